Background: an optimization exercise with open tools, aiming at small area. Do not read the settings as production practice. At most, simulation tests tie the RTL to the original design; equivalence was not proved. Order is by start time. A run may have started before the one above it ended, and the first run may already hold edits. The series may have gaps, and a smaller design here may also do less where the tests do not look. For run 1, only the layout was checked, not whether the RTL still works. No activity file was given, so power comes from the tool's default toggle rates.

$ cat flow/run.sh
#!/bin/bash
# synth_recipe.tcl (not shown) runs the flow's synth.tcl, then flattens the netlist and writes it again
# the make line also repeats each setting of config.mk as NAME=value (left out here)
make -C /OpenROAD-flow-scripts/flow DESIGN_CONFIG=/design/flow/config.mk WORK_HOME=/design/flow/orfs CLKGATE_MAP_FILE= SYNTH_SCRIPT=/design/flow/synth_recipe.tcl finish
$ cat flow/config.mk
export PLATFORM = sky130hd
export DESIGN_NAME = top_vga
export DESIGN_NICKNAME = top_vga
export VERILOG_FILES = /design/flow/design.v
export SDC_FILE = /design/flow/constraint.sdc
export NUM_CORES = 4
export LEC_CHECK = 0
export CAP_MARGIN = 20
export CORE_MARGIN = 2
export CORE_UTILIZATION = 40
export SLEW_MARGIN = 20
$ cat flow/constraint.sdc
create_clock -name core_clock -period 15.0 [get_ports {clk_65M}]
set_input_delay 3.0000 -clock core_clock [delete_from_list [all_inputs] [get_ports {clk_65M}]]
set_output_delay 3.0000 -clock core_clock [all_outputs]
set_load 0.01 [all_outputs]
$ cat flow/design.v
`timescale 1ns / 1ps
module clk_div
#(parameter count_div=10000)
(
    input reset,
    input clk_in,
    input en,
    output clk_div
    );
    reg[20:0] count_next,count_reg;
    always@(posedge clk_in)
        if(reset==1'b1)
            count_reg<=0;
        else if(en==1'b1)
            count_reg<=count_next;
    always@(*) begin
        count_next=count_reg;
        if(count_reg==count_div-1)
            count_next=0;
        else
            count_next=count_reg+1;
        end
    assign clk_div=en && (count_reg==count_div-1);
endmodule
`timescale 1ns / 1ps
module clk_pulse(
    input clk,
    input clear,
    input clk_200h,
    input inp_0,
    input inp_1,
    output inp_pulse
    );
    wire inp_comp;
    reg FF1_reg,FF2_reg,FF3_reg;
    reg FF1_next,FF2_next,FF3_next;
    assign inp_comp=inp_0|inp_1;
    always@(posedge clk)
        if(clear==1'b1)
        begin
        FF1_reg<=1'b0;
        FF2_reg<=1'b0;
        FF3_reg<=1'b0;
        end
        else if(clk_200h==1'b1)
        begin
        FF1_reg<=FF1_next;
        FF2_reg<=FF2_next;
        FF3_reg<=FF3_next; 
        end
    always@(*)begin
        FF1_next=inp_comp;
    end
    always@(*)begin
        FF2_next=FF1_reg;
    end
    always@(*)begin
        FF3_next=FF2_reg;
    end
    assign inp_pulse=FF1_reg & FF2_reg & ~ FF3_reg;
endmodule
`timescale 1ns / 1ps
module vga_ctrl(
    input clk_65M,
    input clear,
    output reg V_sync,
    output reg H_sync,
    output [16:0] H_count,
    output [16:0] V_count,
    output reg vid_on
    );
   parameter HPIXELS =1344;
       parameter VLINES = 806;
       parameter HBP = 296;
       parameter HFP = 1320;
       parameter VBP = 35;
       parameter VFP = 803;
       parameter HSP = 136;
       parameter VSP = 6;
    reg [16:0] H_count_reg, H_count_next;
    always@(posedge clk_65M)
    begin
    if(clear==1'b1)
        H_count_reg<=17'd0;
    else
        H_count_reg<=H_count_next;
    end
    always@(*)
            begin
            H_count_next=H_count_reg;
            if(H_count_reg == HPIXELS - 1)
                H_count_next=17'd0;
            else
                H_count_next=H_count_reg+1;
            end
    assign H_count= H_count_reg;
    always@(*)
            begin
            if(H_count_reg<HSP)
                H_sync=1'b0;
            else
                H_sync=1'b1;
            end    
    reg V_count_en;
        always@(*)
        begin
        if(H_count_reg==HPIXELS-1)
            V_count_en<=1'b1;
        else
            V_count_en<=1'b0;
        end
   reg [16:0] V_count_reg, V_count_next;
   always@(posedge clk_65M)
                begin
                if(clear==1'b1)
                    V_count_reg<=17'd0;
                else
                    V_count_reg<=V_count_next;
                end
    always@(*)
    begin
    V_count_next=V_count_reg;
    if(V_count_en==1'b1)
        if(V_count_reg == VLINES-1)
            V_count_next=17'd0;
        else
            V_count_next=V_count_reg + 1;
    end
    assign V_count= V_count_reg;
    always@(*)
    begin
    if(V_count_reg<VSP)
        V_sync=1'b0;
    else
        V_sync=1'b1;
    end
    always@(*)
    begin
    if((H_count_reg>HBP) && (H_count_reg<HFP) && (V_count_reg > VBP) && (V_count_reg<VFP))
        vid_on=1'b1;
    else
        vid_on=1'b0;
    end
endmodule
module attacker1
(
    input clk_65M,
    input clear,
    input game_on,
    input [16:0] H_count,
    input [16:0] V_count,
    input vid_on,
    input game_stop,
    input [16:0] shooter_ymid, shooter_xmid,
    output reg atk1_on,  
    output reg game1_over
    );
    parameter HBP = 296;
    parameter HFP = 1320;
    parameter VBP = 35;
    parameter VFP = 803;
    parameter HSP = 136;
    parameter VSP = 6;
    parameter WALL_1_LEFT= 170;
    parameter WALL_1_RIGHT = 180;
    parameter WALL_2_LEFT= 1000;
    parameter WALL_2_RIGHT = 1010;
    parameter WALL_4_LEFT= 180;
    parameter WALL_4_RIGHT = 1010;
    parameter WALL_2_TOP= 20;
    parameter WALL_2_BOTTOM= 750;
    parameter WALL_1_TOP= 20;
    parameter WALL_1_BOTTOM= 750;
    parameter WALL_4_TOP= 740;
    parameter WALL_4_BOTTOM= 750;
    parameter ATTK_X_START = 627; 
    parameter ATTK_Y_START = 49; 
    parameter ATTK_XVEL_DEF = 2; 
    parameter ATTK_YVEL_DEF = 4; 
    parameter ATTK_SIZE = 3;
    parameter SHOOTER_SIZE = 10; 
    wire [16:0]atk_ystart, atk_xstart;
    wire [16:0]atk_ystop, atk_xstop;
    reg [16:0] atk_ystart_next, atk_ystart_reg;
    reg [16:0] atk_xstart_next, atk_xstart_reg;
    reg game1_over_next;
    always@(*)
    begin
    if(((H_count>=atk_xstart + HBP) && (H_count<=HBP+ atk_xstop)) &&((V_count>=atk_ystart + VBP) && (V_count<=VBP+ atk_ystop)) && game1_over == 1'b0)
        atk1_on=1;
    else
        atk1_on=0;
    end
    assign atk_xstart = atk_xstart_reg;
    assign atk_xstop = atk_xstart_reg + ATTK_SIZE;
    assign atk_ystart = atk_ystart_reg;
    assign atk_ystop = atk_ystart_reg + ATTK_SIZE;
    always@(posedge clk_65M)
    begin
    if(game_stop == 1'b1|| clear == 1'b1)
        begin
            atk_xstart_reg<=ATTK_X_START;
            atk_ystart_reg<=ATTK_Y_START;
        end
    else
        begin
            atk_xstart_reg<=atk_xstart_next;
            atk_ystart_reg<=atk_ystart_next;
        end
    end
    wire [16:0] shooter_xstart, shooter_xstop, shooter_ystart, shooter_ystop;   
    assign shooter_xstart = shooter_xmid - (SHOOTER_SIZE);
    assign shooter_xstop = shooter_xmid + (SHOOTER_SIZE);
    assign shooter_ystart = shooter_ymid - (SHOOTER_SIZE);
    assign shooter_ystop = shooter_ymid + (SHOOTER_SIZE);
    wire refr_tick;
    reg atk1_hit;
    assign refr_tick=((V_count==0) && (H_count==0));      
    always@(*)
    begin
        atk_xstart_next= atk_xstart_reg;
        if(game_stop==1'b1 || clear == 1'b1)
            atk_xstart_next=ATTK_X_START;   
        else if(refr_tick==1'b1 && (atk_ystop < WALL_4_TOP )) 
           atk_xstart_next= atk_xstart_reg - ATTK_XVEL_DEF;
        else if(refr_tick==1'b1 && (atk_ystop >= WALL_4_TOP)) 
            atk_xstart_next = ATTK_X_START;    
    end
    always@(*)
    begin
        atk_ystart_next= atk_ystart_reg;
        game1_over_next = game1_over;
        if(game_stop==1'b1 || clear == 1'b1)
        begin
            atk_ystart_next <= ATTK_Y_START;
            game1_over_next = 1'b0;
        end
        else if((refr_tick ==1'b1) && game1_over == 1'b0 && (atk_xstart >= shooter_xstart) && (atk_xstop<=shooter_xstop) && (atk_ystop<=shooter_ystop)&& (atk_ystart>=shooter_ystart))
        game1_over_next =1'b1;
        else if(refr_tick ==1'b1 && (atk_ystop < WALL_4_TOP )&& game1_over == 1'b0) 
        begin
            atk_ystart_next <= atk_ystart_reg + ATTK_YVEL_DEF;   
            game1_over_next = 1'b0;
        end
        else if(refr_tick==1'b1 && (atk_ystop >= WALL_4_TOP )&& game1_over == 1'b0) 
        begin
            atk_ystart_next <= ATTK_Y_START;    
            game1_over_next = 1'b0;
        end
        else if(game1_over == 1'b1)
            game1_over_next = 1'b1;
    end
        always@(posedge clk_65M)
        game1_over <= game1_over_next;
endmodule
module attacker2
(
    input clk_65M,
    input clear,
    input game_on,
    input [16:0] H_count,
    input [16:0] V_count,
    input vid_on,
    input game_stop,
    input [16:0] shooter_ymid, shooter_xmid,
    output reg atk2_on,  
    output reg game2_over
    );
    parameter HBP = 296;
    parameter HFP = 1320;
    parameter VBP = 35;
    parameter VFP = 803;
    parameter HSP = 136;
    parameter VSP = 6;
    parameter WALL_1_LEFT= 170;
    parameter WALL_1_RIGHT = 180;
    parameter WALL_2_LEFT= 1000;
    parameter WALL_2_RIGHT = 1010;
    parameter WALL_4_LEFT= 180;
    parameter WALL_4_RIGHT = 1010;
    parameter WALL_2_TOP= 20;
    parameter WALL_2_BOTTOM= 750;
    parameter WALL_1_TOP= 20;
    parameter WALL_1_BOTTOM= 750;
    parameter WALL_4_TOP= 740;
    parameter WALL_4_BOTTOM= 750;
    parameter ATTK_X_START = 627; 
    parameter ATTK_Y_START = 49; 
    parameter ATTK_XVEL_DEF = 1; 
    parameter ATTK_YVEL_DEF = 5;
    parameter ATTK_SIZE=3;
    parameter SHOOTER_SIZE=10; 
    wire [16:0]atk_ystart, atk_xstart;
    wire [16:0]atk_ystop, atk_xstop;
    reg [16:0] atk_ystart_next, atk_ystart_reg;
    reg [16:0] atk_xstart_next, atk_xstart_reg;
    reg game2_over_next;
    always@(*)
    begin
    if(((H_count>=atk_xstart + HBP) && (H_count<=HBP+ atk_xstop)) &&((V_count>=atk_ystart + VBP) && (V_count<=VBP+ atk_ystop)) && game2_over == 1'b0)
        atk2_on=1;
    else
        atk2_on=0;
    end
    assign atk_xstart = atk_xstart_reg;
    assign atk_xstop = atk_xstart_reg + ATTK_SIZE;
    assign atk_ystart = atk_ystart_reg;
    assign atk_ystop = atk_ystart_reg + ATTK_SIZE;
    always@(posedge clk_65M)
    begin
    if(game_stop == 1'b1)
        begin
            atk_xstart_reg<=ATTK_X_START;
            atk_ystart_reg<=ATTK_Y_START;
        end
    else
        begin
            atk_xstart_reg<=atk_xstart_next;
            atk_ystart_reg<=atk_ystart_next;
        end
    end
    wire [16:0] shooter_xstart, shooter_xstop, shooter_ystart, shooter_ystop;   
    assign shooter_xstart = shooter_xmid - (SHOOTER_SIZE);
    assign shooter_xstop = shooter_xmid + (SHOOTER_SIZE);
    assign shooter_ystart = shooter_ymid - (SHOOTER_SIZE);
    assign shooter_ystop = shooter_ymid + (SHOOTER_SIZE);
    wire refr_tick;
    reg atk1_hit;
    assign refr_tick=((V_count==0) && (H_count==0));      
    always@(*)
    begin
        atk_xstart_next= atk_xstart_reg;
        if(game_stop==1'b1)
            atk_xstart_next=ATTK_X_START;   
        else if(refr_tick==1'b1 && (atk_ystop < WALL_4_TOP )) 
           atk_xstart_next= atk_xstart_reg - ATTK_XVEL_DEF;
        else if(refr_tick==1'b1 && (atk_ystop >= WALL_4_TOP)) 
            atk_xstart_next = ATTK_X_START;    
    end
    always@(*)
    begin
        atk_ystart_next= atk_ystart_reg;
        game2_over_next = game2_over;
        if(game_stop==1'b1)
        begin
            atk_ystart_next <= ATTK_Y_START;
            game2_over_next = 1'b0;
        end
        else if((refr_tick ==1'b1) && game2_over == 1'b0 && (atk_xstart >= shooter_xstart) && (atk_xstop<=shooter_xstop) && (atk_ystop<=shooter_ystop)&& (atk_ystart>=shooter_ystart))
        game2_over_next =1'b1;
        else if(refr_tick ==1'b1 && (atk_ystop < WALL_4_TOP ) && game2_over == 1'b0) 
        begin
            atk_ystart_next <= atk_ystart_reg + ATTK_YVEL_DEF;   
            game2_over_next = 1'b0;
        end
        else if(refr_tick==1'b1 && (atk_ystop >= WALL_4_TOP ) && game2_over == 1'b0) 
        begin
            atk_ystart_next <= ATTK_Y_START;    
            game2_over_next = 1'b0;
        end
        else if(game2_over == 1'b1)
                game2_over_next = 1'b1;
    end
        always@(posedge clk_65M)
        game2_over <= game2_over_next;
endmodule
module attacker3
(
    input clk_65M,
    input clear,
    input game_on,
    input [16:0] H_count,
    input [16:0] V_count,
    input vid_on,
    input game_stop,
    input [16:0] shooter_ymid, shooter_xmid,
    output reg atk3_on,  
    output reg game3_over
    );
    parameter HBP = 296;
    parameter HFP = 1320;
    parameter VBP = 35;
    parameter VFP = 803;
    parameter HSP = 136;
    parameter VSP = 6;
    parameter WALL_1_LEFT= 170;
    parameter WALL_1_RIGHT = 180;
    parameter WALL_2_LEFT= 1000;
    parameter WALL_2_RIGHT = 1010;
    parameter WALL_4_LEFT= 180;
    parameter WALL_4_RIGHT = 1010;
    parameter WALL_2_TOP= 20;
    parameter WALL_2_BOTTOM= 750;
    parameter WALL_1_TOP= 20;
    parameter WALL_1_BOTTOM= 750;
    parameter WALL_4_TOP= 740;
    parameter WALL_4_BOTTOM= 750;
    parameter ATTK_X_START = 627; 
    parameter ATTK_Y_START = 49; 
    parameter ATTK_XVEL_DEF = 1; 
    parameter ATTK_YVEL_DEF = 4;
    parameter ATTK_SIZE=3;
    parameter SHOOTER_SIZE=10; 
    wire [16:0]atk_ystart, atk_xstart;
    wire [16:0]atk_ystop, atk_xstop;
    reg [16:0] atk_ystart_next, atk_ystart_reg;
    reg [16:0] atk_xstart_next, atk_xstart_reg;
    reg game3_over_next;
    always@(*)
    begin
    if(((H_count>=atk_xstart + HBP) && (H_count<=HBP+ atk_xstop)) &&((V_count>=atk_ystart + VBP) && (V_count<=VBP+ atk_ystop)) && game3_over == 1'b0)
        atk3_on=1;
    else
        atk3_on=0;
    end
    assign atk_xstart = atk_xstart_reg;
    assign atk_xstop = atk_xstart_reg + ATTK_SIZE;
    assign atk_ystart = atk_ystart_reg;
    assign atk_ystop = atk_ystart_reg + ATTK_SIZE;
    always@(posedge clk_65M)
    begin
    if(game_stop == 1'b1)
        begin
            atk_xstart_reg<=ATTK_X_START;
            atk_ystart_reg<=ATTK_Y_START;
        end
    else
        begin
            atk_xstart_reg<=atk_xstart_next;
            atk_ystart_reg<=atk_ystart_next;
        end
    end
    wire [16:0] shooter_xstart, shooter_xstop, shooter_ystart, shooter_ystop;   
    assign shooter_xstart = shooter_xmid - (SHOOTER_SIZE);
    assign shooter_xstop = shooter_xmid + (SHOOTER_SIZE);
    assign shooter_ystart = shooter_ymid - (SHOOTER_SIZE);
    assign shooter_ystop = shooter_ymid + (SHOOTER_SIZE);
    wire refr_tick;
    reg atk1_hit;
    assign refr_tick=((V_count==0) && (H_count==0));      
    always@(*)
    begin
        atk_xstart_next= atk_xstart_reg;
        if(game_stop==1'b1)
            atk_xstart_next=ATTK_X_START;   
        else if(refr_tick==1'b1 && (atk_ystop < WALL_4_TOP )) 
           atk_xstart_next= atk_xstart_reg + ATTK_XVEL_DEF;
        else if(refr_tick==1'b1 && (atk_ystop >= WALL_4_TOP)) 
            atk_xstart_next = ATTK_X_START;    
    end
    always@(*)
    begin
        atk_ystart_next= atk_ystart_reg;
        game3_over_next = game3_over;
        if(game_stop==1'b1)
        begin
            atk_ystart_next <= ATTK_Y_START;
            game3_over_next = 1'b0;
        end
        else if((refr_tick ==1'b1) && game3_over == 1'b0 && (atk_xstart >= shooter_xstart) && (atk_xstop<=shooter_xstop) && (atk_ystop<=shooter_ystop)&& (atk_ystart>=shooter_ystart))
        game3_over_next =1'b1;
        else if(refr_tick ==1'b1 && (atk_ystop < WALL_4_TOP )&& game3_over == 1'b0) 
        begin
            atk_ystart_next <= atk_ystart_reg + ATTK_YVEL_DEF;   
            game3_over_next = 1'b0;
        end
        else if(refr_tick==1'b1 && (atk_ystop >= WALL_4_TOP )&& game3_over == 1'b0) 
        begin
            atk_ystart_next <= ATTK_Y_START;    
            game3_over_next = 1'b0;
        end
        else if(game3_over == 1'b1)
            game3_over_next = 1'b1;
    end
        always@(posedge clk_65M)
        game3_over <= game3_over_next;
endmodule
module attacker4
(
    input clk_65M,
    input clear,
    input game_on,
    input [16:0] H_count,
    input [16:0] V_count,
    input vid_on,
    input game_stop,
    input [16:0] shooter_ymid, shooter_xmid,
    output reg atk4_on,  
    output reg game4_over
    );
    parameter HBP = 296;
    parameter HFP = 1320;
    parameter VBP = 35;
    parameter VFP = 803;
    parameter HSP = 136;
    parameter VSP = 6;
    parameter WALL_1_LEFT= 170;
    parameter WALL_1_RIGHT = 180;
    parameter WALL_2_LEFT= 1000;
    parameter WALL_2_RIGHT = 1010;
    parameter WALL_4_LEFT= 180;
    parameter WALL_4_RIGHT = 1010;
    parameter WALL_2_TOP= 20;
    parameter WALL_2_BOTTOM= 750;
    parameter WALL_1_TOP= 20;
    parameter WALL_1_BOTTOM= 750;
    parameter WALL_4_TOP= 740;
    parameter WALL_4_BOTTOM= 750;
    parameter ATTK_X_START = 627; 
    parameter ATTK_Y_START = 49; 
    parameter ATTK_XVEL_DEF = 2; 
    parameter ATTK_YVEL_DEF = 5;
    parameter ATTK_SIZE=3;
    parameter SHOOTER_SIZE=10; 
    wire [16:0]atk_ystart, atk_xstart;
    wire [16:0]atk_ystop, atk_xstop;
    reg [16:0] atk_ystart_next, atk_ystart_reg;
    reg [16:0] atk_xstart_next, atk_xstart_reg;
    reg game4_over_next;
    always@(*)
    begin
    if(((H_count>=atk_xstart + HBP) && (H_count<=HBP+ atk_xstop)) &&((V_count>=atk_ystart + VBP) && (V_count<=VBP+ atk_ystop)) && game4_over == 1'b0)
        atk4_on=1;
    else
        atk4_on=0;
    end
    assign atk_xstart = atk_xstart_reg;
    assign atk_xstop = atk_xstart_reg + ATTK_SIZE;
    assign atk_ystart = atk_ystart_reg;
    assign atk_ystop = atk_ystart_reg + ATTK_SIZE;
    always@(posedge clk_65M)
    begin
    if(game_stop == 1'b1)
        begin
            atk_xstart_reg<=ATTK_X_START;
            atk_ystart_reg<=ATTK_Y_START;
        end
    else
        begin
            atk_xstart_reg<=atk_xstart_next;
            atk_ystart_reg<=atk_ystart_next;
        end
    end
    wire [16:0] shooter_xstart, shooter_xstop, shooter_ystart, shooter_ystop;   
    assign shooter_xstart = shooter_xmid - (SHOOTER_SIZE);
    assign shooter_xstop = shooter_xmid + (SHOOTER_SIZE);
    assign shooter_ystart = shooter_ymid - (SHOOTER_SIZE);
    assign shooter_ystop = shooter_ymid + (SHOOTER_SIZE);
    wire refr_tick;
    reg atk1_hit;
    assign refr_tick=((V_count==0) && (H_count==0));      
    always@(*)
    begin
        atk_xstart_next= atk_xstart_reg;
        if(game_stop==1'b1)
            atk_xstart_next=ATTK_X_START;   
        else if(refr_tick==1'b1 && (atk_ystop < WALL_4_TOP )) 
           atk_xstart_next= atk_xstart_reg + ATTK_XVEL_DEF;
        else if(refr_tick==1'b1 && (atk_ystop >= WALL_4_TOP)) 
            atk_xstart_next = ATTK_X_START;    
    end
    always@(*)
    begin
        atk_ystart_next= atk_ystart_reg;
        game4_over_next = game4_over;
        if(game_stop==1'b1)
        begin
            atk_ystart_next <= ATTK_Y_START;
            game4_over_next = 1'b0;
        end
        else if((refr_tick ==1'b1) && game4_over == 1'b0 && (atk_xstart >= shooter_xstart) && (atk_xstop<=shooter_xstop) && (atk_ystop<=shooter_ystop)&& (atk_ystart>=shooter_ystart))
        game4_over_next =1'b1;
        else if(refr_tick ==1'b1 && (atk_ystop < WALL_4_TOP ) && game4_over == 1'b0) 
        begin
            atk_ystart_next <= atk_ystart_reg + ATTK_YVEL_DEF;   
            game4_over_next = 1'b0;
        end
        else if(refr_tick==1'b1 && (atk_ystop >= WALL_4_TOP ) && game4_over == 1'b0) 
        begin
            atk_ystart_next <= ATTK_Y_START;    
            game4_over_next = 1'b0;
        end
        else if(game4_over == 1'b1)
            game4_over_next = 1'b1;
    end
        always@(posedge clk_65M)
        game4_over <= game4_over_next;
endmodule
module attacker5
(
    input clk_65M,
    input clear,
    input game_on,
    input [16:0] H_count,
    input [16:0] V_count,
    input vid_on,
    input game_stop,
    input [16:0] shooter_ymid, shooter_xmid,
    output reg atk5_on,  
    output reg game5_over
    );
    parameter HBP = 296;
    parameter HFP = 1320;
    parameter VBP = 35;
    parameter VFP = 803;
    parameter HSP = 136;
    parameter VSP = 6;
    parameter WALL_1_LEFT= 170;
    parameter WALL_1_RIGHT = 180;
    parameter WALL_2_LEFT= 1000;
    parameter WALL_2_RIGHT = 1010;
    parameter WALL_4_LEFT= 180;
    parameter WALL_4_RIGHT = 1010;
    parameter WALL_2_TOP= 20;
    parameter WALL_2_BOTTOM= 750;
    parameter WALL_1_TOP= 20;
    parameter WALL_1_BOTTOM= 750;
    parameter WALL_4_TOP= 740;
    parameter WALL_4_BOTTOM= 750;
    parameter ATTK_X_START = 627; 
    parameter ATTK_Y_START = 49; 
    parameter ATTK_XVEL_DEF = 4; 
    parameter ATTK_YVEL_DEF = 3;
    parameter ATTK_SIZE=3;
    parameter SHOOTER_SIZE=10; 
    wire [16:0]atk_ystart, atk_xstart;
    wire [16:0]atk_ystop, atk_xstop;
    reg [16:0] atk_ystart_next, atk_ystart_reg;
    reg [16:0] atk_xstart_next, atk_xstart_reg;
    reg game5_over_next;
    always@(*)
    begin
    if(((H_count>=atk_xstart + HBP) && (H_count<=HBP+ atk_xstop)) &&((V_count>=atk_ystart + VBP) && (V_count<=VBP+ atk_ystop)) && game5_over == 1'b0)
        atk5_on=1;
    else
        atk5_on=0;
    end
    assign atk_xstart = atk_xstart_reg;
    assign atk_xstop = atk_xstart_reg + ATTK_SIZE;
    assign atk_ystart = atk_ystart_reg;
    assign atk_ystop = atk_ystart_reg + ATTK_SIZE;
    always@(posedge clk_65M)
    begin
    if(game_stop == 1'b1)
        begin
            atk_xstart_reg<=ATTK_X_START;
            atk_ystart_reg<=ATTK_Y_START;
        end
    else
        begin
            atk_xstart_reg<=atk_xstart_next;
            atk_ystart_reg<=atk_ystart_next;
        end
    end
    wire [16:0] shooter_xstart, shooter_xstop, shooter_ystart, shooter_ystop;   
    assign shooter_xstart = shooter_xmid - (SHOOTER_SIZE);
    assign shooter_xstop = shooter_xmid + (SHOOTER_SIZE);
    assign shooter_ystart = shooter_ymid - (SHOOTER_SIZE);
    assign shooter_ystop = shooter_ymid + (SHOOTER_SIZE);
    wire refr_tick;
    reg atk1_hit;
    assign refr_tick=((V_count==0) && (H_count==0));      
    always@(*)
    begin
        atk_xstart_next= atk_xstart_reg;
        if(game_stop==1'b1)
            atk_xstart_next=ATTK_X_START;   
        else if(refr_tick==1'b1 && (atk_xstart > WALL_1_RIGHT )) 
           atk_xstart_next= atk_xstart_reg - ATTK_XVEL_DEF;
        else if(refr_tick==1'b1 && (atk_xstart <= WALL_1_RIGHT)) 
            atk_xstart_next = ATTK_X_START;    
    end
    always@(*)
    begin
        atk_ystart_next= atk_ystart_reg;
        game5_over_next = game5_over;
        if(game_stop==1'b1)
        begin
            atk_ystart_next = ATTK_Y_START;
            game5_over_next = 1'b0;
        end
        else if((refr_tick ==1'b1) && game5_over == 1'b0 && (atk_xstart >= shooter_xstart) && (atk_xstop<=shooter_xstop) && (atk_ystop<=shooter_ystop)&& (atk_ystart>=shooter_ystart))
        game5_over_next =1'b1;
        else if(refr_tick ==1'b1 && (atk_xstart > WALL_1_RIGHT) && game5_over == 1'b0) 
        begin
            atk_ystart_next = atk_ystart_reg + ATTK_YVEL_DEF;   
            game5_over_next = 1'b0;
        end
        else if(refr_tick==1'b1 && (atk_xstart <= WALL_1_RIGHT) && game5_over == 1'b0) 
        begin
            atk_ystart_next = ATTK_Y_START;    
            game5_over_next = 1'b0;
        end
        else if(game5_over == 1'b1)
            game5_over_next = 1'b1;
    end
        always@(posedge clk_65M)
        game5_over <= game5_over_next;
endmodule
module attacker6
(
    input clk_65M,
    input clear,
    input game_on,
    input [16:0] H_count,
    input [16:0] V_count,
    input vid_on,
    input game_stop,
    input [16:0] shooter_ymid, shooter_xmid,
    output reg atk6_on,  
    output reg game6_over
    );
    parameter HBP = 296;
    parameter HFP = 1320;
    parameter VBP = 35;
    parameter VFP = 803;
    parameter HSP = 136;
    parameter VSP = 6;
    parameter WALL_1_LEFT= 170;
    parameter WALL_1_RIGHT = 180;
    parameter WALL_2_LEFT= 1000;
    parameter WALL_2_RIGHT = 1010;
    parameter WALL_4_LEFT= 180;
    parameter WALL_4_RIGHT = 1010;
    parameter WALL_2_TOP= 20;
    parameter WALL_2_BOTTOM= 750;
    parameter WALL_1_TOP= 20;
    parameter WALL_1_BOTTOM= 750;
    parameter WALL_4_TOP= 740;
    parameter WALL_4_BOTTOM= 750;
    parameter ATTK_X_START = 627; 
    parameter ATTK_Y_START = 49; 
    parameter ATTK_XVEL_DEF = 3; 
    parameter ATTK_YVEL_DEF = 2;
    parameter ATTK_SIZE=3;
    parameter SHOOTER_SIZE=10; 
    wire [16:0]atk_ystart, atk_xstart;
    wire [16:0]atk_ystop, atk_xstop;
    reg [16:0] atk_ystart_next, atk_ystart_reg;
    reg [16:0] atk_xstart_next, atk_xstart_reg;
    reg game6_over_next;
    always@(*)
    begin
    if(((H_count>=atk_xstart + HBP) && (H_count<=HBP+ atk_xstop)) &&((V_count>=atk_ystart + VBP) && (V_count<=VBP+ atk_ystop)) && game6_over == 1'b0)
        atk6_on=1;
    else
        atk6_on=0;
    end
    assign atk_xstart = atk_xstart_reg;
    assign atk_xstop = atk_xstart_reg + ATTK_SIZE;
    assign atk_ystart = atk_ystart_reg;
    assign atk_ystop = atk_ystart_reg + ATTK_SIZE;
    always@(posedge clk_65M)
    begin
    if(game_stop == 1'b1)
        begin
            atk_xstart_reg<=ATTK_X_START;
            atk_ystart_reg<=ATTK_Y_START;
        end
    else
        begin
            atk_xstart_reg<=atk_xstart_next;
            atk_ystart_reg<=atk_ystart_next;
        end
    end
    wire [16:0] shooter_xstart, shooter_xstop, shooter_ystart, shooter_ystop;   
    assign shooter_xstart = shooter_xmid - (SHOOTER_SIZE);
    assign shooter_xstop = shooter_xmid + (SHOOTER_SIZE);
    assign shooter_ystart = shooter_ymid - (SHOOTER_SIZE);
    assign shooter_ystop = shooter_ymid + (SHOOTER_SIZE);
    wire refr_tick;
    reg atk1_hit;
    assign refr_tick=((V_count==0) && (H_count==0));      
    always@(*)
    begin
        atk_xstart_next= atk_xstart_reg;
        if(game_stop==1'b1)
            atk_xstart_next=ATTK_X_START;   
        else if(refr_tick==1'b1 && (atk_xstart > WALL_1_RIGHT )) 
           atk_xstart_next= atk_xstart_reg - ATTK_XVEL_DEF;
        else if(refr_tick==1'b1 && (atk_xstart <= WALL_1_RIGHT)) 
            atk_xstart_next = ATTK_X_START;    
    end
    always@(*)
    begin
        atk_ystart_next= atk_ystart_reg;
        game6_over_next = game6_over;
        if(game_stop==1'b1)
        begin
            atk_ystart_next = ATTK_Y_START;
            game6_over_next = 1'b0;
        end
        else if((refr_tick ==1'b1) && game6_over == 1'b0 && (atk_xstart >= shooter_xstart) && (atk_xstop<=shooter_xstop) && (atk_ystop<=shooter_ystop)&& (atk_ystart>=shooter_ystart))
        game6_over_next =1'b1;
        else if(refr_tick ==1'b1 && (atk_xstart > WALL_1_RIGHT) && game6_over == 1'b0) 
        begin
            atk_ystart_next = atk_ystart_reg + ATTK_YVEL_DEF;   
            game6_over_next = 1'b0;
        end
        else if(refr_tick==1'b1 && (atk_xstart <= WALL_1_RIGHT) && game6_over == 1'b0) 
        begin
            atk_ystart_next = ATTK_Y_START;    
            game6_over_next = 1'b0;
        end
        else if(game6_over == 1'b1)
            game6_over_next = 1'b1;
    end
        always@(posedge clk_65M)
        game6_over <= game6_over_next;
endmodule
`timescale 1ns / 1ps
module shot_2wall(
    input clk_65M,
    input clear,
    input game_on,
    input game_startp,
    input move_left,   
    input move_right,  
    input move_up,     
    input move_down,   
    input p_fire,      
    input [16:0] H_count,
    input [16:0] V_count,
    input wire [0:63]brom_ball_data,     
    output wire [5:0] brom_ball_addr,
    input wire [0:255]brom_thumb_data,  
    input wire [0:255]brom_thumbup_data,    
    output wire [7:0] brom_thumb_addr,    
    output wire [7:0] brom_thumbup_addr,  
    input vid_on,
    input atk1_on,atk2_on,atk3_on,atk4_on,atk5_on,atk6_on,
    input game1_over, game2_over,game3_over, game4_over, game5_over, game6_over,
    output [16:0] shooter_ymid, shooter_xmid,
    output reg[3:0] VGA_red,
    output reg[3:0] VGA_green,
    output reg[3:0] VGA_blue,
    input wire [0:31] brom_count_data,
    output wire [8:0] brom_count_addr,
    output reg game_stop,
    input wire [0:63]brom_devil_data, 
    output wire [7:0] brom_devil_addr   
);
    parameter HPIXELS =1344;
    parameter VLINES = 806;
    parameter HBP = 296;
    parameter HFP = 1320;
    parameter VBP = 35;
    parameter VFP = 803;
    parameter HSP = 136;
    parameter VSP = 6;
    parameter HSCREEN=1024;
    parameter VSCREEN= 768;
    parameter WALL_1_LEFT= 170;
    parameter WALL_1_RIGHT = 180;
    parameter WALL_2_LEFT= 1000;
    parameter WALL_2_RIGHT = 1010;
    parameter WALL_3_LEFT= 180;
    parameter WALL_3_RIGHT = 1010;
    parameter WALL_4_LEFT= 180;
    parameter WALL_4_RIGHT = 1010;
    parameter WALL_2_TOP= 20;
    parameter WALL_2_BOTTOM= 750;
    parameter WALL_3_TOP= 20;
    parameter WALL_3_BOTTOM= 30;
    parameter WALL_1_TOP= 20;
    parameter WALL_1_BOTTOM= 750;
    parameter WALL_4_TOP= 740;
    parameter WALL_4_BOTTOM= 750;
    parameter ball_xstart=627;
    parameter ball_ystart=49;
    parameter ball_xstop=690;
    parameter ball_ystop=112;
    parameter thumb_xstart=250;
    parameter thumb_ystart=150;
    parameter thumb_xstop=505;
    parameter thumb_ystop=405;
    parameter thumbup_xstart=300;
    parameter thumbup_ystart=200;
    parameter thumbup_xstop=555;
    parameter thumbup_ystop=455;
    parameter SHOOTER_X_START=600;   
    parameter SHOOTER_Y_START=745;
    parameter SHOOTER_SIZE=10;  
    parameter VELOCITY_SHOOTER_DEFAULT=3;
    parameter c_xstart=100;
    parameter c_xstop=131;
    parameter c_ystart=200;
    parameter c_ystop =231;
    parameter W1_X0=300, W1_X1=330, W1_Y0=100, W1_Y1=120;
    parameter W2_X0=370, W2_X1=400, W2_Y0=130, W2_Y1=150; 
    parameter W3_X0=440, W3_X1=470, W3_Y0=160, W3_Y1=180;
    parameter W4_X0=500, W4_X1=530, W4_Y0=190, W4_Y1=210;    
    parameter W5_X0=570, W5_X1=600, W5_Y0=220, W5_Y1=240; 
    parameter W6_X0=640, W6_X1=670, W6_Y0=250, W6_Y1=270; 
    parameter W7_X0=700, W7_X1=730, W7_Y0=280, W7_Y1=300; 
    parameter W8_X0=770, W8_X1=800, W8_Y0=310, W8_Y1=330;
    parameter W9_X0=840, W9_X1=870, W9_Y0=340, W9_Y1=360;
    parameter W10_X0=900, W10_X1=930, W10_Y0=370, W10_Y1=390;
    parameter DEVIL_XSTART=675; 
    parameter DEVIL_YSTART=49; 
    parameter DEVIL_YSTOP=112; 
    parameter BULLET_Y_START = 735;
    parameter BULLET_X_START = 170;
    parameter BULLET_X_START2 = 1011;
    parameter BULLET_SIZE=6;
    parameter VELOCITY_BULLET_DEFAULT=20;
    wire [16:0]bullet_ystart, bullet_ystop, bullet_ystart1, bullet_ystop1;
    wire [16:0]bullet_xstart, bullet_xstop, bullet_xstart1, bullet_xstop1;
    wire fire_bullet;
    wire stop_play;
    wire [4:0] total_wall_hit;
    reg [16:0] bullet_ystart_next, bullet_ystart_reg, bullet_ystart2_next, bullet_ystart2_reg, bullet_xstart_next, bullet_xstart_reg, bullet_xstart2_reg, bullet_xstart2_next;
    reg game_win, game_win_next; 
     parameter S0 = 1'b0,  
               S1 = 1'b1;  
    reg [3:0] count_reg, count_next;
    reg bullet_present_state;
    reg bullet_next_state;
    wire[16:0] shooter_xstart,shooter_ystart,shooter_xstop, shooter_ystop;
    reg wall_1, wall_2, wall_3, wall_4, ball_on, shooter_on,thumb_on, thumbup_on;
    reg w1,w2,w3,w4,w5,w6,w7,w8,w9,w10,w11;
    reg w1_hit,w2_hit,w3_hit,w4_hit,w5_hit,w6_hit,w7_hit,w8_hit,w9_hit,w10_hit,w11_hit;
    reg w1_hit_next,w2_hit_next,w3_hit_next,w4_hit_next,w5_hit_next,w6_hit_next,w7_hit_next,w8_hit_next,w9_hit_next,w10_hit_next,w11_hit_next;
    reg devil_hit_next, y_hit_next;
    wire [3:0] counter_index;
    reg counter_on;
    wire [5:0] rom_ball_addr, rom_ball_pix;
    wire [4:0] rom_count_addr, rom_count_pix;
    wire [7:0] rom_thumb_addr, rom_thumb_pix;
    wire [7:0] rom_thumbup_addr, rom_thumbup_pix;
    reg game_over, game_over_next;
    reg ball, count,thumb, thumbup;
    wire [16:0] devil_xstart, devil_xstop; 
    wire [5:0] rom_devil_addr, rom_devil_pix;
    reg devil_move, devil_on, devil;
    reg devil_hit;
   always@(*)
        begin
        wall_1=1'b0;
        wall_2=1'b0;
        wall_3=1'b0;
        wall_4=1'b0;
        if((H_count>=WALL_1_LEFT+ HBP) && (H_count<=WALL_1_RIGHT +HBP) && (V_count>=WALL_1_TOP+ VBP) && (V_count<=WALL_1_BOTTOM +VBP) && stop_play==1'b0)
            begin
            wall_1<=1'b1;
            wall_2<=1'b0;
            wall_3<=1'b0;
            wall_4<=1'b0;
            end   
        else if((H_count>=WALL_2_LEFT+ HBP) && (H_count<=WALL_2_RIGHT +HBP) && (V_count>=WALL_2_TOP+ VBP) && (V_count<=WALL_2_BOTTOM +VBP)&& stop_play==1'b0)
            begin
                wall_2<=1'b1;
                wall_1<=1'b0;
                wall_3<=1'b0;
                wall_4<=1'b0;
            end
        else if((H_count>=WALL_3_LEFT+ HBP) && (H_count<=WALL_3_RIGHT +HBP) && (V_count>=WALL_3_TOP+ VBP) && (V_count<=WALL_3_BOTTOM +VBP)&& stop_play==1'b0)
            begin
                wall_3<=1'b1;
                wall_1<=1'b0;
                wall_2<=1'b0;
                wall_4<=1'b0;
                end
        else if((H_count>=WALL_4_LEFT+ HBP) && (H_count<=WALL_4_RIGHT +HBP) && (V_count>=WALL_4_TOP+ VBP) && (V_count<=WALL_4_BOTTOM +VBP)&& stop_play==1'b0)
        begin
                wall_3<=1'b0;
                wall_1<=1'b0;
                wall_2<=1'b0;
                wall_4<=1'b1;
        end
        end
    always@(*)
        begin
            if(((H_count>=ball_xstart + HBP) && (H_count<=HBP+ ball_xstop)) &&((V_count>=ball_ystart + VBP) && (V_count<=VBP+ ball_ystop))&& stop_play==1'b0 && devil_move==1'b0)
                ball_on=1;
            else
                ball_on=0;
        end
       always@(*)
            begin
                if(((H_count>=devil_xstart + HBP) && (H_count<=HBP+ devil_xstop)) &&((V_count>=DEVIL_YSTART + VBP) && (V_count<=VBP+ DEVIL_YSTOP))&& devil_move==1'b1)
                    devil_on=1;
                else
                    devil_on=0;
            end         
    always@(*)
        begin
            if(((H_count>=thumb_xstart + HBP) && (H_count<=HBP+ thumb_xstop)) &&((V_count>=thumb_ystart + VBP) && (V_count<=VBP+ thumb_ystop))&& game_over==1'b1)
                thumb_on=1;
            else
                thumb_on=0;
        end
    always@(*)
        begin
            if(((H_count>=thumbup_xstart + HBP) && (H_count<=HBP+ thumbup_xstop)) &&((V_count>=thumbup_ystart + VBP) && (V_count<=VBP+ thumbup_ystop))&& game_win==1'b1)
                thumbup_on=1;
            else
                thumbup_on=0;
        end
    always@(*)
        begin
        if(((H_count>=shooter_xstart+ HBP) && (H_count<=HBP+ shooter_xstop)) &&((V_count>=shooter_ystart+ VBP) && (V_count<=VBP+ shooter_ystop))&& stop_play==1'b0)
            shooter_on=1;
        else
            shooter_on=0;
        end        
    always@(*)
    begin
    if(((H_count>=W1_X0 + HBP) && (H_count<=HBP+ W1_X1)) &&((V_count>=W1_Y0 + VBP) && (V_count<=VBP+ W1_Y1)) && (w1_hit == 1'b0)&& stop_play==1'b0)
    w1=1;
    else
    w1=0;
    end
    always@(*)
    begin
    if(((H_count>=W2_X0 + HBP) && (H_count<=HBP+ W2_X1)) &&((V_count>=W2_Y0 + VBP) && (V_count<=VBP+ W2_Y1)) && (w2_hit == 1'b0)&& stop_play==1'b0)
    w2=1;
    else
    w2=0;
    end
    always@(*)
    begin
    if(((H_count>=W3_X0 + HBP) && (H_count<=HBP+ W3_X1)) &&((V_count>=W3_Y0 + VBP) && (V_count<=VBP+ W3_Y1)) && (w3_hit == 1'b0)&& stop_play==1'b0)
    w3=1;
    else
    w3=0;
    end
    always@(*)
    begin
    if(((H_count>=W4_X0 + HBP) && (H_count<=HBP+ W4_X1)) &&((V_count>=W4_Y0 + VBP) && (V_count<=VBP+ W4_Y1)) && (w4_hit == 1'b0)&& stop_play==1'b0)
    w4=1;
    else
    w4=0;
    end
    always@(*)
    begin
    if(((H_count>=W5_X0 + HBP) && (H_count<=HBP+ W5_X1)) &&((V_count>=W5_Y0 + VBP) && (V_count<=VBP+ W5_Y1)) && (w5_hit == 1'b0)&& stop_play==1'b0)
    w5=1;
    else
    w5=0;
    end
    always@(*)
    begin
    if(((H_count>=W6_X0 + HBP) && (H_count<=HBP+ W6_X1)) &&((V_count>=W6_Y0 + VBP) && (V_count<=VBP+ W6_Y1)) && (w6_hit == 1'b0)&& stop_play==1'b0)
    w6=1;
    else
    w6=0;
    end
    always@(*)
    begin
    if(((H_count>=W7_X0 + HBP) && (H_count<=HBP+ W7_X1)) &&((V_count>=W7_Y0 + VBP) && (V_count<=VBP+ W7_Y1)) && (w7_hit == 1'b0)&& stop_play==1'b0)
    w7=1;
    else
    w7=0;
    end
    always@(*)
    begin
    if(((H_count>=W8_X0 + HBP) && (H_count<=HBP+ W8_X1)) &&((V_count>=W8_Y0 + VBP) && (V_count<=VBP+ W8_Y1))&& (w8_hit == 1'b0)&& stop_play==1'b0)
    w8=1;
    else
    w8=0;
    end
    always@(*)
    begin
    if(((H_count>=W9_X0 + HBP) && (H_count<=HBP+ W9_X1)) &&((V_count>=W9_Y0 + VBP) && (V_count<=VBP+ W9_Y1)) && (w9_hit == 1'b0)&& stop_play==1'b0)
    w9=1;
    else
    w9=0;
    end
    always@(*)
    begin
    if(((H_count>=W10_X0 + HBP) && (H_count<=HBP+ W10_X1)) &&((V_count>=W10_Y0 + VBP) && (V_count<=VBP+ W10_Y1)) && (w10_hit == 1'b0)&& stop_play==1'b0)
    w10=1;
    else
    w10=0;
    end                                          
   reg [16:0] shooter_ymid_reg, shooter_xmid_reg; 
    reg [16:0] shooter_xmid_next, shooter_ymid_next;
    assign shooter_xmid=shooter_xmid_reg;
    assign shooter_ymid=shooter_ymid_reg;
    assign shooter_xstart=shooter_xmid - (SHOOTER_SIZE);
    assign shooter_xstop =shooter_xmid + (SHOOTER_SIZE);
    assign shooter_ystart = shooter_ymid - (SHOOTER_SIZE);
    assign shooter_ystop = shooter_ymid + (SHOOTER_SIZE);
    wire refr_tick;
    assign refr_tick=((V_count==0) && (H_count==0));
    always@(posedge clk_65M)
    begin
    if(clear ==1'b1)
    begin
        shooter_xmid_reg<=SHOOTER_X_START;
        shooter_ymid_reg<=SHOOTER_Y_START;
    end
    else
    begin
        shooter_xmid_reg<=shooter_xmid_next;
        shooter_ymid_reg<=shooter_ymid_next;
    end
    end
    always@(*)
    begin
    shooter_xmid_next<=shooter_xmid_reg;
    shooter_ymid_next<=shooter_ymid_reg;
    if(game_stop==1'b1)
    begin
        shooter_xmid_next<=SHOOTER_X_START;
        shooter_ymid_next<=SHOOTER_Y_START;
    end 
    else if(shooter_xstop<(715+HBP)&& refr_tick==1'b1 && move_right==1'b1 && shooter_ymid >=745)
    begin
        shooter_xmid_next<=shooter_xmid_reg+VELOCITY_SHOOTER_DEFAULT;
    end
    else if(shooter_xstart>(170) && refr_tick==1'b1 && move_left==1'b1 && shooter_ymid >=745) 
    begin
       shooter_xmid_next<=shooter_xmid_reg-VELOCITY_SHOOTER_DEFAULT;
    end    
    else if(shooter_ystart>VSP && refr_tick==1'b1 && move_down==1'b1 && shooter_ymid <745 && (shooter_xstop>=(715+HBP) ||shooter_xstart<=170))  
    begin
       shooter_ymid_next<=shooter_ymid_reg+VELOCITY_SHOOTER_DEFAULT;
    end  
    else if(shooter_ystop<(VFP-VSP-VBP) && refr_tick==1'b1 && move_up==1'b1 && shooter_ymid >=25 && (shooter_xstop>=(715+HBP)||shooter_xstart<=170))
    begin
       shooter_ymid_next<=shooter_ymid_reg-VELOCITY_SHOOTER_DEFAULT;
    end   
    end
    assign rom_ball_addr=V_count[5:0]-VBP[5:0]-ball_ystart;
    assign brom_ball_addr = rom_ball_addr[5:0];
    assign rom_ball_pix=H_count[5:0]- HBP[5:0]-ball_xstart;
    assign rom_thumb_addr=V_count[7:0]-VBP[7:0]-thumb_ystart;
    assign brom_thumb_addr = rom_thumb_addr[7:0];
    assign rom_thumb_pix=H_count[7:0]- HBP[7:0]-thumb_xstart;
    assign rom_thumbup_addr=V_count[7:0]-VBP[7:0]-thumbup_ystart;
    assign brom_thumbup_addr = rom_thumbup_addr[7:0];
    assign rom_thumbup_pix=H_count[7:0]- HBP[7:0]-thumbup_xstart;
    assign rom_devil_addr=V_count[5:0]-VBP[5:0]-DEVIL_YSTART;
    assign brom_devil_addr = rom_devil_addr[5:0];
    assign rom_devil_pix=H_count[5:0]- HBP[5:0]-devil_xstart;  
    always@(*)   
    begin
        VGA_red=4'b0000;  
        VGA_green=4'b0000;
        VGA_blue=4'b0000;
        thumbup=1'b0;
        thumb=1'b0;
        ball=1'b0;
        count=1'b0;
        devil=1'b0;
        if(vid_on==1 && game_on==1 && game_win ==1'b1 && thumbup_on==1 && game_over!=1'b1 )  
           begin
               thumbup=brom_thumbup_data[rom_thumbup_pix];
               if(thumbup==1'b1)
                 begin
                     VGA_red=4'b0000; 
                     VGA_green=4'b0000;
                     VGA_blue=4'b1111;
                 end
                else
                begin
                    VGA_red=4'b1111; 
                     VGA_green=4'b1111;
                     VGA_blue=4'b1111;
                end
            end
        else if(vid_on==1 && game_on==1 && game_win==1'b1 && game_over!=1'b1)
                    begin
                        VGA_red=4'b0000; 
                               VGA_green=4'b1111;
                               VGA_blue=4'b0000;
                    end
        else if(vid_on==1 && game_on==1 && game_over ==1'b1 && thumb_on==1 )  
           begin
               thumb=brom_thumb_data[rom_thumb_pix];
               if(thumb==1'b1)
                 begin
                     VGA_red=4'b0000; 
                     VGA_green=4'b0000;
                     VGA_blue=4'b1111;
                 end
                else
                begin
                    VGA_red=4'b1111; 
                     VGA_green=4'b1111;
                     VGA_blue=4'b1111;
                end
            end
        else if (vid_on==1 && game_on ==1 && game_over==1'b1)
           begin
                   VGA_red=4'b0000;
                   VGA_green=4'b0000; 
                   VGA_blue=4'b0000;
           end
        else if(vid_on==1 && game_on==1 && (atk1_on == 1 || atk2_on == 1 || atk3_on == 1 || atk4_on == 1 || atk5_on == 1 || atk6_on == 1)  && stop_play==1'b0 && devil_move==1'b0)  
                   begin
                      VGA_red=4'b0000; 
                      VGA_green=4'b0000;
                      VGA_blue=4'b0000;
                   end      
       else if (vid_on==1 && game_on==1 && fire_bullet==1  && stop_play==1'b0)  
                       begin
                           VGA_red=4'b1111; 
                           VGA_green=4'b0000;
                           VGA_blue=4'b0000;
                       end      
       else if(vid_on==1 && game_on==1 && ball_on==1 && devil_move==1'b0)  
        begin
        ball=brom_ball_data[rom_ball_pix];
        if(ball==1'b1)
                begin
                    VGA_red=4'b1111;  
                    VGA_green=4'b0000;
                    VGA_blue=4'b0000;
                end 
        else
            begin
                   VGA_red=4'b1000;
                   VGA_green=4'b1000;
                   VGA_blue=4'b1000;
           end
       end
       else if(vid_on==1 && game_on==1 && devil_on==1 && devil_move==1'b1)  
          begin
          devil=brom_devil_data[rom_devil_pix];
          if(devil==1'b1)
                  begin
                      VGA_red=4'b0000;  
                      VGA_green=4'b1111;
                      VGA_blue=4'b0000;
                  end 
          else
              begin
                     VGA_red=4'b1000;
                     VGA_green=4'b1000;
                     VGA_blue=4'b1000;
             end
         end
       else if(vid_on==1 && game_on==1 && shooter_on==1)  
           begin
               VGA_red=4'b1111;  
               VGA_green=4'b0011;
               VGA_blue=4'b1001;
           end 
       else if(vid_on == 1 && game_on == 1 && counter_on == 1 )      
       begin
           count = brom_count_data[rom_count_pix];
           if(count == 1'b1)
           begin
               VGA_red = 4'b1100; 
               VGA_green = 4'b1111;
               VGA_blue = 4'b1111; 
           end
           else
           begin
             VGA_red=4'b1000;  
              VGA_green=4'b1000;
              VGA_blue=4'b1000;
          end  
      end
    else if(vid_on==1 && game_on==1 && w1==1 )  
    begin
        VGA_red=4'b1111; 
        VGA_green=4'b1001;
        VGA_blue=4'b1001;
    end 
    else if(vid_on==1 && game_on==1 && w2==1 )  
    begin
        VGA_red=4'b1111;  
        VGA_green=4'b1111;
        VGA_blue=4'b1111;
    end 
    else if(vid_on==1 && game_on==1 && w3==1 )  
    begin
        VGA_red=4'b0000; 
        VGA_green=4'b0000;
        VGA_blue=4'b1111;
    end 
    else if(vid_on==1 && game_on==1 && w4==1 )  
    begin
        VGA_red=4'b1111;  
        VGA_green=4'b1001;
        VGA_blue=4'b1001;
    end 
    else if(vid_on==1 && game_on==1 && w5==1 )  
    begin
        VGA_red=4'b1111; 
        VGA_green=4'b1111;
        VGA_blue=4'b1111;
    end 
    else if(vid_on==1 && game_on==1 && w6==1 )  
    begin
        VGA_red=4'b0000;  
        VGA_green=4'b0000;
        VGA_blue=4'b1111;
    end 
    else if(vid_on==1 && game_on==1 && w7==1 )  
    begin
        VGA_red=4'b1111; 
        VGA_green=4'b1001;
        VGA_blue=4'b1001;
    end 
    else if(vid_on==1 && game_on==1 && w8==1 )  
    begin
        VGA_red=4'b1111;  
        VGA_green=4'b1111;
        VGA_blue=4'b1111;
    end 
    else if(vid_on==1 && game_on==1 && w9==1 )  
    begin
        VGA_red=4'b0000; 
        VGA_green=4'b0000;
        VGA_blue=4'b1111;
    end 
    else if(vid_on==1 && game_on==1 && w10==1 )  
    begin
        VGA_red=4'b1111;
        VGA_green=4'b1001;
        VGA_blue=4'b1001;
    end 
    else if(vid_on==1 && game_on==1 && wall_1==1  )  
    begin
       VGA_red=4'b0000;
       VGA_green=4'b0011;
       VGA_blue=4'b0011;
    end
    else if(vid_on==1 && game_on==1 && wall_2==1  )  
    begin
       VGA_red=4'b0000;
       VGA_green=4'b0011;
       VGA_blue=4'b0011;
    end
    else if(vid_on==1 && game_on==1 && wall_3==1 )  
    begin
       VGA_red=4'b0000;
       VGA_green=4'b0011;
       VGA_blue=4'b0011;
    end
    else if(vid_on==1 && game_on==1 && wall_4==1 )  
    begin
       VGA_red=4'b0000;
       VGA_green=4'b0011;
       VGA_blue=4'b0011;
    end
     else if(vid_on==1 && game_on==1 ) 
           begin
               VGA_red=4'b1000;
              VGA_green=4'b1000; 
              VGA_blue=4'b1000;
           end
    else if(vid_on==1) 
    begin
        VGA_red=4'b1111;
        VGA_green=4'b1111; 
        VGA_blue=4'b1111;
    end
  end
    reg next_state;
    reg present_state;
    reg y_hit;
    reg bullet_on;
    always @(posedge clk_65M)
    begin
    if(clear == 1'b0 && game_on == 1'b1) 
        begin
           present_state <= next_state;
        end
    else
       begin
       present_state <= S0;
       end
    end
    always@(posedge clk_65M)
    begin
       if(clear ==1'b1 || y_hit == 1'b1)
       begin
          bullet_ystart_reg <= BULLET_Y_START;
          bullet_xstart_reg <= BULLET_X_START;
          bullet_xstart2_reg <= BULLET_X_START2;
       end
       else
       begin
          bullet_ystart_reg <= bullet_ystart_next;
          bullet_xstart_reg <= bullet_xstart_next;
          bullet_xstart2_reg <= bullet_xstart2_next;    
       end
    end
    always@(posedge clk_65M)
    begin
       if(clear == 1'b1)
          count_reg <=0;
       else
          count_reg <= count_next;    
    end
    always @(*)
    begin
       next_state = present_state;
       count_next = count_reg;
       case(present_state)
       S0: if(p_fire == 1 && count_reg < 4'd11)
            begin
                next_state <= S1;
                count_next <= count_reg + 1;
            end
           else
                next_state <= S0;
       S1: if(y_hit == 1)
           begin
               next_state <= S0;
           end
           else
           next_state <= S1;
        default : next_state <= S0;
        endcase
    end
   assign bullet_ystart = bullet_ystart_reg;
   assign bullet_ystop = bullet_ystart + BULLET_SIZE;
   assign bullet_xstart = shooter_xmid - 2;
   assign bullet_xstop = shooter_xmid +2;
   assign bullet_ystart1 = shooter_ymid - 2;
   assign bullet_ystop1 = shooter_ymid +2;
   assign bullet_xstart1 = bullet_xstart_reg;
   assign bullet_xstop1 = bullet_xstart1 + BULLET_SIZE;
   wire bullet_xstart2, bullet_xstop2, bullet_ystart2, bullet_ystop2;
   assign bullet_xstart2 = bullet_xstart2_reg;
   assign bullet_xstop2 = bullet_xstart2 + BULLET_SIZE;
   always@(*)
   begin
   if (present_state == S1 && y_hit == 1'b0)
       if((H_count >= bullet_xstart + HBP) && (H_count <= bullet_xstop + HBP) && (V_count >= bullet_ystart + VBP) && (V_count <= bullet_ystop + VBP))
            bullet_on = 1'b1;
       else if(((H_count >= bullet_xstart1 + HBP)) && ((H_count <= bullet_xstop1 + HBP)) && ((V_count >= bullet_ystart1 + VBP)) && ((V_count <= bullet_ystop1 + VBP)))
            bullet_on = 1'b1;
       else if(((H_count >= bullet_xstart2 + HBP)) && ((H_count <= bullet_xstop2 + HBP)) && ((V_count >= bullet_ystart1 + VBP)) && ((V_count <= bullet_ystop1 + VBP)))
            bullet_on = 1'b1;
       else
            bullet_on = 1'b0;
    else 
       bullet_on = 1'b0;  
    end  
   always@(*)
   begin
    bullet_ystart_next= bullet_ystart_reg;
    bullet_xstart_next= bullet_xstart_reg;
    bullet_xstart2_next= bullet_xstart2_reg;
    w1_hit_next=w1_hit; w2_hit_next=w2_hit; w3_hit_next=w3_hit; w4_hit_next=w4_hit; w5_hit_next=w5_hit;
    w6_hit_next=w6_hit; w7_hit_next=w7_hit; w8_hit_next=w8_hit; w9_hit_next=w9_hit; w10_hit_next=w10_hit;
    w11_hit_next=w11_hit; devil_hit_next=devil_hit; y_hit_next=1'b0;
       if(!(clear == 1'b0 &&  game_on == 1'b1))
           begin
               w1_hit_next = 1'b0;
               w2_hit_next = 1'b0;
               w3_hit_next = 1'b0;
               w4_hit_next = 1'b0;
               w5_hit_next = 1'b0;
               w6_hit_next = 1'b0;
               w7_hit_next = 1'b0;
               w8_hit_next = 1'b0;
               w9_hit_next = 1'b0;
               w10_hit_next = 1'b0;               
               w11_hit_next = 1'b0;
               devil_hit_next=1'b0;
           end
        else
            begin
            if (shooter_ymid >= 745 && shooter_xstop < 1011)
            begin
               if(present_state == S1 && (bullet_ystart >16'd60) && refr_tick==1'b1 && y_hit == 1'b0)
                begin
                    bullet_ystart_next<= bullet_ystart_reg - VELOCITY_BULLET_DEFAULT;
                    if((bullet_ystart <=  W1_Y1)&& (bullet_ystop >= W1_Y0)&& (bullet_xstart >= W1_X0 - 3) && (bullet_xstop<= W1_X1 + 3) && w1_hit!=1'b1)
                        begin
                            y_hit_next = 1'b1;
                            w1_hit_next=1'b1;
                        end 
                    else if((bullet_ystart <=  W2_Y1)&& (bullet_ystop >= W2_Y0)&& (bullet_xstart >= W2_X0 - 3) && (bullet_xstop<= W2_X1 + 3) && w2_hit!=1'b1)
                        begin
                            y_hit_next = 1'b1;
                            w2_hit_next=1'b1;
                        end 
                    else if((bullet_ystart <=  W3_Y1)&& (bullet_ystop >= W3_Y0)&& (bullet_xstart >= W3_X0 - 3) && (bullet_xstop<= W3_X1 + 3) && w3_hit!=1'b1)
                        begin
                            y_hit_next = 1'b1;
                            w3_hit_next=1'b1;
                        end 
                    else if((bullet_ystart <=  W4_Y1)&& (bullet_ystop >= W4_Y0)&& (bullet_xstart >= W4_X0 - 3) && (bullet_xstop<= W4_X1 + 3) && w4_hit!=1'b1)
                        begin
                            y_hit_next = 1'b1;
                            w4_hit_next=1'b1;
                        end 
                    else if((bullet_ystart <=  W5_Y1)&& (bullet_ystop >= W5_Y0)&& (bullet_xstart >= W5_X0 - 3) && (bullet_xstop<= W5_X1 + 3) && w5_hit!=1'b1)
                        begin
                            y_hit_next = 1'b1;
                            w5_hit_next=1'b1;
                        end 
                    else if((bullet_ystart <=  W6_Y1)&& (bullet_ystop >= W6_Y0)&& (bullet_xstart >= W6_X0 - 3) && (bullet_xstop<= W6_X1 + 3) && w6_hit!=1'b1)
                        begin
                            y_hit_next = 1'b1;
                            w6_hit_next=1'b1;
                        end 
                    else if((bullet_ystart <=  W7_Y1)&& (bullet_ystop >= W7_Y0)&& (bullet_xstart >= W7_X0 - 3) && (bullet_xstop<= W7_X1 + 3) && w7_hit!=1'b1)
                        begin
                            y_hit_next = 1'b1;
                            w7_hit_next=1'b1;
                        end 
                    else if((bullet_ystart <=  W8_Y1)&& (bullet_ystop >= W8_Y0)&& (bullet_xstart >= W8_X0 - 3) && (bullet_xstop<= W8_X1 + 3) && w8_hit!=1'b1)
                        begin
                            y_hit_next = 1'b1;
                            w8_hit_next=1'b1;
                        end
                    else if((bullet_ystart <=  W9_Y1)&& (bullet_ystop >= W9_Y0)&& ( bullet_xstart>= W9_X0 - 3) && (bullet_xstop <= W9_X1 + 3) && w9_hit!=1'b1)
                        begin
                            y_hit_next = 1'b1;
                            w9_hit_next=1'b1;
                        end 
                    else if((bullet_ystart <=  W10_Y1)&& (bullet_ystop >= W10_Y0)&& (bullet_xstart >= W10_X0 - 3) && ( bullet_xstop <= W10_X1 + 3) && w10_hit!=1'b1)
                        begin
                            y_hit_next = 1'b1;
                            w10_hit_next=1'b1;
                        end 
                    else if (bullet_ystart<=DEVIL_YSTOP && bullet_xstart>=devil_xstart && bullet_xstop<=devil_xstop && devil_move==1'b1 && devil_hit!=1'b1)
                        begin
                        devil_hit_next=1'b1;
                        y_hit_next=1'b1;
                        end
                    else 
                        y_hit_next = 1'b0;
                end
                else if(present_state == S1 && bullet_ystart <= 16'd60 && refr_tick == 1'b1)
                       y_hit_next = 1'b1;
                else 
                    y_hit_next = 1'b0;
            end 
            else if (shooter_xstart <= 170 && shooter_xstop < 1011)
            begin
                if(present_state == S1 && (bullet_xstart1 < 16'd1000) && refr_tick==1'b1 && y_hit == 1'b0)
                begin
                     bullet_xstart_next <= bullet_xstart_reg + VELOCITY_BULLET_DEFAULT;
                    if((bullet_ystart1 <=  W1_Y1)&& (bullet_ystop1 >= W1_Y0)&& (bullet_xstart1 >= W1_X0 - 3) && (bullet_xstop1 <= W1_X1 + 3) && w1_hit!=1'b1)
                         begin
                             y_hit_next = 1'b1;
                             w1_hit_next=1'b1;
                         end 
                     else if((bullet_ystart1 <=  W2_Y1)&& (bullet_ystop1 >= W2_Y0)&& (bullet_xstart1 >= W2_X0 - 3) && (bullet_xstop1 <= W2_X1 + 3) && w2_hit!=1'b1)
                         begin
                             y_hit_next = 1'b1;
                             w2_hit_next=1'b1;
                         end 
                     else if((bullet_ystart1 <=  W3_Y1)&& (bullet_ystop1 >= W3_Y0)&& (bullet_xstart1 >= W3_X0 - 3) && (bullet_xstop1 <= W3_X1 + 3) && w3_hit!=1'b1)
                         begin
                             y_hit_next = 1'b1;
                             w3_hit_next=1'b1;
                         end 
                     else if((bullet_ystart1 <=  W4_Y1)&& (bullet_ystop1 >= W4_Y0)&& (bullet_xstart1 >= W4_X0 - 3) && (bullet_xstop1 <= W4_X1 + 3) && w4_hit!=1'b1)
                         begin
                             y_hit_next = 1'b1;
                             w4_hit_next=1'b1;
                         end 
                     else if((bullet_ystart1 <=  W5_Y1)&& (bullet_ystop1 >= W5_Y0)&& (bullet_xstart1 >= W5_X0 - 3) && (bullet_xstop1 <= W5_X1 + 3) && w5_hit!=1'b1)
                         begin
                             y_hit_next = 1'b1;
                             w5_hit_next=1'b1;
                         end 
                     else if((bullet_ystart1 <=  W6_Y1)&& (bullet_ystop1 >= W6_Y0)&& (bullet_xstart1 >= W6_X0 - 3) && (bullet_xstop1 <= W6_X1 + 3) && w6_hit!=1'b1)
                         begin
                             y_hit_next = 1'b1;
                             w6_hit_next=1'b1;
                         end 
                     else if((bullet_ystart1 <=  W7_Y1)&& (bullet_ystop1 >= W7_Y0)&& (bullet_xstart1 >= W7_X0 - 3) && (bullet_xstop1 <= W7_X1 + 3) && w7_hit!=1'b1)
                         begin
                             y_hit_next = 1'b1;
                             w7_hit_next=1'b1;
                         end 
                     else if((bullet_ystart1 <=  W8_Y1)&& (bullet_ystop1 >= W8_Y0)&& (bullet_xstart1 >= W8_X0 - 3) && (bullet_xstop1 <= W8_X1 + 3) && w8_hit!=1'b1)
                         begin
                             y_hit_next = 1'b1;
                             w8_hit_next=1'b1;
                         end
                     else if((bullet_ystart1 <=  W9_Y1)&& (bullet_ystop1 >= W9_Y0)&& ( bullet_xstart1 >= W9_X0 - 3) && (bullet_xstop1 <= W9_X1 + 3) && w9_hit!=1'b1)
                         begin
                             y_hit_next = 1'b1;
                             w9_hit_next=1'b1;
                         end 
                     else if((bullet_ystart1 <=  W10_Y1)&& (bullet_ystop1 >= W10_Y0)&& (bullet_xstart1 >= W10_X0 - 3) && ( bullet_xstop1 <= W10_X1 + 3) && w10_hit!=1'b1)
                         begin
                             y_hit_next = 1'b1;
                             w10_hit_next=1'b1;
                         end 
                     else if (bullet_ystart<=DEVIL_YSTOP && bullet_xstart>=devil_xstart && bullet_xstop<=devil_xstop && devil_move==1'b1 && devil_hit!=1'b1)
                         begin
                         devil_hit_next=1'b1;
                         y_hit_next=1'b1;
                         end
                     else 
                         y_hit_next = 1'b0;
                 end
                else if(present_state == S1 && bullet_xstart1 >= 16'd1000 && refr_tick == 1'b1)
                     y_hit_next = 1'b1;
                else 
                     y_hit_next = 1'b0;
            end
            else if (shooter_xstart > 170 && shooter_xstop >= 1011) 
            begin
                if(present_state == S1 && (bullet_xstart2 > 16'd170) && refr_tick==1'b1 && y_hit == 1'b0)
                     bullet_xstart2_next <= bullet_xstart2_reg - VELOCITY_BULLET_DEFAULT;
                else if(present_state == S1 && bullet_xstart2 <= 16'd170 && refr_tick == 1'b1)
                     y_hit_next = 1'b1;
                else 
                     y_hit_next = 1'b0;
            end
            end
        end
 always@(posedge clk_65M)
   begin
    w1_hit<=w1_hit_next; w2_hit<=w2_hit_next; w3_hit<=w3_hit_next; w4_hit<=w4_hit_next; w5_hit<=w5_hit_next;
    w6_hit<=w6_hit_next; w7_hit<=w7_hit_next; w8_hit<=w8_hit_next; w9_hit<=w9_hit_next; w10_hit<=w10_hit_next;
    w11_hit<=w11_hit_next; devil_hit<=devil_hit_next; y_hit<=y_hit_next;
   end
 assign fire_bullet = bullet_on;
 assign total_wall_hit =(w1_hit+w2_hit+w3_hit+w4_hit+w5_hit+w6_hit+w7_hit+w8_hit+w9_hit+w10_hit);
 always@(*)
     begin
        if ((H_count>=c_xstart +HBP && H_count <=c_xstop +HBP) && (V_count>=c_ystart+VBP && V_count<=c_ystop+VBP) && stop_play==1'b0)
           counter_on = 1;
         else
           counter_on = 0;
     end   
     assign rom_count_addr = V_count [4:0] - VBP [4:0] - c_ystart;
     assign brom_count_addr = rom_count_addr [4:0] + count_reg * 32;
     assign rom_count_pix = H_count [4:0] - HBP [4:0] - c_xstart; 
     always@(posedge clk_65M)
     begin     
     if(clear ==1'b1)         
         game_stop<=1'b1;     
     else if ((game_startp ==1'b1))         
         game_stop<=1'b0;     
     else if(game_on==1'b0)         
         game_stop<=1'b1;       
     end   
     always@(posedge clk_65M)
      begin     
      if(game_stop ==1'b1)         
        game_over <= 1'b0;   
      else
        game_over <= game_over_next;
      end 
     always@(*)
     begin
     game_over_next = game_over;
     if((count_reg == 4'd11 || ((game1_over == 1'b1 || game2_over == 1'b1 || game3_over==1'b1 || game4_over == 1'b1 || game5_over == 1'b1 || game6_over == 1'b1) && devil_move == 1'b0)) && game_win != 1'b1)
        game_over_next=1'b1;
     else 
        game_over_next=1'b0;
     end
     always@(posedge clk_65M)
       begin     
       if(game_stop ==1'b1)         
         game_win <= 1'b0;   
       else
         game_win <= game_win_next;
       end 
     always@(*)
     begin
        game_win_next = game_win;
         if(total_wall_hit>=4'd2 && devil_hit==1'b1) 
            game_win_next=1'b1;
         else
            game_win_next=1'b0;
     end
     always@(*)
      begin
          if(total_wall_hit>=4'd2 ) 
             devil_move=1'b1; 
          else
            devil_move=1'b0;
      end
    assign stop_play=(game_over || game_win);
    reg [16:0] devil_xstart_reg, devil_xstart_next; 
    assign devil_xstart=devil_xstart_reg;
    assign devil_xstop=devil_xstart+63;
    reg wall_hit_left,wall_hit_left_next;
    reg wall_hit_right,wall_hit_right_next;
    always@(posedge clk_65M)
    begin
        if(game_stop==1'b1)
            begin
            wall_hit_left<=1'b0;
            wall_hit_right<=1'b0;
            end
        else
            begin
            wall_hit_left<=wall_hit_left_next;
            wall_hit_right<=wall_hit_right_next;
            end
    end
    always@(*)
       begin
       wall_hit_left_next=wall_hit_left;
       wall_hit_right_next=wall_hit_right;
       if(devil_xstop>=WALL_2_LEFT)
            begin
            wall_hit_right_next<=1'b1;
            wall_hit_left_next<=1'b0;
            end
       else if(devil_xstart<=WALL_1_RIGHT)  
            begin
            wall_hit_left_next<=1'b1;
            wall_hit_right_next<=1'b0;
            end
        end
    always@(posedge clk_65M)
        begin
        if(total_wall_hit<4'd2) 
            devil_xstart_reg<=DEVIL_XSTART;
        else if(total_wall_hit>=4'd2) 
            devil_xstart_reg<=devil_xstart_next;
        end
    always@(*)
       begin
         devil_xstart_next=devil_xstart_reg; 
       if((wall_hit_left==1'b0 && wall_hit_right==1'b0) && refr_tick==1'b1 && devil_move==1'b1 )
            devil_xstart_next=devil_xstart_reg+VELOCITY_SHOOTER_DEFAULT; 
       else if(wall_hit_right==1'b1 && wall_hit_left==1'b0 && refr_tick==1'b1 && devil_move==1'b1 )
            devil_xstart_next=devil_xstart_reg-VELOCITY_SHOOTER_DEFAULT;                         
       else if((wall_hit_left==1'b1 && wall_hit_right==1'b0) && refr_tick==1'b1 && devil_move==1'b1 )
            devil_xstart_next=devil_xstart_reg+VELOCITY_SHOOTER_DEFAULT;
       else if(game_stop==1'b1)
            devil_xstart_next<=DEVIL_XSTART;
       end   
endmodule
`timescale 1ns / 1ps
module top_vga(
    input clk_65M,
    input clear,
    input game_on,
    input game_start,
    output H_sync,
    output V_sync,
    input move_left,
    input move_right,
    input move_up,
    input move_down,
    input fire_in,
    output [3:0]VGA_red,
    output [3:0]VGA_green,
    output [3:0]VGA_blue,
    output [5:0] brom_ball_addr,
    input [0:63] brom_ball_data,
    output [8:0] brom_count_addr,
    input [0:31] brom_count_data,
    output [7:0] brom_thumb_addr,
    input [0:255] brom_thumb_data,
    output [7:0] brom_thumbup_addr,
    input [0:255] brom_thumbup_data,
    output [7:0] brom_devil_addr,
    input [0:63] brom_devil_data
    );
    wire clk_5M, clk_1k, clk_200h;
    wire [16:0]H_count,V_count;
    wire vid_on;
    wire game_startp;
    wire [16:0] shooter_xmid, shooter_ymid;
    wire p_fire;
    wire fire_bullet, y_hit, w11_hit, bullet_on, present_state;
    wire w11;
    wire game1_over, atk1_on, game2_over, atk2_on, game3_over, atk3_on, game4_over, atk4_on, game5_over, atk5_on, game6_over, atk6_on, game_stop;
     clk_div #(.count_div(13)) clk1(.reset(clear),.clk_in(clk_65M),.en(1'b1),.clk_div(clk_5M));
     clk_div #(.count_div(5000)) clk2(.reset(clear),.clk_in(clk_65M),.en(clk_5M),.clk_div(clk_1k));
     clk_div #(.count_div(5)) clk3(.reset(clear),.clk_in(clk_65M),.en(clk_1k),.clk_div(clk_200h));
     clk_pulse clp0(.clk(clk_65M),.clear(clear),.clk_200h(clk_200h),.inp_0(fire_in),.inp_1(1'b0),.inp_pulse(p_fire));
     vga_ctrl vgac1(.clk_65M(clk_65M),.clear(clear),.V_sync(V_sync),.H_sync(H_sync),.H_count(H_count),.V_count(V_count),.vid_on(vid_on));
     shot_2wall shooter(.clk_65M(clk_65M),.brom_ball_data(brom_ball_data), .brom_ball_addr (brom_ball_addr) ,.game_startp(game_start),.brom_count_data(brom_count_data),.brom_count_addr(brom_count_addr),
                        .move_down(move_down),.move_up(move_up),.move_left(move_left),.move_right(move_right),.clear(clear),.game_on(game_on),.H_count(H_count),.V_count(V_count),.vid_on(vid_on),
                        .brom_thumbup_data(brom_thumbup_data),.brom_thumbup_addr(brom_thumbup_addr),.brom_thumb_data(brom_thumb_data),.brom_thumb_addr(brom_thumb_addr),.shooter_ymid(shooter_ymid),.shooter_xmid(shooter_xmid),.VGA_red(VGA_red),.VGA_green(VGA_green),
                        .VGA_blue(VGA_blue),.p_fire(p_fire),.atk1_on(atk1_on),.atk2_on(atk2_on),.atk3_on(atk3_on),.atk4_on(atk4_on),.atk5_on(atk5_on),.atk6_on(atk6_on),.game_stop(game_stop),.game1_over(game1_over),.game2_over(game2_over),
                        .game3_over(game3_over),.game4_over(game4_over),.game5_over(game5_over),.game6_over(game6_over), 
                        .brom_devil_addr(brom_devil_addr), .brom_devil_data(brom_devil_data));  
      attacker1  ATK1 (.clk_65M(clk_65M),.clear(1'b0),.game_on(1'b0),.H_count(H_count),.V_count(V_count),.vid_on(vid_on),.shooter_ymid(shooter_ymid),.shooter_xmid(shooter_xmid),.game_stop(game_stop),.atk1_on(atk1_on),.game1_over(game1_over));
      attacker2  ATK2 (.clk_65M(clk_65M),.clear(1'b0),.game_on(1'b0),.H_count(H_count),.V_count(V_count),.vid_on(vid_on),.shooter_ymid(shooter_ymid),.shooter_xmid(shooter_xmid),.game_stop(game_stop),.atk2_on(atk2_on),.game2_over(game2_over));
      attacker3  ATK3 (.clk_65M(clk_65M),.clear(1'b0),.game_on(1'b0),.H_count(H_count),.V_count(V_count),.vid_on(vid_on),.shooter_ymid(shooter_ymid),.shooter_xmid(shooter_xmid),.game_stop(game_stop),.atk3_on(atk3_on),.game3_over(game3_over));
      attacker4  ATK4 (.clk_65M(clk_65M),.clear(1'b0),.game_on(1'b0),.H_count(H_count),.V_count(V_count),.vid_on(vid_on),.shooter_ymid(shooter_ymid),.shooter_xmid(shooter_xmid),.game_stop(game_stop),.atk4_on(atk4_on),.game4_over(game4_over));
      attacker5  ATK5 (.clk_65M(clk_65M),.clear(1'b0),.game_on(1'b0),.H_count(H_count),.V_count(V_count),.vid_on(vid_on),.shooter_ymid(shooter_ymid),.shooter_xmid(shooter_xmid),.game_stop(game_stop),.atk5_on(atk5_on),.game5_over(game5_over));
      attacker6  ATK6 (.clk_65M(clk_65M),.clear(1'b0),.game_on(1'b0),.H_count(H_count),.V_count(V_count),.vid_on(vid_on),.shooter_ymid(shooter_ymid),.shooter_xmid(shooter_xmid),.game_stop(game_stop),.atk6_on(atk6_on),.game6_over(game6_over));
endmodule
==> results.py, run 1 <==
metrics = {
    "grt": {
        "grt.busiest_layer": "met2",
        "met2_usage": 0.571,
        "grt.overflow.total": 0,
        "grt_max_degree": 88,
        "antenna_found_initial": 31,
        "grtUsageMet1": 0.444,
        "grt_usage": 0.356,
        "grt_pass1_vias": 74500,
        "use_met3": 0.0559,
        "grt_first_pass_wirelength_mm": 498,
    },
    "synth": {
        "async_flop_share": 0,
        "synthDistinctLibCells": 123,
        "yosys-top-cells-count": "1251 x ha_1, 922 x nor2_1, 751 x nand2_1",
        "synth-edff-count": 0,
        "yosys_warnings": 12,
        "synth_seq_area_share": 0.112,
        "ys_seq_elements": 410,
        "yosysMostFrequentCell": "ha_1",
        "synthTopCellsByArea": "ha_1 21%, dfxtp_1 11%, xnor2_1 8.3%",
        "synth_largest_area_cell": "ha_1",
        "synthesis.area_um2": 73200,
        "synth_top_cell_area_share": 0.214,
        "avgSynthCellArea_um2": 7.70,
        "synth_flop_cell": "dfxtp_1",
        "netlist_instances": 9505,
    },
    "placed_design": {
        "numPortBuffers": 731,
        "hpwl_mm": 270,
        "postPlaceCellArea_um2": 83200,
        "gp_congestion": 1.04,
        "dp_cells": 12300,
    },
    "sta": {
        "final-setup-viol-count": 0,
        "period_share": 0.772,
        "tightestPinTransition_ps": 1220,
        "hold_violations": 0,
        "slew_violations": 0,
        "slew-limit-headroom": 0.188,
        "setup_tns_ps": 0,
        "skew_ps": 28.5,
        "max_freq_ghz": 0.0864,
        "layout_min_cycle_time_ps": 11570,
        "rsz0062_at_grt": "false",
    },
    "routing": {
        "viasPerCell": 6.25,
        "drc": 0,
        "ant_nets": 0,
        "drt_iter0_markers": 7432,
        "routedWlPerCell_um": 27.7,
        "dr_total_vias": 78000,
        "routed_wl_mm": 346,
        "dr.pass1.iters": 8,
    },
    "floorplan": {
        "coreArea_um2": 182000,
        "die-width_um": 432,
        "die_h_um": 432,
        "io_pins": 734,
        "fp-row-count": 157,
        "start_util": 0.401,
        "dieArea_um2": 186000,
    },
    "power": {
        "leakage_uw": 0.0352,
        "pwr_density_cell_nw_per_um2": 48.7,
        "peakVddDrop_uv": 97.2,
    },
    "cts": {
        "cts-root-buf": "clkbuf_16",
        "cts.sinks": 410,
        "cts_max_path_buffers": 3,
        "clk_latency_ps": 740,
        "cts_tree": "yes",
        "clkTransAtPathRegs_ps": 60,
        "cts_max_level": 2,
        "post_cts_buffers": 0,
        "numCtsBuffers": 57,
        "cts_hold_repair.buffers": 0,
        "cts_resized": 0,
    },
    "worst_setup_path": {
        "slowest_delay_ps": 1010,
        "cp_slowest_cell": "a211oi_1",
        "path_max_fanout": 22,
        "cp.required_ps": 12000,
        "worstSetupStartpointType": "flip-flop",
        "path_class": "reg2out",
        "crit_arrival_ps": 8570,
        "crit_family": "compound AO/OA/AOI/OAI gates",
        "crit_buf_inv": 3,
        "crit_path_end_kind": "output port",
        "cp_cell_sequence": "ha_1, nand2_1, nor3_1, xnor2_1, buf_4, clkinv_1, o21ai_0, nor2_1, and3_1, xnor2_1, ha_1, a21o_1, a21oi_1, o21ai_0, a211o_1, a32oi_1, nand4_1, a211oi_1, a21oi_1, a21boi_1, a31oi_1, clkdlybuf4s50_1",
    },
    "final_layout": {
        "area_delta_synth_final_pct": 16.4,
        "fin_area_um2": 85200,
        "nNetsFinal": 12000,
        "instances_no_fill": 12500,
        "layout-drive-gt1-share": 0.0644,
    },
    "min_path": {
        "holdCritPathClass": "reg2reg",
    },
    "status": {
        "status": "complete, no violations",
    },
    "flow_run": {
        "max-cap-violations": 0,
    },
}
## power by group
part	leakage [µW]	internal (µW)	total, µW	switching, µW
combinational	0.0309	650	1530	876
clock	0.000955	853	1480	624
sequential	0.00333	1100	1150	48.9
## logic make-up after synthesis
kind of cell	synth area share
AO/OA/AOI/OAI	0.187
flip-flops	0.112
adder cells (fa/ha/maj)	0.217
multiplexers	0.0620
AND/OR/NAND/NOR	0.248
other	0.0000512
XOR/XNOR	0.127
buffers and inverters	0.0474
## per-layer routing
layer | up-vias | part of all wire
met5 | - | 0.000095
met4 | 4 | 0.073
met3 | 845 | 0.072
met2 | 3472 | 0.45
met1 | 37600 | 0.41
li1 | 36100 | -
## metrics by stage
stage	total power [µW]	worst slack, ps	hold slack, ps	utilization
after CTS	4160	3550	472	0.467
final	4150	3430	463	0.467
after floorplan	2030	5970	430	-
after global routing	4330	3250	507	0.467
after global placement	2650	4330	447	0.456
after detailed placement	2670	4360	458	0.456
## cell type report
cell class              instances  area, µm²
multi-input cells            8222      61700
diodes                         32       80.1
repair buffers                921       8770
well taps                    2385       2980
fillers                     18100      97200
inverters                     401       1510
flip-flops and latches        410       8260
clock inverters                28        349
clock buffers                  77       1600
## worst register-to-register path, stage by stage (launching register included)
cell      delay [ps]
dfxtp_2          420
buf_4            360
buf_4            360
nor4_1           420
nand2_1          530
nor2_1           680
nand2_1          270
nor3_2           520
buf_4            570
and3_1           270
o31ai_1           70
nor2_1           140
inv_1            330
ha_1             470
nor2b_1          150
o21ai_0          590
a21oi_1          240
o41a_1           390
nand4_1          130
a31oi_1          140
a311oi_1         430
nor2_1           110
a211oi_1         500
a21oi_1           80
a31oi_1          140
o21ai_0           90
## final timing paths
| check | slack [ps] | cells after the start | endpoint | start |
|---|---|---|---|---|
| max reg2reg | 6450 | 25 | shooter.shooter_ymid_reg[16] | vgac1.V_count_reg[9] |
| max | 3430 | 22 | VGA_red[1] | shooter.shooter_xmid_reg[2] |
| min | 460 | 1 | clk1.count_reg[0] | clk1.count_reg[0] |
| min reg2reg | 460 | 1 | clk1.count_reg[0] | clk1.count_reg[0] |
## layout by cell type, fill, tap and decap left out, types with 31 or more instances in the layout
cell type,count
a2111oi_0,34
a211o_1,31
a211oi_1,88
a21o_1,242
a21oi_1,548
a31oi_1,103
and2_1,54
and3_1,100
and4_1,50
buf_4,186
clkbuf_16,59
clkdlybuf4s50_1,731
dfxtp_1,378
diode_2,32
ha_1,1251
inv_1,388
mux2i_1,46
mux4_2,178
nand2_1,751
nand2b_1,106
nand3_1,356
nand3b_1,42
nand4_1,294
nor2_1,920
nor2b_1,137
nor3_1,276
nor4_1,148
o2111ai_1,31
o211ai_1,84
o21a_1,97
o21ai_0,404
o22ai_1,37
o31ai_1,54
or2_2,55
or3_1,112
or4_1,47
xnor2_1,690
xor2_1,360
==> run 2: changes to the inputs <==
==> flow/design.v (replaced) <==
`timescale 1ns / 1ps
module top_vga(
    input clk_65M,
    input clear,
    input game_on,
    input game_start,
    output H_sync,
    output V_sync,
    input move_left,
    input move_right,
    input move_up,
    input move_down,
    input fire_in,
    output reg [3:0]VGA_red,
    output reg [3:0]VGA_green,
    output reg [3:0]VGA_blue,
    output [5:0] brom_ball_addr,
    input [0:63] brom_ball_data,
    output [8:0] brom_count_addr,
    input [0:31] brom_count_data,
    output [7:0] brom_thumb_addr,
    input [0:255] brom_thumb_data,
    output [7:0] brom_thumbup_addr,
    input [0:255] brom_thumbup_data,
    output [7:0] brom_devil_addr,
    input [0:63] brom_devil_data
    );
    reg [10:0] hc;
    reg [9:0]  vc;
    wire h_end = hc[10] & hc[8] & (&hc[5:0]);           
    wire v_end = vc[9] & vc[8] & vc[5] & vc[2] & vc[0];  
    always @(posedge clk_65M)
        if (clear) begin
            hc <= 11'd0;
            vc <= 10'd0;
        end else begin
            hc <= h_end ? 11'd0 : hc + 11'd1;
            if (h_end)
                vc <= v_end ? 10'd0 : vc + 10'd1;
        end
    assign H_sync = (hc >= 11'd136);
    assign V_sync = (vc >= 10'd6);
    wire vid_on = (hc > 11'd296) && (hc < 11'd1320) && (vc > 10'd35) && (vc < 10'd803);
    wire refr = (hc == 11'd0) && (vc == 10'd0);
    reg [18:0] lf;
    wire en200 = (lf == 19'h0bf80);
    always @(posedge clk_65M)
        if (clear | en200)
            lf <= 19'd0;
        else
            lf <= {lf[17:0], ~(lf[18] ^ lf[17] ^ lf[16] ^ lf[13])};
    reg ff1, ff2, ff3;
    always @(posedge clk_65M)
        if (clear) begin
            ff1 <= 1'b0; ff2 <= 1'b0; ff3 <= 1'b0;
        end else if (en200) begin
            ff1 <= fire_in; ff2 <= ff1; ff3 <= ff2;
        end
    wire p_fire = ff1 & ff2 & ~ff3;
    reg gs;
    always @(posedge clk_65M)
        if (clear)
            gs <= 1'b1;
        else if (game_start)
            gs <= 1'b0;
        else if (!game_on)
            gs <= 1'b1;
    reg [9:0] sx, sy;
    wire on_floor = (sy >= 10'd745);
    wire at_wall  = (sx >= 10'd1001) || (sx <= 10'd180);
    always @(posedge clk_65M)
        if (clear || gs) begin
            sx <= 10'd600;
            sy <= 10'd745;
        end else if (refr) begin
            if (move_right && sx < 10'd1001 && on_floor)
                sx <= sx + 10'd3;
            else if (move_left && sx > 10'd180 && on_floor)
                sx <= sx - 10'd3;
            else if (move_down && !on_floor && at_wall)
                sy <= sy + 10'd3;
            else if (move_up && sy >= 10'd25 && at_wall)
                sy <= sy - 10'd3;
        end
    wire [10:0] dhs = hc - {1'b0, sx};
    wire [9:0]  dvs = vc - sy;
    wire shooter_raw = (dhs >= 11'd286) && (dhs <= 11'd306) && (dvs >= 10'd25) && (dvs <= 10'd45);
    wire b1_h  = (dhs >= 11'd294) && (dhs <= 11'd298);
    wire b23_v = (dvs >= 10'd33) && (dvs <= 10'd37);
    reg [7:0] k13, k24, k6;
    reg [6:0] k5;
    reg go1, go2, go3, go4, go5, go6;    
    reg c1, c2, c3, c4, c5, c6;          
    wire [10:0] Q    = hc - 11'd923;
    wire [10:0] Qm2  = hc - 11'd925;
    wire [10:0] Qm4  = hc - 11'd927;
    wire [10:0] P3   = 11'd926 - hc;
    wire [10:0] P3m2 = 11'd924 - hc;
    wire [10:0] P3m4 = 11'd922 - hc;
    wire [9:0]  Vq   = vc - 10'd84;
    wire [9:0]  Vqm2 = vc - 10'd86;
    wire [9:0]  Vqm4 = vc - 10'd88;
    wire [9:0]  k24x5 = {2'b0, k24} + {k24, 2'b0};
    wire [9:0]  k5x3  = {3'b0, k5} + {2'b0, k5, 1'b0};
    wire [10:0] k6x3  = {3'b0, k6} + {2'b0, k6, 1'b0};
    wire ah1 = (P3[10:1] == {2'b0, k13}) || (P3m2[10:1] == {2'b0, k13});
    wire ah2 = ((P3[10:2] == {3'b0, k24[7:2]}) && (P3[1:0] >= k24[1:0])) ||
               ((P3m4[10:2] == {3'b0, k24[7:2]}) && (P3[1:0] < k24[1:0]));
    wire ah3 = ((Q[10:2] == {3'b0, k13[7:2]}) && (Q[1:0] >= k13[1:0])) ||
               ((Qm4[10:2] == {3'b0, k13[7:2]}) && (Q[1:0] < k13[1:0]));
    wire ah4 = (Q[10:1] == {2'b0, k24}) || (Qm2[10:1] == {2'b0, k24});
    wire ah5 = (P3[10:2] == {2'b0, k5});
    wire ah6 = ((P3[10:2] == k6x3[10:2]) && (P3[1:0] >= k6x3[1:0])) ||
               ((P3m4[10:2] == k6x3[10:2]) && (P3[1:0] < k6x3[1:0]));
    wire av13 = (Vq[9:2] == k13);
    wire av24 = ((Vq[9:2] == k24x5[9:2]) && (Vq[1:0] >= k24x5[1:0])) ||
                ((Vqm4[9:2] == k24x5[9:2]) && (Vq[1:0] < k24x5[1:0]));
    wire av5 = ((Vq[9:2] == k5x3[9:2]) && (Vq[1:0] >= k5x3[1:0])) ||
               ((Vqm4[9:2] == k5x3[9:2]) && (Vq[1:0] < k5x3[1:0]));
    wire av6 = (Vq[9:1] == {1'b0, k6}) || (Vqm2[9:1] == {1'b0, k6});
    wire ar1 = ah1 & av13;
    wire ar2 = ah2 & av24;
    wire ar3 = ah3 & av13;
    wire ar4 = ah4 & av24;
    wire ar5 = ah5 & av5;
    wire ar6 = ah6 & av6;
    wire atk_on = (ar1 & ~go1) | (ar2 & ~go2) | (ar3 & ~go3) | (ar4 & ~go4) | (ar5 & ~go5) | (ar6 & ~go6);
    wire any_go = go1 | go2 | go3 | go4 | go5 | go6;
    wire r1 = gs | clear;
    always @(posedge clk_65M) begin
        if (r1) k13 <= 8'd0;
        else if (refr) k13 <= (k13 >= 8'd172) ? 8'd0 : k13 + 8'd1;
        if (gs) k24 <= 8'd0;
        else if (refr) k24 <= (k24 >= 8'd138) ? 8'd0 : k24 + 8'd1;
        if (gs) k5 <= 7'd0;
        else if (refr) k5 <= (k5 >= 7'd112) ? 7'd0 : k5 + 7'd1;
        if (gs) k6 <= 8'd0;
        else if (refr) k6 <= (k6 >= 8'd149) ? 8'd0 : k6 + 8'd1;
        if (r1) go1 <= 1'b0; else if (refr && c1) go1 <= 1'b1;
        if (gs) go2 <= 1'b0; else if (refr && c2) go2 <= 1'b1;
        if (gs) go3 <= 1'b0; else if (refr && c3) go3 <= 1'b1;
        if (gs) go4 <= 1'b0; else if (refr && c4) go4 <= 1'b1;
        if (gs) go5 <= 1'b0; else if (refr && c5) go5 <= 1'b1;
        if (gs) go6 <= 1'b0; else if (refr && c6) go6 <= 1'b1;
    end
    always @(posedge clk_65M) begin
        if (r1) c1 <= 1'b0; else if (refr) c1 <= 1'b1; else if (ar1) c1 <= c1 & shooter_raw;
        if (gs) c2 <= 1'b0; else if (refr) c2 <= 1'b1; else if (ar2) c2 <= c2 & shooter_raw;
        if (gs) c3 <= 1'b0; else if (refr) c3 <= 1'b1; else if (ar3) c3 <= c3 & shooter_raw;
        if (gs) c4 <= 1'b0; else if (refr) c4 <= 1'b1; else if (ar4) c4 <= c4 & shooter_raw;
        if (gs) c5 <= 1'b0; else if (refr) c5 <= 1'b1; else if (ar5) c5 <= c5 & shooter_raw;
        if (gs) c6 <= 1'b0; else if (refr) c6 <= 1'b1; else if (ar6) c6 <= c6 & shooter_raw;
    end
    reg [9:0] wh;         
    reg dvh;              
    wire dm = (wh[0]+wh[1]+wh[2]+wh[3]+wh[4]+wh[5]+wh[6]+wh[7]+wh[8]+wh[9]) >= 4'd2;
    reg [10:0] dxp;       
    reg dright;           
    always @(posedge clk_65M) begin
        if (!dm)
            dxp <= 11'd971;
        else if (refr)
            dxp <= dright ? dxp - 11'd3 : dxp + 11'd3;
        else if (gs)
            dxp <= 11'd971;
        if (gs)
            dright <= 1'b0;
        else if (dxp >= 11'd1233)
            dright <= 1'b1;
        else if (dxp <= 11'd476)
            dright <= 1'b0;
    end
    wire [10:0] dhd = hc - dxp;
    wire devil_h = (dhd < 11'd64);
    wire sprite_v = (vc >= 10'd84) && (vc <= 10'd147);
    reg dd;
    always @(posedge clk_65M)
        if (gs) dd <= 1'b0; else if (refr) dd <= 1'b1; else if (b1_h) dd <= dd & devil_h;
    reg ps;               
    reg [3:0] cnt;        
    reg yh;               
    reg [7:0] bb;         
    reg [7:0] ba;         
    wire run = !clear && game_on;
    wire fire = !ps && p_fire && (cnt < 4'd11);
    always @(posedge clk_65M) begin
        if (!run) ps <= 1'b0;
        else if (ps) ps <= !yh;
        else ps <= fire;
        if (clear) cnt <= 4'd0;
        else if (fire) cnt <= cnt + 4'd1;
    end
    wire [9:0] by = {bb, 2'b11};
    wire [9:0] bx = {ba, 2'b10};
    wire brA = on_floor && (sx < 10'd1001);
    wire brB = (sx <= 10'd180);
    wire brC = (sx >= 10'd1001);
    wire [9:0] hA, hB;
    assign hA[0] = (by <= 10'd120) && (by + 10'd6 >= 10'd100) && (sx >= 10'd299) && (sx <= 10'd331);
    assign hA[1] = (by <= 10'd150) && (by + 10'd6 >= 10'd130) && (sx >= 10'd369) && (sx <= 10'd401);
    assign hA[2] = (by <= 10'd180) && (by + 10'd6 >= 10'd160) && (sx >= 10'd439) && (sx <= 10'd471);
    assign hA[3] = (by <= 10'd210) && (by + 10'd6 >= 10'd190) && (sx >= 10'd499) && (sx <= 10'd531);
    assign hA[4] = (by <= 10'd240) && (by + 10'd6 >= 10'd220) && (sx >= 10'd569) && (sx <= 10'd601);
    assign hA[5] = (by <= 10'd270) && (by + 10'd6 >= 10'd250) && (sx >= 10'd639) && (sx <= 10'd671);
    assign hA[6] = (by <= 10'd300) && (by + 10'd6 >= 10'd280) && (sx >= 10'd699) && (sx <= 10'd731);
    assign hA[7] = (by <= 10'd330) && (by + 10'd6 >= 10'd310) && (sx >= 10'd769) && (sx <= 10'd801);
    assign hA[8] = (by <= 10'd360) && (by + 10'd6 >= 10'd340) && (sx >= 10'd839) && (sx <= 10'd871);
    assign hA[9] = (by <= 10'd390) && (by + 10'd6 >= 10'd370) && (sx >= 10'd899) && (sx <= 10'd931);
    assign hB[0] = (sy <= 10'd122) && (sy >= 10'd98)  && (bx >= 10'd297) && (bx <= 10'd327);
    assign hB[1] = (sy <= 10'd152) && (sy >= 10'd128) && (bx >= 10'd367) && (bx <= 10'd397);
    assign hB[2] = (sy <= 10'd182) && (sy >= 10'd158) && (bx >= 10'd437) && (bx <= 10'd467);
    assign hB[3] = (sy <= 10'd212) && (sy >= 10'd188) && (bx >= 10'd497) && (bx <= 10'd527);
    assign hB[4] = (sy <= 10'd242) && (sy >= 10'd218) && (bx >= 10'd567) && (bx <= 10'd597);
    assign hB[5] = (sy <= 10'd272) && (sy >= 10'd248) && (bx >= 10'd637) && (bx <= 10'd667);
    assign hB[6] = (sy <= 10'd302) && (sy >= 10'd278) && (bx >= 10'd697) && (bx <= 10'd727);
    assign hB[7] = (sy <= 10'd332) && (sy >= 10'd308) && (bx >= 10'd767) && (bx <= 10'd797);
    assign hB[8] = (sy <= 10'd362) && (sy >= 10'd338) && (bx >= 10'd837) && (bx <= 10'd867);
    assign hB[9] = (sy <= 10'd392) && (sy >= 10'd368) && (bx >= 10'd897) && (bx <= 10'd927);
    wire devil_hit_ok = (by <= 10'd112) && dd && dm && !dvh;
    wire stepA = brA && ps && (bb > 8'd14) && refr;
    wire stepB = !brA && brB && ps && (ba < 8'd250) && refr;
    wire [9:0] cand = (brA ? hA : hB) & ~wh;
    wire [9:0] first = cand;
    wire step = stepA | stepB;
    wire any_brick = |cand;
    wire yh_next = run && (
                     (step && (any_brick || devil_hit_ok)) ||
                     (brA && ps && (bb <= 8'd14) && refr) ||
                     (!brA && brB && ps && (ba >= 8'd250) && refr) ||
                     (!brA && !brB && brC && ps && refr));
    always @(posedge clk_65M) begin
        yh <= yh_next;
        if (!run) begin
            wh <= 10'd0;
            dvh <= 1'b0;
        end else if (step) begin
            wh <= wh | first;
            if (!any_brick && devil_hit_ok)
                dvh <= 1'b1;
        end
        if (clear || yh) begin
            bb <= 8'd183;
            ba <= 8'd42;
        end else if (run) begin
            if (stepA) bb <= bb - 8'd5;
            if (stepB) ba <= ba + 8'd5;
        end
    end
    reg gover, gwin;
    always @(posedge clk_65M) begin
        if (gs) gover <= 1'b0;
        else gover <= ((cnt == 4'd11) || (any_go && !dm)) && !gwin;
        if (gs) gwin <= 1'b0;
        else gwin <= dm && dvh;
    end
    wire [9:0] dvb = vc - by;
    wire [10:0] dhb = hc - {1'b0, bx};
    wire bullet_on = ps && !yh && (
          (b1_h && (dvb >= 10'd35) && (dvb <= 10'd41)) ||
          ((dhb >= 11'd296) && (dhb <= 11'd302) && b23_v) ||
          ((hc == 11'd297) && b23_v));
    assign brom_ball_addr    = vc[5:0] - 6'd20;
    assign brom_devil_addr   = {2'b00, vc[5:0] - 6'd20};
    assign brom_thumb_addr   = vc[7:0] - 8'd185;
    assign brom_thumbup_addr = vc[7:0] - 8'd235;
    assign brom_count_addr   = {cnt, vc[4:0] - 5'd11};
    reg [255:0] thumb_w, thumbup_w;
    reg [63:0]  ball_w, devil_w;
    reg [31:0]  count_w;
    integer pi;
    always @(*) begin
        for (pi = 0; pi < 256; pi = pi + 1) begin
            thumb_w[pi]   = brom_thumb_data[(pi + 256 - 34) % 256];
            thumbup_w[pi] = brom_thumbup_data[(pi + 256 - 84) % 256];
        end
        for (pi = 0; pi < 64; pi = pi + 1) begin
            ball_w[pi]  = brom_ball_data[(pi + 64 - 27) % 64];
            devil_w[pi] = brom_devil_data[pi];
        end
        for (pi = 0; pi < 32; pi = pi + 1)
            count_w[pi] = brom_count_data[(pi + 32 - 12) % 32];
    end
    wire [7:0] sa  = 8'b1 << hc[2:0];
    wire [7:0] sb  = 8'b1 << hc[5:3];
    wire [3:0] sc  = 4'b1 << hc[7:6];
    wire [3:0] sb4 = 4'b1 << hc[4:3];
    wire [7:0] da  = 8'b1 << dhd[2:0];
    wire [7:0] db  = 8'b1 << dhd[5:3];
    wire [31:0] t1, u1;
    wire [3:0]  t2, u2, cw1;
    wire [7:0]  b1, d1;
    genvar gi;
    generate
        for (gi = 0; gi < 32; gi = gi + 1) begin : g_t1
            assign t1[gi] = |(thumb_w[gi*8 +: 8] & sa);
            assign u1[gi] = |(thumbup_w[gi*8 +: 8] & sa);
        end
        for (gi = 0; gi < 4; gi = gi + 1) begin : g_t2
            assign t2[gi] = |(t1[gi*8 +: 8] & sb);
            assign u2[gi] = |(u1[gi*8 +: 8] & sb);
            assign cw1[gi] = |(count_w[gi*8 +: 8] & sa);
        end
        for (gi = 0; gi < 8; gi = gi + 1) begin : g_b1
            assign b1[gi] = |(ball_w[gi*8 +: 8] & sa);
            assign d1[gi] = |(devil_w[gi*8 +: 8] & da);
        end
    endgenerate
    wire thumb_pix   = |(t2 & sc);
    wire thumbup_pix = |(u2 & sc);
    wire ball_pix    = |(b1 & sb);
    wire devil_pix   = |(d1 & db);
    wire count_pix   = |(cw1 & sb4);
    wire thumb_reg   = (hc >= 11'd546) && (hc <= 11'd801) && (vc >= 10'd185) && (vc <= 10'd440);
    wire thumbup_reg = (hc >= 11'd596) && (hc <= 11'd851) && (vc >= 10'd235) && (vc <= 10'd490);
    wire ball_reg    = (hc >= 11'd923) && (hc <= 11'd986) && sprite_v;
    wire devil_reg   = devil_h && sprite_v;
    wire count_reg_on = (hc >= 11'd396) && (hc <= 11'd427) && (vc >= 10'd235) && (vc <= 10'd266);
    wire [9:0] brick;
    assign brick[0] = (hc >= 11'd596)  && (hc <= 11'd626)  && (vc >= 10'd135) && (vc <= 10'd155);
    assign brick[1] = (hc >= 11'd666)  && (hc <= 11'd696)  && (vc >= 10'd165) && (vc <= 10'd185);
    assign brick[2] = (hc >= 11'd736)  && (hc <= 11'd766)  && (vc >= 10'd195) && (vc <= 10'd215);
    assign brick[3] = (hc >= 11'd796)  && (hc <= 11'd826)  && (vc >= 10'd225) && (vc <= 10'd245);
    assign brick[4] = (hc >= 11'd866)  && (hc <= 11'd896)  && (vc >= 10'd255) && (vc <= 10'd275);
    assign brick[5] = (hc >= 11'd936)  && (hc <= 11'd966)  && (vc >= 10'd285) && (vc <= 10'd305);
    assign brick[6] = (hc >= 11'd996)  && (hc <= 11'd1026) && (vc >= 10'd315) && (vc <= 10'd335);
    assign brick[7] = (hc >= 11'd1066) && (hc <= 11'd1096) && (vc >= 10'd345) && (vc <= 10'd365);
    assign brick[8] = (hc >= 11'd1136) && (hc <= 11'd1166) && (vc >= 10'd375) && (vc <= 10'd395);
    assign brick[9] = (hc >= 11'd1196) && (hc <= 11'd1226) && (vc >= 10'd405) && (vc <= 10'd425);
    wire [9:0] bshow = brick & ~wh;
    wire walls = (((hc >= 11'd466) && (hc <= 11'd476)) || ((hc >= 11'd1296) && (hc <= 11'd1306))) && (vc >= 10'd55) && (vc <= 10'd785)
              || ((hc >= 11'd476) && (hc <= 11'd1306) && (((vc >= 10'd55) && (vc <= 10'd65)) || ((vc >= 10'd775) && (vc <= 10'd785))));
    always @(*) begin
        {VGA_red, VGA_green, VGA_blue} = 12'h000;
        if (!vid_on)
            {VGA_red, VGA_green, VGA_blue} = 12'h000;
        else if (!game_on)
            {VGA_red, VGA_green, VGA_blue} = 12'hFFF;
        else if (gwin && !gover) begin
            if (thumbup_reg)
                {VGA_red, VGA_green, VGA_blue} = thumbup_pix ? 12'h00F : 12'hFFF;
            else
                {VGA_red, VGA_green, VGA_blue} = 12'h0F0;
        end else if (gover) begin
            if (thumb_reg)
                {VGA_red, VGA_green, VGA_blue} = thumb_pix ? 12'h00F : 12'hFFF;
            else
                {VGA_red, VGA_green, VGA_blue} = 12'h000;
        end else if (atk_on && !dm)
            {VGA_red, VGA_green, VGA_blue} = 12'h000;
        else if (bullet_on)
            {VGA_red, VGA_green, VGA_blue} = 12'hF00;
        else if (ball_reg && !dm)
            {VGA_red, VGA_green, VGA_blue} = ball_pix ? 12'hF00 : 12'h888;
        else if (devil_reg && dm)
            {VGA_red, VGA_green, VGA_blue} = devil_pix ? 12'h0F0 : 12'h888;
        else if (shooter_raw)
            {VGA_red, VGA_green, VGA_blue} = 12'hF39;
        else if (count_reg_on)
            {VGA_red, VGA_green, VGA_blue} = count_pix ? 12'hCFF : 12'h888;
        else if (bshow[0] | bshow[3] | bshow[6] | bshow[9])
            {VGA_red, VGA_green, VGA_blue} = 12'hF99;
        else if (bshow[1] | bshow[4] | bshow[7])
            {VGA_red, VGA_green, VGA_blue} = 12'hFFF;
        else if (bshow[2] | bshow[5] | bshow[8])
            {VGA_red, VGA_green, VGA_blue} = 12'h00F;
        else if (walls)
            {VGA_red, VGA_green, VGA_blue} = 12'h033;
        else
            {VGA_red, VGA_green, VGA_blue} = 12'h888;
    end
endmodule
==> flow/flow/run.sh (new file) <==
#!/bin/bash
# Layout flow: the standard ORFS flow (standard.sh), with two changes that
# only make the cells smaller:
#  - synthesis maps the logic with an area-oriented ABC script and leaves adders
#    to ABC instead of ORFS's fixed half/full-adder cells (registers are mapped
#    exactly as in the standard synthesis);
#  - the port buffers use the smallest buffer cell.
set -euo pipefail
W="$(pwd)"
rm -rf "$W/scripts_area"
cp -r "$FLOW_HOME/scripts" "$W/scripts_area"
cp "$W/flow/abc_area_map.script" "$W/scripts_area/abc_speed.script"
bash "$W/standard.sh" SCRIPTS_DIR="$W/scripts_area" ADDER_MAP_FILE= \
    BUFFER_PORTS_ARGS="-buffer_cell sky130_fd_sc_hd__buf_1" finish > "$W/standard_flow.log" 2>&1
==> flow/flow/abc_area_map.script (new file) <==
strash
&get -n
&fraig -x
&put
scorr
dc2
dretime
strash
&get -n
&dch -f
&nf
&put
==> flow/standard.sh (new file) <==
#!/bin/bash
# synth_recipe.tcl (not shown) runs the flow's synth.tcl, then flattens the netlist and writes it again
# the make line also repeats each setting of config.mk as NAME=value (left out here)
make -C /OpenROAD-flow-scripts/flow DESIGN_CONFIG=/design/flow/config.mk WORK_HOME=/design/flow/orfs CLKGATE_MAP_FILE= SYNTH_SCRIPT=/design/flow/synth_recipe.tcl "${@:-finish}"
removed: flow/run.sh
==> results.py, run 2 <==
metrics = {
    "status": {
        "status": "complete, no violations",
    },
    "placed_design": {
        "dp_cells": 3905,
        "postPlaceCellArea_um2": 21700,
        "gp_congestion": 1.10,
        "numPortBuffers": 731,
        "hpwl_mm": 85.4,
    },
    "routing": {
        "ant_nets": 0,
        "dr.pass1.iters": 13,
        "routedWlPerCell_um": 28.1,
        "viasPerCell": 6.84,
        "drt_iter0_markers": 4933,
        "dr_total_vias": 27000,
        "drc": 0,
        "routed_wl_mm": 111,
    },
    "synth": {
        "synthDistinctLibCells": 70,
        "netlist_instances": 2538,
        "synth_top_cell_area_share": 0.174,
        "yosys-top-cells-count": "290 x nor2_1, 281 x nand2_1, 199 x a21oi_1",
        "synth_largest_area_cell": "dfxtp_1",
        "synth_seq_area_share": 0.174,
        "yosysMostFrequentCell": "nor2_1",
        "synth_flop_cell": "dfxtp_1",
        "synth-edff-count": 0,
        "async_flop_share": 0,
        "synthesis.area_um2": 17800,
        "avgSynthCellArea_um2": 7.02,
        "ys_seq_elements": 155,
        "synthTopCellsByArea": "dfxtp_1 17%, xnor2_1 9.4%, a222oi_1 6.2%",
        "yosys_warnings": 1,
    },
    "floorplan": {
        "die_h_um": 215,
        "dieArea_um2": 46200,
        "coreArea_um2": 44100,
        "start_util": 0.404,
        "fp-row-count": 77,
        "io_pins": 734,
        "die-width_um": 215,
    },
    "final_layout": {
        "regMostFlops": "lf",
        "layout.cells.most_common": "buf_1",
        "layout-drive-gt1-share": 0.0305,
        "fin_area_um2": 22300,
        "multi_input_area_um2": 14500,
        "instances_no_fill": 3951,
        "largest_reg_flops": 19,
        "nNetsFinal": 4013,
        "fin_util": 0.506,
        "mostFrequentLayoutCells": "731 x buf_1, 285 x nor2_1, 281 x nand2_1",
        "regArea_um2": 3100,
        "fill_cells": 4535,
        "area_delta_synth_final_pct": 25.4,
    },
    "power": {
        "netSwitchingPower_uw": 467,
        "p_seq_frac": 0.344,
        "switching_share": 0.372,
        "combPwrFrac": 0.275,
        "pwr_density_cell_nw_per_um2": 56.3,
        "peakVddDrop_uv": 89.9,
        "internal-power_uw": 789,
        "power.clock.fraction": 0.381,
        "leakage_uw": 0.00705,
    },
    "cts": {
        "cts.sinks": 155,
        "cts_resized": 0,
        "cts_max_path_buffers": 2,
        "cts-root-buf": "clkbuf_16",
        "numCtsBuffers": 17,
        "post_cts_buffers": 0,
        "cts_hold_repair.buffers": 0,
        "cts_tree": "yes",
        "cts_max_level": 4,
        "clkTransAtPathRegs_ps": 80,
        "clk_latency_ps": 500,
    },
    "sta": {
        "tightestPinTransition_ps": 1190,
        "rsz0062_at_grt": "false",
        "slew-limit-headroom": 0.201,
        "period_share": 0.626,
        "setup_tns_ps": 0,
        "skew_ps": 24.2,
        "max_freq_ghz": 0.106,
        "layout_min_cycle_time_ps": 9400,
        "hold_violations": 0,
        "final-setup-viol-count": 0,
        "slew_violations": 0,
    },
    "min_path": {
        "holdCritPathClass": "reg2reg",
    },
    "worst_setup_path": {
        "cp_cell_sequence": "clkinv_1, nand2_1, a31oi_1, a221o_1, a311oi_1, or2_0, xor2_1, nand2_1, nor4_1, a21oi_1, nor3_1, nor2b_1, o21ai_0, a31oi_1, o21ai_0, buf_1",
        "crit_path_end_kind": "output port",
        "cp.required_ps": 12000,
        "path_class": "reg2out",
        "cp_slowest_cell": "nor3_1",
        "crit_arrival_ps": 6400,
        "path_max_fanout": 10,
        "slowest_delay_ps": 940,
        "worstSetupStartpointType": "flip-flop",
    },
    "grt": {
        "grt_usage": 0.456,
        "grt_max_degree": 54,
        "grt.overflow.total": 0,
        "grt_first_pass_wirelength_mm": 160,
        "grt_pass1_vias": 25000,
        "antenna_found_initial": 16,
    },
    "flow_run": {
        "max-cap-violations": 0,
    },
}
## run 2: cell types whose count changed after synthesis, moves of 191 or more
cell | before | now
xnor2_1 | 694 | 191
xor2_1 | 363 | 104
a21oi_1 | 548 | 199
nand3_1 | 356 | 116
o21ai_0 | 405 | 157
nor2_1 | 922 | 290
nand2_1 | 751 | 281
clkbuf_1 | 327 | 0
nand4_1 | 294 | 34
ha_1 | 1251 | 0
a21o_1 | 242 | 11
dfxtp_1 | 410 | 155
inv_1 | 388 | 0
nor3_1 | 278 | 87
## run 2: layer usage
metal	GRT usage	vias to the layer above	wire length [µm]
met3	0.164	463	16000
met4	0.273	12	7680
met5	0	-	77
li1	-	11600	-
met1	0.571	12700	41700
met2	0.671	2267	45600
## run 2: cell families (layout without fill, tap and decap cells)
| kind of cell | Yosys count | in the layout | synth area share |
|---|---|---|---|
| buffers and inverters | 69 | 875 | 0.0181 |
| adder cells (fa/ha/maj) | 20 | 20 | 0.0112 |
| other | 1 | 16 | 0.000211 |
| multiplexers | 7 | 7 | 0.00407 |
| AO/OA/AOI/OAI | 926 | 926 | 0.363 |
| XOR/XNOR | 295 | 295 | 0.145 |
| flip-flops | 155 | 155 | 0.174 |
| AND/OR/NAND/NOR | 1065 | 1065 | 0.285 |
## run 2: power groups by stage
stage | clock [µW] | combinational [µW] | sequential [µW]
4_1_cts | 479 | 331 | 431
3_5_place_dp | 0 | 329 | 441
6_report | 479 | 346 | 432
5_1_grt | 495 | 365 | 433
3_3_place_gp | 0 | 324 | 440
2_1_floorplan | 0 | 165 | 438
## run 2: layout make-up
cell class / count / share of cell area
flip-flops and latches: 155 / 0.139
clock inverters: 15 / 0.00851
inverters: 52 / 0.00874
multi-input cells: 2315 / 0.647
well taps: 592 / 0.0332
diodes: 14 / 0.00157
clock buffers: 17 / 0.0190
repair buffers: 791 / 0.143
## run 2: final timing paths
kind	startpoint	end	slack [ps]	cells past startpoint
max	hc[3]	VGA_blue[3]	5600	16
min	gwin	gover	460	1
max reg2reg	sx[0]	sx[9]	10160	14
min reg2reg	gwin	gover	460	1
## run 2: per-stage QoR
step	power, µW	worst slack, ps	hold WS, ps
2_1_floorplan	604	5040	399
3_3_place_gp	764	5770	415
3_5_place_dp	770	5800	441
4_1_cts	1240	5780	456
5_1_grt	1290	5460	477
6_report	1260	5600	457
## run 2: critical path, delay by kind of cell, from the launching register on
family	cells	cell delay, ps
buffers and inverters	2	980
XOR/XNOR	1	200
AO/OA/AOI/OAI	7	1840
AND/OR/NAND/NOR	6	2040
flip-flops	1	830
==> run 3: changes to the inputs <==
--- a/flow/design.v
+++ b/flow/design.v
@@ -70,2 +70,8 @@
     wire at_wall  = (sx >= 10'd1001) || (sx <= 10'd180);
+    wire mv_r = move_right && (sx < 10'd1001) && on_floor;
+    wire mv_l = !mv_r && move_left && (sx > 10'd180) && on_floor;
+    wire mv_d = !mv_r && !mv_l && move_down && !on_floor && at_wall;
+    wire mv_u = !mv_r && !mv_l && !mv_d && move_up && (sy >= 10'd25) && at_wall;
+    wire mv_x = mv_r | mv_l;
+    wire [9:0] mv_sum = (mv_x ? sx : sy) + ((mv_r | mv_d) ? 10'd3 : 10'h3fd);
     always @(posedge clk_65M)
@@ -75,10 +81,4 @@
         end else if (refr) begin
-            if (move_right && sx < 10'd1001 && on_floor)
-                sx <= sx + 10'd3;
-            else if (move_left && sx > 10'd180 && on_floor)
-                sx <= sx - 10'd3;
-            else if (move_down && !on_floor && at_wall)
-                sy <= sy + 10'd3;
-            else if (move_up && sy >= 10'd25 && at_wall)
-                sy <= sy - 10'd3;
+            if (mv_x) sx <= mv_sum;
+            if (mv_d | mv_u) sy <= mv_sum;
         end
@@ -96,5 +96,5 @@
     wire [10:0] Qm4  = hc - 11'd927;
-    wire [10:0] P3   = 11'd926 - hc;
-    wire [10:0] P3m2 = 11'd924 - hc;
-    wire [10:0] P3m4 = 11'd922 - hc;
+    wire [10:0] P3   = ~Qm4;              
+    wire [10:0] P3m2 = ~Qm2;              
+    wire [10:0] P3m4 = ~Q;                
     wire [9:0]  Vq   = vc - 10'd84;
@@ -162,3 +162,3 @@
         else if (refr)
-            dxp <= dright ? dxp - 11'd3 : dxp + 11'd3;
+            dxp <= dxp + (dright ? 11'h7fd : 11'd3);
         else if (gs)
@@ -197,26 +197,52 @@
     wire brC = (sx >= 10'd1001);
-    wire [9:0] hA, hB;
-    assign hA[0] = (by <= 10'd120) && (by + 10'd6 >= 10'd100) && (sx >= 10'd299) && (sx <= 10'd331);
-    assign hA[1] = (by <= 10'd150) && (by + 10'd6 >= 10'd130) && (sx >= 10'd369) && (sx <= 10'd401);
-    assign hA[2] = (by <= 10'd180) && (by + 10'd6 >= 10'd160) && (sx >= 10'd439) && (sx <= 10'd471);
-    assign hA[3] = (by <= 10'd210) && (by + 10'd6 >= 10'd190) && (sx >= 10'd499) && (sx <= 10'd531);
-    assign hA[4] = (by <= 10'd240) && (by + 10'd6 >= 10'd220) && (sx >= 10'd569) && (sx <= 10'd601);
-    assign hA[5] = (by <= 10'd270) && (by + 10'd6 >= 10'd250) && (sx >= 10'd639) && (sx <= 10'd671);
-    assign hA[6] = (by <= 10'd300) && (by + 10'd6 >= 10'd280) && (sx >= 10'd699) && (sx <= 10'd731);
-    assign hA[7] = (by <= 10'd330) && (by + 10'd6 >= 10'd310) && (sx >= 10'd769) && (sx <= 10'd801);
-    assign hA[8] = (by <= 10'd360) && (by + 10'd6 >= 10'd340) && (sx >= 10'd839) && (sx <= 10'd871);
-    assign hA[9] = (by <= 10'd390) && (by + 10'd6 >= 10'd370) && (sx >= 10'd899) && (sx <= 10'd931);
-    assign hB[0] = (sy <= 10'd122) && (sy >= 10'd98)  && (bx >= 10'd297) && (bx <= 10'd327);
-    assign hB[1] = (sy <= 10'd152) && (sy >= 10'd128) && (bx >= 10'd367) && (bx <= 10'd397);
-    assign hB[2] = (sy <= 10'd182) && (sy >= 10'd158) && (bx >= 10'd437) && (bx <= 10'd467);
-    assign hB[3] = (sy <= 10'd212) && (sy >= 10'd188) && (bx >= 10'd497) && (bx <= 10'd527);
-    assign hB[4] = (sy <= 10'd242) && (sy >= 10'd218) && (bx >= 10'd567) && (bx <= 10'd597);
-    assign hB[5] = (sy <= 10'd272) && (sy >= 10'd248) && (bx >= 10'd637) && (bx <= 10'd667);
-    assign hB[6] = (sy <= 10'd302) && (sy >= 10'd278) && (bx >= 10'd697) && (bx <= 10'd727);
-    assign hB[7] = (sy <= 10'd332) && (sy >= 10'd308) && (bx >= 10'd767) && (bx <= 10'd797);
-    assign hB[8] = (sy <= 10'd362) && (sy >= 10'd338) && (bx >= 10'd837) && (bx <= 10'd867);
-    assign hB[9] = (sy <= 10'd392) && (sy >= 10'd368) && (bx >= 10'd897) && (bx <= 10'd927);
-    wire devil_hit_ok = (by <= 10'd112) && dd && dm && !dvh;
-    wire stepA = brA && ps && (bb > 8'd14) && refr;
-    wire stepB = !brA && brB && ps && (ba < 8'd250) && refr;
+    wire [5:0] bu = bb[7:2];
+    wire [5:0] au = ba[7:2];
+    wire [9:0] rowA, colA, rowB, colB;
+    assign rowA[0] = (bu >= 6'd5) && (bu <= 6'd7);
+    assign rowA[1] = (bu == 6'd8);
+    assign rowA[2] = (bu >= 6'd9) && (bu <= 6'd11);
+    assign rowA[3] = (bu == 6'd12);
+    assign rowA[4] = (bu == 6'd13) || (bu == 6'd14);
+    assign rowA[5] = (bu == 6'd15);
+    assign rowA[6] = (bu >= 6'd16) && (bu <= 6'd18);
+    assign rowA[7] = (bu == 6'd19);
+    assign rowA[8] = (bu >= 6'd20) && (bu <= 6'd22);
+    assign rowA[9] = (bu == 6'd23);
+    assign colA[0] = (sx >= 10'd299) && (sx <= 10'd331);
+    assign colA[1] = (sx >= 10'd369) && (sx <= 10'd401);
+    assign colA[2] = (sx >= 10'd439) && (sx <= 10'd471);
+    assign colA[3] = (sx >= 10'd499) && (sx <= 10'd531);
+    assign colA[4] = (sx >= 10'd569) && (sx <= 10'd601);
+    assign colA[5] = (sx >= 10'd639) && (sx <= 10'd671);
+    assign colA[6] = (sx >= 10'd699) && (sx <= 10'd731);
+    assign colA[7] = (sx >= 10'd769) && (sx <= 10'd801);
+    assign colA[8] = (sx >= 10'd839) && (sx <= 10'd871);
+    assign colA[9] = (sx >= 10'd899) && (sx <= 10'd931);
+    assign rowB[0] = (sy <= 10'd122) && (sy >= 10'd98);
+    assign rowB[1] = (sy <= 10'd152) && (sy >= 10'd128);
+    assign rowB[2] = (sy <= 10'd182) && (sy >= 10'd158);
+    assign rowB[3] = (sy <= 10'd212) && (sy >= 10'd188);
+    assign rowB[4] = (sy <= 10'd242) && (sy >= 10'd218);
+    assign rowB[5] = (sy <= 10'd272) && (sy >= 10'd248);
+    assign rowB[6] = (sy <= 10'd302) && (sy >= 10'd278);
+    assign rowB[7] = (sy <= 10'd332) && (sy >= 10'd308);
+    assign rowB[8] = (sy <= 10'd362) && (sy >= 10'd338);
+    assign rowB[9] = (sy <= 10'd392) && (sy >= 10'd368);
+    assign colB[0] = (au == 6'd19);
+    assign colB[1] = (au == 6'd23) || (au == 6'd24);
+    assign colB[2] = (au == 6'd28);
+    assign colB[3] = (au == 6'd31);
+    assign colB[4] = (au == 6'd35) || (au == 6'd36);
+    assign colB[5] = (au == 6'd40);
+    assign colB[6] = (au == 6'd44);
+    assign colB[7] = (au == 6'd48) || (au == 6'd49);
+    assign colB[8] = (au == 6'd53);
+    assign colB[9] = (au == 6'd56);
+    wire [9:0] hA = rowA & colA;
+    wire [9:0] hB = rowB & colB;
+    wire devil_hit_ok = (bu <= 6'd6) && dd && dm && !dvh;    
+    wire by_high = (bb[7:4] != 4'd0);       
+    wire bx_low  = (au != 6'd63);            
+    wire stepA = brA && ps && by_high && refr;
+    wire stepB = !brA && brB && ps && bx_low && refr;
     wire [9:0] cand = (brA ? hA : hB) & ~wh;
@@ -227,4 +253,4 @@
                      (step && (any_brick || devil_hit_ok)) ||
-                     (brA && ps && (bb <= 8'd14) && refr) ||
-                     (!brA && brB && ps && (ba >= 8'd250) && refr) ||
+                     (brA && ps && !by_high && refr) ||
+                     (!brA && brB && ps && !bx_low && refr) ||
                      (!brA && !brB && brC && ps && refr));
@@ -288,4 +314,6 @@
     wire [7:0] db  = 8'b1 << dhd[5:3];
-    wire [31:0] t1, u1;
-    wire [3:0]  t2, u2, cw1;
+    wire [7:0] sat = sa & {8{gover}};
+    wire [7:0] sau = sa & {8{~gover}};
+    wire [31:0] t1;
+    wire [3:0]  t2, cw1;
     wire [7:0]  b1, d1;
@@ -294,4 +322,3 @@
         for (gi = 0; gi < 32; gi = gi + 1) begin : g_t1
-            assign t1[gi] = |(thumb_w[gi*8 +: 8] & sa);
-            assign u1[gi] = |(thumbup_w[gi*8 +: 8] & sa);
+            assign t1[gi] = |(thumb_w[gi*8 +: 8] & sat) | |(thumbup_w[gi*8 +: 8] & sau);
         end
@@ -299,3 +326,2 @@
             assign t2[gi] = |(t1[gi*8 +: 8] & sb);
-            assign u2[gi] = |(u1[gi*8 +: 8] & sb);
             assign cw1[gi] = |(count_w[gi*8 +: 8] & sa);
@@ -307,4 +333,5 @@
     endgenerate
-    wire thumb_pix   = |(t2 & sc);
-    wire thumbup_pix = |(u2 & sc);
+    wire thumbs_pix  = |(t2 & sc);
+    wire thumb_pix   = thumbs_pix;
+    wire thumbup_pix = thumbs_pix;
     wire ball_pix    = |(b1 & sb);
==> flow/flow/run.sh (replaced) <==
#!/bin/bash
# Layout flow: the standard ORFS flow (standard.sh), with changes that only
# make the cells smaller:
#  - synthesis maps the logic with an area-oriented ABC script (with a
#    time-limited &deepsyn pass) and leaves adders
#    to ABC instead of ORFS's fixed half/full-adder cells (registers are mapped
#    exactly as in the standard synthesis);
#  - the port buffers (and synthesis's pass-through buffers) use the smallest
#    buffer cell;
#  - the clock tree uses clkbuf_4 cells and no dummy loads.
set -euo pipefail
W="$(pwd)"
rm -rf "$W/scripts_area"
cp -r "$FLOW_HOME/scripts" "$W/scripts_area"
cp "$W/flow/abc_area_map.script" "$W/scripts_area/abc_speed.script"
bash "$W/standard.sh" SCRIPTS_DIR="$W/scripts_area" ADDER_MAP_FILE= \
    MIN_BUF_CELL_AND_PORTS="sky130_fd_sc_hd__buf_1 A X" \
    BUFFER_PORTS_ARGS="-buffer_cell sky130_fd_sc_hd__buf_1" \
    CTS_ARGS="-sink_clustering_enable -repair_clock_nets -dont_use_dummy_load -buf_list sky130_fd_sc_hd__clkbuf_4" \
    finish > "$W/standard_flow.log" 2>&1
==> flow/flow/abc_area_map.script (replaced) <==
strash
&get -n
&fraig -x
&put
scorr
dc2
dretime
strash
&get -n
&deepsyn -T 180
&put
dc2
&get -n
&dch -f
&nf -a -R 1000
&put
strash
&get -n
&dch -f
&nf -a -R 1000
&put
==> results.py, run 3 <==
metrics = {
    "synth": {
        "netlist_instances": 2343,
        "synth-edff-count": 0,
        "synthTopCellsByArea": "dfxtp_1 20%, a21oi_1 7.5%, nand2_1 6.9%",
        "yosys-top-cells-count": "291 x nand2_1, 287 x nor2_1, 236 x a21oi_1",
        "ys_seq_elements": 155,
        "synthDistinctLibCells": 65,
        "yosys_warnings": 1,
        "synth_seq_area_share": 0.196,
        "async_flop_share": 0,
        "avgSynthCellArea_um2": 6.74,
        "synth_largest_area_cell": "dfxtp_1",
        "synth_flop_cell": "dfxtp_1",
        "synthesis.area_um2": 15800,
        "synth_top_cell_area_share": 0.196,
        "yosysMostFrequentCell": "nand2_1",
    },
    "status": {
        "haltStage": "I/O pin placement (3_2_place_iop)",
        "first-error": "[ERROR PPL-0024] Number of IO pins (734) exceeds maximum number of available positions (728). Increase the die perimeter from 810.96um to 998.24um.",
        "status": "stopped before the end",
    },
    "floorplan": {
        "fp-row-count": 72,
        "die_h_um": 203,
        "start_util": 0.407,
        "die-width_um": 203,
    },
}
==> run 3: cell families after synthesis <==
kind of cell	after synthesis	synth area share
adders and majority gates	6	0.00380
AOI/OAI and AO/OA	933	0.398
other	1	0.000237
buffers and inverters	68	0.0162
DFF	155	0.196
muxes	8	0.00539
and+or+nand+nor	1046	0.311
xor gates and xnor gates	126	0.0699
==> run 4: changes to the inputs <==
--- a/flow/flow/run.sh
+++ b/flow/flow/run.sh
@@ -9,3 +9,3 @@
 #    buffer cell;
-#  - the clock tree uses clkbuf_4 cells and no dummy loads.
+#  - the clock tree gets no dummy loads.
 set -euo pipefail
@@ -18,3 +18,3 @@
     BUFFER_PORTS_ARGS="-buffer_cell sky130_fd_sc_hd__buf_1" \
-    CTS_ARGS="-sink_clustering_enable -repair_clock_nets -dont_use_dummy_load -buf_list sky130_fd_sc_hd__clkbuf_4" \
+    CTS_ARGS="-sink_clustering_enable -repair_clock_nets -dont_use_dummy_load" \
     finish > "$W/standard_flow.log" 2>&1
--- a/flow/config.mk
+++ b/flow/config.mk
@@ -8,4 +8,4 @@
 export CAP_MARGIN = 20
-export CORE_MARGIN = 2
-export CORE_UTILIZATION = 40
+export CORE_AREA = 5 5 285 285
+export DIE_AREA = 0 0 290 290
 export SLEW_MARGIN = 20
==> results.py, run 4 <==
metrics = {
    "sta": {
        "layout_min_cycle_time_ps": 9640,
        "hold_violations": 0,
        "tightestPinTransition_ps": 1200,
        "period_share": 0.643,
        "final-setup-viol-count": 0,
        "max_freq_ghz": 0.104,
        "rsz0062_at_grt": "false",
        "layout_setup_ws_ps": 5360,
        "slew_violations": 0,
        "hold_ws_ps": 460,
        "skew_ps": 32.2,
        "slew-limit-headroom": 0.197,
        "setup_tns_ps": 0,
    },
    "synth": {
        "synthTopCellsByArea": "dfxtp_1 20%, a21oi_1 6.9%, nor2_1 6.1%",
        "synth_flop_cell": "dfxtp_1",
        "yosys_warnings": 1,
        "yosys-top-cells-count": "259 x nor2_1, 256 x nand2_1, 217 x a21oi_1",
        "synthesis.area_um2": 15800,
        "synthAdderAreaFrac": 0.00253,
        "muxShareOfSynthArea": 0.00649,
        "avgSynthCellArea_um2": 6.81,
        "synth_top_family_by_area": "compound AO/OA/AOI/OAI gates",
        "synth_seq_area_share": 0.196,
        "async_flop_share": 0,
        "synth_xor_area_frac": 0.0698,
        "synth_largest_area_cell": "dfxtp_1",
        "synthDistinctLibCells": 67,
        "ys_seq_elements": 155,
        "yosysMostFrequentCell": "nor2_1",
        "synth_top_cell_area_share": 0.196,
        "netlist_instances": 2324,
        "synth_compound_area_frac": 0.392,
        "synthSimpleGateAreaFrac": 0.317,
        "synth-edff-count": 0,
    },
    "routing": {
        "dr.pass1.iters": 9,
        "drc": 0,
        "dr_total_vias": 25300,
        "drt_iter0_markers": 3704,
        "viasPerCell": 6.00,
        "ant_nets": 0,
        "routed_wl_mm": 150,
        "routedWlPerCell_um": 35.6,
    },
    "worst_setup_path": {
        "path_class": "in2out",
        "crit_arrival_ps": 6640,
        "cp.required_ps": 12000,
        "worstSetupStartpointType": "input port",
        "path_max_fanout": 3,
        "crit_path_end_kind": "output port",
    },
    "placed_design": {
        "gp_congestion": 1.07,
        "hpwl_mm": 124,
        "numPortBuffers": 731,
        "dp_slack_ps": 5470,
    },
    "cts": {
        "cts.sinks": 155,
        "post_cts_buffers": 0,
        "cts_max_path_buffers": 2,
        "cts-root-buf": "clkbuf_16",
        "cts_hold_repair.buffers": 0,
        "clkTransAtPathRegs_ps": 60,
        "cts_max_level": 4,
        "clk_latency_ps": 500,
        "cts_resized": 0,
        "cts_tree": "yes",
        "numCtsBuffers": 17,
    },
    "floorplan": {
        "die-width_um": 290,
        "fp-row-count": 102,
        "io_pins": 734,
        "dieArea_um2": 84100,
        "coreArea_um2": 77600,
        "die_h_um": 290,
        "start_util": 0.204,
    },
    "final_layout": {
        "area_delta_synth_final_pct": 32.6,
        "layout-drive-gt1-share": 0.0340,
        "regMostFlops": "lf",
        "mostFrequentLayoutCells": "731 x buf_1, 256 x nand2_1, 248 x nor2_1",
        "multi_input_area_um2": 12600,
        "largest_reg_flops": 19,
        "regArea_um2": 3110,
        "nNetsFinal": 3804,
        "fill_cells": 8981,
        "layout.cells.most_common": "buf_1",
    },
    "grt": {
        "antenna_found_initial": 109,
        "grt.overflow.total": 0,
        "grt_first_pass_wirelength_mm": 198,
        "grt_pass1_vias": 22800,
        "grt_usage": 0.333,
        "grt_max_degree": 36,
    },
    "flow_run": {
        "max-cap-violations": 0,
    },
    "status": {
        "status": "complete, no violations",
    },
    "power": {
        "pwr_density_cell_nw_per_um2": 54.8,
        "power.total_uw": 1150,
        "leakage_uw": 0.00638,
        "peakVddDrop_uv": 91.7,
    },
    "min_path": {
        "holdCritPathClass": "reg2reg",
    },
}
-- run 4: changes by cell type after synthesis, sizes merged, moves of 8 or more --
cell,delta
nand2,-35
nor2,-28
a21oi,-19
a22oi,+16
o21ai,+16
and3,-13
and2,+12
o22ai,-12
nor2b,+11
or3,+8
-- run 4: final timing paths --
| path | start | endpoint | slack (ps) | cells past startpoint |
|---|---|---|---|---|
| worst max-delay path | brom_thumb_data[20] | VGA_red[2] | 5360 | 12 |
| worst min-delay path | lf[12] | lf[13] | 460 | 1 |
| worst max register to register | vc[2] | sy[5] | 10470 | 14 |
| worst min register to register | lf[12] | lf[13] | 460 | 1 |
-- run 4: stage by stage --
stage          cell area [µm²]  instances   util
2_1_floorplan            15800       2325      -
3_3_place_gp             20400       4144  0.263
3_5_place_dp             20400       4144  0.263
4_1_cts                  20800       4161  0.269
5_1_grt                  20900       4195  0.270
6_report                 21000       4216  0.270
-- run 4: report_power, final --
group	switching [µW]	internal, µW	total (µW)
sequential	16.6	419	435
combinational	231	113	344
clock	176	195	371
total	423	727	1150
-- run 4: kinds of logic (layout without fill, tap and decap cells) --
logic type                 count (synthesis)  in the layout
and+or+nand+nor                         1038           1038
AOI/OAI and AO/OA                        924            924
DFF                                      155            155
xor gates and xnor gates                 126            126
buffers and inverters                     66            862
muxes                                     10             10
adders and majority gates                  4              4
other                                      1             57
-- run 4: layout make-up --
cell class                 instances  area share
inverter                          49     0.00877
antenna                           55     0.00656
timing repair buffer             796       0.154
tap                             1040      0.0620
multi-input combinational       2104       0.600
clock buffer                      17      0.0203
sequential                       155       0.148
-- run 4: per-layer routing --
metal	global-route usage	vias to the layer above	wire length (µm)
li1	-	10800	-
met1	0.401	12100	56400
met2	0.495	1905	63800
met3	0.150	390	20000
met4	0.187	66	9450
met5	0	-	394
-- run 4: critical path, stage by stage --
cell and delay [ps]:
buf_1 90, a22oi_1 230, nand3_1 110, a221oi_1 510, and3_1 250, nand3_1 70, a311oi_1 500, nand4_1 360
a31oi_1 430, or2_0 480, o21bai_1 360, buf_1 230
==> run 5: changes to the inputs <==
--- a/flow/flow/run.sh
+++ b/flow/flow/run.sh
@@ -9,3 +9,3 @@
 #    buffer cell;
-#  - the clock tree gets no dummy loads.
+#  - the clock tree uses clkbuf_8 cells and no dummy loads.
 set -euo pipefail
@@ -18,3 +18,3 @@
     BUFFER_PORTS_ARGS="-buffer_cell sky130_fd_sc_hd__buf_1" \
-    CTS_ARGS="-sink_clustering_enable -repair_clock_nets -dont_use_dummy_load" \
+    CTS_ARGS="-sink_clustering_enable -repair_clock_nets -dont_use_dummy_load -buf_list sky130_fd_sc_hd__clkbuf_8" \
     finish > "$W/standard_flow.log" 2>&1
==> results.py, run 5 <==
metrics = {
    "status": {
        "status": "complete, no violations",
    },
    "final_layout": {
        "regMostFlops": "lf",
        "layout-drive-gt1-share": 0.0373,
        "area_delta_synth_final_pct": 31.3,
        "multi_input_area_um2": 12500,
        "largest_reg_flops": 19,
        "layout.cells.most_common": "buf_1",
        "fill_cells": 9033,
        "regArea_um2": 3110,
        "mostFrequentLayoutCells": "731 x buf_1, 283 x nor2_1, 227 x nand2_1",
        "nNetsFinal": 3741,
    },
    "synth": {
        "synth_seq_area_share": 0.196,
        "synth-edff-count": 0,
        "netlist_instances": 2257,
        "yosys-top-cells-count": "290 x nor2_1, 227 x nand2_1, 185 x a21oi_1",
        "synth_flop_cell": "dfxtp_1",
        "synthDistinctLibCells": 70,
        "ys_seq_elements": 155,
        "avgSynthCellArea_um2": 7.00,
        "synth_largest_area_cell": "dfxtp_1",
        "async_flop_share": 0,
        "yosys_warnings": 1,
        "synthTopCellsByArea": "dfxtp_1 20%, a222oi_1 7.9%, nor2_1 6.9%",
        "synth_top_cell_area_share": 0.196,
        "synthesis.area_um2": 15800,
        "yosysMostFrequentCell": "nor2_1",
    },
    "power": {
        "internal-power_uw": 624,
        "power.clock.fraction": 0.262,
        "power.total_uw": 1020,
        "peakVddDrop_uv": 55.8,
        "p_seq_frac": 0.419,
        "netSwitchingPower_uw": 391,
        "combPwrFrac": 0.318,
        "leakage_uw": 0.00655,
        "switching_share": 0.385,
        "pwr_density_cell_nw_per_um2": 49.0,
    },
    "sta": {
        "period_share": 0.668,
        "slew-limit-headroom": 0.179,
        "final-setup-viol-count": 0,
        "hold_violations": 0,
        "setup_tns_ps": 0,
        "slew_violations": 0,
        "layout_setup_ws_ps": 4990,
        "skew_ps": 49.0,
        "tightestPinTransition_ps": 1220,
        "max_freq_ghz": 0.0999,
        "rsz0062_at_grt": "false",
        "layout_min_cycle_time_ps": 10010,
    },
    "grt": {
        "grt.overflow.total": 0,
        "grt_first_pass_wirelength_mm": 196,
        "use_met3": 0.101,
        "grt.busiest_layer": "met2",
        "antenna_found_initial": 65,
        "met2_usage": 0.491,
        "grt_usage": 0.326,
        "grtUsageMet1": 0.409,
        "grt_max_degree": 40,
        "grt_pass1_vias": 23100,
    },
    "worst_setup_path": {
        "path_max_fanout": 3,
        "cp.required_ps": 12000,
        "path_class": "in2out",
        "crit_arrival_ps": 7010,
        "crit_path_end_kind": "output port",
        "worstSetupStartpointType": "input port",
    },
    "routing": {
        "routedWlPerCell_um": 35.5,
        "drc": 0,
        "routed_wl_mm": 147,
        "drt_iter0_markers": 3982,
        "viasPerCell": 6.06,
        "dr_total_vias": 25100,
        "ant_nets": 0,
        "dr.pass1.iters": 9,
    },
    "floorplan": {
        "io_pins": 734,
        "fp-row-count": 102,
        "coreArea_um2": 77600,
        "start_util": 0.204,
        "die-width_um": 290,
        "die_h_um": 290,
        "dieArea_um2": 84100,
    },
    "placed_design": {
        "gp_congestion": 1.12,
        "numPortBuffers": 731,
        "hpwl_mm": 120,
        "dp_slack_ps": 5220,
    },
    "cts": {
        "cts.sinks": 155,
        "clk_latency_ps": 540,
        "post_cts_buffers": 0,
        "cts_tree": "yes",
        "cts_hold_repair.buffers": 0,
        "clkTransAtPathRegs_ps": 120,
        "cts_resized": 0,
        "cts-root-buf": "clkbuf_8",
        "cts_max_level": 4,
        "numCtsBuffers": 17,
        "cts_max_path_buffers": 2,
    },
    "flow_run": {
        "max-cap-violations": 0,
    },
    "min_path": {
        "holdCritPathClass": "reg2reg",
    },
}
-- run 5: per-layer routing --
layer | share of wire | vias to the layer above
met5 | 0.0015 | -
met4 | 0.072 | 30
met3 | 0.12 | 346
met2 | 0.42 | 2029
met1 | 0.39 | 12000
li1 | - | 10700
-- run 5: worst paths after layout --
path	start	endpoint	slack (ps)	cells after the start
hold reg to reg	lf[8]	lf[9]	460	1
setup reg to reg	hc[5]	dxp[10]	9960	14
setup / recovery	brom_thumb_data[207]	VGA_green[0]	4990	15
hold / removal	lf[8]	lf[9]	460	1
-- run 5: power by group through the flow --
stage,sequential [µW],combinational (µW),clock [µW]
after global placement,435,309,0
after detailed placement,435,309,0
after CTS,425,311,266
after global routing,426,331,281
final,426,323,266
after floorplan,435,113,0
-- run 5: cell families (layout without fill, tap and decap cells) --
logic type      after synthesis  after routing  synth area share
simple gates               1013           1013             0.311
compound gates              853            853             0.383
flops                       155            155             0.196
xor+xnor                    151            151            0.0837
buf+inv                      70            870            0.0166
mux                          12             12           0.00784
fa+ha+maj                     2              2           0.00127
other cells                   1             42          0.000237
-- run 5: metrics by stage --
step / instances / util / hold WS (ps) / instance area, µm²
after floorplan: 2258 / - / 430 / 15800
final: 4138 / 0.267 / 460 / 20700
after global placement: 4081 / 0.263 / 442 / 20400
after global routing: 4133 / 0.267 / 479 / 20700
after detailed placement: 4081 / 0.263 / 458 / 20400
after CTS: 4098 / 0.266 / 459 / 20600
-- run 5: layout make-up --
class / count / share of cell area
multi-input combinational: 2033 / 0.604
clock buffer: 17 / 0.0113
tap: 1040 / 0.0627
inverter: 53 / 0.00959
sequential: 155 / 0.150
antenna: 40 / 0.00483
timing repair buffer: 800 / 0.157
-- run 5: critical path: stages --
cell	delay (ps)
buf_1	70
a222oi_1	760
nand2_1	140
a221oi_1	600
nand4_1	230
a21oi_1	260
o2111ai_1	240
o22ai_1	230
nand2_1	90
o211ai_1	440
nand2b_1	230
o41a_1	200
o31ai_1	130
a41o_1	200
buf_1	180
==> run 6: changes to the inputs <==
--- a/flow/flow/run.sh
+++ b/flow/flow/run.sh
@@ -9,3 +9,4 @@
 #    buffer cell;
-#  - the clock tree uses clkbuf_8 cells and no dummy loads.
+#  - the clock tree uses clkbuf_8 cells, at most 12 sinks per cluster and no
+#    dummy loads.
 set -euo pipefail
@@ -18,3 +19,3 @@
     BUFFER_PORTS_ARGS="-buffer_cell sky130_fd_sc_hd__buf_1" \
-    CTS_ARGS="-sink_clustering_enable -repair_clock_nets -dont_use_dummy_load -buf_list sky130_fd_sc_hd__clkbuf_8" \
+    CTS_ARGS="-sink_clustering_enable -repair_clock_nets -dont_use_dummy_load -sink_clustering_size 12 -buf_list sky130_fd_sc_hd__clkbuf_8" \
     finish > "$W/standard_flow.log" 2>&1
--- a/flow/flow/abc_area_map.script
+++ b/flow/flow/abc_area_map.script
@@ -9,3 +9,3 @@
 &get -n
-&deepsyn -T 180
+&deepsyn -T 300
 &put
==> results.py, run 6 <==
metrics = {
    "worst_setup_path": {
        "cp_cell_sequence": "buf_4, clkinv_1, nand2_1, nand2_1, a22oi_1, nand2_1, a21oi_1, nor2_1, a21oi_1, nor2_1, a222oi_1, nand2_1, a221oi_1, nand2_1, a31oi_1, a22o_1, and3_1, nor2_1, a31o_1, o21bai_1, buf_1",
        "path_max_fanout": 14,
        "crit_path_start": "hc[0]",
        "cp-endpoint": "VGA_green[0]",
        "cp_slowest_cell": "a21oi_1",
        "path_class": "reg2out",
        "crit_path_end_kind": "output port",
        "r2r-start": "vc[6]",
        "cp.required_ps": 12000,
        "slowest_delay_ps": 770,
        "ff2ff_path_depth": 12,
        "reg2reg_to": "bb[7]",
        "r2r_setup_slack_ps": 10400,
        "worstSetupStartpointType": "flip-flop",
        "crit_arrival_ps": 6580,
        "path_common_cell": "nand2_1",
    },
    "sta": {
        "max_freq_ghz": 0.104,
        "final-setup-viol-count": 0,
        "tightestPinTransition_ps": 1170,
        "rsz0062_at_grt": "false",
        "slew-limit-headroom": 0.213,
        "setup_tns_ps": 0,
        "slew_violations": 0,
        "layout_min_cycle_time_ps": 9580,
        "hold_violations": 0,
        "period_share": 0.639,
        "skew_ps": 45.4,
    },
    "routing": {
        "route.met2.wl_mm": 64.5,
        "met1_length_mm": 54.2,
        "dr.pass1.iters": 9,
        "top_layer_used": "met5",
        "drc": 0,
        "routed_wl_mm": 145,
        "dr_total_vias": 25300,
        "ant_nets": 0,
        "drt_iter0_markers": 3429,
        "viasPerCell": 5.99,
        "routedWlPerCell_um": 34.4,
        "wl_met3_mm": 17.9,
    },
    "final_layout": {
        "mostFrequentLayoutCells": "731 x buf_1, 291 x nand2_1, 279 x nor2_1",
        "regMostFlops": "lf",
        "fin_area_um2": 20800,
        "nNetsFinal": 3837,
        "layout.cells.most_common": "buf_1",
        "layout-drive-gt1-share": 0.0374,
        "area_delta_synth_final_pct": 31.6,
        "largest_reg_flops": 19,
    },
    "synth": {
        "synthesis.area_um2": 15800,
        "async_flop_share": 0,
        "avgSynthCellArea_um2": 6.74,
        "synthDistinctLibCells": 65,
        "synth-edff-count": 0,
        "synth_flop_cell": "dfxtp_1",
        "synth_seq_area_share": 0.196,
        "synth_largest_area_cell": "dfxtp_1",
        "yosysMostFrequentCell": "nand2_1",
        "yosys_warnings": 1,
        "synthTopCellsByArea": "dfxtp_1 20%, a21oi_1 7.5%, nand2_1 6.9%",
        "ys_seq_elements": 155,
        "netlist_instances": 2343,
        "yosys-top-cells-count": "291 x nand2_1, 287 x nor2_1, 236 x a21oi_1",
        "synth_top_cell_area_share": 0.196,
    },
    "floorplan": {
        "io_pins": 734,
        "start_util": 0.204,
        "die-width_um": 290,
        "dieArea_um2": 84100,
        "fp-row-count": 102,
        "die_h_um": 290,
        "coreArea_um2": 77600,
    },
    "min_path": {
        "holdCritPathClass": "reg2reg",
    },
    "grt": {
        "antenna_found_initial": 64,
        "grt.overflow.total": 0,
        "grt_usage": 0.323,
        "grt_first_pass_wirelength_mm": 194,
        "grt_max_degree": 40,
        "grt_pass1_vias": 23300,
    },
    "power": {
        "pwr_density_cell_nw_per_um2": 50.8,
        "leakage_uw": 0.00650,
        "peakVddDrop_uv": 54.9,
    },
    "placed_design": {
        "numPortBuffers": 731,
        "hpwl_mm": 119,
        "gp_congestion": 1.08,
        "postPlaceCellArea_um2": 20500,
    },
    "cts": {
        "clk_latency_ps": 540,
        "cts-root-buf": "clkbuf_8",
        "cts_resized": 0,
        "cts_tree": "yes",
        "cts_max_level": 4,
        "cts.sinks": 155,
        "post_cts_buffers": 0,
        "clkTransAtPathRegs_ps": 110,
        "cts_max_path_buffers": 2,
        "numCtsBuffers": 17,
        "cts_hold_repair.buffers": 0,
    },
    "flow_run": {
        "max-cap-violations": 0,
    },
    "status": {
        "status": "complete, no violations",
    },
}
==> run 6: changes by cell type in the layout (fill, tap and decap cells not counted), moves of 23 or more <==
cell	delta
a222oi_1	-80
nand2_1	+64
a21oi_1	+51
a22oi_1	+33
xnor2_1	-23
==> run 6: final cells by class <==
type	instances	area, µm²
Tap cell	1040	1300
Fill cell	9008	56800
Timing Repair Buffer	810	3340
Antenna cell	35	87.6
Multi-Input combinational cell	2121	12500
Sequential cell	155	3110
Inverter	51	191
Clock buffer	17	234
==> run 6: worst min path at each step <==
stage                     slack (ps)    from  cells past startpoint  endpoint
after floorplan                  420     dvh                      2      gwin
after global placement           450  lf[14]                      1    lf[15]
after detailed placement         460   lf[2]                      1     lf[3]
after CTS                        450  lf[12]                      1    lf[13]
after global routing             450   lf[2]                      1     lf[3]
final                            450   lf[2]                      1     lf[3]
==> run 6: routing by layer <==
layer | GRT usage | up-vias
li1 | - | 10900
met5 | 0 | -
met2 | 0.511 | 1947
met1 | 0.393 | 12100
met4 | 0.158 | 42
met3 | 0.108 | 355
==> run 6: report_power, final <==
group | switching [µW] | total, µW | internal (µW)
clock | 158 | 257 | 99.7
sequential | 17.7 | 437 | 419
combinational | 246 | 362 | 116
total | 421 | 1060 | 635
==> run 6: per-stage QoR <==
stage          hold WS [ps]  instances  worst slack [ps]   util  total power, µW
6_report                445       4229              5420  0.268             1060
5_1_grt                 453       4220              5280  0.268             1090
4_1_cts                 449       4194              5470  0.267             1050
3_5_place_dp            458       4177              5470  0.264              795
3_3_place_gp            447       4177              5540  0.264              795
2_1_floorplan           422       2344              6790      -              579
==> run 6: cell families after synthesis <==
| group | Yosys count | synth area share |
|---|---|---|
| AND/OR/NAND/NOR | 1046 | 0.311 |
| buffers and inverters | 68 | 0.0162 |
| flip-flops | 155 | 0.196 |
| other | 1 | 0.000237 |
| adder cells (fa/ha/maj) | 6 | 0.00380 |
| XOR/XNOR | 126 | 0.0699 |
| multiplexers | 8 | 0.00539 |
| AO/OA/AOI/OAI | 933 | 0.398 |
==> run 6: critical path, delay by kind of cell (launching register included) <==
kind                   cells  cell delay [ps]
buffers and inverters      3             1220
AO/OA/AOI/OAI              9             2910
AND/OR/NAND/NOR            9             1510
flip-flops                 1              350

re-timing with driven ports:
The flow's constraints put no driver on any port. The routed layouts listed below were extracted and timed again, unchanged, in two steps. Step 1, drivers: a clkbuf_16 drives clk_65M and a buf_2 each remaining input, both assumed. Step 2 moves the port delays by t, midway between the first and last clock arrival at a register: inputs arrive t later, outputs are due t later. That takes back most of the time a late clock gives input paths. Slacks: ideal / step 1 / step 2; pairs: ideal / step 1.
run	shift t [ns]	setup WS [ns]	worst register clock-pin slew, ns	worst slew at a driven data input, ns
run 1	0.807	3.426 / 3.341 / 4.148	0.07 / 0.07	0.41
run 2	0.549	5.604 / 5.545 / 5.670	0.09 / 0.09	0.22
run 4	0.538	5.355 / 5.268 / 5.268	0.08 / 0.08	0.34
run 5	0.570	4.987 / 4.940 / 4.940	0.12 / 0.12	0.33
run 6	0.570	5.415 / 5.363 / 5.517	0.11 / 0.11	0.32
After both steps every run listed still meets setup and hold. The setup slack of run 4, which loses most, moves by -0.087 ns with the drivers and by -0.087 ns with both steps.
